This is an optimization exercise on Yosys and OpenROAD, whose aim is small area, not a production implementation. Only simulation tests tie the RTL to the original design; equivalence was not proved. Order is by start time. A run may have started before the one above it ended, and the first run may already hold edits. Some runs may be left out. An edit can pass the tests and still lose a function that they never use. No activity file was given, so power comes from the tool's default toggle rates. The clock port is modelled as an ideal driver; clocking choices that lean on that would not hold on a real chip.

[design/flow/run.sh]
#!/bin/bash
# synth_recipe.tcl (not shown) runs the flow's synth.tcl, then flattens the netlist and writes it again
# the make line also repeats each setting of config.mk as NAME=value (left out here)
make -C /OpenROAD-flow-scripts/flow DESIGN_CONFIG=/design/flow/config.mk WORK_HOME=/design/flow/orfs CLKGATE_MAP_FILE= SYNTH_SCRIPT=/design/flow/synth_recipe.tcl finish
[design/flow/config.mk]
export PLATFORM = sky130hd
export DESIGN_NAME = mmu_top
export DESIGN_NICKNAME = mmu_top
export VERILOG_FILES = /design/flow/design.v
export SDC_FILE = /design/flow/constraint.sdc
export NUM_CORES = 4
export LEC_CHECK = 0
export CAP_MARGIN = 20
export CORE_MARGIN = 2
export CORE_UTILIZATION = 40
export SLEW_MARGIN = 20
[design/flow/constraint.sdc]
create_clock -name core_clock -period 6.0 [get_ports {clk}]
set_input_delay 1.2000 -clock core_clock [delete_from_list [all_inputs] [get_ports {clk}]]
set_output_delay 1.2000 -clock core_clock [all_outputs]
set_load 0.01 [all_outputs]
[design/flow/design.v]
`timescale 1ns/1ps
`default_nettype none
module mmu_decode
(
    input  wire [2:0] fc,           
    output wire       is_user,      
    output wire       is_super,     
    output wire       is_program,   
    output wire       is_data,      
    output wire       cpu_space     
);
    wire fc_user_data   = (fc == 3'b001);
    wire fc_user_prog   = (fc == 3'b010);
    wire fc_super_data  = (fc == 3'b101);
    wire fc_super_prog  = (fc == 3'b110);
    wire fc_cpu_space   = (fc == 3'b111);
    assign is_super  = fc[2];
    assign is_user   = ~fc[2];
    assign cpu_space = fc_cpu_space;
    assign is_program = fc_user_prog | fc_super_prog;
    assign is_data    = fc_user_data | fc_super_data;
endmodule
`default_nettype wire
`timescale 1ns/1ps
`default_nettype none
module perm_check
(
    input  wire       req_r,
    input  wire       req_w,
    input  wire       req_x,
    input  wire       is_user,
    input  wire [2:0] u_perm,    
    input  wire [2:0] s_perm,    
    input  wire       tt_bypass,
    output wire       allow,
    output wire [4:0] fault
);
    wire [2:0] req = {req_x, req_w, req_r};
    wire       req_none = (req == 3'b000);
    wire [1:0] req_sum = req[0] + req[1] + req[2];
    wire       req_multi = (req_sum > 2'd1);
    wire       bad_req = req_none | req_multi;
    wire       req_valid = ~bad_req;
    wire [2:0] act_perm = is_user ? u_perm : s_perm;
    wire ur = act_perm[0];
    wire uw = act_perm[1];
    wire ux = act_perm[2];
    wire allow_r = req_r & ur;
    wire allow_w = req_w & uw;
    wire allow_x = req_x & ux;
    wire perm_allow = allow_r | allow_w | allow_x;
    wire deny_r = req_r & ~ur;
    wire deny_w = req_w & ~uw;
    wire deny_x = req_x & ~ux;
    wire no_read = deny_r;
    wire wr_prot = deny_w;
    wire no_exec = deny_x;
    wire priv_rel_r = is_user & deny_r & s_perm[0];
    wire priv_rel_w = is_user & deny_w & s_perm[1];
    wire priv_rel_x = is_user & deny_x & s_perm[2];
    wire priv_rel   = priv_rel_r | priv_rel_w | priv_rel_x;
    assign allow = tt_bypass ? 1'b1
                             : (req_valid & perm_allow);
    assign fault = tt_bypass ? 5'b00000
                             : { bad_req, priv_rel, no_exec, wr_prot, no_read };
endmodule
`default_nettype wire
`timescale 1ns/1ps
`default_nettype none
module tlb_compare #(
  parameter integer TAG_WIDTH  = 8,
  parameter integer PFN_WIDTH  = 8,
  parameter integer PAGE_SHIFT = 8,
  parameter integer FC_WIDTH   = 3,
  parameter integer ATTR_WIDTH = 4
) (
  input  wire                  valid_i,
  input  wire [TAG_WIDTH-1:0]  tag_i,
  input  wire [PFN_WIDTH-1:0]  pfn_i,
  input  wire [FC_WIDTH-1:0]   fc_i,
  input  wire [ATTR_WIDTH-1:0] attr_i,
  input  wire [TAG_WIDTH-1:0]  lookup_tag_i,
  input  wire [PAGE_SHIFT-1:0] lookup_offset_i,
  input  wire [FC_WIDTH-1:0]   lookup_fc_i,
  output wire                  hit_o,
  output wire [PFN_WIDTH+PAGE_SHIFT-1:0] pa_o,
  output wire [ATTR_WIDTH-1:0] attr_o
);
  wire entry_match = (tag_i == lookup_tag_i) && (fc_i == lookup_fc_i);
  assign hit_o  = valid_i && entry_match;
  assign pa_o   = hit_o ? {pfn_i, lookup_offset_i} : {(PFN_WIDTH+PAGE_SHIFT){1'b0}};
  assign attr_o = hit_o ? attr_i : {ATTR_WIDTH{1'b0}};
endmodule
`default_nettype wire
`timescale 1ns/1ps
`default_nettype none
module tlb_dm #(
  parameter integer VA_WIDTH   = 24,
  parameter integer PA_WIDTH   = 24,
  parameter integer PAGE_SHIFT = 12,
  parameter integer ENTRIES    = 16,
  parameter integer FC_WIDTH   = 3,
  parameter integer ATTR_WIDTH = 4
) (
  input  wire                  clk,
  input  wire                  rst_n,
  input  wire                  lookup_valid_i,
  input  wire [VA_WIDTH-1:0]   lookup_va_i,
  input  wire [FC_WIDTH-1:0]   lookup_fc_i,
  output wire                  lookup_hit_o,
  output wire                  lookup_miss_o,
  output wire [PA_WIDTH-1:0]   lookup_pa_o,
  output wire [ATTR_WIDTH-1:0] lookup_attr_o,
  input  wire                  refill_valid_i,
  input  wire [VA_WIDTH-1:0]   refill_va_i,
  input  wire [PA_WIDTH-1:0]   refill_pa_i,
  input  wire [FC_WIDTH-1:0]   refill_fc_i,
  input  wire [ATTR_WIDTH-1:0] refill_attr_i,
  input  wire                  invalidate_all_i,
  input  wire                  invalidate_match_i,
  input  wire [VA_WIDTH-1:0]   invalidate_va_i,
  input  wire [FC_WIDTH-1:0]   invalidate_fc_i
);
  localparam integer INDEX_WIDTH = $clog2(ENTRIES);
  localparam integer VPN_WIDTH   = VA_WIDTH - PAGE_SHIFT;
  localparam integer PFN_WIDTH   = PA_WIDTH - PAGE_SHIFT;
  localparam integer TAG_WIDTH   = VPN_WIDTH - INDEX_WIDTH;
  integer idx;
  reg                    valid_mem [0:ENTRIES-1];
  reg [TAG_WIDTH-1:0]    tag_mem   [0:ENTRIES-1];
  reg [PFN_WIDTH-1:0]    pfn_mem   [0:ENTRIES-1];
  reg [FC_WIDTH-1:0]     fc_mem    [0:ENTRIES-1];
  reg [ATTR_WIDTH-1:0]   attr_mem  [0:ENTRIES-1];
  wire [VPN_WIDTH-1:0] lookup_vpn    = lookup_va_i[VA_WIDTH-1:PAGE_SHIFT];
  wire [INDEX_WIDTH-1:0] lookup_index = lookup_vpn[INDEX_WIDTH-1:0];
  wire [TAG_WIDTH-1:0] lookup_tag    = lookup_vpn[VPN_WIDTH-1:INDEX_WIDTH];
  wire [PAGE_SHIFT-1:0] lookup_offset = lookup_va_i[PAGE_SHIFT-1:0];
  wire [VPN_WIDTH-1:0] refill_vpn    = refill_va_i[VA_WIDTH-1:PAGE_SHIFT];
  wire [INDEX_WIDTH-1:0] refill_index = refill_vpn[INDEX_WIDTH-1:0];
  wire [TAG_WIDTH-1:0] refill_tag    = refill_vpn[VPN_WIDTH-1:INDEX_WIDTH];
  wire [PFN_WIDTH-1:0] refill_pfn    = refill_pa_i[PA_WIDTH-1:PAGE_SHIFT];
  wire [VPN_WIDTH-1:0] invalidate_vpn = invalidate_va_i[VA_WIDTH-1:PAGE_SHIFT];
  wire [INDEX_WIDTH-1:0] invalidate_index = invalidate_vpn[INDEX_WIDTH-1:0];
  wire [TAG_WIDTH-1:0] invalidate_tag = invalidate_vpn[VPN_WIDTH-1:INDEX_WIDTH];
  /*verilator lint_off UNUSED*/
  wire ignored_page_offsets = ^refill_va_i[PAGE_SHIFT-1:0] ^
                              ^refill_pa_i[PAGE_SHIFT-1:0] ^
                              ^invalidate_va_i[PAGE_SHIFT-1:0];
  /*verilator lint_on UNUSED*/
  wire invalidate_entry_hit = valid_mem[invalidate_index] &&
                              (tag_mem[invalidate_index] == invalidate_tag) &&
                              (fc_mem[invalidate_index] == invalidate_fc_i);
  wire                  lookup_hit_raw;
  wire [PA_WIDTH-1:0]   lookup_pa_raw;
  wire [ATTR_WIDTH-1:0] lookup_attr_raw;
  tlb_compare #(
    .TAG_WIDTH (TAG_WIDTH),
    .PFN_WIDTH (PFN_WIDTH),
    .PAGE_SHIFT(PAGE_SHIFT),
    .FC_WIDTH  (FC_WIDTH),
    .ATTR_WIDTH(ATTR_WIDTH)
  ) lookup_cmp (
    .valid_i        (valid_mem[lookup_index]),
    .tag_i          (tag_mem[lookup_index]),
    .pfn_i          (pfn_mem[lookup_index]),
    .fc_i           (fc_mem[lookup_index]),
    .attr_i         (attr_mem[lookup_index]),
    .lookup_tag_i   (lookup_tag),
    .lookup_offset_i(lookup_offset),
    .lookup_fc_i    (lookup_fc_i),
    .hit_o          (lookup_hit_raw),
    .pa_o           (lookup_pa_raw),
    .attr_o         (lookup_attr_raw)
  );
  assign lookup_hit_o  = lookup_valid_i && lookup_hit_raw;
  assign lookup_miss_o = lookup_valid_i && !lookup_hit_raw;
  assign lookup_pa_o   = lookup_valid_i ? lookup_pa_raw : {PA_WIDTH{1'b0}};
  assign lookup_attr_o = lookup_hit_o ? lookup_attr_raw : {ATTR_WIDTH{1'b0}};
  initial begin
    if (ENTRIES < 2) begin
      $fatal(1, "tlb_dm ENTRIES must be >= 2");
    end
    if ((1 << INDEX_WIDTH) != ENTRIES) begin
      $fatal(1, "tlb_dm ENTRIES must be a power of two");
    end
    if (VA_WIDTH <= PAGE_SHIFT) begin
      $fatal(1, "tlb_dm VA_WIDTH must exceed PAGE_SHIFT");
    end
    if (PA_WIDTH <= PAGE_SHIFT) begin
      $fatal(1, "tlb_dm PA_WIDTH must exceed PAGE_SHIFT");
    end
    if (VPN_WIDTH <= INDEX_WIDTH) begin
      $fatal(1, "tlb_dm VA_WIDTH/PAGE_SHIFT/ENTRIES leave no tag bits");
    end
  end
  always @(posedge clk) begin
    if (!rst_n) begin
      for (idx = 0; idx < ENTRIES; idx = idx + 1) begin
        valid_mem[idx] <= 1'b0;
        tag_mem[idx]   <= {TAG_WIDTH{1'b0}};
        pfn_mem[idx]   <= {PFN_WIDTH{1'b0}};
        fc_mem[idx]    <= {FC_WIDTH{1'b0}};
        attr_mem[idx]  <= {ATTR_WIDTH{1'b0}};
      end
    end else if (invalidate_all_i) begin
      for (idx = 0; idx < ENTRIES; idx = idx + 1) begin
        valid_mem[idx] <= 1'b0;
      end
    end else begin
      if (invalidate_match_i && invalidate_entry_hit) begin
        valid_mem[invalidate_index] <= 1'b0;
      end
      if (refill_valid_i) begin
        valid_mem[refill_index] <= 1'b1;
        tag_mem[refill_index]   <= refill_tag;
        pfn_mem[refill_index]   <= refill_pfn;
        fc_mem[refill_index]    <= refill_fc_i;
        attr_mem[refill_index]  <= refill_attr_i;
      end
    end
  end
endmodule
`default_nettype wire
`timescale 1ns/1ps
`default_nettype none
module mmu_regs #(
    parameter VA_WIDTH = 32,      
    parameter PA_WIDTH = 32       
)(
    input  wire                  clk,
    input  wire                  rst_n,         
    input  wire                  wr_en,         
    input  wire                  rd_en,         
    input  wire [3:0]            addr,          
    input  wire [31:0]           wr_data,       
    output reg  [31:0]           rd_data,       
    output reg  [PA_WIDTH-1:0]   crp,            
    output reg  [PA_WIDTH-1:0]   srp,            
    output reg  [31:0]           tc,             
    output reg  [31:0]           tt0,            
    output reg  [31:0]           tt1,            
    output reg  [15:0]           mmusr           
);
    localparam REG_CRP   = 4'h0;
    localparam REG_SRP   = 4'h1;
    localparam REG_TC    = 4'h2;
    localparam REG_TT0   = 4'h3;
    localparam REG_TT1   = 4'h4;
    localparam REG_MMUSR = 4'h5;
    localparam [PA_WIDTH-1:0] CRP_RST   = {PA_WIDTH{1'b0}};
    localparam [PA_WIDTH-1:0] SRP_RST   = {PA_WIDTH{1'b0}};
    localparam [31:0]         TC_RST    = 32'h0000_0000;
    localparam [31:0]         TT0_RST   = 32'h0000_0000;
    localparam [31:0]         TT1_RST   = 32'h0000_0000;
    localparam [15:0]         MMUSR_RST = 16'h0000;
    localparam [15:0] MMUSR_STICKY_MASK         = 16'hFE80;
    localparam [15:0] MMUSR_LEVEL_WR_MASK       = 16'h000F;
    localparam [15:0] MMUSR_SW_WRITABLE_MASK    = MMUSR_STICKY_MASK |
                                                   MMUSR_LEVEL_WR_MASK;
    always @(posedge clk) begin
        if (!rst_n) begin
            crp   <= CRP_RST;
            srp   <= SRP_RST;
            tc    <= TC_RST;
            tt0   <= TT0_RST;
            tt1   <= TT1_RST;
            mmusr <= MMUSR_RST;
        end else begin
            if (wr_en) begin
                case (addr)
                    REG_CRP:   crp   <= wr_data[PA_WIDTH-1:0];
                    REG_SRP:   srp   <= wr_data[PA_WIDTH-1:0];
                    REG_TC:    tc    <= wr_data;
                    REG_TT0:   tt0   <= wr_data;
                    REG_TT1:   tt1   <= wr_data;
                    REG_MMUSR: begin
                        mmusr <= wr_data[15:0] & MMUSR_SW_WRITABLE_MASK;
                    end
                    default: begin
                    end
                endcase
            end
        end
    end
    always @(*) begin
        rd_data = 32'h0000_0000;
        if (rd_en) begin
            case (addr)
                REG_CRP:   rd_data = {{(32-PA_WIDTH){1'b0}}, crp};
                REG_SRP:   rd_data = {{(32-PA_WIDTH){1'b0}}, srp};
                REG_TC:    rd_data = tc;
                REG_TT0:   rd_data = tt0;
                REG_TT1:   rd_data = tt1;
                REG_MMUSR: rd_data = {16'h0000, mmusr};
                default:   rd_data = 32'h0000_0000;
            endcase
        end
    end
endmodule
`default_nettype wire
`timescale 1ns/1ps
`default_nettype none
module pt_walker #(
  parameter integer VA_WIDTH    = 24,
  parameter integer PA_WIDTH    = 24,
  parameter integer PAGE_SHIFT  = 12,
  parameter integer DESCR_WIDTH = 64,
  parameter integer FC_WIDTH    = 3,
  parameter integer ATTR_WIDTH  = 5,
  parameter integer DESC_DT_HI     = 33,
  parameter integer DESC_DT_LO     = 32,
  parameter integer DESC_S_BIT     = 40,
  parameter integer DESC_WP_BIT    = 34,
  parameter integer DESC_CI_BIT    = 38,
  parameter integer DESC_M_BIT     = 36,
  parameter integer DESC_U_BIT     = 35,
  parameter integer DESC_PADDR_HI  = 31,
  parameter integer DESC_PADDR_LO  = 8,
  parameter [1:0] DESC_DT_PAGE  = 2'b01,
  parameter [1:0] FAULT_NONE    = 2'b00,
  parameter [1:0] FAULT_INVALID = 2'b01,
  parameter [1:0] FAULT_UNMAPPED= 2'b10,
  parameter [1:0] FAULT_BUS     = 2'b11
) (
  input  wire                  clk,
  input  wire                  rst_n,
  input  wire                  start_i,
  input  wire [VA_WIDTH-1:0]   va_i,
  input  wire [FC_WIDTH-1:0]   fc_i,
  input  wire [PA_WIDTH-1:0]   table_base_i,
  input  wire [VA_WIDTH-PAGE_SHIFT-1:0] table_entries_i,
  output wire                  mem_req_valid_o,
  output wire [PA_WIDTH-1:0]   mem_req_addr_o,
  input  wire                  mem_resp_valid_i,
  input  wire [DESCR_WIDTH-1:0] mem_resp_data_i,
  input  wire                  mem_resp_err_i,
  output wire                  busy_o,
  output reg                   done_o,
  output reg                   refill_valid_o,
  output reg  [VA_WIDTH-1:0]   refill_va_o,
  output reg  [PA_WIDTH-1:0]   walk_pa_base_o,
  output reg  [PA_WIDTH-PAGE_SHIFT-1:0] walk_ppn_o,
  output reg  [ATTR_WIDTH-1:0] walk_attr_o,
  output reg                   fault_valid_o,
  output reg  [1:0]            fault_code_o
);
  localparam integer VPN_WIDTH         = VA_WIDTH - PAGE_SHIFT;
  localparam integer PFN_WIDTH         = (PA_WIDTH > PAGE_SHIFT) ? (PA_WIDTH - PAGE_SHIFT) : 1;
  localparam integer DESCR_BYTES       = DESCR_WIDTH / 8;
  localparam integer DESCR_BYTE_SHIFT  = $clog2(DESCR_BYTES);
  localparam integer DESC_PFN_HI       = PAGE_SHIFT + PFN_WIDTH - 1;
  localparam integer DESC_PFN_LO       = PAGE_SHIFT;
  localparam [1:0] ST_IDLE = 2'd0;
  localparam [1:0] ST_WAIT = 2'd1;
  reg [1:0]              state_q;
  reg [PA_WIDTH-1:0]     mem_req_addr_q;
  reg                    mem_req_valid_q;
  wire [VPN_WIDTH-1:0] start_vpn = va_i[VA_WIDTH-1:PAGE_SHIFT];
  wire [PFN_WIDTH-1:0] resp_pfn     = mem_resp_data_i[DESC_PFN_HI:DESC_PFN_LO];
  wire [1:0]            resp_dt      = mem_resp_data_i[DESC_DT_HI:DESC_DT_LO];
  wire                  resp_invalid = (resp_dt == 2'b00);
  wire [ATTR_WIDTH-1:0] resp_attr = {
    mem_resp_data_i[DESC_S_BIT],
    mem_resp_data_i[DESC_WP_BIT],
    mem_resp_data_i[DESC_CI_BIT],
    mem_resp_data_i[DESC_M_BIT],
    mem_resp_data_i[DESC_U_BIT]
  };
  /*verilator lint_off UNUSED*/
  wire unused_fc = ^fc_i;
  /*verilator lint_on UNUSED*/
  assign busy_o          = (state_q != ST_IDLE);
  assign mem_req_valid_o = mem_req_valid_q;
  assign mem_req_addr_o  = mem_req_addr_q;
  initial begin
    if (VA_WIDTH <= PAGE_SHIFT) begin
      $fatal(1, "pt_walker VA_WIDTH must exceed PAGE_SHIFT");
    end
    if (PA_WIDTH <= PAGE_SHIFT) begin
      $fatal(1, "pt_walker PA_WIDTH must exceed PAGE_SHIFT");
    end
    if (DESCR_WIDTH < 64) begin
      $fatal(1, "pt_walker DESCR_WIDTH must be >= 64 for long-format descriptors");
    end
    if ((DESCR_WIDTH % 8) != 0) begin
      $fatal(1, "pt_walker DESCR_WIDTH must be byte-aligned");
    end
    if ((1 << DESCR_BYTE_SHIFT) != DESCR_BYTES) begin
      $fatal(1, "pt_walker DESCR_WIDTH/8 must be a power of two");
    end
    if (ATTR_WIDTH < 5) begin
      $fatal(1, "pt_walker ATTR_WIDTH must be >= 5");
    end
    if (DESC_DT_HI >= DESCR_WIDTH || DESC_S_BIT >= DESCR_WIDTH ||
        DESC_WP_BIT >= DESCR_WIDTH || DESC_CI_BIT >= DESCR_WIDTH ||
        DESC_M_BIT >= DESCR_WIDTH || DESC_U_BIT >= DESCR_WIDTH ||
        DESC_PFN_HI >= DESCR_WIDTH) begin
      $fatal(1, "pt_walker long-format descriptor fields exceed DESCR_WIDTH");
    end
    if (DESC_DT_HI < DESC_DT_LO) begin
      $fatal(1, "pt_walker descriptor DT field is malformed");
    end
    if (PAGE_SHIFT < DESC_PADDR_LO || DESC_PFN_HI > DESC_PADDR_HI) begin
      $fatal(1, "pt_walker descriptor page-address field cannot represent PA/PAGE_SHIFT");
    end
  end
  always @(posedge clk) begin
    if (!rst_n) begin
      state_q         <= ST_IDLE;
      mem_req_addr_q  <= {PA_WIDTH{1'b0}};
      mem_req_valid_q <= 1'b0;
      done_o          <= 1'b0;
      refill_valid_o  <= 1'b0;
      refill_va_o     <= {VA_WIDTH{1'b0}};
      walk_pa_base_o  <= {PA_WIDTH{1'b0}};
      walk_ppn_o      <= {PFN_WIDTH{1'b0}};
      walk_attr_o     <= {ATTR_WIDTH{1'b0}};
      fault_valid_o   <= 1'b0;
      fault_code_o    <= FAULT_NONE;
    end else begin
      done_o          <= 1'b0;
      refill_valid_o  <= 1'b0;
      fault_valid_o   <= 1'b0;
      fault_code_o    <= FAULT_NONE;
      mem_req_valid_q <= 1'b0;
      case (state_q)
        ST_IDLE: begin
          if (start_i) begin
            refill_va_o <= va_i;
            if (start_vpn >= table_entries_i) begin
              done_o         <= 1'b1;
              fault_valid_o  <= 1'b1;
              fault_code_o   <= FAULT_UNMAPPED;
            end else begin
              mem_req_addr_q  <= table_base_i + ({ {(PA_WIDTH-VPN_WIDTH){1'b0}}, start_vpn } << DESCR_BYTE_SHIFT);
              mem_req_valid_q <= 1'b1;
              state_q         <= ST_WAIT;
            end
          end
        end
        ST_WAIT: begin
          if (mem_resp_valid_i) begin
            state_q <= ST_IDLE;
            done_o  <= 1'b1;
            if (mem_resp_err_i) begin
              fault_valid_o <= 1'b1;
              fault_code_o  <= FAULT_BUS;
            end else if (resp_invalid) begin
              fault_valid_o <= 1'b1;
              fault_code_o  <= FAULT_INVALID;
            end else if (resp_dt != DESC_DT_PAGE) begin
              fault_valid_o <= 1'b1;
              fault_code_o  <= FAULT_UNMAPPED;
            end else begin
              walk_ppn_o     <= resp_pfn;
              walk_pa_base_o <= {resp_pfn, {PAGE_SHIFT{1'b0}}};
              walk_attr_o    <= resp_attr;
              refill_valid_o <= 1'b1;
            end
          end
        end
        default: begin
          state_q <= ST_IDLE;
        end
      endcase
    end
  end
endmodule
`default_nettype wire
`timescale 1ns/1ps
`default_nettype none
module flush_ctrl #(
  parameter integer VA_WIDTH    = 24,
  parameter integer PA_WIDTH    = 24,
  parameter integer FC_WIDTH    = 3,
  parameter integer STATUS_WIDTH = 8,
  parameter integer CMD_WIDTH   = 3,
  parameter [CMD_WIDTH-1:0] CMD_NOP          = 3'd0,
  parameter [CMD_WIDTH-1:0] CMD_FLUSH_ALL    = 3'd1,
  parameter [CMD_WIDTH-1:0] CMD_FLUSH_MATCH  = 3'd2,
  parameter [CMD_WIDTH-1:0] CMD_PROBE        = 3'd3,
  parameter [CMD_WIDTH-1:0] CMD_PRELOAD      = 3'd4
) (
  input  wire                    clk,
  input  wire                    rst_n,
  input  wire                    cmd_valid_i,
  input  wire [CMD_WIDTH-1:0]    cmd_op_i,
  input  wire [VA_WIDTH-1:0]     cmd_addr_i,
  input  wire [FC_WIDTH-1:0]     cmd_fc_i,
  output wire                    cmd_ready_o,
  output wire                    busy_o,
  output reg                     flush_all_o,
  output reg                     flush_match_o,
  output reg  [VA_WIDTH-1:0]     flush_addr_o,
  output reg  [FC_WIDTH-1:0]     flush_fc_o,
  output reg                     probe_req_valid_o,
  output reg  [VA_WIDTH-1:0]     probe_addr_o,
  output reg  [FC_WIDTH-1:0]     probe_fc_o,
  input  wire                    probe_resp_valid_i,
  input  wire                    probe_resp_hit_i,
  input  wire [PA_WIDTH-1:0]     probe_resp_pa_i,
  input  wire [STATUS_WIDTH-1:0] probe_resp_status_i,
  output reg                     preload_req_valid_o,
  output reg  [VA_WIDTH-1:0]     preload_addr_o,
  output reg  [FC_WIDTH-1:0]     preload_fc_o,
  input  wire                    preload_req_ready_i,
  output reg                     status_valid_o,
  output reg  [CMD_WIDTH-1:0]    status_cmd_o,
  output reg                     status_hit_o,
  output reg  [PA_WIDTH-1:0]     status_pa_o,
  output reg  [STATUS_WIDTH-1:0] status_bits_o
);
  localparam [1:0] ST_IDLE         = 2'd0;
  localparam [1:0] ST_WAIT_PROBE   = 2'd1;
  localparam [1:0] ST_WAIT_PRELOAD = 2'd2;
  localparam integer STATUS_BIT_TT_MATCH   = STATUS_WIDTH - 1;
  localparam integer STATUS_BIT_TRANSLATED = STATUS_WIDTH - 2;
  reg [1:0] state_q;
  reg [VA_WIDTH-1:0] probe_addr_q;
  function automatic [PA_WIDTH-1:0] va_to_status_pa(
    input [VA_WIDTH-1:0] va_i
  );
    integer idx;
    begin
      va_to_status_pa = {PA_WIDTH{1'b0}};
      for (idx = 0; idx < PA_WIDTH; idx = idx + 1) begin
        if (idx < VA_WIDTH) begin
          va_to_status_pa[idx] = va_i[idx];
        end
      end
    end
  endfunction
  function automatic is_tt_match_status(
    input [STATUS_WIDTH-1:0] status_i
  );
    begin
      if (STATUS_WIDTH >= 1) begin
        is_tt_match_status = status_i[STATUS_BIT_TT_MATCH];
      end else begin
        is_tt_match_status = 1'b0;
      end
    end
  endfunction
  function automatic [STATUS_WIDTH-1:0] normalize_probe_status(
    input                      resp_hit_i,
    input [STATUS_WIDTH-1:0]   resp_status_i
  );
    reg [STATUS_WIDTH-1:0] status_v;
    begin
      status_v = resp_status_i;
      if (STATUS_WIDTH >= 2) begin
        if (is_tt_match_status(resp_status_i)) begin
          status_v[STATUS_BIT_TRANSLATED] = 1'b0;
        end else if (resp_hit_i) begin
          status_v[STATUS_BIT_TRANSLATED] = 1'b1;
        end
      end
      normalize_probe_status = status_v;
    end
  endfunction
  function automatic probe_status_hit(
    input                      resp_hit_i,
    input [STATUS_WIDTH-1:0]   resp_status_i
  );
    begin
      probe_status_hit = resp_hit_i | is_tt_match_status(resp_status_i);
    end
  endfunction
  assign cmd_ready_o = (state_q == ST_IDLE);
  assign busy_o      = (state_q != ST_IDLE);
  initial begin
    if (VA_WIDTH < 1) begin
      $fatal(1, "flush_ctrl VA_WIDTH must be >= 1");
    end
    if (PA_WIDTH < 1) begin
      $fatal(1, "flush_ctrl PA_WIDTH must be >= 1");
    end
    if (FC_WIDTH < 1) begin
      $fatal(1, "flush_ctrl FC_WIDTH must be >= 1");
    end
    if (STATUS_WIDTH < 1) begin
      $fatal(1, "flush_ctrl STATUS_WIDTH must be >= 1");
    end
    if (STATUS_WIDTH < 2) begin
      $fatal(1, "flush_ctrl STATUS_WIDTH must be >= 2 for TT/TTR-aware status classification");
    end
    if (CMD_WIDTH < 3) begin
      $fatal(1, "flush_ctrl CMD_WIDTH must be >= 3");
    end
  end
  always @(posedge clk) begin
    if (!rst_n) begin
      state_q              <= ST_IDLE;
      probe_addr_q         <= {VA_WIDTH{1'b0}};
      flush_all_o          <= 1'b0;
      flush_match_o        <= 1'b0;
      flush_addr_o         <= {VA_WIDTH{1'b0}};
      flush_fc_o           <= {FC_WIDTH{1'b0}};
      probe_req_valid_o    <= 1'b0;
      probe_addr_o         <= {VA_WIDTH{1'b0}};
      probe_fc_o           <= {FC_WIDTH{1'b0}};
      preload_req_valid_o  <= 1'b0;
      preload_addr_o       <= {VA_WIDTH{1'b0}};
      preload_fc_o         <= {FC_WIDTH{1'b0}};
      status_valid_o       <= 1'b0;
      status_cmd_o         <= CMD_NOP;
      status_hit_o         <= 1'b0;
      status_pa_o          <= {PA_WIDTH{1'b0}};
      status_bits_o        <= {STATUS_WIDTH{1'b0}};
    end else begin
      flush_all_o       <= 1'b0;
      flush_match_o     <= 1'b0;
      probe_req_valid_o <= 1'b0;
      status_valid_o    <= 1'b0;
      case (state_q)
        ST_IDLE: begin
          if (cmd_valid_i) begin
            case (cmd_op_i)
              CMD_FLUSH_ALL: begin
                flush_all_o   <= 1'b1;
                status_valid_o <= 1'b1;
                status_cmd_o  <= CMD_FLUSH_ALL;
                status_hit_o  <= 1'b0;
                status_pa_o   <= {PA_WIDTH{1'b0}};
                status_bits_o <= {STATUS_WIDTH{1'b0}};
              end
              CMD_FLUSH_MATCH: begin
                flush_match_o  <= 1'b1;
                flush_addr_o   <= cmd_addr_i;
                flush_fc_o     <= cmd_fc_i;
                status_valid_o <= 1'b1;
                status_cmd_o   <= CMD_FLUSH_MATCH;
                status_hit_o   <= 1'b0;
                status_pa_o    <= {PA_WIDTH{1'b0}};
                status_bits_o  <= {STATUS_WIDTH{1'b0}};
              end
              CMD_PROBE: begin
                probe_req_valid_o <= 1'b1;
                probe_addr_o      <= cmd_addr_i;
                probe_fc_o        <= cmd_fc_i;
                probe_addr_q      <= cmd_addr_i;
                state_q           <= ST_WAIT_PROBE;
              end
              CMD_PRELOAD: begin
                preload_req_valid_o <= 1'b1;
                preload_addr_o      <= cmd_addr_i;
                preload_fc_o        <= cmd_fc_i;
                state_q             <= ST_WAIT_PRELOAD;
              end
              default: begin
                status_valid_o <= 1'b1;
                status_cmd_o   <= CMD_NOP;
                status_hit_o   <= 1'b0;
                status_pa_o    <= {PA_WIDTH{1'b0}};
                status_bits_o  <= {STATUS_WIDTH{1'b0}};
              end
            endcase
          end
        end
        ST_WAIT_PROBE: begin
          if (probe_resp_valid_i) begin
            state_q         <= ST_IDLE;
            status_valid_o  <= 1'b1;
            status_cmd_o    <= CMD_PROBE;
            status_hit_o    <= probe_status_hit(probe_resp_hit_i, probe_resp_status_i);
            status_pa_o     <= is_tt_match_status(probe_resp_status_i) ? va_to_status_pa(probe_addr_q)
                                                                        : probe_resp_pa_i;
            status_bits_o   <= normalize_probe_status(probe_resp_hit_i, probe_resp_status_i);
          end
        end
        ST_WAIT_PRELOAD: begin
          if (preload_req_ready_i) begin
            preload_req_valid_o <= 1'b0;
            state_q             <= ST_IDLE;
            status_valid_o      <= 1'b1;
            status_cmd_o        <= CMD_PRELOAD;
            status_hit_o        <= 1'b0;
            status_pa_o         <= {PA_WIDTH{1'b0}};
            status_bits_o       <= {STATUS_WIDTH{1'b0}};
          end
        end
        default: begin
          state_q             <= ST_IDLE;
          preload_req_valid_o <= 1'b0;
        end
      endcase
    end
  end
endmodule
`default_nettype wire
`timescale 1ns/1ps
`default_nettype none
module mmu_top #(
  parameter integer VA_WIDTH      = 24,
  parameter integer PA_WIDTH      = 24,
  parameter integer PAGE_SHIFT    = 12,
  parameter integer FC_WIDTH      = 3,
  parameter integer DESCR_WIDTH   = 64,
  parameter integer TLB_ENTRIES   = 16,
  parameter integer ATTR_WIDTH    = 5,
  parameter integer STATUS_WIDTH  = 8,
  parameter integer CMD_WIDTH     = 3,
  parameter integer RESP_FAULT_W  = 3,
  parameter [CMD_WIDTH-1:0] CMD_NOP         = 3'd0,
  parameter [CMD_WIDTH-1:0] CMD_FLUSH_ALL   = 3'd1,
  parameter [CMD_WIDTH-1:0] CMD_FLUSH_MATCH = 3'd2,
  parameter [CMD_WIDTH-1:0] CMD_PROBE       = 3'd3,
  parameter [CMD_WIDTH-1:0] CMD_PRELOAD     = 3'd4,
  parameter [RESP_FAULT_W-1:0] RESP_FAULT_NONE     = 3'd0,
  parameter [RESP_FAULT_W-1:0] RESP_FAULT_PERM     = 3'd1,
  parameter [RESP_FAULT_W-1:0] RESP_FAULT_INVALID  = 3'd2,
  parameter [RESP_FAULT_W-1:0] RESP_FAULT_UNMAPPED = 3'd3,
  parameter [RESP_FAULT_W-1:0] RESP_FAULT_BUS      = 3'd4
) (
  input  wire                    clk,
  input  wire                    rst_n,
  input  wire                    req_valid_i,
  output wire                    req_ready_o,
  input  wire [VA_WIDTH-1:0]     req_va_i,
  input  wire [FC_WIDTH-1:0]     req_fc_i,
  input  wire                    req_rw_i,
  input  wire                    req_fetch_i,
  output reg                     resp_valid_o,
  output reg  [PA_WIDTH-1:0]     resp_pa_o,
  output reg                     resp_hit_o,
  output reg                     resp_fault_o,
  output reg  [RESP_FAULT_W-1:0] resp_fault_code_o,
  output reg  [4:0]              resp_perm_fault_o,
  input  wire                    reg_wr_en_i,
  input  wire                    reg_rd_en_i,
  input  wire [3:0]              reg_addr_i,
  input  wire [31:0]             reg_wr_data_i,
  output wire [31:0]             reg_rd_data_o,
  input  wire                    cmd_valid_i,
  input  wire [CMD_WIDTH-1:0]    cmd_op_i,
  input  wire [VA_WIDTH-1:0]     cmd_addr_i,
  input  wire [FC_WIDTH-1:0]     cmd_fc_i,
  output wire                    cmd_ready_o,
  output wire                    cmd_busy_o,
  output wire                    status_valid_o,
  output wire [CMD_WIDTH-1:0]    status_cmd_o,
  output wire                    status_hit_o,
  output wire [PA_WIDTH-1:0]     status_pa_o,
  output wire [STATUS_WIDTH-1:0] status_bits_o,
  output wire                    walk_mem_req_valid_o,
  output wire [PA_WIDTH-1:0]     walk_mem_req_addr_o,
  input  wire                    walk_mem_resp_valid_i,
  input  wire [DESCR_WIDTH-1:0]  walk_mem_resp_data_i,
  input  wire                    walk_mem_resp_err_i,
  output wire                    busy_o
);
  localparam integer VPN_WIDTH = VA_WIDTH - PAGE_SHIFT;
  localparam integer TTR_KEY_WIDTH = (VA_WIDTH >= 8) ? 8 : VA_WIDTH;
  localparam integer STATUS_BIT_TT_MATCH = STATUS_WIDTH - 1;
  localparam [1:0] ST_IDLE       = 2'd0;
  localparam [1:0] ST_START_WALK = 2'd1;
  localparam [1:0] ST_WAIT_WALK  = 2'd2;
  localparam [1:0] WALK_FAULT_NONE     = 2'b00;
  localparam [1:0] WALK_FAULT_INVALID  = 2'b01;
  localparam [1:0] WALK_FAULT_UNMAPPED = 2'b10;
  localparam [1:0] WALK_FAULT_BUS      = 2'b11;
  reg [1:0]          state_q;
  reg                pending_is_cpu_q;
  reg [VA_WIDTH-1:0] pending_va_q;
  reg [FC_WIDTH-1:0] pending_fc_q;
  reg                pending_rw_q;
  reg                pending_fetch_q;
  reg                probe_pending_q;
  reg [VA_WIDTH-1:0] probe_addr_q;
  reg [FC_WIDTH-1:0] probe_fc_q;
  wire [PA_WIDTH-1:0] crp_q;
  wire [PA_WIDTH-1:0] srp_q;
  wire [31:0]         tc_q;
  wire [31:0]         tt0_q;
  wire [31:0]         tt1_q;
  wire [15:0]         mmusr_q;
  wire decode_is_user;
  wire decode_is_super;
  wire decode_is_program;
  wire decode_is_data;
  wire decode_cpu_space;
  wire decode_is_normal_mem;
  wire flush_all;
  wire flush_match;
  wire [VA_WIDTH-1:0] flush_addr;
  wire [FC_WIDTH-1:0] flush_fc;
  wire probe_req_valid;
  wire [VA_WIDTH-1:0] probe_req_addr;
  wire [FC_WIDTH-1:0] probe_req_fc;
  wire preload_req_valid;
  wire [VA_WIDTH-1:0] preload_req_addr;
  wire [FC_WIDTH-1:0] preload_req_fc;
  wire [VPN_WIDTH-1:0] table_entries_cfg;
  wire [STATUS_WIDTH-1:0] probe_status_bits;
  wire state_idle = (state_q == ST_IDLE);
  wire walker_start = (state_q == ST_START_WALK);
  wire preload_accept = state_idle && !req_valid_i && !probe_pending_q;
  wire lookup_src_cpu     = state_idle && req_valid_i;
  wire lookup_src_probe   = !lookup_src_cpu && probe_pending_q;
  wire lookup_src_preload = !lookup_src_cpu && !lookup_src_probe &&
                            preload_req_valid && preload_accept;
  wire lookup_valid = lookup_src_cpu || lookup_src_probe || lookup_src_preload;
  wire [VA_WIDTH-1:0] lookup_va = lookup_src_cpu     ? req_va_i :
                                  lookup_src_probe   ? probe_addr_q :
                                  lookup_src_preload ? preload_req_addr :
                                                       {VA_WIDTH{1'b0}};
  wire [FC_WIDTH-1:0] lookup_fc = lookup_src_cpu     ? req_fc_i :
                                  lookup_src_probe   ? probe_fc_q :
                                  lookup_src_preload ? preload_req_fc :
                                                       {FC_WIDTH{1'b0}};
  wire                  tlb_lookup_hit;
  wire                  tlb_lookup_miss;
  wire [PA_WIDTH-1:0]   tlb_lookup_pa;
  wire [ATTR_WIDTH-1:0] tlb_lookup_attr;
  wire                  walker_busy;
  wire                  walker_done;
  wire                  walker_refill_valid;
  wire [VA_WIDTH-1:0]   walker_refill_va;
  wire [PA_WIDTH-1:0]   walker_pa_base;
  wire [ATTR_WIDTH-1:0] walker_attr;
  wire                  walker_fault_valid;
  wire [1:0]            walker_fault_code;
  wire [2:0] hit_user_perm;
  wire [2:0] hit_super_perm;
  wire       hit_perm_allow;
  wire [4:0] hit_perm_fault;
  wire [2:0] walk_user_perm;
  wire [2:0] walk_super_perm;
  wire       walk_perm_allow;
  wire [4:0] walk_perm_fault;
  wire                tt0_match;
  wire                tt1_match;
  wire                tt_match_any;
  wire [PA_WIDTH-1:0] tt_lookup_pa;
  wire                tt_cpu_bypass;
  function automatic [2:0] user_perm_from_attr(
    input [ATTR_WIDTH-1:0] attr_i
  );
    begin
      user_perm_from_attr[2] = ~attr_i[4] | (attr_i[2] & ~attr_i[2]);
      user_perm_from_attr[1] = (~attr_i[4] & ~attr_i[3]) | (attr_i[1] & ~attr_i[1]);
      user_perm_from_attr[0] = ~attr_i[4] | (attr_i[0] & ~attr_i[0]);
    end
  endfunction
  function automatic [2:0] super_perm_from_attr(
    input [ATTR_WIDTH-1:0] attr_i
  );
    begin
      super_perm_from_attr[2] = 1'b1 | (attr_i[4] & ~attr_i[4]);
      super_perm_from_attr[1] = ~attr_i[3] | (attr_i[1] & ~attr_i[1]);
      super_perm_from_attr[0] = 1'b1 | (attr_i[0] & ~attr_i[0]) | (attr_i[2] & ~attr_i[2]);
    end
  endfunction
  function automatic [PA_WIDTH-1:0] va_to_pa(
    input [VA_WIDTH-1:0] va_i
  );
    integer idx;
    begin
      va_to_pa = {PA_WIDTH{1'b0}};
      for (idx = 0; idx < PA_WIDTH; idx = idx + 1) begin
        if (idx < VA_WIDTH) begin
          va_to_pa[idx] = va_i[idx];
        end
      end
    end
  endfunction
  /*verilator lint_off UNUSED*/
  function automatic ttr_match(
    input [31:0]         ttr_i,
    input [VA_WIDTH-1:0] va_i,
    input                is_user_i,
    input                is_program_i,
    input                is_data_i,
    input                is_cpu_space_i
  );
    reg [TTR_KEY_WIDTH-1:0] va_key_v;
    reg [TTR_KEY_WIDTH-1:0] base_key_v;
    reg [TTR_KEY_WIDTH-1:0] mask_key_v;
    reg                     priv_match_v;
    reg                     space_match_v;
    reg                     compare_match_v;
    begin
      va_key_v        = va_i[VA_WIDTH-1 -: TTR_KEY_WIDTH];
      base_key_v      = ttr_i[31 -: TTR_KEY_WIDTH];
      mask_key_v      = ttr_i[23 -: TTR_KEY_WIDTH];
      priv_match_v    = (is_user_i && ttr_i[13]) || (!is_user_i && ttr_i[14]);
      space_match_v   = (is_program_i && ttr_i[12]) || (is_data_i && ttr_i[11]);
      compare_match_v = ((va_key_v & ~mask_key_v) == (base_key_v & ~mask_key_v));
      ttr_match = ttr_i[15] && !is_cpu_space_i && priv_match_v &&
                  space_match_v && compare_match_v;
    end
  endfunction
  /*verilator lint_on UNUSED*/
  generate
    if (VPN_WIDTH <= 32) begin : gen_table_entries_narrow
      assign table_entries_cfg = tc_q[VPN_WIDTH-1:0];
    end else begin : gen_table_entries_wide
      assign table_entries_cfg = {{(VPN_WIDTH-32){1'b0}}, tc_q};
    end
    if (STATUS_WIDTH >= ATTR_WIDTH) begin : gen_probe_status_wide
      assign probe_status_bits = tt_match_any
                               ? ({STATUS_WIDTH{1'b0}} |
                                  ({{(STATUS_WIDTH-1){1'b0}}, 1'b1} << STATUS_BIT_TT_MATCH))
                               : {{(STATUS_WIDTH-ATTR_WIDTH){1'b0}}, tlb_lookup_attr};
    end else begin : gen_probe_status_narrow
      assign probe_status_bits = tt_match_any
                               ? ({STATUS_WIDTH{1'b0}} |
                                  ({{(STATUS_WIDTH-1){1'b0}}, 1'b1} << STATUS_BIT_TT_MATCH))
                               : tlb_lookup_attr[STATUS_WIDTH-1:0];
    end
  endgenerate
  assign req_ready_o = state_idle;
  assign busy_o      = !state_idle || walker_busy || cmd_busy_o;
  mmu_regs #(
    .VA_WIDTH(VA_WIDTH),
    .PA_WIDTH(PA_WIDTH)
  ) u_regs (
    .clk    (clk),
    .rst_n  (rst_n),
    .wr_en  (reg_wr_en_i),
    .rd_en  (reg_rd_en_i),
    .addr   (reg_addr_i),
    .wr_data(reg_wr_data_i),
    .rd_data(reg_rd_data_o),
    .crp    (crp_q),
    .srp    (srp_q),
    .tc     (tc_q),
    .tt0    (tt0_q),
    .tt1    (tt1_q),
    .mmusr  (mmusr_q)
  );
  mmu_decode u_decode (
    .fc        (lookup_fc),
    .is_user   (decode_is_user),
    .is_super  (decode_is_super),
    .is_program(decode_is_program),
    .is_data   (decode_is_data),
    .cpu_space (decode_cpu_space)
  );
  assign decode_is_normal_mem = decode_is_program | decode_is_data;
  assign tt0_match = lookup_valid &&
                     decode_is_normal_mem &&
                     ttr_match(tt0_q, lookup_va, decode_is_user,
                               decode_is_program, decode_is_data,
                               decode_cpu_space);
  assign tt1_match = lookup_valid &&
                     decode_is_normal_mem &&
                     ttr_match(tt1_q, lookup_va, decode_is_user,
                               decode_is_program, decode_is_data,
                               decode_cpu_space);
  assign tt_match_any  = tt0_match | tt1_match;
  assign tt_lookup_pa  = va_to_pa(lookup_va);
  assign tt_cpu_bypass = lookup_src_cpu && tt_match_any;
  perm_check u_hit_perm (
    .req_r    (lookup_src_cpu && !req_fetch_i && req_rw_i),
    .req_w    (lookup_src_cpu && !req_fetch_i && !req_rw_i),
    .req_x    (lookup_src_cpu && req_fetch_i),
    .is_user  (decode_is_user),
    .u_perm   (hit_user_perm),
    .s_perm   (hit_super_perm),
    .tt_bypass(tt_cpu_bypass),
    .allow    (hit_perm_allow),
    .fault    (hit_perm_fault)
  );
  perm_check u_walk_perm (
    .req_r    (pending_is_cpu_q && !pending_fetch_q && pending_rw_q),
    .req_w    (pending_is_cpu_q && !pending_fetch_q && !pending_rw_q),
    .req_x    (pending_is_cpu_q && pending_fetch_q),
    .is_user  (pending_fc_q[FC_WIDTH-1] ? 1'b0 : 1'b1),
    .u_perm   (walk_user_perm),
    .s_perm   (walk_super_perm),
    .tt_bypass(1'b0),
    .allow    (walk_perm_allow),
    .fault    (walk_perm_fault)
  );
  tlb_dm #(
    .VA_WIDTH   (VA_WIDTH),
    .PA_WIDTH   (PA_WIDTH),
    .PAGE_SHIFT (PAGE_SHIFT),
    .ENTRIES    (TLB_ENTRIES),
    .FC_WIDTH   (FC_WIDTH),
    .ATTR_WIDTH (ATTR_WIDTH)
  ) u_tlb (
    .clk               (clk),
    .rst_n             (rst_n),
    .lookup_valid_i    (lookup_valid),
    .lookup_va_i       (lookup_va),
    .lookup_fc_i       (lookup_fc),
    .lookup_hit_o      (tlb_lookup_hit),
    .lookup_miss_o     (tlb_lookup_miss),
    .lookup_pa_o       (tlb_lookup_pa),
    .lookup_attr_o     (tlb_lookup_attr),
    .refill_valid_i    (walker_refill_valid),
    .refill_va_i       (walker_refill_va),
    .refill_pa_i       (walker_pa_base),
    .refill_fc_i       (pending_fc_q),
    .refill_attr_i     (walker_attr),
    .invalidate_all_i  (flush_all),
    .invalidate_match_i(flush_match),
    .invalidate_va_i   (flush_addr),
    .invalidate_fc_i   (flush_fc)
  );
  pt_walker #(
    .VA_WIDTH    (VA_WIDTH),
    .PA_WIDTH    (PA_WIDTH),
    .PAGE_SHIFT  (PAGE_SHIFT),
    .DESCR_WIDTH (DESCR_WIDTH),
    .FC_WIDTH    (FC_WIDTH),
    .ATTR_WIDTH  (ATTR_WIDTH)
  ) u_walker (
    .clk             (clk),
    .rst_n           (rst_n),
    .start_i         (walker_start),
    .va_i            (pending_va_q),
    .fc_i            (pending_fc_q),
    .table_base_i    (crp_q),
    .table_entries_i (table_entries_cfg),
    .mem_req_valid_o (walk_mem_req_valid_o),
    .mem_req_addr_o  (walk_mem_req_addr_o),
    .mem_resp_valid_i(walk_mem_resp_valid_i),
    .mem_resp_data_i (walk_mem_resp_data_i),
    .mem_resp_err_i  (walk_mem_resp_err_i),
    .busy_o          (walker_busy),
    .done_o          (walker_done),
    .refill_valid_o  (walker_refill_valid),
    .refill_va_o     (walker_refill_va),
    .walk_pa_base_o  (walker_pa_base),
    /*verilator lint_off PINCONNECTEMPTY*/
    .walk_ppn_o      (),
    /*verilator lint_on PINCONNECTEMPTY*/
    .walk_attr_o     (walker_attr),
    .fault_valid_o   (walker_fault_valid),
    .fault_code_o    (walker_fault_code)
  );
  flush_ctrl #(
    .VA_WIDTH      (VA_WIDTH),
    .PA_WIDTH      (PA_WIDTH),
    .FC_WIDTH      (FC_WIDTH),
    .STATUS_WIDTH  (STATUS_WIDTH),
    .CMD_WIDTH     (CMD_WIDTH),
    .CMD_NOP       (CMD_NOP),
    .CMD_FLUSH_ALL (CMD_FLUSH_ALL),
    .CMD_FLUSH_MATCH(CMD_FLUSH_MATCH),
    .CMD_PROBE     (CMD_PROBE),
    .CMD_PRELOAD   (CMD_PRELOAD)
  ) u_flush_ctrl (
    .clk                (clk),
    .rst_n              (rst_n),
    .cmd_valid_i        (cmd_valid_i),
    .cmd_op_i           (cmd_op_i),
    .cmd_addr_i         (cmd_addr_i),
    .cmd_fc_i           (cmd_fc_i),
    .cmd_ready_o        (cmd_ready_o),
    .busy_o             (cmd_busy_o),
    .flush_all_o        (flush_all),
    .flush_match_o      (flush_match),
    .flush_addr_o       (flush_addr),
    .flush_fc_o         (flush_fc),
    .probe_req_valid_o  (probe_req_valid),
    .probe_addr_o       (probe_req_addr),
    .probe_fc_o         (probe_req_fc),
    .probe_resp_valid_i (probe_pending_q),
    .probe_resp_hit_i   (tlb_lookup_hit),
    .probe_resp_pa_i    (tlb_lookup_pa),
    .probe_resp_status_i(probe_status_bits),
    .preload_req_valid_o(preload_req_valid),
    .preload_addr_o     (preload_req_addr),
    .preload_fc_o       (preload_req_fc),
    .preload_req_ready_i(preload_accept),
    .status_valid_o     (status_valid_o),
    .status_cmd_o       (status_cmd_o),
    .status_hit_o       (status_hit_o),
    .status_pa_o        (status_pa_o),
    .status_bits_o      (status_bits_o)
  );
  assign hit_user_perm  = user_perm_from_attr(tlb_lookup_attr);
  assign hit_super_perm = super_perm_from_attr(tlb_lookup_attr);
  assign walk_user_perm = user_perm_from_attr(walker_attr);
  assign walk_super_perm = super_perm_from_attr(walker_attr);
  /*verilator lint_off UNUSED*/
  wire unused_regs_decode = ^srp_q ^ ^tc_q ^ ^mmusr_q ^ decode_is_super;
  wire unused_cmd_value = ^CMD_NOP;
  /*verilator lint_on UNUSED*/
  always @(posedge clk) begin
    if (!rst_n) begin
      state_q             <= ST_IDLE;
      pending_is_cpu_q    <= 1'b0;
      pending_va_q        <= {VA_WIDTH{1'b0}};
      pending_fc_q        <= {FC_WIDTH{1'b0}};
      pending_rw_q        <= 1'b0;
      pending_fetch_q     <= 1'b0;
      probe_pending_q     <= 1'b0;
      probe_addr_q        <= {VA_WIDTH{1'b0}};
      probe_fc_q          <= {FC_WIDTH{1'b0}};
      resp_valid_o        <= 1'b0;
      resp_pa_o           <= {PA_WIDTH{1'b0}};
      resp_hit_o          <= 1'b0;
      resp_fault_o        <= 1'b0;
      resp_fault_code_o   <= RESP_FAULT_NONE;
      resp_perm_fault_o   <= 5'b0;
    end else begin
      resp_valid_o      <= 1'b0;
      resp_hit_o        <= 1'b0;
      resp_fault_o      <= 1'b0;
      resp_fault_code_o <= RESP_FAULT_NONE;
      resp_perm_fault_o <= 5'b0;
      if (probe_pending_q) begin
        probe_pending_q <= 1'b0;
      end
      if (probe_req_valid) begin
        probe_pending_q <= 1'b1;
        probe_addr_q    <= probe_req_addr;
        probe_fc_q      <= probe_req_fc;
      end
      case (state_q)
        ST_IDLE: begin
          if (lookup_src_cpu) begin
            if (tt_match_any) begin
              resp_valid_o <= 1'b1;
              resp_pa_o    <= tt_lookup_pa;
            end else if (tlb_lookup_hit) begin
              resp_valid_o <= 1'b1;
              resp_pa_o    <= tlb_lookup_pa;
              resp_hit_o   <= 1'b1;
              if (!hit_perm_allow) begin
                resp_fault_o        <= 1'b1;
                resp_fault_code_o   <= RESP_FAULT_PERM;
                resp_perm_fault_o   <= hit_perm_fault;
              end
            end else if (tlb_lookup_miss) begin
              pending_is_cpu_q <= 1'b1;
              pending_va_q     <= req_va_i;
              pending_fc_q     <= req_fc_i;
              pending_rw_q     <= req_rw_i;
              pending_fetch_q  <= req_fetch_i;
              state_q          <= ST_START_WALK;
            end
          end else if (lookup_src_preload) begin
            if (tlb_lookup_miss) begin
              pending_is_cpu_q <= 1'b0;
              pending_va_q     <= preload_req_addr;
              pending_fc_q     <= preload_req_fc;
              pending_rw_q     <= 1'b1;
              pending_fetch_q  <= 1'b0;
              state_q          <= ST_START_WALK;
            end
          end
        end
        ST_START_WALK: begin
          state_q <= ST_WAIT_WALK;
        end
        ST_WAIT_WALK: begin
          if (walker_done) begin
            state_q <= ST_IDLE;
            if (pending_is_cpu_q) begin
              resp_valid_o <= 1'b1;
              resp_pa_o    <= walker_pa_base |
                              {{(PA_WIDTH-PAGE_SHIFT){1'b0}}, pending_va_q[PAGE_SHIFT-1:0]};
              if (walker_fault_valid) begin
                resp_fault_o <= 1'b1;
                case (walker_fault_code)
                  WALK_FAULT_INVALID:  resp_fault_code_o <= RESP_FAULT_INVALID;
                  WALK_FAULT_UNMAPPED: resp_fault_code_o <= RESP_FAULT_UNMAPPED;
                  WALK_FAULT_BUS:      resp_fault_code_o <= RESP_FAULT_BUS;
                  default:             resp_fault_code_o <= RESP_FAULT_NONE;
                endcase
              end else if (!walk_perm_allow) begin
                resp_fault_o      <= 1'b1;
                resp_fault_code_o <= RESP_FAULT_PERM;
                resp_perm_fault_o <= walk_perm_fault;
              end
            end
          end
        end
        default: begin
          state_q <= ST_IDLE;
        end
      endcase
    end
  end
endmodule
`default_nettype wire
==> results.txt, run 1 <==
* Row count at 118
* Area grow syn2layout at 19.71%
* Worst-Skew Late Latency at 690 ps
* Mapped Area at 41930 sq um
* CP Class: in -> reg
* Ports at 300
* Starting density of the core at 40.40%
* Top FF cell, synth: edfxtp_1
* Longest Clk Path Bufs at 3
* Die Wd at 327.8 microns
* Share of flip-flops with an asynchronous set or reset at 0%
* Max-slew violations at 0
* Total Routing Usage GR at 27.81%
* Port-buffer cells at 253
* H-tree Lvls at 3
* Post-synth EDFFs at 448
* CTS Hold Bufs at 0
* Final hold vios at 0
* Top cells by count, synth: nand2_1, edfxtp_1, and2_1
* Final worst slack at 514.3 ps
* DRC Markers at 0
* Via density at 5.921
* Fill cells at 9450
* Post-synthesis cell type count at 96
* Die Y at 327.8 microns
* CP max FO at 17
* Initial antenna violation count at 8
* Outcome: no timing/DRC/antenna violations
* Fmax at 182.3 MHz
* CTS tree: yes
* Layout cell share with drive strength beyond 1 at 12.14%
* Dpl ws at -56.92 ps
* WP data required at 6600 ps
* Initial DRT Pass Iterations at 8
* Most frequent cell after synthesis: nand2_1
* Average wire per standard cell at 26.18 microns
* Top cells by area, synth: edfxtp_1, dfxtp_1, and2_1
* Clock net sink count at 890
* Post-CTS sizing at 0
* Vias at 34623
* Global route overflow at 0
* Final core occ at 48.36%
* Post-synthesis sequential element count at 890
* Reg clk slew, reported paths at 60 ps
* Clk_skew at 26.75 ps
* YS warnings at 5
* Largest net degree at the start of global routing at 196
* Drt total wl at 153100 microns
* First-pass GRT wire length at 222200 microns
* Period Utilization, post-route at 91.43%
* Crit path DAT at 6080 ps
* Root buffer cell: clkbuf_16
* Worst slew pin tran at 1173 ps
* Placed cell count at 5670
* DRT antenna net count at 0
* Setup violators final at 0
* Post-CTS Setup Inserts at 0
* Register area share after synthesis at 53.19%
* Pwr Total at 14530 uW
* Synthesized netlist cell count at 4175
* NumNets Final at 4590
* RSZ-0062 raised after global routing: false
* Final min period at 5486 ps
* Crit path capture type: register
* Finished Layout Cells at 5847
* Lkg Pwr at 0.01735 uW
* Mean Syn Cell Area at 10.04 sq um
* Leading area contributor after synthesis: edfxtp_1
* Hold Path Class: reg -> reg
* Initial DRC count at 4159
* GPL Wtd Cong at 0.9280
* Post-DP HPWL at 100400 microns
* Vias in the first global route at 32694
* Total CTS buffers at 95
* Die area at 107400 sq um
* Worst vdd ir at 0.1905 mV
* Pwr/cell area at 289.5 nW/um^2
* Max-cap viol count at 0
* Core Area at 103800 sq um
* WHS at 453.4 ps
* CP Launch Type: input pin
* Yosys top cell area share at 32.09%
* Rel. slew slack at 21.79%
[layer usage]
| layer | GRT usage, % | up-vias | share of wire, % | wire length [microns] |
|---|---|---|---|---|
| met5 | 0 | - | 0.0085 | 13 |
| met1 | 38.59 | 17047 | 42 | 63950 |
| met2 | 43.11 | 1829 | 45 | 68760 |
| met3 | 5.815 | 273 | 9.9 | 15160 |
| li1 | - | 15472 | - | - |
| met4 | 9.633 | 2 | 3.4 | 5174 |
[worst max-delay path: stages]
cell,delay [ps]
clkdlybuf4s50_1,550
or3b_2,550
buf_12,190
mux2i_4,190
buf_4,210
nor2_2,450
mux2i_1,250
a211oi_1,90
or3_1,340
a2111oi_2,610
nor2_1,90
nor4b_1,580
buf_4,230
nand3_1,160
buf_4,230
o21ai_0,140
[flip-flops by register name (all words and copies together), names as in the netlist, 32 cells and up, named ones only]
| register | flops |
|---|---|
| u_regs.tt1 | 32 |
| u_regs.tc | 32 |
| u_regs.tt0 | 32 |
| u_tlb.attr_mem | 80 |
| u_tlb.fc_mem | 48 |
| u_tlb.pfn_mem | 192 |
| u_tlb.tag_mem | 128 |
[per-stage QoR]
step / cell area (sq um) / TNS [ps]
floorplan: 41930 / 0
CTS: 50180 / 0
detailed placement: 47000 / -115.1
finish: 50190 / 0
global placement: 47000 / 0
global route: 50180 / 0
[cells in the final DEF (no fill, tap or decap), types with 20 or more instances in the layout]
cell / instances
clkbuf_16: 99
o211ai_1: 36
o21ai_0: 112
and3_1: 53
buf_4: 188
mux2i_1: 85
nor3_1: 42
nand2_1: 714
a221o_1: 37
a21oi_1: 407
a22oi_1: 90
mux2_2: 20
dfxtp_1: 439
nor2_1: 124
mux4_2: 60
and2_1: 445
edfxtp_1: 448
buf_12: 24
nand3_1: 62
ha_1: 35
inv_1: 69
clkdlybuf4s50_1: 252
a221oi_1: 69
a222oi_1: 20
a211oi_1: 55
nand2b_1: 31
xnor2_1: 34
[layout make-up]
cell class                      instances  area (sq um)  share of cell area (%)
Clock buffer                          127          2673                   5.325
Inverter                               70         270.3                  0.5385
Clock inverter                         46         506.7                   1.010
Tap cell                             1380          1727                   3.440
Multi-Input combinational cell       2866         18280                   36.43
Timing Repair Buffer                  464          4414                   8.795
Antenna cell                            4         10.01                 0.01994
Sequential cell                       890         22310                   44.44
[worst paths after layout]
check	from	endpoint	slack [ps]	cells after the start
worst max-delay path	req_valid_i	resp_fault_o$_SDFF_PN0_	510	16
worst min-delay path	u_regs.mmusr[11]$_SDFFE_PN0P_	u_regs.mmusr[11]$_SDFFE_PN0P_	450	2
worst max register to register	state_q[0]$_SDFFE_PN0P_	resp_fault_o$_SDFF_PN0_	910	13
worst min register to register	u_regs.mmusr[11]$_SDFFE_PN0P_	u_regs.mmusr[11]$_SDFFE_PN0P_	450	2
[kinds of logic (layout without fill, tap and decap cells)]
group	count (synthesis)	count (layout)	share of synthesized area, %
other	1	5	0.008944
DFF	890	890	53.19
AOI/OAI and AO/OA	1003	1003	15.93
buffers and inverters	419	707	3.966
muxes	168	168	5.906
xor gates and xnor gates	39	39	0.8147
and+or+nand+nor	1619	1619	19.10
adders and majority gates	36	36	1.092
[power breakdown]
group | leakage, uW | switching (uW) | internal (uW) | total [uW]
clock network | 0.00156 | 2500 | 3590 | 6090
logic | 0.00760 | 1140 | 626 | 1760
registers | 0.00820 | 137 | 6540 | 6680
total | 0.0174 | 3780 | 10800 | 14500
==> inputs of run 2 (changes only) <==
==> design/flow/design.v (replaced) <==
`timescale 1ns/1ps
`default_nettype none
module mmu_top (
  input  wire        clk,
  input  wire        rst_n,
  input  wire        req_valid_i,
  output wire        req_ready_o,
  input  wire [23:0] req_va_i,
  input  wire [2:0]  req_fc_i,
  input  wire        req_rw_i,
  input  wire        req_fetch_i,
  output reg         resp_valid_o,
  output wire [23:0] resp_pa_o,
  output reg         resp_hit_o,
  output wire        resp_fault_o,
  output wire [2:0]  resp_fault_code_o,
  output wire [4:0]  resp_perm_fault_o,
  input  wire        reg_wr_en_i,
  input  wire        reg_rd_en_i,
  input  wire [3:0]  reg_addr_i,
  input  wire [31:0] reg_wr_data_i,
  output reg  [31:0] reg_rd_data_o,
  input  wire        cmd_valid_i,
  input  wire [2:0]  cmd_op_i,
  input  wire [23:0] cmd_addr_i,
  input  wire [2:0]  cmd_fc_i,
  output wire        cmd_ready_o,
  output wire        cmd_busy_o,
  output reg         status_valid_o,
  output wire [2:0]  status_cmd_o,
  output wire        status_hit_o,
  output reg  [23:0] status_pa_o,
  output wire [7:0]  status_bits_o,
  output reg         walk_mem_req_valid_o,
  output reg  [23:0] walk_mem_req_addr_o,
  input  wire        walk_mem_resp_valid_i,
  input  wire [63:0] walk_mem_resp_data_i,
  input  wire        walk_mem_resp_err_i,
  output wire        busy_o
);
  integer i;
  reg [23:0] crp_q;
  reg [23:0] srp_q;
  reg [31:0] tc_q;
  reg [31:0] tt0_q;
  reg [31:0] tt1_q;
  reg [11:0] mmusr_q;    
  wire [31:0] reg_wd = reg_wr_data_i & {32{rst_n}};
  wire        reg_we = reg_wr_en_i | !rst_n;
  always @(posedge clk) begin
    if (reg_we && (!rst_n || reg_addr_i == 4'd0)) crp_q <= reg_wd[23:0];
    if (reg_we && (!rst_n || reg_addr_i == 4'd1)) srp_q <= reg_wd[23:0];
    if (reg_we && (!rst_n || reg_addr_i == 4'd2)) tc_q  <= reg_wd;
    if (reg_we && (!rst_n || reg_addr_i == 4'd3)) tt0_q <= reg_wd;
    if (reg_we && (!rst_n || reg_addr_i == 4'd4)) tt1_q <= reg_wd;
    if (reg_we && (!rst_n || reg_addr_i == 4'd5))
      mmusr_q <= {reg_wd[15:9], reg_wd[7], reg_wd[3:0]};
  end
  always @(*) begin
    case (reg_addr_i)
      4'd0:    reg_rd_data_o = {8'h00, crp_q};
      4'd1:    reg_rd_data_o = {8'h00, srp_q};
      4'd2:    reg_rd_data_o = tc_q;
      4'd3:    reg_rd_data_o = tt0_q;
      4'd4:    reg_rd_data_o = tt1_q;
      4'd5:    reg_rd_data_o = {16'h0000, mmusr_q[11:5], 1'b0, mmusr_q[4], 3'b000, mmusr_q[3:0]};
      default: reg_rd_data_o = 32'h0000_0000;
    endcase
  end
  reg        cbusy_q;
  reg        cph_q;
  reg [2:0]  cop_q;
  reg [23:0] caddr_q;
  reg [2:0]  cfc_q;
  wire probe_lk_cycle = cbusy_q & cph_q;
  wire preload_wait   = cbusy_q & cop_q[2];
  assign cmd_ready_o = !cbusy_q;
  assign cmd_busy_o  = cbusy_q;
  wire flush_all   = status_valid_o & (cop_q == 3'd1);
  wire flush_match = status_valid_o & (cop_q == 3'd2);
  assign status_cmd_o = (cop_q[2] & (cop_q[1] | cop_q[0])) ? 3'd0 : cop_q;
  localparam [1:0] S_IDLE  = 2'd0;
  localparam [1:0] S_START = 2'd1;
  localparam [1:0] S_MEM   = 2'd2;
  localparam [1:0] S_DONE  = 2'd3;
  reg [1:0]  st_q;
  reg [23:0] pva_q;
  reg [2:0]  pfc_q;
  reg        prw_q;
  reg        pfetch_q;
  reg        pcpu_q;
  reg [1:0]  wf_q;        
  reg [4:0]  wattr_q;
  reg [11:0] pa_base_q;
  wire st_idle = (st_q == S_IDLE);
  wire st_done = (st_q == S_DONE);
  assign req_ready_o = st_idle;
  assign busy_o      = !st_idle | cbusy_q;
  reg        tv  [0:15];
  reg [7:0]  ttag[0:15];
  reg [11:0] tpfn[0:15];
  reg [2:0]  tfc [0:15];
  reg [4:0]  tatr[0:15];
  wire       cpu_lk  = st_idle & req_valid_i;
  wire [23:0] lk_va  = cpu_lk ? req_va_i : caddr_q;
  wire [2:0]  lk_fc  = cpu_lk ? req_fc_i : cfc_q;
  wire [3:0]  lk_idx = lk_va[15:12];
  wire        rd_v    = tv[lk_idx];
  wire [7:0]  rd_tag  = ttag[lk_idx];
  wire [11:0] rd_pfn  = tpfn[lk_idx];
  wire [2:0]  rd_fc   = tfc[lk_idx];
  wire [4:0]  rd_attr = tatr[lk_idx];
  wire hit = rd_v & (rd_tag == lk_va[23:16]) & (rd_fc == lk_fc);
  wire lk_user    = ~lk_fc[2];
  wire lk_program = lk_fc[1] & ~lk_fc[0];
  wire lk_data    = ~lk_fc[1] & lk_fc[0];
  function automatic ttr_hit(input [31:0] ttr, input [7:0] key,
                             input user, input prog, input data);
    begin
      ttr_hit = ttr[15] &
                (user ? ttr[13] : ttr[14]) &
                ((prog & ttr[12]) | (data & ttr[11])) &
                (((key ^ ttr[31:24]) & ~ttr[23:16]) == 8'h00);
    end
  endfunction
  wire tt = ttr_hit(tt0_q, lk_va[23:16], lk_user, lk_program, lk_data) |
            ttr_hit(tt1_q, lk_va[23:16], lk_user, lk_program, lk_data);
  wire xlat = hit & ~tt;
  wire [3:0] inv_idx = caddr_q[15:12];
  wire inv_hit = tv[inv_idx] & (ttag[inv_idx] == caddr_q[23:16]) &
                 (tfc[inv_idx] == cfc_q);
  wire refill = st_done & (wf_q == 2'd0);
  wire [3:0] rf_idx = pva_q[15:12];
  always @(posedge clk) begin
    for (i = 0; i < 16; i = i + 1) begin
      if (!rst_n || flush_all)
        tv[i] <= 1'b0;
      else if (refill && rf_idx == i)
        tv[i] <= 1'b1;
      else if (flush_match && inv_hit && inv_idx == i)
        tv[i] <= 1'b0;
      if (refill && rf_idx == i) begin
        ttag[i] <= pva_q[23:16];
        tpfn[i] <= pa_base_q;
        tfc[i]  <= pfc_q;
        tatr[i] <= wattr_q;
      end
    end
  end
  wire preload_lk = preload_wait & st_idle & ~req_valid_i;
  wire cmd_take   = !cbusy_q & cmd_valid_i;
  wire cmd_long   = (cmd_op_i == 3'd3) | (cmd_op_i == 3'd4);
  always @(posedge clk) begin
    if (!cbusy_q) begin
      cop_q   <= cmd_op_i;
      caddr_q <= cmd_addr_i;
      cfc_q   <= cmd_fc_i;
    end
    if (!rst_n) begin
      cbusy_q        <= 1'b0;
      cph_q          <= 1'b0;
      status_valid_o <= 1'b0;
    end else begin
      cbusy_q        <= cbusy_q ? (cop_q[2] ? ~preload_lk : ~cph_q)
                                : (cmd_take & cmd_long);
      cph_q          <= cbusy_q & ~cph_q & ~cop_q[2];
      status_valid_o <= (cmd_take & ~cmd_long) | probe_lk_cycle | preload_lk;
    end
  end
  reg [6:0] sbits_q;    
  always @(posedge clk) begin
    sbits_q     <= probe_lk_cycle ? {tt, xlat, rd_attr & {5{xlat}}} : 7'd0;
    status_pa_o <= !probe_lk_cycle ? 24'd0 :
                   tt              ? caddr_q :
                   hit             ? {rd_pfn, lk_va[11:0]} : 24'd0;
  end
  assign status_bits_o = {sbits_q[6:5], 1'b0, sbits_q[4:0]};
  assign status_hit_o  = sbits_q[6] | sbits_q[5];
  wire miss_walk = (cpu_lk & ~tt & ~hit) | (preload_lk & ~hit);
  wire in_range  = (pva_q[23:12] < tc_q[11:0]);
  wire [1:0] dt = walk_mem_resp_data_i[33:32];
  wire mem_ok   = ~walk_mem_resp_err_i & (dt == 2'b01);
  always @(posedge clk) begin
    if (st_idle) begin
      pva_q    <= req_valid_i ? req_va_i : caddr_q;
      pfc_q    <= req_valid_i ? req_fc_i : cfc_q;
      prw_q    <= req_rw_i;
      pfetch_q <= req_fetch_i;
      pcpu_q   <= req_valid_i;
    end
    walk_mem_req_addr_o <= crp_q + {9'd0, pva_q[23:12], 3'b000};
    wf_q    <= (st_q == S_START) ? 2'd2 :
               walk_mem_resp_err_i ? 2'd3 :
               (dt == 2'b00) ? 2'd1 :
               (dt != 2'b01) ? 2'd2 : 2'd0;
    wattr_q <= {walk_mem_resp_data_i[40], walk_mem_resp_data_i[34],
                walk_mem_resp_data_i[38], walk_mem_resp_data_i[36],
                walk_mem_resp_data_i[35]};
    if (!rst_n) begin
      st_q                 <= S_IDLE;
      walk_mem_req_valid_o <= 1'b0;
      pa_base_q            <= 12'd0;
    end else begin
      walk_mem_req_valid_o <= (st_q == S_START) & in_range;
      case (st_q)
        S_IDLE:  st_q <= miss_walk ? S_START : S_IDLE;
        S_START: st_q <= in_range ? S_MEM : S_DONE;
        S_MEM:   st_q <= walk_mem_resp_valid_i ? S_DONE : S_MEM;
        default: st_q <= S_IDLE;
      endcase
      if (st_q == S_MEM && walk_mem_resp_valid_i && mem_ok)
        pa_base_q <= walk_mem_resp_data_i[23:12];
    end
  end
  wire r_fetch = st_done ? pfetch_q : req_fetch_i;
  wire r_rw    = st_done ? prw_q    : req_rw_i;
  wire r_user  = st_done ? ~pfc_q[2] : ~req_fc_i[2];
  wire r_s     = st_done ? (wattr_q[4] & (wf_q == 2'd0)) : (xlat & rd_attr[4]);
  wire r_wp    = st_done ? (wattr_q[3] & (wf_q == 2'd0)) : (xlat & rd_attr[3]);
  wire rq_r = ~r_fetch & r_rw;
  wire rq_w = ~r_fetch & ~r_rw;
  wire rq_x = r_fetch;
  wire f_nr   = rq_r & r_user & r_s;
  wire f_wp   = rq_w & (r_wp | (r_user & r_s));
  wire f_nx   = rq_x & r_user & r_s;
  wire f_priv = r_user & r_s & (rq_r | rq_x | (rq_w & ~r_wp));
  reg [11:0] rpa_hi_q;
  reg [2:0]  rcode_q;
  reg [3:0]  rperm_q;
  always @(posedge clk) begin
    resp_valid_o <= rst_n & ((cpu_lk & (tt | hit)) | (st_done & pcpu_q));
    resp_hit_o   <= ~st_done & xlat;
    rpa_hi_q     <= st_done ? pa_base_q : (tt ? req_va_i[23:12] : rd_pfn);
    rcode_q      <= {st_done & (wf_q == 2'd3),
                     st_done & (wf_q[1] ^ wf_q[0]),
                     (st_done & (wf_q == 2'd2)) | f_nr | f_wp | f_nx};
    rperm_q      <= {f_priv, f_nx, f_wp, f_nr};
  end
  assign resp_pa_o         = {rpa_hi_q, pva_q[11:0]};
  assign resp_fault_code_o = rcode_q;
  assign resp_fault_o      = |rcode_q;
  assign resp_perm_fault_o = {1'b0, rperm_q};
  /*verilator lint_off UNUSED*/
  wire unused_ok = ^srp_q ^ ^tc_q[31:12] ^ reg_rd_en_i ^ ^walk_mem_resp_data_i;
  /*verilator lint_on UNUSED*/
endmodule
`default_nettype wire
--- a/design/flow/config.mk
+++ b/design/flow/config.mk
@@ -7,5 +7,6 @@
 export LEC_CHECK = 0
+export ABC_AREA = 1
 export CAP_MARGIN = 20
 export CORE_MARGIN = 2
-export CORE_UTILIZATION = 40
+export CORE_UTILIZATION = 55
 export SLEW_MARGIN = 20
==> run 2 against run 1 <==
  * Critical path depth fell by 6
  * Register-to-register slack gained 200 ps
  * Clock power fell by 19%
  * Synthesized area decreased by 22%
  * Fmax is 7.3% higher
  * Routed wire length shrank 28%
  * Die area fell by 42%
  * Clock-buffer cell count decreased by 8
  * Largest cell class unchanged
  * Largest power group unchanged
==> results.txt, run 2 <==
* Outcome: no timing/DRC/antenna violations
* YS warnings at 6 (+1)
* Period Utilization, post-route at 85.22% (-6.2 points)
* Die area at 61790 sq um (-42%)
* CTS tree: yes
* CP Launch Type: input pin
* NumNets Final at 3496 (-24%)
* Largest registers: tpfn: 192 flops, ttag: 128 flops, tatr: 80 flops
* CP max FO at 18 (+1)
* Global route overflow at 0 (unchanged)
* Synthesized netlist cell count at 2997 (-28%)
* Post-CTS Setup Inserts at 0 (unchanged)
* Largest stage delay, worst path at 530 ps (-80 ps)
* CP max-delay cell: clkdlybuf4s50_1
* Root buffer cell: clkbuf_16
* Fmax at 195.6 MHz (+7.3%)
* Total Routing Usage GR at 35.17% (+7.4 points)
* Die Wd at 248.6 microns (-24%)
* Post-synthesis cell type count at 53 (-45%)
* RSZ-0062 raised after global routing: false
* Leading area contributor after synthesis: edfxtp_1
* Placed Area at 36560 sq um (-22%)
* Total CTS buffers at 82 (-14%)
* Most frequent cells in the layout: nand2_1, edfxtp_1, nand3_1
* Largest net degree at the start of global routing at 57 (-71%)
* Lkg Pwr at 0.01472 uW (-15%)
* Fin area at 39150 sq um (-22%)
* Vias at 25060 (-28%)
* Worst slew pin tran at 1170 ps (-2.708 ps)
* Hold Path Class: reg -> reg
* First-pass GRT wire length at 158000 microns (-29%)
* Starting density of the core at 55.64% (+15 points)
* GPL Wtd Cong at 0.9702 (+4.5%)
* Initial DRT Pass Iterations at 7 (-1)
* Drt total wl at 110000 microns (-28%)
* Post-synth EDFFs at 664 (+48%)
* DRT antenna net count at 0 (unchanged)
* Crit path DAT at 3910 ps (-2170 ps)
* CTS Hold Bufs at 0 (unchanged)
* Yosys top cell area share at 60.60% (+29 points)
* Post-DP HPWL at 75020 microns (-25%)
* Average wire per standard cell at 26.55 microns (+1.4%)
* Post-synthesis sequential element count at 781 (-12%)
* Initial DRC count at 3192 (-23%)
* Top cells by area, synth: edfxtp_1, nand2_1, dfxtp_1
* Initial antenna violation count at 9 (+1)
* Setup violators final at 0 (unchanged)
* Top FF cell, synth: edfxtp_1
* Core Area at 59130 sq um (-43%)
* Most frequent cell after synthesis: nand2_1
* H-tree Lvls at 3 (unchanged)
* Setup tns final at 0 ps (unchanged)
* Final min period at 5113 ps (-372.5 ps)
* Final core occ at 66.21% (+18 points)
* Ports at 300 (unchanged)
* Share of flip-flops with an asynchronous set or reset at 0% (unchanged)
* Pwr/cell area at 366.7 nW/um^2 (+27%)
* Top cells by count, synth: nand2_1, edfxtp_1, nand3_1
* Mean Syn Cell Area at 10.98 sq um (+9.3%)
* Layout cell share with drive strength beyond 1 at 8.559% (-3.6 points)
* CP dominant cell by count: buf_4
* Vias in the first global route at 23827 (-27%)
* Final hold vios at 0 (unchanged)
* Die Y at 248.6 microns (-24%)
* Max-slew violations at 0 (unchanged)
* Area grow syn2layout at 18.99%
* Mapped Area at 32900 sq um (-22%)
* CP Class: in -> out
* Biggest register: tpfn
* Longest Clk Path Bufs at 3 (unchanged)
* Via density at 6.049 (+2.1%)
* Post-CTS sizing at 0 (unchanged)
* Worst-Skew Late Latency at 630 ps (-60 ps)
* Max-cap viol count at 0 (unchanged)
* Max FFs per register at 192 (unchanged)
* Crit path capture type: primary output
* Reg clk slew, reported paths at 60 ps (about the same)
* Most common cell after layout, fill and taps aside: nand2_1
* CP cell instances: clkdlybuf4s50_1 -> nor2_1 -> buf_4 -> nand2_1 -> buf_4 -> inv_1 -> buf_4 -> a221oi_1 -> o211ai_1 -> clkdlybuf4s50_1
* Rel. slew slack at 21.79% (about the same)
* Clk_skew at 22.44 ps (-4.311 ps)
* WP data required at 4800 ps (-1800 ps)
* Clock net sink count at 781 (-12%)
* Row count at 89 (-25%)
* Worst vdd ir at 0.2680 mV (+41%)
* DRC Markers at 0 (unchanged)
* Port-buffer cells at 251 (-0.79%)
* Register area share after synthesis at 67.72% (+15 points)
==> run 2: critical path: cells and delay by family <==
kind	cells	cell delay, ps
AOI/OAI and AO/OA	2	750
buffers and inverters	6	1810
and+or+nand+nor	2	120
==> run 2: final timing paths <==
check	start	end	slack (ps)	cells past startpoint
min	crp_q[1]$_DFFE_PP_	walk_mem_req_addr_o[1]$_DFF_P_	370	0
max reg2reg	st_q[0]$_SDFF_PN0_	status_pa_o[6]$_SDFF_PN0_	1110	23
max	reg_addr_i[1]	reg_rd_data_o[21]	890	10
min reg2reg	crp_q[1]$_DFFE_PP_	walk_mem_req_addr_o[1]$_DFF_P_	370	0
==> run 2: layer usage <==
metal	global-route usage, %	wire length (microns)	up-vias	share of wire, %
met5	0	79	-	0.072
met3	7.348	12090	284	11
li1	-	-	11065	-
met4	14.55	4996	12	4.5
met1	48.41	43030	12190	39
met2	54.86	49810	1509	45
==> run 2: layout make-up <==
type / count / area (sq um)
Antenna cell: 5 / 12.51
Clock buffer: 119 / 2336
Clock inverter: 33 / 239.0
Fill cell: 4456 / 19980
Inverter: 291 / 1092
Multi-Input combinational cell: 1801 / 9039
Sequential cell: 781 / 22280
Tap cell: 773 / 967.2
Timing Repair Buffer: 340 / 3183
==> run 2: through the flow <==
stage                     total power, uW  setup slack (ps)  hold WS [ps]  std cells
after floorplan                      8121             865.2         348.7       2998
after global placement               9401             613.1         366.0       3985
after detailed placement             9447             578.4         359.7       3985
after CTS                           14290             899.9         377.3       4137
after global routing                14790             824.1         399.3       4139
final                               14360             886.8         374.7       4143
==> run 2: logic make-up (layout without fill, tap and decap cells) <==
kind of cell	Yosys count	after routing	synth area share, %
and+or+nand+nor	1361	1361	17.66
AOI/OAI and AO/OA	383	383	7.396
adders and majority gates	32	32	1.240
DFF	781	781	67.72
other	1	7	0.01140
muxes	1	1	0.03042
buffers and inverters	416	783	5.362
xor gates and xnor gates	22	22	0.5856
==> run 2: report_power, final <==
group	switching, uW	leakage, uW	internal [uW]	total, uW
sequential	293	0.00681	6280	6570
combinational	1890	0.00664	966	2860
clock	2090	0.00127	2830	4920
==> inputs of run 3 (changes only) <==
--- a/design/flow/design.v
+++ b/design/flow/design.v
@@ -31,3 +31,3 @@
   output wire        status_hit_o,
-  output reg  [23:0] status_pa_o,
+  output wire [23:0] status_pa_o,
   output wire [7:0]  status_bits_o,
@@ -170,7 +170,6 @@
   reg [6:0] sbits_q;    
-  always @(posedge clk) begin
-    sbits_q     <= probe_lk_cycle ? {tt, xlat, rd_attr & {5{xlat}}} : 7'd0;
-    status_pa_o <= !probe_lk_cycle ? 24'd0 :
-                   tt              ? caddr_q :
-                   hit             ? {rd_pfn, lk_va[11:0]} : 24'd0;
+  reg       sidle_q;
+  always @(posedge clk) begin
+    sbits_q <= probe_lk_cycle ? {tt, xlat, rd_attr & {5{xlat}}} : 7'd0;
+    sidle_q <= st_idle;
   end
@@ -226,3 +225,5 @@
   wire f_priv = r_user & r_s & (rq_r | rq_x | (rq_w & ~r_wp));
-  reg [11:0] rpa_hi_q;
+  reg [11:0] rpfn_q;
+  reg        rwalk_q;
+  reg        rtt_q;
   reg [2:0]  rcode_q;
@@ -232,3 +233,5 @@
     resp_hit_o   <= ~st_done & xlat;
-    rpa_hi_q     <= st_done ? pa_base_q : (tt ? req_va_i[23:12] : rd_pfn);
+    rpfn_q       <= rd_pfn;
+    rwalk_q      <= st_done;
+    rtt_q        <= tt;
     rcode_q      <= {st_done & (wf_q == 2'd3),
@@ -238,3 +241,7 @@
   end
-  assign resp_pa_o         = {rpa_hi_q, pva_q[11:0]};
+  assign resp_pa_o = {rwalk_q ? pa_base_q : (rtt_q ? pva_q[23:12] : rpfn_q),
+                      pva_q[11:0]};
+  assign status_pa_o = sbits_q[6] ? caddr_q :
+                       sbits_q[5] ? {rpfn_q, sidle_q ? pva_q[11:0] : caddr_q[11:0]} :
+                       24'd0;
   assign resp_fault_code_o = rcode_q;
--- a/design/flow/config.mk
+++ b/design/flow/config.mk
@@ -7,6 +7,5 @@
 export LEC_CHECK = 0
-export ABC_AREA = 1
 export CAP_MARGIN = 20
 export CORE_MARGIN = 2
-export CORE_UTILIZATION = 55
+export CORE_UTILIZATION = 65
 export SLEW_MARGIN = 20
==> run 3 against run 2 <==
  * Largest power group unchanged
  * Worst hold slack got worse by 1.9 ps
  * Routed wire length rose by 0.59%
  * Via count fell by 4.0%
  * Clock power fell by 1%
  * Synthesized area fell by 2.8%
  * Cell area fell by 2.4%
  * Sequential power fell by 0.8%
  * Sequential share of layout area rose by 0.32 points
  * Clock skew rose by 2.3 ps
==> results.txt, run 3 <==
* Outcome: no timing/DRC/antenna violations
* Setup tns final at 0 ps (unchanged)
* Fill cells at 2832 (-36%)
* Setup crit end: tv[9]$_SDFFE_PP0P_
* RSZ-0062 raised after global routing: false
* Largest net degree at the start of global routing at 59 (+3.5%)
* Register area share after synthesis at 68.32% (+0.60 points)
* Top cells by area, synth: edfxtp_1, dfxtp_1, a22oi_1
* Worst vdd ir at 0.3084 mV (+15%)
* Hold path depth at 0 (unchanged)
* DRC Markers at 0 (unchanged)
* Initial antenna violation count at 10 (+1)
* Pwr Total at 13770 uW (-4.0%)
* Drt total wl at 110700 microns (+0.59%)
* Largest registers: tpfn: 192 flops, ttag: 128 flops, tatr: 80 flops
* Die Y at 225.9 microns (-9.1%)
* Initial DRC count at 4193 (+31%)
* CP Class: reg -> reg
* Mean Syn Cell Area at 14.13 sq um (+29%)
* Initial DRT Pass Iterations at 13 (+6)
* WP data required at 6510 ps (+1710 ps)
* Most common cell after layout, fill and taps aside: edfxtp_1
* Placed Area at 35600 sq um (-2.6%)
* Crit path DAT at 5400 ps (+1490 ps)
* CTS Hold Bufs at 0 (unchanged)
* Reg2Reg Setup Slack at 1110 ps (about the same)
* Hold Path Class: reg -> reg
* Worst-Skew Late Latency at 650 ps (+20 ps)
* Worst r2r src: caddr_q[14]$_DFFE_PN_
* CP cell instances: nor4bb_2 -> buf_4 -> a22o_1 -> a221oi_1 -> nand4_1 -> o22ai_1 -> xnor2_1 -> nor4_1 -> nand4_1 -> buf_4 -> o41ai_1 -> a21oi_1
* Port-buffer cells at 251 (unchanged)
* Period Utilization, post-route at 81.42% (-3.8 points)
* Post-synthesis cell type count at 99 (+87%)
* Via density at 7.299 (+21%)
* Critical path launch point: caddr_q[14]$_DFFE_PN_
* Rel. slew slack at 11.69% (-10 points)
* Max FFs per register at 192 (unchanged)
* Worst slew pin tran at 1321 ps (+150.8 ps)
* WHS at 372.8 ps (-1.946 ps)
* Total Routing Usage GR at 43.35% (+8.2 points)
* Yosys top cell area share at 62.32% (+1.7 points)
* Final hold vios at 0 (unchanged)
* YS warnings at 6 (unchanged)
* Ports at 300 (unchanged)
* Pwr/cell area at 360.6 nW/um^2 (-1.6%)
* Die area at 51020 sq um (-17%)
* NumNets Final at 2758 (-21%)
* Fin area at 38200 sq um (-2.4%)
* Post-synth EDFFs at 664 (unchanged)
* H-tree Lvls at 3 (unchanged)
* Root buffer cell: clkbuf_16
* Lkg Pwr at 0.01290 uW (-12%)
* Crit path capture type: register
* Fmax at 204.7 MHz (+4.7%)
* Die Wd at 225.9 microns (-9.1%)
* Max-slew violations at 0 (unchanged)
* CP max FO at 22 (+4)
* Final core occ at 78.36% (+12 points)
* Mapped Area at 32000 sq um (-2.8%)
* Clock net sink count at 760 (-2.7%)
* Total CTS buffers at 75 (-8.5%)
* Leading area contributor after synthesis: edfxtp_1
* Setup violators final at 0 (unchanged)
* DRT antenna net count at 0 (unchanged)
* Most frequent cell after synthesis: edfxtp_1
* Biggest register: tpfn
* Longest Clk Path Bufs at 3 (unchanged)
* Reg clk slew, reported paths at 60 ps (about the same)
* CTS tree: yes
* Post-CTS Setup Inserts at 0 (unchanged)
* Final min period at 4885 ps (-228.0 ps)
* Reg2Reg Depth at 12 (-48%)
* Starting density of the core at 65.64% (+10 points)
* CP Launch Type: register
* Top cells by count, synth: edfxtp_1, a22oi_1, nand2_1
* CP max-delay cell: nor4bb_2
* Post-synthesis sequential element count at 760 (-2.7%)
* Terminus of the critical flop-to-flop path: tv[9]$_SDFFE_PP0P_
* Layout cell share with drive strength beyond 1 at 12.01% (+3.5 points)
* Vias in the first global route at 23135 (-2.9%)
* Post-CTS sizing at 0 (unchanged)
* Post-DP HPWL at 68460 microns (-8.8%)
* Share of flip-flops with an asynchronous set or reset at 0% (unchanged)
* Row count at 81 (-9.0%)
* Largest stage delay, worst path at 1130 ps (+600 ps)
* Clk_skew at 24.74 ps (+2.304 ps)
* First-pass GRT wire length at 155900 microns (-1.4%)
* Vias at 24066 (-4.0%)
* Area grow syn2layout at 19.38%
* Synthesized netlist cell count at 2265 (-24%)
* GPL Wtd Cong at 1.032 (+6.3%)
* Top FF cell, synth: edfxtp_1
* Global route overflow at 0 (unchanged)
* Average wire per standard cell at 33.56 microns (+26%)
* Most frequent cells in the layout: edfxtp_1, clkdlybuf4s50_1, a22oi_1
* Core Area at 48750 sq um (-18%)
* Max-cap viol count at 0 (unchanged)
-- run 3: worst min-delay path by stage --
| stage | slack (ps) | endpoint | startpoint |
|---|---|---|---|
| floorplan | 350 | walk_mem_req_addr_o[2]$_DFF_P_ | crp_q[2]$_DFFE_PP_ |
| global placement | 360 | walk_mem_req_addr_o[2]$_DFF_P_ | crp_q[2]$_DFFE_PP_ |
| detailed placement | 360 | walk_mem_req_addr_o[0]$_DFF_P_ | crp_q[0]$_DFFE_PP_ |
| CTS | 370 | walk_mem_req_addr_o[0]$_DFF_P_ | crp_q[0]$_DFFE_PP_ |
| global route | 390 | walk_mem_req_addr_o[0]$_DFF_P_ | crp_q[0]$_DFFE_PP_ |
| finish | 370 | walk_mem_req_addr_o[0]$_DFF_P_ | crp_q[0]$_DFFE_PP_ |
-- run 3: layout make-up --
type                            instances  area, sq um  share of cell area, %
Antenna cell                           11        27.53                0.07207
Clock buffer                           99         2088                  5.467
Clock inverter                         40        481.7                  1.261
Inverter                               74        277.8                 0.7272
Multi-Input combinational cell       1293         9326                  24.42
Sequential cell                       760        21860                  57.23
Tap cell                              664        830.8                  2.175
Timing Repair Buffer                  356         3303                  8.648
-- run 3: cells by family after synthesis --
kind of cell             share of synthesized area (%)
AO/OA/AOI/OAI                                    14.96
XOR/XNOR                                         1.150
adder cells (fa/ha/maj)                          1.236
buffers and inverters                            2.886
flip-flops                                       68.32
multiplexers                                     2.749
other                                          0.01172
AND/OR/NAND/NOR                                  8.681
-- run 3: power by group --
group | leakage, uW | internal, uW | switching [uW]
clock network | 0.00126 | 2750 | 2110
registers | 0.00660 | 6140 | 380
logic | 0.00504 | 964 | 1430
-- run 3: routing by layer --
layer | track usage (%) | part of all wire, % | wire length [microns]
met1 | 55.78 | 34 | 37380
met2 | 64.83 | 45 | 49310
met3 | 12.83 | 14 | 15760
met4 | 27.62 | 7.4 | 8191
met5 | 0 | 0.012 | 13
-- run 3: critical path: cells and delay by family (launching register included) --
family | cells | cell delay (ps)
buf+inv | 2 | 580
xor+xnor | 1 | 150
flops | 1 | 1080
compound gates | 5 | 800
simple gates | 4 | 2130
-- run 3: metrics by stage --
stage | setup slack [ps] | std cells
2_1_floorplan | 1984 | 2266
3_3_place_gp | 748.2 | 3147
3_5_place_dp | 697.6 | 3147
4_1_cts | 1273 | 3286
5_1_grt | 1117 | 3293
6_report | 1115 | 3297
==> inputs of run 4 (changes only) <==
==> design/flow/flow/run.sh (new file) <==
#!/bin/bash
set -euo pipefail
export BUFFER_PORTS_ARGS="-buffer_cell sky130_fd_sc_hd__buf_1"
export CTS_ARGS="-sink_clustering_enable -repair_clock_nets -dont_use_dummy_load"
bash standard.sh > standard_make.log 2>&1
==> design/flow/standard.sh (new file) <==
#!/bin/bash
# synth_recipe.tcl (not shown) runs the flow's synth.tcl, then flattens the netlist and writes it again
# the make line also repeats each setting of config.mk as NAME=value (left out here)
make -C /OpenROAD-flow-scripts/flow DESIGN_CONFIG=/design/flow/config.mk WORK_HOME=/design/flow/orfs CLKGATE_MAP_FILE= SYNTH_SCRIPT=/design/flow/synth_recipe.tcl "${@:-finish}"
removed: design/flow/run.sh
==> run 4 against run 3 <==
  * Sequential cell count unchanged
  * Synthesized area unchanged
  * Clock-buffer cell count down 22
  * Fmax rose by 1.7%
  * Global-route usage down 1.6 points
  * Sequential power is 0.8% higher
  * Critical path type unchanged
  * Critical endpoint is now st_q[0]$_SDFF_PN0_
  * Largest cell class unchanged
==> results.txt, run 4 <==
* Die Wd at 225.9 microns (unchanged)
* Initial antenna violation count at 8 (-2)
* Worst slew pin tran at 1215 ps (-105.7 ps)
* Mapped Area at 32000 sq um (unchanged)
* Most frequent cell after synthesis: edfxtp_1
* NumNets Final at 2756 (-0.073%)
* Combinational Power Share at 16.2% (-1.2 points)
* CP Launch Type: register
* Flop pwr share at 51.9% (+4.6 points)
* RSZ-0062 raised after global routing: false
* Post-CTS Setup Inserts at 0 (unchanged)
* Post-DP HPWL at 67730 microns (-1.1%)
* Starting density of the core at 65.64% (unchanged)
* P_sw at 3551 uW (-9.3%)
* Top FF cell, synth: edfxtp_1
* Max FFs per register at 192 (unchanged)
* Lkg Pwr at 0.01196 uW (-7.3%)
* Reg clk slew, reported paths at 60 ps (about the same)
* Outcome: no timing/DRC/antenna violations
* Period Utilization, post-route at 80.07% (-1.4 points)
* Worst vdd ir at 0.2680 mV (-13%)
* Post-synth EDFFs at 664 (unchanged)
* Port-buffer cells at 251 (unchanged)
* Layout cell share with drive strength beyond 1 at 10.09% (-1.9 points)
* Top cells by count, synth: edfxtp_1, a22oi_1, nand2_1
* Longest Clk Path Bufs at 3 (unchanged)
* Worst-Skew Late Latency at 640 ps (about the same)
* Total Routing Usage GR at 41.78% (-1.6 points)
* Average wire per standard cell at 33.02 microns (-1.6%)
* Core Area at 48750 sq um (unchanged)
* Top cells by area, synth: edfxtp_1, dfxtp_1, a22oi_1
* Die Y at 225.9 microns (unchanged)
* Internal power at 9101 uW (-7.7%)
* Die area at 51020 sq um (unchanged)
* WHS Endpoint: walk_mem_req_addr_o[2]$_DFF_P_
* Area grow syn2layout at 12.45%
* Largest net degree at the start of global routing at 59 (unchanged)
* Total CTS buffers at 77 (+2.7%)
* Final worst slack at 1196 ps (+81.23 ps)
* Hold wc startpoint: crp_q[2]$_DFFE_PP_
* Hold path depth at 0 (unchanged)
* Pwr/cell area at 351.6 nW/um^2 (-2.5%)
* CP Class: reg -> reg
* Post-CTS sizing at 0 (unchanged)
* Most common cell after layout, fill and taps aside: edfxtp_1
* Global route overflow at 0 (unchanged)
* Via density at 7.304 (about the same)
* Max-slew violations at 0 (unchanged)
* WP data required at 6460 ps (-50 ps)
* Vias in the first global route at 22246 (-3.8%)
* Clock share of power at 31.9% (-3.4 points)
* Crit path DAT at 5260 ps (-140 ps)
* Sw frac at 28.07% (-0.36 points)
* YS warnings at 6 (unchanged)
* Root buffer cell: clkbuf_16
* CTS Hold Bufs at 0 (unchanged)
* Share of flip-flops with an asynchronous set or reset at 0% (unchanged)
* Final min period at 4804 ps (-81.23 ps)
* DRC Markers at 0 (unchanged)
* Yosys top cell area share at 62.32% (unchanged)
* Reg2Reg Setup Slack at 1200 ps (+80 ps)
* Register area share after synthesis at 68.32% (unchanged)
* H-tree Lvls at 3 (unchanged)
* Terminus of the critical flop-to-flop path: st_q[0]$_SDFF_PN0_
* Ports at 300 (unchanged)
* DRT antenna net count at 0 (unchanged)
* Post-synthesis sequential element count at 760 (unchanged)
* CTS tree: yes
* Biggest register: tpfn
* Setup violators final at 0 (unchanged)
* First-pass GRT wire length at 149900 microns (-3.8%)
* Drt total wl at 106600 microns (-3.7%)
* Worst r2r src: caddr_q[15]$_DFFE_PN_
* Synthesized netlist cell count at 2265 (unchanged)
* Hold Path Class: reg -> reg
* Initial DRT Pass Iterations at 8 (-5)
* Rel. slew slack at 18.85% (+7.2 points)
* Post-synthesis cell type count at 99 (unchanged)
* Fmax at 208.2 MHz (+1.7%)
* Most frequent cells in the layout: edfxtp_1, buf_1, a22oi_1
* Row count at 81 (unchanged)
* Final hold vios at 0 (unchanged)
* Leading area contributor after synthesis: edfxtp_1
* Clock net sink count at 760 (unchanged)
* Reg2Reg Depth at 13 (+1)
* Initial DRC count at 4406 (+5.1%)
* Dpl ws at 948.6 ps (+251.0 ps)
* Clk_skew at 81.06 ps (+56.32 ps)
* Vias at 23585 (-2.0%)
* CP max FO at 20 (-9.1%)
* Setup tns final at 0 ps (unchanged)
* Mean Syn Cell Area at 14.13 sq um (unchanged)
* Crit path capture type: register
* Max-cap viol count at 0 (unchanged)
* GPL Wtd Cong at 1.017 (-1.4%)
* Largest registers: tpfn: 192 flops, ttag: 128 flops, tatr: 80 flops
==> run 4: changes by cell type in the layout (fill, tap and decap cells not counted), moves of 5 or more <==
cell	before	now
clkbuf_8	10	0
inv_1	58	67
bufinv_16	6	0
buf_4	104	98
inv_2	16	7
clkinv_2	19	0
clkdlybuf4s50_1	249	0
clkinv_1	6	0
clkinv_16	5	0
buf_1	0	249
clkbuf_1	13	0
==> run 4: routing by layer <==
metal / vias up / routed length (microns) / global-route usage, % / part of all wire (%)
met3: 429 / 14580 / 11.77 / 14
met4: 4 / 7346 / 24.97 / 6.9
li1: 9597 / - / - / -
met5: - / 63 / 0 / 0.059
met1: 11500 / 37220 / 54.69 / 35
met2: 2055 / 47400 / 62.69 / 44
==> run 4: area by class of cell <==
type                            count  area (sq um)
Antenna cell                        9         22.52
Multi-Input combinational cell   1293          9319
Clock buffer                       77          1927
Fill cell                        3126         12770
Timing Repair Buffer              352          1740
Tap cell                          664         830.8
Sequential cell                   760         21860
Inverter                           74         277.8
==> run 4: worst max-delay path by stage <==
stage	from	cells past startpoint	slack (ps)	to
finish	caddr_q[15]$_DFFE_PN_	13	1200	st_q[0]$_SDFF_PN0_
detailed placement	req_va_i[15]	12	950	rperm_q[1]$_DFF_P_
CTS	caddr_q[15]$_DFFE_PN_	13	1420	st_q[0]$_SDFF_PN0_
global route	caddr_q[15]$_DFFE_PN_	12	1180	rperm_q[0]$_DFF_P_
floorplan	st_q[0]$_SDFF_PN0_	14	1980	sbits_q[0]$_SDFF_PN0_
global placement	req_va_i[13]	14	1040	rperm_q[0]$_DFF_P_
==> run 4: power groups by stage <==
| stage | Combinational (uW) | Sequential (uW) | Clock [uW] |
|---|---|---|---|
| 2_1_floorplan | 1210 | 6440 | 0 |
| 3_3_place_gp | 1930 | 6620 | 0 |
| 3_5_place_dp | 1960 | 6630 | 0 |
| 4_1_cts | 1980 | 6530 | 4030 |
| 5_1_grt | 2140 | 6570 | 4210 |
| 6_report | 2050 | 6570 | 4030 |
==> run 4: kinds of logic (layout without fill, tap and decap cells) <==
family | Yosys count | in the layout | share of synthesized area [%]
other | 1 | 11 | 0.01172
AOI/OAI and AO/OA | 632 | 632 | 14.96
adders and majority gates | 31 | 31 | 1.236
DFF | 760 | 760 | 68.32
and+or+nand+nor | 504 | 504 | 8.681
xor gates and xnor gates | 42 | 42 | 1.150
buffers and inverters | 213 | 503 | 2.886
muxes | 82 | 82 | 2.749
==> run 4: through the flow <==
step           hold WS [ps]  std cells  instance area, sq um  utilization (%)  power, uW
2_1_floorplan         348.4       2266                 32000                -       7649
3_3_place_gp          353.3       3143                 34030            69.80       8546
3_5_place_dp          358.3       3143                 34030            69.80       8597
4_1_cts               364.1       3220                 35950            73.75      12540
5_1_grt               371.1       3224                 35970            73.78      12920
6_report              362.6       3229                 35980            73.81      12650
==> run 4: worst max-delay path, stage by stage, from the launching register on <==
cell and delay (ps):
edfxtp_1 990, buf_4 300, nor2b_1 690, mux2_2 620, a31oi_1 140, o211ai_1 200
buf_4 200, nor3_2 70, mux2i_1 180, a2111oi_2 430, nand4b_2 290, buf_4 240
a32oi_1 200, a21oi_1 90
==> inputs of run 5 (changes only) <==
--- a/design/flow/design.v
+++ b/design/flow/design.v
@@ -107,7 +107,18 @@
   wire [3:0]  lk_idx = lk_va[15:12];
-  wire        rd_v    = tv[lk_idx];
-  wire [7:0]  rd_tag  = ttag[lk_idx];
-  wire [11:0] rd_pfn  = tpfn[lk_idx];
-  wire [2:0]  rd_fc   = tfc[lk_idx];
-  wire [4:0]  rd_attr = tatr[lk_idx];
+  wire [15:0] lk_oh  = 16'd1 << lk_idx;
+  reg         rd_v;
+  reg  [7:0]  rd_tag;
+  reg  [11:0] rd_pfn;
+  reg  [2:0]  rd_fc;
+  reg  [4:0]  rd_attr;
+  always @(*) begin
+    rd_v = 1'b0; rd_tag = 8'd0; rd_pfn = 12'd0; rd_fc = 3'd0; rd_attr = 5'd0;
+    for (i = 0; i < 16; i = i + 1) begin
+      rd_v    = rd_v    | (tv[i]   & lk_oh[i]);
+      rd_tag  = rd_tag  | (ttag[i] & {8{lk_oh[i]}});
+      rd_pfn  = rd_pfn  | (tpfn[i] & {12{lk_oh[i]}});
+      rd_fc   = rd_fc   | (tfc[i]  & {3{lk_oh[i]}});
+      rd_attr = rd_attr | (tatr[i] & {5{lk_oh[i]}});
+    end
+  end
   wire hit = rd_v & (rd_tag == lk_va[23:16]) & (rd_fc == lk_fc);
@@ -129,4 +140,15 @@
   wire [3:0] inv_idx = caddr_q[15:12];
-  wire inv_hit = tv[inv_idx] & (ttag[inv_idx] == caddr_q[23:16]) &
-                 (tfc[inv_idx] == cfc_q);
+  wire [15:0] inv_oh = 16'd1 << inv_idx;
+  reg        iv_v;
+  reg  [7:0] iv_tag;
+  reg  [2:0] iv_fc;
+  always @(*) begin
+    iv_v = 1'b0; iv_tag = 8'd0; iv_fc = 3'd0;
+    for (i = 0; i < 16; i = i + 1) begin
+      iv_v   = iv_v   | (tv[i]   & inv_oh[i]);
+      iv_tag = iv_tag | (ttag[i] & {8{inv_oh[i]}});
+      iv_fc  = iv_fc  | (tfc[i]  & {3{inv_oh[i]}});
+    end
+  end
+  wire inv_hit = iv_v & (iv_tag == caddr_q[23:16]) & (iv_fc == cfc_q);
   wire refill = st_done & (wf_q == 2'd0);
==> design/flow/flow/run.sh (replaced) <==
#!/bin/bash
# Layout flow: the standard flow, except that
#  - the synthesis maps the combinational logic with an area-oriented ABC
#    script (flow/area.abc); every other synthesis step, and so every
#    register, is the standard synthesis's;
#  - ports are buffered with the smallest buffer cell;
#  - clock tree synthesis inserts no dummy loads.
# Each tool's output goes to its own log in this folder (ORFS's own logs are
# under orfs/logs).
set -euo pipefail
W=$PWD
export BUFFER_PORTS_ARGS="-buffer_cell sky130_fd_sc_hd__buf_1"
export CTS_ARGS="-sink_clustering_enable -repair_clock_nets -dont_use_dummy_load"
cat > "$W/area_synth.tcl" <<EOT
proc abc {args} {
  set i [lsearch -exact \$args -script]
  if { \$i >= 0 } { lset args [expr {\$i + 1}] {$W/flow/area.abc} }
  yosys abc {*}\$args
}
source {$W/synth_recipe.tcl}
EOT
sed "s#SYNTH_SCRIPT=[^ ]*#SYNTH_SCRIPT=$W/area_synth.tcl#" standard.sh > area_standard.sh
bash area_standard.sh synth > synth_make.log 2>&1
bash standard.sh > standard_make.log 2>&1
==> design/flow/flow/area.abc (new file) <==
&get -n
&st
&deepsyn -T 60
&st
&dch
&nf -a
&st
&dch
&nf -a
&put
==> run 5 against run 4 <==
  * Critical path depth is 5 higher
  * Highest routed layer unchanged
  * Cell area is 6.7% lower
  * Worst setup slack worse by 270 ps
  * Utilization is 1.9 points higher
  * Via count is 13% lower
  * Die area is 8.4% lower
  * Global-route usage is 2.8 points lower
  * Still clean
  * Critical path type is now in -> reg
  * Non-clock buffer count is 18 lower
  * Worst hold slack better by 15 ps
  * Synthesized area is 8.6% lower
  * Routed wire length is 14% lower
  * Clock power is 5% lower
==> results.txt, run 5 <==
* Outcome: no timing/DRC/antenna violations
* Top FF cell, synth: edfxtp_1
* Layout cell share with drive strength beyond 1 at 8.771% (-1.3 points)
* Reg2Reg Setup Slack at 960 ps (-240 ps)
* Setup tns final at 0 ps (unchanged)
* Average wire per standard cell at 32.15 microns (-2.6%)
* Via density at 7.233 (-0.97%)
* Critical path launch point: req_valid_i
* Worst slew pin tran at 1177 ps (-38.27 ps)
* Most frequent cell after synthesis: edfxtp_1
* Rel. slew slack at 21.44% (+2.6 points)
* CP Class: in -> reg
* Die Y at 216.1 microns (-4.3%)
* Initial DRC count at 4417 (+0.25%)
* Post-CTS Setup Inserts at 0 (unchanged)
* Reg clk slew, reported paths at 50 ps (about the same)
* Setup crit end: rperm_q[3]$_DFF_P_
* Vias in the first global route at 20075 (-9.8%)
* Met2 routed WL at 41670 microns (-12%)
* CP max FO at 14 (-30%)
* Reg2Reg Depth at 18 (+5)
* Most common cell after layout, fill and taps aside: edfxtp_1
* Highest metal used: met5
* Synthesized netlist cell count at 1853 (-18%)
* CP Launch Type: input pin
* Met1 Wirelength at 32240 microns (-13%)
* Crit path DAT at 5530 ps (+270 ps)
* WL met3 at 13080 microns (-10%)
* Post-synth EDFFs at 664 (unchanged)
* Row count at 77 (-4.9%)
* Final min period at 5073 ps (+269.2 ps)
* Clock net sink count at 760 (unchanged)
* Largest registers: tpfn: 192 flops, ttag: 128 flops, tatr: 80 flops
* Lkg Pwr at 0.01092 uW (-8.7%)
* Global route overflow at 0 (unchanged)
* Ports at 300 (unchanged)
* Yosys top cell area share at 68.18% (+5.9 points)
* NumNets Final at 2446 (-11%)
* Worst-Skew Late Latency at 620 ps (-20 ps)
* Max FFs per register at 192 (unchanged)
* Die area at 46710 sq um (-8.4%)
* Clk_skew at 45.16 ps (-35.89 ps)
* Final hold vios at 0 (unchanged)
* Crit path capture type: register
* Pwr/cell area at 358.1 nW/um^2 (+1.8%)
* Area grow syn2layout at 14.78%
* Leading area contributor after synthesis: edfxtp_1
* Post-synthesis sequential element count at 760 (unchanged)
* Share of flip-flops with an asynchronous set or reset at 0% (unchanged)
* Die Wd at 216.1 microns (-4.3%)
* Period Utilization, post-route at 84.55% (+4.5 points)
* Biggest register: tpfn
* First-pass GRT wire length at 130600 microns (-13%)
* Post-CTS sizing at 0 (unchanged)
* Max-cap viol count at 0 (unchanged)
* Mapped Area at 29250 sq um (-8.6%)
* Dpl ws at 457.2 ps (-491.4 ps)
* Terminus of the critical flop-to-flop path: rperm_q[3]$_DFF_P_
* Final worst slack at 926.9 ps (-269.2 ps)
* Register area share after synthesis at 74.75% (+6.4 points)
* Worst r2r src: st_q[0]$_SDFF_PN0_
* Worst vdd ir at 0.2912 mV (+8.7%)
* CTS Hold Bufs at 0 (unchanged)
* Total Routing Usage GR at 39.02% (-2.8 points)
* Drt total wl at 91500 microns (-14%)
* YS warnings at 6 (unchanged)
* DRT antenna net count at 0 (unchanged)
* Most frequent cells in the layout: edfxtp_1, buf_1, nand2_1
* Initial DRT Pass Iterations at 10 (+2)
* Total CTS buffers at 72 (-6.5%)
* Longest Clk Path Bufs at 3 (unchanged)
* CTS tree: yes
* Initial antenna violation count at 7 (-1)
* Setup violators final at 0 (unchanged)
* Mean Syn Cell Area at 15.78 sq um (+12%)
* WP data required at 6460 ps (about the same)
* Top cells by area, synth: edfxtp_1, dfxtp_1, a222oi_1
* Largest net degree at the start of global routing at 36 (-39%)
* Vias at 20585 (-13%)
* Root buffer cell: clkbuf_16
* Hold Path Class: reg -> reg
* GPL Wtd Cong at 0.9770 (-3.9%)
* DRC Markers at 0 (unchanged)
* Post-synthesis cell type count at 53 (-46%)
* Port-buffer cells at 251 (unchanged)
* Max-slew violations at 0 (unchanged)
* H-tree Lvls at 3 (unchanged)
* Core Area at 44320 sq um (-9.1%)
* Top cells by count, synth: edfxtp_1, nand2_1, a222oi_1
* Fmax at 197.1 MHz (-5.3%)
* RSZ-0062 raised after global routing: false
* Post-DP HPWL at 54720 microns (-19%)
* Starting density of the core at 65.99% (+0.36 points)
==> run 5: logic make-up after synthesis <==
logic type / synth area share (%)
AOI/OAI and AO/OA: 13.19
xor gates and xnor gates: 0.8385
adders and majority gates: 1.352
buffers and inverters: 1.091
DFF: 74.75
muxes: 1.206
other: 0.01282
and+or+nand+nor: 7.568
==> run 5: cell type report <==
type / instances / area, sq um
flip-flops and latches: 760 / 21860
inverters: 57 / 214.0
multi-input cells: 1023 / 7351
clock buffers: 72 / 1802
diodes: 8 / 20.02
fillers: 2761 / 10750
repair buffers: 334 / 1580
well taps: 592 / 740.7
==> run 5: critical path: stages <==
cell and delay (ps):
clkbuf_2 150, buf_4 210, nand2_1 330, o31ai_1 110, buf_4 200, nor4b_4 960, buf_4 320, buf_4 230
nand2_1 80, and3_1 160, nand4_1 90, o21ai_0 90, nor3_1 240, nand4_1 320, nor3_1 370, nand2_1 90
a21o_1 210, nor2b_1 130
==> run 5: worst min-delay path by stage <==
stage	start	endpoint	slack (ps)	depth (start not counted)
after floorplan	crp_q[1]$_DFFE_PP_	walk_mem_req_addr_o[1]$_DFF_P_	350	0
after global placement	crp_q[2]$_DFFE_PP_	walk_mem_req_addr_o[2]$_DFF_P_	350	0
after detailed placement	crp_q[2]$_DFFE_PP_	walk_mem_req_addr_o[2]$_DFF_P_	360	0
after CTS	crp_q[2]$_DFFE_PP_	walk_mem_req_addr_o[2]$_DFF_P_	380	0
after global routing	crp_q[1]$_DFFE_PP_	walk_mem_req_addr_o[1]$_DFF_P_	380	0
final	crp_q[2]$_DFFE_PP_	walk_mem_req_addr_o[2]$_DFF_P_	380	0
==> run 5: power breakdown <==
group / switching (uW) / internal [uW] / total [uW]
Clock: 1730 / 2110 / 3830
Sequential: 341 / 6150 / 6490
Combinational: 1100 / 602 / 1700
==> run 5: metal layers <==
layer | global-route usage, % | up-vias
met2 | 59.32 | 1783
met1 | 53.49 | 9982
met4 | 18.13 | 2
li1 | - | 8460
met3 | 10.32 | 358
met5 | 0 | -
==> run 5: stage by stage <==
step           power, uW  std cells  util, %  hold slack, ps  cell area (sq um)
2_1_floorplan       7418       1854        -           346.9              29280
3_3_place_gp        8176       2766    71.63           351.9              31750
3_5_place_dp        8221       2766    71.63           364.4              31750
4_1_cts            11980       2838    75.70           376.7              33550
5_1_grt            12330       2845    75.74           380.6              33570
6_report           12020       2846    75.75           378.0              33570
==> inputs of run 6 (changes only) <==
--- a/design/flow/flow/run.sh
+++ b/design/flow/flow/run.sh
@@ -12,3 +12,3 @@
 export BUFFER_PORTS_ARGS="-buffer_cell sky130_fd_sc_hd__buf_1"
-export CTS_ARGS="-sink_clustering_enable -repair_clock_nets -dont_use_dummy_load"
+export CTS_ARGS="-sink_clustering_enable -repair_clock_nets -dont_use_dummy_load -sink_clustering_size 30 -sink_clustering_max_diameter 100"
 cat > "$W/area_synth.tcl" <<EOT
==> run 6 against run 5 <==
  * First-iteration DRC count shrank 7.3%
  * Routed wire length shrank 2.2%
  * Clock skew grew 3.4 ps
  * Worst setup slack gained 11 ps
  * Clock power shrank 39%
==> results.txt, run 6 <==
* CP max-delay cell: nor4b_4
* NumNets Final at 2403 (-1.8%)
* Clock share of power at 22.1% (-9.8 points)
* RSZ-0062 raised after global routing: false
* Max-slew violations at 0 (unchanged)
* Period Utilization, post-route at 84.36% (-0.19 points)
* Synthesized netlist cell count at 1853 (unchanged)
* Post-CTS Setup Inserts at 0 (unchanged)
* P_sw at 2871 uW (-9.3%)
* Lkg Pwr at 0.01039 uW (-4.9%)
* Longest Clk Path Bufs at 3 (unchanged)
* Post-DP HPWL at 54720 microns (unchanged)
* CTS tree: yes
* Die Y at 216.1 microns (unchanged)
* Ports at 300 (unchanged)
* Top FF cell, synth: edfxtp_1
* Top cells by count, synth: edfxtp_1, nand2_1, a222oi_1
* Share of flip-flops with an asynchronous set or reset at 0% (unchanged)
* Port-buffer cells at 251 (unchanged)
* Reg2Reg Setup Slack at 940 ps (-20 ps)
* Setup tns final at 0 ps (unchanged)
* Worst vdd ir at 0.3010 mV (+3.4%)
* Hold Path Class: reg -> reg
* Setup violators final at 0 (unchanged)
* Clk_skew at 48.52 ps (+3.359 ps)
* CTS Hold Bufs at 0 (unchanged)
* Hold path depth at 0 (unchanged)
* Worst-Skew Late Latency at 630 ps (about the same)
* Register area share after synthesis at 74.75% (unchanged)
* Terminus of the critical flop-to-flop path: sbits_q[1]$_SDFF_PN0_
* Most common cell after layout, fill and taps aside: edfxtp_1
* Pwr Total at 10480 uW (-13%)
* Biggest register: tpfn
* Total Routing Usage GR at 37.78% (-1.2 points)
* Starting density of the core at 65.99% (unchanged)
* Row count at 77 (unchanged)
* Combinational Power Share at 16.1% (+2.0 points)
* Yosys top cell area share at 68.18% (unchanged)
* Most frequent cells in the layout: edfxtp_1, buf_1, nand2_1
* Average wire per standard cell at 31.93 microns (-0.67%)
* Mean Syn Cell Area at 15.78 sq um (unchanged)
* Drt total wl at 89480 microns (-2.2%)
* Final min period at 5062 ps (-11.35 ps)
* DRC Markers at 0 (unchanged)
* Clock net sink count at 760 (unchanged)
* Die Wd at 216.1 microns (unchanged)
* Total CTS buffers at 29 (-60%)
* WP data required at 6540 ps (+80 ps)
* Outcome: no timing/DRC/antenna violations
* Max FFs per register at 192 (unchanged)
* Reg clk slew, reported paths at 110 ps (+60 ps)
* Post-synthesis cell type count at 53 (unchanged)
* Post-CTS sizing at 0 (unchanged)
* Largest registers: tpfn: 192 flops, ttag: 128 flops, tatr: 80 flops
* Via density at 7.231 (about the same)
* Hold wc startpoint: crp_q[1]$_DFFE_PP_
* Flop pwr share at 61.8% (+7.8 points)
* Largest net degree at the start of global routing at 36 (unchanged)
* Vias at 20260 (-1.6%)
* Mapped Area at 29250 sq um (unchanged)
* Pwr/cell area at 322.5 nW/um^2 (-10%)
* Final hold vios at 0 (unchanged)
* Reg2Reg Depth at 16 (-2)
* Crit path DAT at 5600 ps (+70 ps)
* WHS Endpoint: walk_mem_req_addr_o[1]$_DFF_P_
* Crit path capture type: register
* Post-synth EDFFs at 664 (unchanged)
* First-pass GRT wire length at 127500 microns (-2.3%)
* Initial DRT Pass Iterations at 9 (-1)
* CP Class: reg -> reg
* Vias in the first global route at 19518 (-2.8%)
* Leading area contributor after synthesis: edfxtp_1
* Max-cap viol count at 0 (unchanged)
* Die area at 46710 sq um (unchanged)
* Root buffer cell: clkbuf_16
* Largest stage delay, worst path at 970 ps (about the same)
* Most frequent cell after synthesis: edfxtp_1
* Global route overflow at 0 (unchanged)
* Critical path launch point: st_q[0]$_SDFF_PN0_
* GPL Wtd Cong at 0.9770 (unchanged)
* H-tree Lvls at 1 (-2)
* Initial DRC count at 4093 (-7.3%)
* Initial antenna violation count at 7 (unchanged)
* Fmax at 197.6 MHz (+0.22%)
* Area grow syn2layout at 11.09%
* Fill cells at 2900 (+5.0%)
* Core Area at 44320 sq um (unchanged)
* CP dominant cell by count: buf_4
* Internal power at 7606 uW (-14%)
* CP max FO at 16 (+2)
* Post-synthesis sequential element count at 760 (unchanged)
* Family with the most delay on the worst path: simple AND/OR/NAND/NOR gates
* DRT antenna net count at 0 (unchanged)
* Sw frac at 27.41% (+1.1 points)
* Worst slew pin tran at 1175 ps (-2.083 ps)
* CP cell instances: clkinv_1 -> ha_2 -> and2_0 -> buf_4 -> o22ai_1 -> nor4b_4 -> buf_4 -> buf_4 -> nand2_1 -> and3_1 -> nand4_1 -> o21ai_0 -> nor3_1 -> nand4_1 -> or3_1 -> a31oi_1
* Top cells by area, synth: edfxtp_1, dfxtp_1, a222oi_1
* Rel. slew slack at 21.58% (+0.14 points)
* Critical path buffers and inverters at 4 (-1)
* Worst r2r src: st_q[0]$_SDFF_PN0_
* YS warnings at 6 (unchanged)
* Layout cell share with drive strength beyond 1 at 6.990% (-1.8 points)
* CP Launch Type: register
## run 6: cell counts after synthesis
No cell type changed its count.
## run 6: cell type report
| type | instances | area, sq um | share of cell area [%] |
|---|---|---|---|
| sequential | 760 | 21860 | 67.29 |
| inverter | 57 | 214.0 | 0.6585 |
| antenna | 7 | 17.52 | 0.05391 |
| timing repair buffer | 334 | 1580 | 4.864 |
| multi-input combinational | 1023 | 7351 | 22.62 |
| tap | 592 | 740.7 | 2.280 |
| clock buffer | 29 | 725.7 | 2.234 |
## run 6: metrics by stage
| stage | hold WS [ps] | util (%) | area, sq um | instances | setup WS (ps) |
|---|---|---|---|---|---|
| final | 390.0 | 73.31 | 32490 | 2802 | 938.2 |
| after global routing | 392.7 | 73.31 | 32490 | 2801 | 717.0 |
| after detailed placement | 364.4 | 71.63 | 31750 | 2766 | 457.2 |
| after CTS | 388.1 | 73.27 | 32470 | 2795 | 1069 |
| after global placement | 351.9 | 71.63 | 31750 | 2766 | 555.9 |
| after floorplan | 346.9 | - | 29280 | 1854 | 110.5 |
## run 6: kinds of logic (layout without fill, tap and decap cells)
kind of cell / after synthesis / in the layout / share of synthesized area (%)
muxes: 32 / 32 / 1.206
buffers and inverters: 71 / 420 / 1.091
AOI/OAI and AO/OA: 468 / 468 / 13.19
DFF: 760 / 760 / 74.75
and+or+nand+nor: 462 / 462 / 7.568
adders and majority gates: 31 / 31 / 1.352
other: 1 / 9 / 0.01282
xor gates and xnor gates: 28 / 28 / 0.8385
## run 6: power by group through the flow
stage / Sequential (uW) / Combinational (uW) / Clock, uW
final: 6470 / 1690 / 2320
after CTS: 6460 / 1660 / 2310
after detailed placement: 6570 / 1650 / 0
after global placement: 6560 / 1620 / 0
after floorplan: 6450 / 969 / 0
after global routing: 6490 / 1810 / 2460
## run 6: worst max-delay path by stage
stage,endpoint,slack [ps],cells after the start
floorplan,rperm_q[3]$_DFF_P_,110,15
CTS,sbits_q[1]$_SDFF_PN0_,1070,16
detailed placement,sbits_q[1]$_SDFF_PN0_,460,16
global route,walk_mem_req_addr_o[23]$_DFF_P_,720,18
finish,sbits_q[1]$_SDFF_PN0_,940,16
global placement,sbits_q[1]$_SDFF_PN0_,560,15
## run 6: metal layers
layer | part of all wire [%] | track usage [%] | routed length (microns) | up-vias
met1 | 36 | 53.39 | 32620 | 9948
met2 | 46 | 58.00 | 40900 | 1651
met3 | 13 | 7.944 | 11720 | 303
met4 | 4.7 | 15.98 | 4224 | 2
met5 | 0.015 | 0 | 13 | -
li1 | - | - | - | 8356
==> inputs of run 7 (changes only) <==
--- a/design/flow/design.v
+++ b/design/flow/design.v
@@ -13,3 +13,3 @@
   output wire [23:0] resp_pa_o,
-  output reg         resp_hit_o,
+  output wire        resp_hit_o,
   output wire        resp_fault_o,
@@ -254,3 +254,2 @@
     resp_valid_o <= rst_n & ((cpu_lk & (tt | hit)) | (st_done & pcpu_q));
-    resp_hit_o   <= ~st_done & xlat;
     rpfn_q       <= rd_pfn;
@@ -268,2 +267,3 @@
                        24'd0;
+  assign resp_hit_o        = ~rwalk_q & ~rtt_q;
   assign resp_fault_code_o = rcode_q;
--- a/design/flow/flow/run.sh
+++ b/design/flow/flow/run.sh
@@ -12,3 +12,3 @@
 export BUFFER_PORTS_ARGS="-buffer_cell sky130_fd_sc_hd__buf_1"
-export CTS_ARGS="-sink_clustering_enable -repair_clock_nets -dont_use_dummy_load -sink_clustering_size 30 -sink_clustering_max_diameter 100"
+export CTS_ARGS="-sink_clustering_enable -repair_clock_nets -dont_use_dummy_load -sink_clustering_size 25 -sink_clustering_max_diameter 100"
 cat > "$W/area_synth.tcl" <<EOT
--- a/design/flow/config.mk
+++ b/design/flow/config.mk
@@ -7,5 +7,5 @@
 export LEC_CHECK = 0
-export CAP_MARGIN = 20
+export CAP_MARGIN = 5
 export CORE_MARGIN = 2
-export CORE_UTILIZATION = 65
-export SLEW_MARGIN = 20
+export CORE_UTILIZATION = 70
+export SLEW_MARGIN = 5
==> run 7 against run 6 <==
  * Worst setup slack got worse by 340 ps
  * Routed wire length rose by 1.7%
  * Worst hold slack got worse by 9.2 ps
  * Non-clock buffer count up 10
  * Via count grew 2.8%
  * Critical endpoint is now rperm_q[1]$_DFF_P_
==> results.txt, run 7 <==
* Largest net degree at the start of global routing at 36 (unchanged)
* Top cells by count, synth: edfxtp_1, a222oi_1, nand2_1
* CP max-delay cell: nor3_4
* Total Routing Usage GR at 41.42% (+3.6 points)
* Starting density of the core at 71.27% (+5.3 points)
* Pwr/cell area at 327.2 nW/um^2 (+1.5%)
* Multiplexer share of the synthesized area at 1.200% (-0.0065 points)
* CP Launch Type: input pin
* Clk_skew at 45.23 ps (-3.298 ps)
* CP max FO at 20 (+4)
* Worst vdd ir at 0.2931 mV (-2.6%)
* Mapped Area at 29300 sq um (+0.18%)
* Yosys top cell area share at 68.05% (-0.13 points)
* Port-buffer cells at 251 (unchanged)
* Clock net sink count at 759 (-0.13%)
* Register area share after synthesis at 74.54% (-0.21 points)
* GPL Wtd Cong at 1.016 (+4.0%)
* Setup violators final at 0 (unchanged)
* Top cells by area, synth: edfxtp_1, dfxtp_1, a222oi_1
* Longest Clk Path Bufs at 3 (unchanged)
* Crit path capture type: register
* CP dominant cell by count: buf_4
* Final hold vios at 0 (unchanged)
* Synthesized netlist cell count at 1861 (+0.43%)
* Largest family of logic cells by synthesized area: compound AO/OA/AOI/OAI gates
* Root buffer cell: clkbuf_16
* Outcome: no timing/DRC/antenna violations
* Global route overflow at 0 (unchanged)
* Initial DRT Pass Iterations at 10 (+1)
* CTS Hold Bufs at 0 (unchanged)
* Via density at 7.524 (+4.1%)
* Vias in the first global route at 20047 (+2.7%)
* Worst slew pin tran at 1256 ps (+80.92 ps)
* Fmax at 185.3 MHz (-6.2%)
* Final min period at 5398 ps (+336.3 ps)
* Storage cell area at 21840 sq um (about the same)
* Mean Syn Cell Area at 15.74 sq um (-0.25%)
* Post-Synth Adder-Cell Area at 1.349% (-0.0025 points)
* Worst-Skew Late Latency at 590 ps (-40 ps)
* Post-synthesis sequential element count at 759 (-0.13%)
* Simple-gate share of the synthesized area at 7.080% (-0.49 points)
* Largest registers: tpfn: 192 flops, ttag: 128 flops, tatr: 80 flops
* Critical path buffers and inverters at 3 (-1)
* Lkg Pwr at 0.01133 uW (+9.1%)
* Rel. slew slack at 16.18% (-5.4 points)
* Post-CTS Setup Inserts at 0 (unchanged)
* WP data required at 6500 ps (-40 ps)
* Drt total wl at 90970 microns (+1.7%)
* CP cell instances: clkbuf_2 -> and2_0 -> o22ai_1 -> buf_4 -> nor3_4 -> buf_4 -> a222oi_1 -> nand3_1 -> a211o_1 -> xor2_1 -> nand4_1 -> or4_1 -> or4b_1 -> a21oi_1 -> nand2b_1 -> nor2b_1
* CP Depth at 16 (unchanged)
* Post-synthesis cell type count at 55 (+3.8%)
* Die Wd at 208.6 microns (-3.5%)
* Leading area contributor after synthesis: edfxtp_1
* First-pass GRT wire length at 129600 microns (+1.6%)
* CP Class: in -> reg
* Average wire per standard cell at 32.88 microns (+3.0%)
* H-tree Lvls at 2 (+1)
* Multi-input gate area at 7281 sq um (-0.95%)
* Layout cell share with drive strength beyond 1 at 7.765% (+0.77 points)
* Most common cell after layout, fill and taps aside: edfxtp_1
* Most frequent cell after synthesis: edfxtp_1
* Reg2Reg Depth at 14 (-2)
* NumNets Final at 2428 (+1.0%)
* Finished Layout Cells at 2767 (-1.2%)
* Largest stage delay, worst path at 720 ps (-250 ps)
* Initial DRC count at 4820 (+18%)
* Ports at 300 (unchanged)
* Fill cells at 2325 (-20%)
* Post-synthesis xor/xnor area fraction at 0.9565% (+0.12 points)
* Post-CTS sizing at 0 (unchanged)
* Share of flip-flops with an asynchronous set or reset at 0% (unchanged)
* Post-synth EDFFs at 664 (unchanged)
* Placed cell count at 2724 (-1.5%)
* Max-slew violations at 0 (unchanged)
* RSZ-0062 raised after global routing: false
* Dpl ws at 304.2 ps (-153.0 ps)
* Initial antenna violation count at 3 (-4)
* CTS tree: yes
* Crit path DAT at 5900 ps (+300 ps)
* Vias at 20819 (+2.8%)
* Row count at 74 (-3.9%)
* Die area at 43510 sq um (-6.8%)
* Period Utilization, post-route at 89.97% (+5.6 points)
* Area grow syn2layout at 11.41%
* Die Y at 208.6 microns (-3.5%)
* Hold path depth at 0 (unchanged)
* Compound-gate portion of the synthesized area at 13.54% (+0.36 points)
* Final worst slack at 601.9 ps (-336.3 ps)
* Setup tns final at 0 ps (unchanged)
* Total CTS buffers at 36 (+24%)
* Most frequent cells in the layout: edfxtp_1, buf_1, a222oi_1
* Max FFs per register at 192 (unchanged)
* DRT antenna net count at 0 (unchanged)
* Family with the most delay on the worst path: simple AND/OR/NAND/NOR gates
* Max-cap viol count at 0 (unchanged)
* Core Area at 41110 sq um (-7.2%)
* Biggest register: tpfn
* Top FF cell, synth: edfxtp_1
* Hold Path Class: reg -> reg
* Post-DP HPWL at 56710 microns (+3.6%)
* DRC Markers at 0 (unchanged)
* Reg clk slew, reported paths at 90 ps (-20 ps)
* YS warnings at 6 (unchanged)
[run 7: cell types whose count changed after synthesis, moves of 5 or more]
cell / delta
nand2_1: -53
and4_1: -6
o21ai_0: +10
a31oi_1: -6
a222oi_1: +5
nand3_1: +21
a211o_1: -6
nor4b_1: -5
o31ai_1: +7
clkinv_1: +18
and2_0: -6
nor2_1: +13
[run 7: layout make-up]
cell class / instances / area share [%]
Sequential cell: 759 / 66.91
Tap cell: 532 / 2.039
Timing Repair Buffer: 344 / 5.071
Antenna cell: 7 / 0.05366
Clock buffer: 36 / 2.760
Multi-Input combinational cell: 1014 / 22.30
Inverter: 75 / 0.8624
[run 7: worst paths after layout]
kind | start | to | slack [ps]
worst min register to register | crp_q[1]$_DFFE_PP_ | walk_mem_req_addr_o[1]$_DFF_P_ | 380
worst max register to register | caddr_q[15]$_DFFE_PN_ | rperm_q[1]$_DFF_P_ | 720
worst max-delay path | req_valid_i | rperm_q[1]$_DFF_P_ | 600
worst min-delay path | crp_q[1]$_DFFE_PP_ | walk_mem_req_addr_o[1]$_DFF_P_ | 380
[run 7: report_power, final]
group          switching, uW  leakage [uW]  total (uW)  internal, uW
Combinational           1150       0.00350        1700           555
Sequential               283       0.00738        6380          6100
Clock                   1520      0.000444        2600          1080
[run 7: cell families after synthesis]
logic type | Yosys count
DFF | 759
AOI/OAI and AO/OA | 485
and+or+nand+nor | 432
buffers and inverters | 89
xor gates and xnor gates | 32
muxes | 32
adders and majority gates | 31
other | 1
[run 7: metrics by stage]
step / area, sq um / hold WS [ps] / util [%] / power [uW]
after floorplan: 29370 / 348.7 / - / 7290
after global placement: 31720 / 356.5 / 77.17 / 8060
after detailed placement: 31720 / 361.7 / 77.17 / 8108
after CTS: 32630 / 382.5 / 79.36 / 10580
after global routing: 32630 / 393.7 / 79.37 / 10920
final: 32640 / 380.8 / 79.40 / 10680
[run 7: per-layer routing]
metal	part of all wire, %	vias to the layer above	global-route usage, %
li1	-	8448	-
met1	34	9975	57.02
met2	44	2043	61.57
met3	16	353	11.93
met4	5.4	0	20.67
met5	0	-	0
[run 7: worst register-to-register path, stage by stage, from the launching register on]
cell and delay [ps]:
edfxtp_1 770, nand2b_1 400, o22a_1 390, nor2_2 980, buf_4 350, a222oi_1 90, nand2_1 110, a211oi_1 100
a22oi_1 280, nand4_1 130, or4_1 650, or4b_1 510, a21oi_1 190, nand2b_1 150, nor2b_1 120
==> inputs of run 8 (changes only) <==
--- a/design/flow/flow/run.sh
+++ b/design/flow/flow/run.sh
@@ -12,3 +12,3 @@
 export BUFFER_PORTS_ARGS="-buffer_cell sky130_fd_sc_hd__buf_1"
-export CTS_ARGS="-sink_clustering_enable -repair_clock_nets -dont_use_dummy_load -sink_clustering_size 25 -sink_clustering_max_diameter 100"
+export CTS_ARGS="-sink_clustering_enable -repair_clock_nets -dont_use_dummy_load -sink_clustering_size 24 -sink_clustering_max_diameter 80"
 cat > "$W/area_synth.tcl" <<EOT
--- a/design/flow/config.mk
+++ b/design/flow/config.mk
@@ -7,5 +7,5 @@
 export LEC_CHECK = 0
-export CAP_MARGIN = 5
+export CAP_MARGIN = 20
 export CORE_MARGIN = 2
-export CORE_UTILIZATION = 70
-export SLEW_MARGIN = 5
+export CORE_UTILIZATION = 65
+export SLEW_MARGIN = 20
==> run 8 against run 7 <==
  * Register-to-register slack got worse by 410 ps
  * Routed wire length rose by 0.16%
  * Non-clock buffer count fell by 2
  * Sequential share of layout area fell by 0.34 points
  * Critical endpoint is now sbits_q[4]$_SDFF_PN0_
  * Largest cell class unchanged
==> results.txt, run 8 <==
* DRT antenna net count at 0 (unchanged)
* Terminus of the critical flop-to-flop path: sbits_q[4]$_SDFF_PN0_
* Final hold vios at 0 (unchanged)
* Vias in the first global route at 19804 (-1.2%)
* Worst slew pin tran at 1140 ps (-116.4 ps)
* Initial DRT Pass Iterations at 12 (+2)
* Starting density of the core at 66.12% (-5.2 points)
* Initial DRC count at 4312 (-11%)
* Fin area at 32810 sq um (+0.51%)
* Placed Area at 31810 sq um (+0.26%)
* Max-slew violations at 0 (unchanged)
* Hold wc startpoint: crp_q[2]$_DFFE_PP_
* Setup tns final at 0 ps (unchanged)
* Fmax at 175.8 MHz (-5.1%)
* Setup violators final at 0 (unchanged)
* Final min period at 5690 ps (+291.6 ps)
* Crit path capture type: register
* Lkg Pwr at 0.01136 uW (+0.33%)
* Die Wd at 216.3 microns (+3.7%)
* Longest Clk Path Bufs at 3 (unchanged)
* CP Class: reg -> reg
* Most frequent cells in the layout: edfxtp_1, buf_1, a222oi_1
* Crit path DAT at 6190 ps (+290 ps)
* Pwr/cell area at 328.5 nW/um^2 (+0.41%)
* Final core occ at 74.03% (-5.4 points)
* Max FFs per register at 192 (unchanged)
* Share of flip-flops with an asynchronous set or reset at 0% (unchanged)
* WHS at 386.2 ps (+5.421 ps)
* Layout cell share with drive strength beyond 1 at 7.761% (about the same)
* Area grow syn2layout at 11.97%
* Reg2Reg Setup Slack at 310 ps (-410 ps)
* Reg2Reg Depth at 16 (+2)
* Worst r2r src: st_q[0]$_SDFF_PN0_
* CP Launch Type: register
* Largest net degree at the start of global routing at 44 (+22%)
* Post-synthesis cell type count at 55 (unchanged)
* Via density at 7.279 (-3.3%)
* Ports at 300 (unchanged)
* Max-cap viol count at 0 (unchanged)
* Reg clk slew, reported paths at 90 ps (about the same)
* Top FF cell, synth: edfxtp_1
* CP max FO at 26 (+30%)
* Total CTS buffers at 39 (+8.3%)
* Hold Path Class: reg -> reg
* Top cells by count, synth: edfxtp_1, a222oi_1, nand2_1
* Post-DP HPWL at 57420 microns (+1.3%)
* Synthesized netlist cell count at 1861 (unchanged)
* First-pass GRT wire length at 129200 microns (-0.29%)
* RSZ-0062 raised after global routing: false
* Mean Syn Cell Area at 15.74 sq um (unchanged)
* Leading area contributor after synthesis: edfxtp_1
* Most frequent cell after synthesis: edfxtp_1
* Row count at 77 (+4.1%)
* Clk_skew at 90.49 ps (+45.26 ps)
* Outcome: no timing/DRC/antenna violations
* Yosys top cell area share at 68.05% (unchanged)
* Port-buffer cells at 251 (unchanged)
* Pwr Total at 10780 uW (+0.92%)
* Global route overflow at 0 (unchanged)
* Mapped Area at 29300 sq um (unchanged)
* Core Area at 44320 sq um (+7.8%)
* Fill cells at 2819 (+21%)
* Total Routing Usage GR at 38.57% (-2.8 points)
* Die Y at 216.3 microns (+3.7%)
* Post-synthesis sequential element count at 759 (unchanged)
* Average wire per standard cell at 32.23 microns (-2.0%)
* Top cells by area, synth: edfxtp_1, dfxtp_1, a222oi_1
* Multi-input gate area at 7289 sq um (+0.12%)
* Most common cell after layout, fill and taps aside: edfxtp_1
* Drt total wl at 91120 microns (+0.16%)
* WHS Endpoint: walk_mem_req_addr_o[2]$_DFF_P_
* Rel. slew slack at 23.98% (+7.8 points)
* Initial antenna violation count at 6 (+3)
* Post-CTS Setup Inserts at 0 (unchanged)
* NumNets Final at 2429 (+0.041%)
* YS warnings at 6 (unchanged)
* Hold path depth at 0 (unchanged)
* Vias at 20578 (-1.2%)
* Worst vdd ir at 0.3453 mV (+18%)
* Register area share after synthesis at 74.54% (unchanged)
* Largest registers: tpfn: 192 flops, ttag: 128 flops, tatr: 80 flops
* Biggest register: tpfn
* GPL Wtd Cong at 0.9551 (-6.0%)
* Worst-Skew Late Latency at 620 ps (+30 ps)
* Post-CTS sizing at 0 (unchanged)
* Root buffer cell: clkbuf_16
* Post-synth EDFFs at 664 (unchanged)
* CTS tree: yes
* CTS Hold Bufs at 0 (unchanged)
* Die area at 46790 sq um (+7.5%)
* Clock net sink count at 759 (unchanged)
* DRC Markers at 0 (unchanged)
* H-tree Lvls at 2 (unchanged)
* WP data required at 6500 ps (about the same)
* Storage cell area at 21840 sq um (unchanged)
* Period Utilization, post-route at 94.83% (+4.9 points)
==> run 8: kinds of logic (layout without fill, tap and decap cells) <==
family                   count (synthesis)  in the layout  share of synthesized area (%)
AO/OA/AOI/OAI                          485            485                          13.54
multiplexers                            32             32                          1.200
AND/OR/NAND/NOR                        432            432                          7.080
XOR/XNOR                                32             32                         0.9565
flip-flops                             759            759                          74.54
buffers and inverters                   89            456                          1.319
other                                    1              8                        0.01280
adder cells (fa/ha/maj)                 31             31                          1.349
==> run 8: worst max-delay path by stage <==
stage / to / depth (start not counted) / slack (ps) / start
after floorplan: rperm_q[1]$_DFF_P_ / 16 / 130 / st_q[0]$_SDFF_PN0_
after global placement: sbits_q[1]$_SDFF_PN0_ / 15 / 320 / req_valid_i
after detailed placement: sbits_q[1]$_SDFF_PN0_ / 15 / 280 / req_valid_i
after CTS: sbits_q[3]$_SDFF_PN0_ / 16 / 530 / st_q[0]$_SDFF_PN0_
after global routing: sbits_q[4]$_SDFF_PN0_ / 16 / 130 / st_q[0]$_SDFF_PN0_
final: sbits_q[4]$_SDFF_PN0_ / 16 / 310 / st_q[0]$_SDFF_PN0_
==> run 8: layer usage <==
| metal | vias to the layer above | part of all wire, % | GRT usage (%) |
|---|---|---|---|
| li1 | 8448 | - | - |
| met1 | 10007 | 35 | 53.40 |
| met2 | 1776 | 45 | 57.66 |
| met3 | 339 | 15 | 11.06 |
| met4 | 8 | 5.0 | 17.37 |
| met5 | - | 0.13 | 0 |
==> run 8: power by group <==
part	leakage, uW	total, uW	internal (uW)	switching, uW
Sequential	0.00738	6380	6100	287
Combinational	0.00350	1700	555	1140
Clock	0.000481	2700	1160	1530
==> run 8: critical path, stage by stage (launching register included) <==
cell and delay [ps]:
dfxtp_1 340, clkinv_1 80, ha_2 590, and2_0 490
a2bb2oi_1 270, nand2_1 270, nor4_4 690, buf_4 270
a222oi_1 120, nand3_1 320, xnor2_1 200, nand3_1 110
nor4_1 290, nand3_1 200, or3_1 530, nor2_1 620
and2_0 210
==> run 8: final cells by class <==
class,count,area share (%)
well taps,592,2.258
diodes,6,0.04576
inverters,75,0.8581
multi-input cells,1014,22.22
clock buffers,39,2.975
repair buffers,342,5.076
flip-flops and latches,759,66.57
==> run 8: per-stage QoR <==
step                      cells  setup slack, ps
after CTS                  2820            527.5
after detailed placement   2781            275.2
after global placement     2781            321.5
after global routing       2825            134.1
after floorplan            1862            129.8
final                      2827            310.4
==> inputs of run 9 (changes only) <==
--- a/design/flow/flow/run.sh
+++ b/design/flow/flow/run.sh
@@ -12,3 +12,3 @@
 export BUFFER_PORTS_ARGS="-buffer_cell sky130_fd_sc_hd__buf_1"
-export CTS_ARGS="-sink_clustering_enable -repair_clock_nets -dont_use_dummy_load -sink_clustering_size 24 -sink_clustering_max_diameter 80"
+export CTS_ARGS="-sink_clustering_enable -repair_clock_nets -dont_use_dummy_load -sink_clustering_size 20 -sink_clustering_max_diameter 60"
 cat > "$W/area_synth.tcl" <<EOT
==> run 9 against run 8 <==
  * Clock-buffer cell count increased by 9
  * Largest cell class unchanged
  * Critical endpoint is now sbits_q[1]$_SDFF_PN0_
  * Global-route usage is 0.16 points higher
  * Sequential share of layout area is 0.44 points lower
  * Worst hold slack got worse by 0.77 ps
  * Total power grew 3.0%
  * Worst setup slack got worse by 61 ps
  * Still clean
  * Die area unchanged
==> results.txt, run 9 <==
* Outcome: no timing/DRC/antenna violations
* Synthesized netlist cell count at 1861 (unchanged)
* Initial DRT Pass Iterations at 11 (-1)
* Starting density of the core at 66.12% (unchanged)
* First-pass GRT wire length at 130000 microns (+0.60%)
* Share of flip-flops with an asynchronous set or reset at 0% (unchanged)
* Worst slew pin tran at 1139 ps (-0.7616 ps)
* CTS tree: yes
* Top FF cell, synth: edfxtp_1
* Post-DP HPWL at 57420 microns (unchanged)
* GPL Wtd Cong at 0.9551 (unchanged)
* Placed cell count at 2781 (unchanged)
* NumNets Final at 2437 (+0.33%)
* Period Utilization, post-route at 95.85% (+1.0 points)
* Pwr/cell area at 336.0 nW/um^2 (+2.3%)
* Row count at 77 (unchanged)
* Worst-Skew Late Latency at 600 ps (-20 ps)
* Worst vdd ir at 0.2917 mV (-16%)
* Post-synthesis sequential element count at 759 (unchanged)
* Yosys top cell area share at 68.05% (unchanged)
* Layout cell share with drive strength beyond 1 at 8.136% (+0.37 points)
* Post-CTS sizing at 0 (unchanged)
* Area grow syn2layout at 12.73%
* Global route overflow at 0 (unchanged)
* Hold Path Class: reg -> reg
* DRT antenna net count at 0 (unchanged)
* Post-synth EDFFs at 664 (unchanged)
* Root buffer cell: clkbuf_16
* Ports at 300 (unchanged)
* Top cells by area, synth: edfxtp_1, dfxtp_1, a222oi_1
* Clk_skew at 31.41 ps (-59.08 ps)
* Reg2Reg Depth at 16 (unchanged)
* Hold path depth at 0 (unchanged)
* Post-CTS Setup Inserts at 0 (unchanged)
* Top cells by count, synth: edfxtp_1, a222oi_1, nand2_1
* CP Launch Type: register
* Crit path capture type: register
* Mapped Area at 29300 sq um (unchanged)
* CP Class: reg -> reg
* Most frequent cells in the layout: edfxtp_1, buf_1, a222oi_1
* DRC Markers at 0 (unchanged)
* Setup tns final at 0 ps (unchanged)
* RSZ-0062 raised after global routing: false
* Pwr Total at 11100 uW (+3.0%)
* Max-slew violations at 0 (unchanged)
* Clock net sink count at 759 (unchanged)
* Total Routing Usage GR at 38.73% (+0.16 points)
* YS warnings at 6 (unchanged)
* Average wire per standard cell at 32.30 microns (+0.21%)
* Most frequent cell after synthesis: edfxtp_1
* Drt total wl at 91570 microns (+0.49%)
* Die Y at 216.3 microns (unchanged)
* Biggest register: tpfn
* Max FFs per register at 192 (unchanged)
* Finished Layout Cells at 2835 (+0.28%)
* Post-synthesis cell type count at 55 (unchanged)
* Port-buffer cells at 251 (unchanged)
* Core Area at 44320 sq um (unchanged)
* Total CTS buffers at 48 (+23%)
* Max-cap viol count at 0 (unchanged)
* Final hold vios at 0 (unchanged)
* Rel. slew slack at 24.04% (+0.051 points)
* H-tree Lvls at 2 (unchanged)
* Die Wd at 216.3 microns (unchanged)
* WP data required at 6540 ps (+40 ps)
* Setup violators final at 0 (unchanged)
* Crit path DAT at 6290 ps (+100 ps)
* Reg clk slew, reported paths at 80 ps (about the same)
* Lkg Pwr at 0.01147 uW (+0.93%)
* CTS Hold Bufs at 0 (unchanged)
* Vias at 20700 (+0.59%)
* Register area share after synthesis at 74.54% (unchanged)
* Fmax at 173.9 MHz (-1.1%)
* Largest registers: tpfn: 192 flops, ttag: 128 flops, tatr: 80 flops
* Initial antenna violation count at 5 (-1)
* Mean Syn Cell Area at 15.74 sq um (unchanged)
* Most common cell after layout, fill and taps aside: edfxtp_1
* Final min period at 5751 ps (+61.35 ps)
* Initial DRC count at 4332 (+0.46%)
* Die area at 46790 sq um (unchanged)
* CP max FO at 26 (unchanged)
* Leading area contributor after synthesis: edfxtp_1
* Largest net degree at the start of global routing at 44 (unchanged)
* Vias in the first global route at 19942 (+0.70%)
* Via density at 7.302 (+0.31%)
* Longest Clk Path Bufs at 3 (unchanged)
[run 9: cell counts after synthesis]
No cell type changed its count.
[run 9: routing by layer]
layer	part of all wire (%)	GRT usage, %	routed length [microns]
met1	35	53.90	32370
met2	45	58.03	40790
met4	5.2	17.26	4797
met5	0	0	0
met3	15	10.67	13610
[run 9: final timing paths]
kind	endpoint	slack, ps	startpoint
setup / recovery	sbits_q[1]$_SDFF_PN0_	250	st_q[0]$_SDFF_PN0_
hold / removal	walk_mem_req_addr_o[0]$_DFF_P_	390	crp_q[0]$_DFFE_PP_
setup reg to reg	sbits_q[1]$_SDFF_PN0_	250	st_q[0]$_SDFF_PN0_
hold reg to reg	walk_mem_req_addr_o[0]$_DFF_P_	390	crp_q[0]$_DFFE_PP_
[run 9: stage by stage]
| step | worst slack [ps] | util [%] | instance area (sq um) | hold slack (ps) |
|---|---|---|---|---|
| 2_1_floorplan | 129.8 | - | 29370 | 348.7 |
| 3_3_place_gp | 321.5 | 71.77 | 31810 | 358.0 |
| 3_5_place_dp | 275.2 | 71.77 | 31810 | 355.7 |
| 4_1_cts | 511.7 | 74.48 | 33010 | 386.2 |
| 5_1_grt | 116.7 | 74.52 | 33030 | 407.4 |
| 6_report | 249.0 | 74.53 | 33030 | 385.5 |
[run 9: worst max-delay path, stage by stage, from the launching register on]
cell       delay [ps]
dfxtp_1           340
clkinv_1           70
ha_2              590
and2_0            490
a2bb2oi_1         270
nand2_1           270
nor4_4            710
buf_4             280
a222oi_1          110
nand3_1           310
xnor2_1           200
nand3_1           120
nor4_1            320
nand3_1           220
or3_1             520
nor2_1            630
o21a_1            220
[run 9: power by group]
part	total, uW	internal, uW	switching, uW
Sequential	6390	6100	288
Clock	3020	1420	1600
Combinational	1690	555	1140
Total	11100	8070	3030
[run 9: area by class of cell]
class	count	area [sq um]
sequential	759	21840
tap	592	740.7
clock buffer	48	1201
timing repair buffer	341	1658
inverter	75	281.5
antenna	6	15.01
multi-input combinational	1014	7292
fill	2783	11290
[run 9: kinds of logic (layout without fill, tap and decap cells)]
logic type                 count (synthesis)  after routing  synth area share [%]
AOI/OAI and AO/OA                        485            485                 13.54
xor gates and xnor gates                  32             32                0.9565
adders and majority gates                 31             31                 1.349
buffers and inverters                     89            464                 1.319
DFF                                      759            759                 74.54
muxes                                     32             32                 1.200
other                                      1              8               0.01280
and+or+nand+nor                          432            432                 7.080

[afterwards: timing with drivers on the ports]
No port has a modelled driver above. Below, the same layouts with a new extraction and two added sets of constraints.
Step 1: set_driving_cell puts a clkbuf_16 on clk and a buf_2 on each other input, an assumption about the parent block.
Step 2, shift: input delay + t, output delay - t, t = (earliest + latest rising clock arrival at the registers) / 2. This alone moves slack from input paths to output paths.
a / b / c = ideal ports / drivers / drivers and shift; a / b = the first two.
run | t, ns | slack for setup (ns) | worst setup path at the end
run 1 | 0.742 | 0.514 / 0.557 / -0.186 | input to register
run 2 | 0.679 | 0.887 / 0.826 / 0.392 | input to register
run 3 | 0.699 | 1.115 / 1.115 / 0.484 | input to register
run 4 | 0.663 | 1.196 / 1.196 / 0.624 | input to register
run 5 | 0.655 | 0.927 / 0.953 / 0.298 | input to register
run 6 | 0.664 | 0.938 / 0.938 / 0.300 | input to register
run 7 | 0.633 | 0.602 / 0.641 / 0.008 | input to register
run 8 | 0.633 | 0.310 / 0.310 / -0.026 | input to register
run 9 | 0.649 | 0.249 / 0.249 / -0.064 | input to register
Met with ideal ports but missed after step 2: setup timing in run 1, run 8 and run 9. The setup slack of run 1, which loses most, moves by +0.043 ns with the drivers and by -0.700 ns with both steps.
